This is an optimization exercise on Yosys and OpenROAD, whose aim is small area, not a production implementation. At most, simulation tests tie the RTL to the original design; equivalence was not proved. Order is by start time. A run may have started before the one above it ended, and the first run may already hold edits. Not every run is shown, and edits may drop behaviour that the tests do not exercise. Function not checked in runs 3 to 6: the RTL went through the layout flow alone. Power is estimated from default activity; no workload was simulated.

<file path="flow/run.sh">
#!/bin/bash
# synth_recipe.tcl (not shown) runs the flow's synth.tcl, then flattens the netlist and writes it again
# the make line also repeats each setting of config.mk as NAME=value (left out here)
make -C /OpenROAD-flow-scripts/flow DESIGN_CONFIG=/design/flow/config.mk WORK_HOME=/design/flow/orfs CLKGATE_MAP_FILE= SYNTH_SCRIPT=/design/flow/synth_recipe.tcl finish
</file>
<file path="flow/config.mk">
export PLATFORM = sky130hd
export DESIGN_NAME = top
export DESIGN_NICKNAME = top
export VERILOG_FILES = /design/flow/design.v
export SDC_FILE = /design/flow/constraint.sdc
export NUM_CORES = 4
export LEC_CHECK = 0
export CAP_MARGIN = 20
export CORE_MARGIN = 2
export CORE_UTILIZATION = 40
export PLACE_DENSITY = 0.6
export SLEW_MARGIN = 20
</file>
<file path="flow/constraint.sdc">
create_clock -name core_clock -period 10.0 [get_ports {clk}]
set_input_delay 2.0000 -clock core_clock [delete_from_list [all_inputs] [get_ports {clk}]]
set_output_delay 2.0000 -clock core_clock [all_outputs]
set_load 0.01 [all_outputs]
</file>
<file path="flow/design.v">
module vga_sync(
	input clk,reset,
	output hsync,vsync, video_on,p_tick,
	output [9:0] x,y 
	);
	localparam H_DISPLAY       = 640;  
	localparam H_L_BORDER      =  48;  
	localparam H_R_BORDER      =  16;  
	localparam H_RETRACE       =  96;  
	localparam H_MAX           = H_DISPLAY + H_L_BORDER + H_R_BORDER + H_RETRACE - 1;
	localparam START_H_RETRACE = H_DISPLAY + H_R_BORDER;
	localparam END_H_RETRACE   = H_DISPLAY + H_R_BORDER + H_RETRACE - 1;
	localparam V_DISPLAY       = 480;  
	localparam V_T_BORDER      =  10;  
	localparam V_B_BORDER      =  33;  
	localparam V_RETRACE       =   2;  
	localparam V_MAX           = V_DISPLAY + V_T_BORDER + V_B_BORDER + V_RETRACE - 1;
   localparam START_V_RETRACE = V_DISPLAY + V_B_BORDER;
	localparam END_V_RETRACE   = V_DISPLAY + V_B_BORDER + V_RETRACE - 1;
	reg pixel_reg;
	wire pixel_next;
	wire pixel_tick;
	always @(posedge clk)
		if(!reset)
		  pixel_reg <= 0;
		else
		  pixel_reg <= pixel_next;
	assign pixel_next = pixel_reg + 1;  
	assign pixel_tick = (pixel_reg == 0);  
	reg [9:0] h_count_reg, h_count_next, v_count_reg, v_count_next;
	reg vsync_reg, hsync_reg;
	wire vsync_next, hsync_next;
	always @(posedge clk)
		if(!reset)
			begin
           		v_count_reg <= 0;
            		h_count_reg <= 0;
            		vsync_reg   <= 0;
            		hsync_reg   <= 0;
			end
		else
			begin
            		v_count_reg <= v_count_next;
            		h_count_reg <= h_count_next;
            		vsync_reg   <= vsync_next;
            		hsync_reg   <= hsync_next;
			end
	always @*
		begin
		h_count_next = pixel_tick ? 
		               h_count_reg == H_MAX ? 0 : h_count_reg + 1
			       : h_count_reg;
		v_count_next = pixel_tick && h_count_reg == H_MAX ? 
		               (v_count_reg == V_MAX ? 0 : v_count_reg + 1) 
			       : v_count_reg;
		end
   assign hsync_next = h_count_reg >= START_H_RETRACE && h_count_reg <= END_H_RETRACE;
   assign vsync_next = v_count_reg >= START_V_RETRACE && v_count_reg <= END_V_RETRACE;
   assign video_on = (h_count_reg < H_DISPLAY) && (v_count_reg < V_DISPLAY);
   assign hsync  = hsync_reg;
   assign vsync  = vsync_reg;
   assign x      = h_count_reg;
   assign y      = v_count_reg;
   assign p_tick = pixel_tick;
endmodule
module render(
	input clk, reset,
	input [9:0] x, y, 
	input video_on,
	output [11:0]rgb,
	input clk_1ms,
	input paddle1_on, paddle2_on, ball_on, 
	input [11:0]rgb_paddle1, rgb_paddle2, rgb_ball,
	input [1:0] game_state
	);
	reg [11:0] rgb_reg;
	localparam H_ACTIVE	= 640;
	localparam V_ACTIVE	= 480;
	localparam zero		= 0;
	localparam X_blocksize = 50;  
	localparam Y_blocksize = 50;
	always @(posedge clk)
	begin
	if (!reset)
		rgb_reg <= 0; 
	else
		begin
			if (game_state == 2'b01)
			begin
				if (paddle1_on)
					rgb_reg <= rgb_paddle1;
				else if (paddle2_on) 
					rgb_reg <= rgb_paddle2;
				else if (ball_on)
					rgb_reg <= rgb_ball;
				else
					rgb_reg <= 12'b000000000000; 
			end
			else if (game_state == 2'b10)
				rgb_reg <= rgb_paddle1;
			else if (game_state == 2'b11)
				rgb_reg <= rgb_paddle2;
			else rgb_reg <= 0;
		end
	end
	assign rgb = (video_on) ? rgb_reg : 8'b0;
endmodule
module clock_divider(
    input clk, reset,
    output clk_1ms
    );
    localparam DIV_COUNT = 1249;
    reg clk_div;
    reg [27:0] i;
    assign clk_1ms = (i == DIV_COUNT) && !clk_div;
	 always @ (posedge clk)
    begin
        if (!reset)
        begin
            i <= 0;
            clk_div <= 0;
        end
        else if (i == DIV_COUNT) 
        begin
            i <= 0;
            clk_div <= ~clk_div;
        end
        else i <= i+1;
    end
endmodule
module ball(
	input clk,clk_1ms,reset,
	input [9:0] x, y,
	output ball_on,
	output [11:0] rgb_ball,
	input [9:0] x_paddle1, x_paddle2, y_paddle1, y_paddle2,
	output reg [3:0]  p1_score, p2_score,
	input [1:0] game_state
	);
	localparam H_ACTIVE	= 640;
	localparam V_ACTIVE	= 480;
	localparam ball_width = 16;  
	localparam ball_height = 16; 
	localparam paddlewidth = 16;
	localparam paddleheight = 80;
	integer dx, dy;
	reg [9:0] x_ball, y_ball;
	always @ (posedge clk)
	begin
		if(!reset)
		begin
			dx = 1;
			dy = 1;
			x_ball <= H_ACTIVE/2;
			y_ball <= V_ACTIVE/2;
			p1_score <= 0;
			p2_score <= 0;	
		end
		else if (!clk_1ms)
		begin
			x_ball <= x_ball;
			y_ball <= y_ball;
		end
		else if (game_state == 2'b01)
		begin
			if (y_ball == (ball_height/2)+1) 
				dy = dy*-1;
			if (y_ball == (V_ACTIVE-(ball_height/2)-1)) 
				dy = dy*-1;
			if (x_ball > (x_paddle2-ball_width/2) && y_ball > (y_paddle2 - paddleheight/2) && y_ball < (y_paddle2 + paddleheight/2))
				dx = dx*-1;
			if (x_ball < (x_paddle1+ball_width/2) && y_ball > (y_paddle1 - paddleheight/2) && y_ball < (y_paddle1 + paddleheight/2))
				dx = dx*-1;
			if (x_ball == (H_ACTIVE -ball_width/2)) 
			begin 
				x_ball <= H_ACTIVE/2;
				y_ball <= V_ACTIVE/2;
				dy = dy*-1;
				dx = dx*-1; 
				p1_score <= p1_score+1;
			end
			else if (x_ball == 0) 
			begin 
				x_ball <= H_ACTIVE/2;
				y_ball <= V_ACTIVE/2;
				dy = dy*-1;
				dx = dx*-1;
				p2_score <= p2_score+1;
			end
			else
			begin
				x_ball <= x_ball + dx;
				y_ball <= y_ball - dy;	
			end
		end
		else  
		begin
			x_ball <= x_ball;
			y_ball <= y_ball;
		end	
	end
	assign ball_on = (x >= x_ball-(ball_width/2) && x <= x_ball+(ball_width/2) && y >= y_ball-(ball_height/2) && y <= y_ball+(ball_height/2))?1:0;
	assign rgb_ball = 12'b111111111111; 
endmodule
module paddle(
	input clk, clk_1ms,reset, 
	input button, button1, button2, button3,
	input [9:0] x, y,
	output paddle1_on,paddle2_on,
	output [11:0] rgb_paddle1, rgb_paddle2,
	output reg [9:0] x_paddle1,
	output reg [9:0] y_paddle1,
	output reg [9:0] x_paddle2,
	output reg [9:0] y_paddle2
	);
	localparam H_active = 640;
	localparam V_active = 480;
	localparam paddlewidth = 20;
	localparam paddleheight = 40;
	localparam L_position = 20;
	localparam R_position = 20;
	always @ (posedge clk)
	begin
		if(!reset)
		begin	
			x_paddle1 <= L_position + (paddlewidth/2);
			y_paddle1 <= V_active/2;
		end
		else if (!clk_1ms)
			y_paddle1 <= y_paddle1;
		else if (!button && y_paddle1-(paddleheight/2) > 0)
			y_paddle1 <= y_paddle1-1;
		else if (!button1 && y_paddle1+(paddleheight/2) < V_active)
			y_paddle1 <= y_paddle1+1;
		else y_paddle1 <= y_paddle1;
	end
	assign paddle1_on = (x >= x_paddle1-(paddlewidth/2) && x <= x_paddle1+(paddlewidth/2) && y >= y_paddle1-(paddleheight/2) && y < y_paddle1+(paddleheight/2))?1:0;
	assign rgb_paddle1 = 12'b000011110000; 
	always @ (posedge clk)
	begin
		if(!reset)
		begin	
			x_paddle2 <= H_active-(R_position + (paddlewidth/2));
			y_paddle2 <= V_active/2;
		end
		else if (!clk_1ms)
			y_paddle2 <= y_paddle2;
		else if (!button2 && y_paddle2-(paddleheight/2) > 0)
			y_paddle2 <= y_paddle2-1;
		else if (!button3 && y_paddle2+(paddleheight/2) < V_active )
			y_paddle2 <= y_paddle2+1;
		else y_paddle2 <= y_paddle2;
	end
	assign paddle2_on = (x >= x_paddle2-(paddlewidth/2) && x <= x_paddle2+(paddlewidth/2) && y >= y_paddle2-(paddleheight/2) && y < y_paddle2+(paddleheight/2))?1:0;
	assign rgb_paddle2 = 12'b110000001100;  
endmodule
module game_state(
	input clk, clk_1ms, reset,
	input [3:0] p1_score, p2_score,
	output reg [1:0] game_state
	);
	localparam [3:0] win = 4'b0101;  
	localparam [59:0] timer = 32'd0;  
	always @ (posedge clk)
	begin
		if (!reset)
			game_state <= 0;
		else 
		begin
			if ( p1_score == win)
				game_state <= 2'b10; 
			else if ( p2_score == win)
				game_state <= 2'b11; 
			else if ( timer <= 32'd59)
				game_state <= 2'b01; 
			else if (timer == 32'd10)
				if (p1_score > p2_score)
					game_state <= 2'b10; 
				else if (p1_score < p2_score)
					game_state <= 2'b11; 
		end
	end
endmodule
module seven_seg (
	input clk, clk_1ms, reset,
	input [3:0] p1_score, p2_score,
	output reg [6:0] seg1, seg2
	);
	always @ (*)
	begin
	if (!reset)
	begin
		seg1 = 7'b1111111;
		seg2 = 7'b1111111;
	end
	else 
	begin
		case (p2_score)
			4'h0 : seg1 = 7'b1000000;   
			4'h1 : seg1 = 7'b1111001;   
			4'h2 : seg1 = 7'b0100100;   
			4'h3 : seg1 = 7'b0110000;   
			4'h4 : seg1 = 7'b0011001;   
			4'h5 : seg1 = 7'b0010010;   
			4'h6 : seg1 = 7'b0000010;   
			4'h7 : seg1 = 7'b1111000;   
			4'h8 : seg1 = 7'b0000000;   
			4'h9 : seg1 = 7'b0010000;   
			default : seg1 = 7'b1111111;
		endcase
		case (p1_score)
			4'h0 : seg2 = 7'b1000000;   
			4'h1 : seg2 = 7'b1111001;   
			4'h2 : seg2 = 7'b0100100;   
			4'h3 : seg2 = 7'b0110000;   
			4'h4 : seg2 = 7'b0011001;   
			4'h5 : seg2 = 7'b0010010;   
			4'h6 : seg2 = 7'b0000010;   
			4'h7 : seg2 = 7'b1111000;   
			4'h8 : seg2 = 7'b0000000;   
			4'h9 : seg2 = 7'b0010000;   
			default : seg2 = 7'b1111111;
		endcase
	end
	end
endmodule
module Timer(
  input wire reset,
  input clk,
  output reg [6:0] seg_left,
  output reg [6:0] seg_right
);
reg [59:0] timer;
reg [31:0] count;
wire [6:0] segments [0:9];
assign segments[0] = 7'b1000000;  
assign segments[1] = 7'b1111001;  
assign segments[2] = 7'b0100100;  
assign segments[3] = 7'b0110000;  
assign segments[4] = 7'b0011001;  
assign segments[5] = 7'b0010010;  
assign segments[6] = 7'b0000010;  
assign segments[7] = 7'b1111000;  
assign segments[8] = 7'b0000000;  
assign segments[9] = 7'b0011000;  
always @(posedge clk)
begin
    count<= count + 32'd1;
	 if(~reset)
	 begin
		timer <= 0;
		count <= 32'd0;
		seg_left <= 7'b1111111;  
		seg_right <= 7'b1111111;
	 end
	 if(count == 32'd50000)  
	 begin
		timer <= timer + 1;
		count <= 0;
		if(timer > 60)
		begin
			timer <= 0;
			seg_left <= 7'b1111111;  
			seg_right <= 7'b1111111;
		end
		case(timer)
			32'd0: begin seg_left <= segments[0]; seg_right <= segments[1];end
			32'd1: begin seg_left <= segments[0]; seg_right <= segments[2];end
			32'd2: begin seg_left <= segments[0]; seg_right <= segments[3];end
			32'd3: begin seg_left <= segments[0]; seg_right <= segments[4];end
			32'd4: begin seg_left <= segments[0]; seg_right <= segments[5];end
			32'd5: begin seg_left <= segments[0]; seg_right <= segments[6];end
			32'd6: begin seg_left <= segments[0]; seg_right <= segments[7];end
			32'd7: begin seg_left <= segments[0]; seg_right <= segments[8];end
			32'd8: begin seg_left <= segments[0]; seg_right <= segments[9];end
			32'd9: begin seg_left <= segments[1]; seg_right <= segments[0];end
			32'd10: begin seg_left <= segments[1]; seg_right <= segments[1];end
			32'd11: begin seg_left <= segments[1]; seg_right <= segments[2];end
			32'd12: begin seg_left <= segments[1]; seg_right <= segments[3];end
			32'd13: begin seg_left <= segments[1]; seg_right <= segments[4];end
			32'd14: begin seg_left <= segments[1]; seg_right <= segments[5];end
			32'd15: begin seg_left <= segments[1]; seg_right <= segments[6];end
			32'd16: begin seg_left <= segments[1]; seg_right <= segments[7];end
			32'd17: begin seg_left <= segments[1]; seg_right <= segments[8];end
			32'd18: begin seg_left <= segments[1]; seg_right <= segments[9];end
			32'd19: begin seg_left <= segments[2]; seg_right <= segments[0];end
			32'd20: begin seg_left <= segments[2]; seg_right <= segments[1];end
			32'd21: begin seg_left <= segments[2]; seg_right <= segments[2];end
			32'd22: begin seg_left <= segments[2]; seg_right <= segments[3];end
			32'd23: begin seg_left <= segments[2]; seg_right <= segments[4];end
			32'd24: begin seg_left <= segments[2]; seg_right <= segments[5];end
			32'd25: begin seg_left <= segments[2]; seg_right <= segments[6];end
			32'd26: begin seg_left <= segments[2]; seg_right <= segments[7];end
			32'd27: begin seg_left <= segments[2]; seg_right <= segments[8];end
			32'd28: begin seg_left <= segments[2]; seg_right <= segments[9];end
			32'd29: begin seg_left <= segments[3]; seg_right <= segments[0];end
			32'd30: begin seg_left <= segments[3]; seg_right <= segments[1];end
			32'd31: begin seg_left <= segments[3]; seg_right <= segments[2];end
			32'd32: begin seg_left <= segments[3]; seg_right <= segments[3];end
			32'd33: begin seg_left <= segments[3]; seg_right <= segments[4];end
			32'd34: begin seg_left <= segments[3]; seg_right <= segments[5];end
			32'd35: begin seg_left <= segments[3]; seg_right <= segments[6];end
			32'd36: begin seg_left <= segments[3]; seg_right <= segments[7];end
			32'd37: begin seg_left <= segments[3]; seg_right <= segments[8];end
			32'd38: begin seg_left <= segments[3]; seg_right <= segments[9];end
			32'd39: begin seg_left <= segments[4]; seg_right <= segments[0];end
			32'd40: begin seg_left <= segments[4]; seg_right <= segments[1];end
			32'd41: begin seg_left <= segments[4]; seg_right <= segments[2];end
			32'd42: begin seg_left <= segments[4]; seg_right <= segments[3];end
			32'd43: begin seg_left <= segments[4]; seg_right <= segments[4];end
			32'd44: begin seg_left <= segments[4]; seg_right <= segments[5];end
			32'd45: begin seg_left <= segments[4]; seg_right <= segments[6];end
			32'd46: begin seg_left <= segments[4]; seg_right <= segments[7];end
			32'd47: begin seg_left <= segments[4]; seg_right <= segments[8];end
			32'd48: begin seg_left <= segments[4]; seg_right <= segments[9];end
			32'd49: begin seg_left <= segments[5]; seg_right <= segments[0];end
			32'd50: begin seg_left <= segments[5]; seg_right <= segments[1];end
			32'd51: begin seg_left <= segments[5]; seg_right <= segments[2];end
			32'd52: begin seg_left <= segments[5]; seg_right <= segments[3];end
			32'd53: begin seg_left <= segments[5]; seg_right <= segments[4];end
			32'd54: begin seg_left <= segments[5]; seg_right <= segments[5];end
			32'd55: begin seg_left <= segments[5]; seg_right <= segments[6];end
			32'd56: begin seg_left <= segments[5]; seg_right <= segments[7];end
			32'd57: begin seg_left <= segments[5]; seg_right <= segments[8];end
			32'd58: begin seg_left <= segments[5]; seg_right <= segments[9];end
			32'd59: begin seg_left <= segments[6]; seg_right <= segments[0];end
		endcase
	end
end
endmodule 
module top (
	input clk, reset, button, button1, button2, button3,
	output [11:0] rgb,
	output hsync, vsync, 
	output [6:0] seg1, seg2,
	output [6:0] seg_left, seg_right
	);
	wire [9:0] x,y;
	wire video_on;
	wire clk_1ms;
	wire [11:0] rgb_paddle1, rgb_paddle2, rgb_ball;
	wire ball_on, paddle1_on, paddle2_on;
	wire [9:0] x_paddle1, x_paddle2, y_paddle1, y_paddle2;
	wire [3:0] p1_score, p2_score;
	wire [1:0] game_state;
	wire [4:0] row; 
	wire [3:0] col;
	vga_sync v1	(.clk(clk), .reset(reset), .hsync(hsync), .vsync(vsync), .x(x), .y(y), .video_on(video_on), .p_tick());
	render r1	(.clk(clk), .reset(reset), .x(x), .y(y), .video_on(video_on), .rgb(rgb), .clk_1ms(clk_1ms),
					.paddle1_on(paddle1_on), .paddle2_on(paddle2_on), .ball_on(ball_on), 
					.rgb_paddle1(rgb_paddle1), .rgb_paddle2(rgb_paddle2), .rgb_ball(rgb_ball),
					.game_state(game_state));
	clock_divider c1 (.clk(clk), .reset(reset), .clk_1ms(clk_1ms));
	ball b1 	(.clk(clk), .clk_1ms(clk_1ms), .reset(reset), .x(x), .y(y),  .ball_on(ball_on), .rgb_ball(rgb_ball),
				.x_paddle1(x_paddle1), .x_paddle2(x_paddle2), .y_paddle1(y_paddle1), .y_paddle2(y_paddle2),
				.p1_score(p1_score), .p2_score(p2_score), .game_state(game_state));
	paddle p1	(.clk(clk), .clk_1ms(clk_1ms), .reset(reset), .x(x), .y(y),
					 .button(button), .button1(button1),  .button2(button2), .button3(button3),
					.paddle1_on(paddle1_on), .rgb_paddle1(rgb_paddle1), .paddle2_on(paddle2_on), .rgb_paddle2(rgb_paddle2),
					.x_paddle1(x_paddle1), .x_paddle2(x_paddle2), .y_paddle1(y_paddle1), .y_paddle2(y_paddle2) );
	game_state gs1 (.clk(clk), .clk_1ms(clk_1ms), .reset(reset), .p1_score(p1_score), .p2_score(p2_score), .game_state(game_state));
	seven_seg ss1 (.clk(clk), .clk_1ms(clk_1ms), .reset(reset), .p1_score(p1_score), .p2_score(p2_score), .seg1(seg1), .seg2(seg2));
	Timer t1 (.reset(reset), .clk(clk), .seg_left(seg_left), .seg_right(seg_right));
endmodule
</file>
==> impl_metrics.tcl, run 1 <==
set metrics [dict create \
    met1_length_um 19100 \
    rsz0062_at_grt "no" \
    end_kind "flop" \
    place_ws_ns 4.54 \
    synth_ff_type "dfxtp_1" \
    reg_top3 "t1.timer (60), t1.count (32), c1.i (28)" \
    arrival_ns 5.96 \
    setup_violations 0 \
    synth.lib_cells_used.distinct 93 \
    max-slew-margin-rel 0.316 \
    ant_nets 0 \
    cts.clk_slew.worst_paths_ns 0.06 \
    area_growth_pct 12.0 \
    cp.required_ns 10.44 \
    grt_antenna_before_repair 0 \
    fin_crit_ns 5.53 \
    gp_congestion 0.871 \
    grt_pass1_wl_um 64700 \
    power.leakage_nw 7.12 \
    wl_met3_um 1770 \
    crit_start "p1.y_paddle1[5]" \
    num_vias 13900 \
    fillers 3955 \
    fin_crit_sh 0.553 \
    rows 74 \
    clock.fmax_ghz 0.181 \
    cts_tree "built" \
    cts_buffer_depth 3 \
    final_common_cell "nor2_1" \
    worst_pin_slew_ns 1.03 \
    synthArstFlopShare 0 \
    antenna_cells 0 \
    grt-ovfl-total 0 \
    highest_layer "met4" \
    synth_top_area_share 0.220 \
    top_register "t1.timer" \
    critPathLaunchType "flop" \
    ys_top_cells_by_area "dfxtp_1 22%, ha_1 13%, edfxtp_1 11%, xnor2_1 5.3%, xor2_1 5.3%" \
    ys_seq_area_frac 0.328 \
    clk_latency_ns 0.59 \
    synth-edff-count 60 \
    pwr_density_cell_nw_per_um2 122 \
    dpl.hpwl_um 27400 \
    drv_cap 0 \
    nNetsFinal 2163 \
    critPathMaxFanout 37 \
    seqCellArea_um2 5470 \
    clock_skew_ns 0.0336 \
    largest_register_ffs 60 \
    drc_errors 0 \
    root_buffer "clkbuf_16" \
    start_util 0.406 \
    grt_util_all_layers 0.176 \
    vias_per_cell 5.50 \
    wire_per_inst_um 15.4 \
    totalWireLength_um 38900 \
    hold_path.class "flop to flop" \
    drtPass1Iterations 5 \
    drt-initial-drc-count 872 \
    dieHeight_um 208 \
    layout_common_cells "227 x nor2_1, 183 x dfxtp_1, 176 x ha_1, 126 x a21oi_1, 118 x nand2_1" \
    wl_met2_um 17200 \
    h-tree-depth 1 \
    ios 48 \
    grt_max_degree 92 \
    syn_area_per_cell_um2 8.62 \
    crit_type "flop to flop" \
    portBuffers 47 \
    cts_buffers 28 \
    layout-drive-gt1-share 0.0506 \
    vdd_ir_drop_max_uv 133 \
    hp-start "c1.i[0]" \
    fin_ws_ns 4.47 \
    netlist_instances 1934 \
    status "complete, no violations" \
    grt_pass1_vias 13000 \
    setup_tns_ns 0 \
    syn_area_um2 16700 \
    synth_seq_cells 243 \
    yosysWarnings 8 \
    r2r_start "p1.y_paddle1[5]" \
    cts_setup_buffers 0 \
    die_area_um2 43300 \
    clock_sinks 243 \
    multi_input_area_um2 10700 \
    yosysTopAreaCell "dfxtp_1" \
    core_area_um2 41000 \
    cts_resized 0 \
    maxSlewViolCount 0 \
    die_w_um 208 \
    cts_hold_buffers 0 \
    finalHoldViolations 0 \
]
## kinds of logic (layout without fill, tap and decap cells)
logic type | after synthesis | after routing | share of synthesized area
multiplexers | 10 | 10 | 0.00653
adder cells (fa/ha/maj) | 180 | 180 | 0.137
AND/OR/NAND/NOR | 744 | 744 | 0.229
XOR/XNOR | 200 | 200 | 0.105
buffers and inverters | 174 | 186 | 0.0434
AO/OA/AOI/OAI | 382 | 382 | 0.151
other | 1 | 53 | 0.000225
flip-flops | 243 | 243 | 0.328
## layer usage
layer | up-vias | global-route usage
li1 | 7054 | -
met1 | 6539 | 0.246
met2 | 253 | 0.283
met3 | 63 | 0.0242
met4 | 0 | 0.0496
met5 | - | 0
## through the flow
stage                     utilization  hold slack [ns]  power (W)  std cells  instance area (um^2)
after floorplan                     -            0.441    0.00119       1986                 16900
after global placement          0.431            0.456    0.00122       2478                 17700
after detailed placement        0.431            0.470    0.00123       2479                 17700
after CTS                       0.455            0.484    0.00231       2530                 18600
after global routing            0.455            0.498    0.00237       2530                 18700
final                           0.455            0.479    0.00228       2530                 18700
## synthesized netlist by cell type, types with 6 or more instances
master     instances
or2_2              6
a211o_1            7
nand2b_1          28
o21bai_1           6
a31oi_1           11
nand2_1          119
o31ai_1            8
buf_1              9
buf_2             22
xor2_1           100
o2111ai_1         17
inv_1             73
nor4b_1            8
dfxtp_1          183
a2111oi_0          8
o21ai_0           66
a211oi_1           8
xnor2_1          100
o211ai_1          17
o22ai_1            7
o21a_1            16
nor2_1           228
nor4_1            45
and2_1             8
a21oi_1          126
nor3_1            54
or4_1             18
nand4_1           45
nand3b_1           8
a41oi_1           10
buf_4              9
mux2i_1            6
clkbuf_1          57
nand3_1           73
ha_1             176
nor2b_1           25
nor3b_1            7
a21o_1            15
and3_1            24
or3_1             20
edfxtp_1          60
## path summary, 6_finish.rpt
check	endpoint	slack, ns	depth (start not counted)
setup / recovery	b1.x_ball[9]	4.47	20
hold reg to reg	c1.i[0]	0.48	1
hold / removal	c1.i[0]	0.48	1
setup reg to reg	b1.x_ball[9]	4.47	20
## critical path: stages, from the launching register on
cell and delay (ns):
dfxtp_1 0.78, o21ai_0 0.34, nand2_1 0.16, xor2_1 0.16, ha_1 0.26, nand2_1 0.07, nor3_1 0.05, nor4bb_1 0.31
o2111ai_1 0.21, a221oi_2 0.28, nor2_2 0.05, buf_4 0.26, xnor2_1 0.28, ha_1 0.28, a21oi_1 0.19, o211ai_1 0.16
o41a_1 0.38, a41oi_1 0.33, a21oi_1 0.10, mux2_2 0.27, or4_1 0.45
## where the power goes
| group | total [W] | internal (W) | switching [W] |
|---|---|---|---|
| sequential | 0.00106 | 0.00103 | 0.0000266 |
| clock | 0.00107 | 0.000644 | 0.000424 |
| combinational | 0.000147 | 0.0000608 | 0.0000865 |
## area by class of cell
type | count | area share
flip-flops and latches | 243 | 0.293
repair buffers | 60 | 0.0303
clock inverters | 11 | 0.00851
clock buffers | 40 | 0.0437
inverters | 75 | 0.0151
multi-input cells | 1569 | 0.574
well taps | 532 | 0.0357
==> inputs of run 2 (changes only) <==
==> flow/design.v (replaced) <==
module top (
	input clk, reset, button, button1, button2, button3,
	output [11:0] rgb,
	output hsync, vsync,
	output [6:0] seg1, seg2,
	output [6:0] seg_left, seg_right
	);
	reg [10:0] w;
	reg [9:0] v;
	wire wend = (w == 11'd1599);
	always @(posedge clk) begin
		if (!reset) begin
			w <= 11'd1;
			v <= 10'd0;
		end else begin
			w <= wend ? 11'd0 : w + 11'd1;
			if (wend) v <= (v == 10'd524) ? 10'd0 : v + 10'd1;
		end
	end
	wire [9:0] x = w[10:1];
	wire [9:0] y = v;
	reg hs_r, vs_r;
	always @(posedge clk) begin
		hs_r <= reset & (x >= 10'd656) & (x <= 10'd751);
		vs_r <= reset & (y >= 10'd513) & (y <= 10'd514);
	end
	assign hsync = hs_r;
	assign vsync = vs_r;
	wire video_on = (x < 10'd640) & (y < 10'd480);
	reg [11:0] dv;
	wire step = ((dv & 12'hDCF) == (12'h539 & 12'hDCF));
	wire dwrap = ((dv & 12'hD7F) == (12'h524 & 12'hD7F));
	always @(posedge clk)
		dv <= (reset & ~dwrap) ? {dv[10:0], ~(dv[10] ^ dv[11])} : 12'd0;
	reg [1:0] gs;
	reg [2:0] s1, s2;
	wire on = (gs == 2'b01);
	always @(posedge clk)
		if (!reset) gs <= 2'b00;
		else if (s1 == 3'd5) gs <= 2'b10;
		else if (s2 == 3'd5) gs <= 2'b11;
		else gs <= 2'b01;
	reg [8:0] p1, p2;
	always @(posedge clk)
		if (!reset) begin
			p1 <= 9'd220;
			p2 <= 9'd220;
		end else if (step) begin
			if (!button && p1 != 9'd0) p1 <= p1 - 9'd1;
			else if (!button1 && p1 != 9'd440) p1 <= p1 + 9'd1;
			if (!button2 && p2 != 9'd0) p2 <= p2 - 9'd1;
			else if (!button3 && p2 != 9'd440) p2 <= p2 + 9'd1;
		end
	reg [9:0] xb;
	reg [8:0] yb;
	reg dx, dy;    
	wire [9:0] d1 = {1'b0, yb} - {1'b0, p1} + 10'd19;
	wire [9:0] d2 = {1'b0, yb} - {1'b0, p2} + 10'd19;
	wire hit1 = (xb < 10'd38) & (p1 >= 9'd20) & (d1 <= 10'd78);
	wire hit2 = (xb > 10'd602) & (p2 >= 9'd20) & (d2 <= 10'd78);
	wire outr = (xb == 10'd632);
	wire outl = (xb == 10'd0);
	wire dxn = dx ^ hit1 ^ hit2 ^ outr ^ outl;
	wire dyn = dy ^ (yb == 9'd9) ^ (yb == 9'd471) ^ outr ^ outl;
	always @(posedge clk)
		if (!reset) begin
			dx <= 1'b1; dy <= 1'b1;
			xb <= 10'd320; yb <= 9'd240;
			s1 <= 3'd0; s2 <= 3'd0;
		end else if (step & on) begin
			dx <= dxn; dy <= dyn;
			if (outr | outl) begin
				xb <= 10'd320; yb <= 9'd240;
				if (outr) s1 <= s1 + 3'd1;
				else s2 <= s2 + 3'd1;
			end else begin
				xb <= dxn ? xb + 10'd1 : xb - 10'd1;
				yb <= dyn ? yb - 9'd1 : yb + 9'd1;
			end
		end
	wire [9:0] bx = x - xb + 10'd8;
	wire [9:0] by = y - {1'b0, yb} + 10'd8;
	wire ball_on = (xb >= 10'd8) & (bx <= 10'd16) & (by <= 10'd16);
	wire [9:0] q1 = y - {1'b0, p1};
	wire [9:0] q2 = y - {1'b0, p2};
	wire pad1_on = (x >= 10'd20) & (x <= 10'd40) & (q1 < 10'd40);
	wire pad2_on = (x >= 10'd600) & (x <= 10'd620) & (q2 < 10'd40);
	reg c, b;
	always @(posedge clk)
		if (!reset) begin
			c <= 1'b0; b <= 1'b0;
		end else case (gs)
			2'b01: begin
				c <= pad1_on | (~pad2_on & ball_on);
				b <= ~pad1_on & (pad2_on | ball_on);
			end
			2'b10: begin c <= 1'b1; b <= 1'b0; end
			2'b11: begin c <= 1'b0; b <= 1'b1; end
			default: begin c <= 1'b0; b <= 1'b0; end
		endcase
	wire rc = video_on & c, rb = video_on & b, rw = rc & b;
	assign rgb = {rb, rb, rw, rw, rc, rc, rc, rc, rb, rb, rw, rw};
	function [6:0] sdec(input [2:0] s);
		case (s)
			3'd0: sdec = 7'b1000000;
			3'd1: sdec = 7'b1111001;
			3'd2: sdec = 7'b0100100;
			3'd3: sdec = 7'b0110000;
			3'd4: sdec = 7'b0011001;
			3'd5: sdec = 7'b0010010;
			default: sdec = 7'bxxxxxxx;
		endcase
	endfunction
	assign seg1 = reset ? sdec(s2) : 7'b1111111;
	assign seg2 = reset ? sdec(s1) : 7'b1111111;
	reg [15:0] tc;
	wire tick = ((tc & 16'hF3FF) == (16'hC717 & 16'hF3FF));
	always @(posedge clk)
		tc <= (reset & ~tick) ? {tc[14:0], ~(tc[12] ^ tc[15])} : 16'd0;
	reg [2:0] tt;
	reg [3:0] tu;
	always @(posedge clk)
		if (tick) begin
			if (tt == 3'd7) begin tt <= 3'd0; tu <= 4'd0; end
			else if (tt == 3'd6) tt <= 3'd7;
			else if (tu == 4'd9) begin tt <= tt + 3'd1; tu <= 4'd0; end
			else tu <= tu + 4'd1;
		end else if (!reset) begin
			tt <= 3'd0; tu <= 4'd0;
		end
	wire blank = (tt == 3'd0) & (tu == 4'd0);
	reg [6:0] sl, sr;
	always @(*) begin
		case (tu)
			4'd0: sr = 7'b1000000;
			4'd1: sr = 7'b1111001;
			4'd2: sr = 7'b0100100;
			4'd3: sr = 7'b0110000;
			4'd4: sr = 7'b0011001;
			4'd5: sr = 7'b0010010;
			4'd6: sr = 7'b0000010;
			4'd7: sr = 7'b1111000;
			4'd8: sr = 7'b0000000;
			4'd9: sr = 7'b0011000;
			default: sr = 7'bxxxxxxx;
		endcase
		case (tt)
			3'd0: sl = 7'b1000000;
			3'd1: sl = 7'b1111001;
			3'd2: sl = 7'b0100100;
			3'd3: sl = 7'b0110000;
			3'd4: sl = 7'b0011001;
			3'd5: sl = 7'b0010010;
			default: sl = 7'b0000010;
		endcase
	end
	assign seg_left = blank ? 7'b1111111 : sl;
	assign seg_right = blank ? 7'b1111111 : sr;
endmodule
==> run 2 against run 1 <==
  * Critical path type is now input port to output port
  * Design area decreased by 45%
  * Clock-buffer cell count fell by 23
  * Wire length down 44%
  * Largest power group unchanged
  * Via count decreased by 45%
  * Non-clock buffer count down 10
  * Worst setup slack got worse by 0.26 ns
  * Still clean
  * Clock power shrank 43%
  * Register-to-register slack gained 0.47 ns
==> impl_metrics.tcl, run 2 <==
set metrics [dict create \
    status "complete, no violations" \
    critPathLaunchType "input port" \
    wire_per_inst_um 15.3 \
    drtPass1Iterations 5 \
    finalHoldViolations 0 \
    cts_buffers 17 \
    end_kind "output port" \
    maxSlewViolCount 0 \
    clk_latency_ns 0.43 \
    drc_errors 0 \
    core_area_um2 22600 \
    start_util 0.407 \
    cp.required_ns 8.00 \
    critPathMaxFanout 17 \
    area_growth_pct 12.1 \
    grt-ovfl-total 0 \
    cts_setup_buffers 0 \
    seqCellArea_um2 2350 \
    root_buffer "clkbuf_16" \
    whs_ns 0.457 \
    yosysWarnings 1 \
    synthArstFlopShare 0 \
    syn_area_per_cell_um2 8.29 \
    drt-initial-drc-count 472 \
    worst_pin_slew_ns 1.03 \
    synth_seq_cells 114 \
    clock_skew_ns 0.0121 \
    rsz0062_at_grt "no" \
    cts_tree "built" \
    die_area_um2 24300 \
    largest_register_ffs 16 \
    grt_antenna_before_repair 1 \
    synth_ff_type "dfxtp_1" \
    hold_path.class "flop to flop" \
    drv_cap 0 \
    cts_hold_buffers 0 \
    ant_nets 0 \
    cts_buffer_depth 2 \
    h-tree-depth 4 \
    ys_top_cells_by_area "dfxtp_1 23%, ha_1 19%, inv_1 4.3%, nor2_1 4.3%, xnor2_1 3.4%" \
    grt_max_degree 58 \
    die_w_um 156 \
    reg_top3 "tc (16), dv (12), w (11)" \
    layout-drive-gt1-share 0.0508 \
    rows 55 \
    post-synth-top-count-cell "ha_1" \
    yosys-top-cells-count "140 x ha_1, 107 x dfxtp_1, 105 x inv_1, 105 x nor2_1, 68 x nand2_1" \
    arrival_ns 3.78 \
    fin_crit_sh 0.578 \
    multi_input_area_um2 6150 \
    yosysTopAreaCell "dfxtp_1" \
    synth.lib_cells_used.distinct 82 \
    grt_pass1_wl_um 36200 \
    grt_util_all_layers 0.185 \
    portBuffers 47 \
    synth_top_area_share 0.233 \
    grt_pass1_vias 7240 \
    totalWireLength_um 21800 \
    dieHeight_um 156 \
    num_vias 7682 \
    ys_seq_area_frac 0.255 \
    cts_resized 0 \
    synth-edff-count 7 \
    dpl.hpwl_um 16000 \
    top_register "tc" \
    vias_per_cell 5.38 \
    setup_tns_ns 0 \
    ios 48 \
    max-slew-margin-rel 0.308 \
    clock.fmax_ghz 0.173 \
    vdd_ir_drop_max_uv 89.3 \
    nNetsFinal 1282 \
    fillers 2193 \
    layout_common_cells "140 x ha_1, 107 x dfxtp_1, 105 x nor2_1, 105 x inv_1, 68 x nand2_1" \
    cts.clk_slew.worst_paths_ns 0.06 \
    setup_violations 0 \
    pwr_density_cell_nw_per_um2 121 \
    antenna_cells 0 \
    power.leakage_nw 4.68 \
    fin_crit_ns 5.78 \
    netlist_instances 1111 \
    syn_area_um2 9210 \
    gp_congestion 0.884 \
    clock_sinks 114 \
    final_common_cell "ha_1" \
    crit_type "input port to output port" \
]
-- run 2: final cells by class --
cell class	instances	share of cell area
clock buffer	17	0.0412
clock inverter	15	0.0156
inverter	107	0.0389
multi-input combinational	839	0.595
sequential	114	0.228
tap	285	0.0345
timing repair buffer	50	0.0472
-- run 2: power by group --
group | total (W) | internal, W | switching (W) | leakage (nW)
Clock | 0.000615 | 0.000355 | 0.000260 | 0.290
Combinational | 0.000147 | 0.0000654 | 0.0000816 | 3.45
Sequential | 0.000487 | 0.000470 | 0.0000170 | 0.934
-- run 2: cells by family (layout without fill, tap and decap cells) --
| kind of cell | count (synthesis) | in the layout | synth area share |
|---|---|---|---|
| simple gates | 372 | 372 | 0.207 |
| compound gates | 244 | 244 | 0.180 |
| buf+inv | 158 | 189 | 0.0775 |
| fa+ha+maj | 147 | 147 | 0.205 |
| flops | 114 | 114 | 0.255 |
| xor+xnor | 62 | 62 | 0.0589 |
| mux | 14 | 14 | 0.0155 |
-- run 2: final timing paths --
kind | startpoint | end | slack [ns] | cells after the start
worst min register to register | tc[10] | tc[11] | 0.46 | 1
worst min-delay path | tc[10] | tc[11] | 0.46 | 1
worst max-delay path | reset | seg2[1] | 4.22 | 6
worst max register to register | p2[1] | xb[8] | 4.94 | 21
-- run 2: worst max-delay path, cell delays in order --
cell,delay [ns]
buf_2,0.12
clkinv_1,0.49
buf_4,0.44
a21oi_1,0.18
inv_1,0.06
clkdlybuf4s50_1,0.47
-- run 2: per-stage QoR --
| step | setup slack, ns | std cells | instance area [um^2] | power (W) | utilization |
|---|---|---|---|---|---|
| floorplan | 4.91 | 1111 | 9210 | 0.000603 | - |
| global placement | 4.23 | 1395 | 9740 | 0.000641 | 0.430 |
| detailed placement | 4.19 | 1395 | 9740 | 0.000642 | 0.430 |
| CTS | 4.18 | 1427 | 10300 | 0.00126 | 0.456 |
| global route | 4.10 | 1427 | 10300 | 0.00130 | 0.456 |
| finish | 4.22 | 1427 | 10300 | 0.00125 | 0.456 |
-- run 2: routing by layer --
| layer | part of all wire | wire length (um) | track usage | vias up |
|---|---|---|---|---|
| met5 | 0.00055 | 12 | 0 | - |
| met4 | 0.020 | 445 | 0.0651 | 2 |
| met3 | 0.035 | 757 | 0.0314 | 29 |
| met2 | 0.45 | 9860 | 0.305 | 141 |
| met1 | 0.49 | 10800 | 0.244 | 3538 |
| li1 | - | - | - | 3972 |
==> inputs of run 3 (changes only) <==
==> flow/design.v (replaced) <==
module vga_sync (
	input clk, reset,
	output [9:0] x, y,
	output hsync, vsync, video_on
	);
	reg [10:0] w;
	reg [9:0] v;
	wire wend = (w == 11'd1599);
	always @(posedge clk)
		if (!reset) begin
			w <= 11'd1;
			v <= 10'd0;
		end else begin
			w <= wend ? 11'd0 : w + 11'd1;
			if (wend) v <= (v == 10'd524) ? 10'd0 : v + 10'd1;
		end
	assign x = w[10:1];
	assign y = v;
	reg hs_r, vs_r;
	always @(posedge clk) begin
		hs_r <= reset & (x >= 10'd656) & (x <= 10'd751);
		vs_r <= reset & (y >= 10'd513) & (y <= 10'd514);
	end
	assign hsync = hs_r;
	assign vsync = vs_r;
	assign video_on = (x < 10'd640) & (y < 10'd480);
endmodule
module render (
	input clk, reset,
	input [9:0] x, y, xs,
	input [8:0] ys, p1, p2,
	input video_on,
	input [1:0] gs,
	output [11:0] rgb
	);
	wire [9:0] bx = x - xs;
	wire [9:0] by = y - {1'b0, ys};
	wire ball_on = (xs[9:3] != 7'h7f) & (bx <= 10'd16) & (by <= 10'd16);
	wire [8:0] pr = x[9] ? p2 : p1;
	wire [9:0] q = y - {1'b0, pr};
	wire pv = (q < 10'd40);
	wire pad1_on = (x >= 10'd20) & (x <= 10'd40) & pv;
	wire pad2_on = (x >= 10'd600) & (x <= 10'd620) & pv;
	reg c, b;
	always @(posedge clk)
		if (!reset) begin
			c <= 1'b0; b <= 1'b0;
		end else case (gs)
			2'b01: begin
				c <= pad1_on | (~pad2_on & ball_on);
				b <= ~pad1_on & (pad2_on | ball_on);
			end
			2'b10: begin c <= 1'b1; b <= 1'b0; end
			2'b11: begin c <= 1'b0; b <= 1'b1; end
			default: begin c <= 1'b0; b <= 1'b0; end
		endcase
	wire rc = video_on & c, rb = video_on & b, rw = rc & b;
	assign rgb = {rb, rb, rw, rw, rc, rc, rc, rc, rb, rb, rw, rw};
endmodule
module clock_divider (
	input clk, reset,
	output step
	);
	reg [11:0] dv;
	assign step = ((dv & 12'hDCF) == (12'h539 & 12'hDCF));     
	wire dwrap = ((dv & 12'hD7F) == (12'h524 & 12'hD7F));      
	always @(posedge clk)
		dv <= (reset & ~dwrap) ? {dv[10:0], ~(dv[10] ^ dv[11])} : 12'd0;
endmodule
module ball (
	input clk, reset, step,
	input [1:0] gs,
	input [8:0] p1, p2,
	output reg [9:0] xs,
	output reg [8:0] ys,
	output reg [2:0] s1, s2
	);
	function [9:0] ud10(input [9:0] a, input en, input dn);
		integer i;
		reg t;
		begin
			t = en;
			for (i = 0; i < 10; i = i + 1) begin
				ud10[i] = a[i] ^ t;
				t = t & (a[i] ^ dn);
			end
		end
	endfunction
	function [2:0] inc3(input [2:0] a, input en);
		inc3 = {a[2] ^ (en & a[1] & a[0]), a[1] ^ (en & a[0]), a[0] ^ en};
	endfunction
	reg dx, dy;    
	wire en = step & (gs == 2'b01);
	wire neg = (xs[9:3] == 7'h7f);    
	wire [8:0] pc = (xs[9] & ~xs[8]) ? p2 : p1;
	wire [9:0] dc = {1'b0, ys} - {1'b0, pc};
	wire hitc = (pc >= 9'd20) & ((dc <= 10'd51) | (dc >= 10'd997));
	wire hit = (((xs < 10'd30) | neg) | ((xs > 10'd594) & ~neg)) & hitc;
	wire outr = (xs == 10'd624);
	wire outl = (xs == 10'd1016);
	wire out = outr | outl;
	wire dxn = dx ^ hit ^ out;
	wire dyn = dy ^ (ys == 9'd1) ^ (ys == 9'd463) ^ out;
	wire ld = ~reset | (en & out);
	wire [9:0] xsn = ud10(xs, en, ~dxn);
	wire [9:0] ysn = ud10({1'b0, ys}, en, dyn);
	always @(posedge clk) begin
		dx <= ~reset | (en ? dxn : dx);
		dy <= ~reset | (en ? dyn : dy);
		xs <= ld ? 10'd312 : xsn;
		ys <= ld ? 9'd232 : ysn[8:0];
		s1 <= reset ? inc3(s1, en & outr) : 3'd0;
		s2 <= reset ? inc3(s2, en & outl) : 3'd0;
	end
endmodule
module paddle (
	input clk, reset, step,
	input button, button1, button2, button3,
	output reg [8:0] p1, p2
	);
	function [8:0] ud9(input [8:0] a, input en, input dn);
		integer i;
		reg t;
		begin
			t = en;
			for (i = 0; i < 9; i = i + 1) begin
				ud9[i] = a[i] ^ t;
				t = t & (a[i] ^ dn);
			end
		end
	endfunction
	wire up1 = ~button & (p1 != 9'd0), dn1 = ~button1 & (p1 != 9'd440);
	wire up2 = ~button2 & (p2 != 9'd0), dn2 = ~button3 & (p2 != 9'd440);
	always @(posedge clk)
		if (!reset) begin
			p1 <= 9'd220;
			p2 <= 9'd220;
		end else begin
			p1 <= ud9(p1, step & (up1 | dn1), up1);
			p2 <= ud9(p2, step & (up2 | dn2), up2);
		end
endmodule
module game_state (
	input clk, reset,
	input [2:0] s1, s2,
	output reg [1:0] gs
	);
	always @(posedge clk)
		if (!reset) gs <= 2'b00;
		else if (s1 == 3'd5) gs <= 2'b10;
		else if (s2 == 3'd5) gs <= 2'b11;
		else gs <= 2'b01;
endmodule
module seven_seg (
	input reset,
	input [2:0] s1, s2,
	output [6:0] seg1, seg2
	);
	function [6:0] sdec(input [2:0] s);
		case (s)
			3'd0: sdec = 7'b1000000;
			3'd1: sdec = 7'b1111001;
			3'd2: sdec = 7'b0100100;
			3'd3: sdec = 7'b0110000;
			3'd4: sdec = 7'b0011001;
			3'd5: sdec = 7'b0010010;
			default: sdec = 7'bxxxxxxx;
		endcase
	endfunction
	assign seg1 = reset ? sdec(s2) : 7'b1111111;
	assign seg2 = reset ? sdec(s1) : 7'b1111111;
endmodule
module Timer (
	input clk, reset,
	output [6:0] seg_left, seg_right
	);
	reg [15:0] tc;
	wire tick = ((tc & 16'hF3FF) == (16'hC717 & 16'hF3FF));
	always @(posedge clk)
		tc <= (reset & ~tick) ? {tc[14:0], ~(tc[12] ^ tc[15])} : 16'd0;
	reg [2:0] tt;
	reg [3:0] tu;
	always @(posedge clk)
		if (tick) begin
			if (tt == 3'd7) begin tt <= 3'd0; tu <= 4'd0; end
			else if (tt == 3'd6) tt <= 3'd7;
			else if (tu == 4'd9) begin tt <= tt + 3'd1; tu <= 4'd0; end
			else tu <= tu + 4'd1;
		end else if (!reset) begin
			tt <= 3'd0; tu <= 4'd0;
		end
	wire blank = (tt == 3'd0) & (tu == 4'd0);
	reg [6:0] sl, sr;
	always @(*) begin
		case (tu)
			4'd0: sr = 7'b1000000;
			4'd1: sr = 7'b1111001;
			4'd2: sr = 7'b0100100;
			4'd3: sr = 7'b0110000;
			4'd4: sr = 7'b0011001;
			4'd5: sr = 7'b0010010;
			4'd6: sr = 7'b0000010;
			4'd7: sr = 7'b1111000;
			4'd8: sr = 7'b0000000;
			4'd9: sr = 7'b0011000;
			default: sr = 7'bxxxxxxx;
		endcase
		case (tt)
			3'd0: sl = 7'b1000000;
			3'd1: sl = 7'b1111001;
			3'd2: sl = 7'b0100100;
			3'd3: sl = 7'b0110000;
			3'd4: sl = 7'b0011001;
			3'd5: sl = 7'b0010010;
			default: sl = 7'b0000010;
		endcase
	end
	assign seg_left = blank ? 7'b1111111 : sl;
	assign seg_right = blank ? 7'b1111111 : sr;
endmodule
module top (
	input clk, reset, button, button1, button2, button3,
	output [11:0] rgb,
	output hsync, vsync,
	output [6:0] seg1, seg2,
	output [6:0] seg_left, seg_right
	);
	wire [9:0] x, y, xs;
	wire [8:0] ys, p1, p2;
	wire [2:0] s1, s2;
	wire [1:0] gs;
	wire video_on, step;
	vga_sync v1 (.clk(clk), .reset(reset), .x(x), .y(y), .hsync(hsync), .vsync(vsync), .video_on(video_on));
	clock_divider c1 (.clk(clk), .reset(reset), .step(step));
	paddle pd (.clk(clk), .reset(reset), .step(step), .button(button), .button1(button1),
		.button2(button2), .button3(button3), .p1(p1), .p2(p2));
	ball b1 (.clk(clk), .reset(reset), .step(step), .gs(gs), .p1(p1), .p2(p2), .xs(xs), .ys(ys), .s1(s1), .s2(s2));
	game_state g1 (.clk(clk), .reset(reset), .s1(s1), .s2(s2), .gs(gs));
	render r1 (.clk(clk), .reset(reset), .x(x), .y(y), .video_on(video_on), .xs(xs), .ys(ys),
		.p1(p1), .p2(p2), .gs(gs), .rgb(rgb));
	seven_seg ss (.reset(reset), .s1(s1), .s2(s2), .seg1(seg1), .seg2(seg2));
	Timer t1 (.clk(clk), .reset(reset), .seg_left(seg_left), .seg_right(seg_right));
endmodule
--- a/flow/config.mk
+++ b/flow/config.mk
@@ -9,4 +9,7 @@
 export CORE_MARGIN = 2
 export CORE_UTILIZATION = 40
+export CTS_BUF_LIST = sky130_fd_sc_hd__clkbuf_4
+export CTS_CLUSTER_DIAMETER = 100
+export CTS_CLUSTER_SIZE = 30
 export PLACE_DENSITY = 0.6
 export SLEW_MARGIN = 20
==> run 3 against run 2 <==
  * Still clean
  * Utilization fell by 0.88 points
  * Wire length fell by 20%
  * Critical path depth fell by 1
  * Combinational power fell by 68%
  * Clock power fell by 45%
  * Sequential share of layout area rose by 5.2 points
  * Clock-buffer cell count rose by 1
  * Die area fell by 16%
  * Worst setup slack got worse by 0.049 ns
  * Worst hold slack got worse by 0.0092 ns
  * Critical path type unchanged
==> impl_metrics.tcl, run 3 <==
set metrics [dict create \
    status "complete, no violations" \
    finalHoldViolations 0 \
    reg_top3 "t1.tc (16), c1.dv (12), v1.w (11)" \
    max-slew-margin-rel 0.287 \
    globalRouteMet1Util 0.240 \
    synth-edff-count 7 \
    layout_common_cells "107 x dfxtp_1, 88 x nor2_1, 86 x nand2_1, 57 x ha_1, 48 x inv_1" \
    dp_cells 1151 \
    grt_util_all_layers 0.179 \
    cts_hold_buffers 0 \
    setup_violations 0 \
    grt_antenna_before_repair 1 \
    cts.clk_slew.worst_paths_ns 0.10 \
    synth.lib_cells_used.distinct 85 \
    grt_pass1_wl_um 29000 \
    drc_errors 0 \
    portBuffers 47 \
    post-synth-top-count-cell "dfxtp_1" \
    clock_sinks 114 \
    clock.fmax_ghz 0.171 \
    drtPass1Iterations 5 \
    synth_ff_type "dfxtp_1" \
    nNetsFinal 1000 \
    synth_top_area_share 0.279 \
    drv_cap 0 \
    worst_pin_slew_ns 1.07 \
    die_w_um 143 \
    final_common_cell "dfxtp_1" \
    p_sw_frac 0.257 \
    area_growth_pct 9.26 \
    netlist_instances 928 \
    seqPwrFrac 0.548 \
    path_cells "buf_2 -> buf_4 -> inv_1 -> a21o_1 -> clkdlybuf4s50_1" \
    pwr_density_cell_nw_per_um2 101 \
    syn_area_per_cell_um2 8.28 \
    yosysWarnings 8 \
    met3_usage 0.0312 \
    maxSlewViolCount 0 \
    cts_buffer_depth 2 \
    fin_crit_sh 0.583 \
    drt-initial-drc-count 281 \
    vias_per_cell 5.36 \
    p_int_w 0.000633 \
    vdd_ir_drop_max_uv 56.2 \
    critPathLaunchType "input port" \
    dieHeight_um 143 \
    fin_crit_ns 5.83 \
    h-tree-depth 4 \
    dpl.hpwl_um 12800 \
    wire_per_inst_um 14.8 \
    cts_setup_buffers 0 \
    cp_slowest_cell "inv_1" \
    core_area_um2 18800 \
    grt-ovfl-total 0 \
    totalWireLength_um 17500 \
    cts_tree "built" \
    yosysTopAreaCell "dfxtp_1" \
    cts_buffers 17 \
    syn_area_um2 7690 \
    rsz0062_at_grt "no" \
    fillers 1912 \
    rows 50 \
    ios 48 \
    ys_seq_area_frac 0.306 \
    clock_skew_ns 0.0163 \
    cts_resized 0 \
    power.leakage_nw 3.44 \
    p_switching_w 0.000219 \
    grt_max_degree 56 \
    end_kind "output port" \
    root_buffer "clkbuf_4" \
    top_register "t1.tc" \
    largest_register_ffs 16 \
    clk_latency_ns 0.54 \
    critPathMaxFanout 55 \
    start_util 0.410 \
    synthArstFlopShare 0 \
    ys_top_cells_by_area "dfxtp_1 28%, ha_1 9.3%, nor2_1 4.3%, nand2_1 4.2%, xnor2_1 4.0%" \
    fin_cells 1184 \
    ant_nets 0 \
    pwr-share-clk 0.397 \
    num_vias 6349 \
    final_util 0.447 \
    crit_type "input port to output port" \
    gr-max-usage-layer "met2" \
    layout-drive-gt1-share 0.0664 \
    setup_tns_ns 0 \
    grt_use_met2 0.292 \
    die_area_um2 20300 \
    comb_power_share 0.056 \
    yosys-top-cells-count "107 x dfxtp_1, 88 x nor2_1, 86 x nand2_1" \
    cpPeakStageDelay_ns 0.53 \
    arrival_ns 3.83 \
    gp_congestion 0.857 \
    synth_seq_cells 114 \
    hold_path.class "flop to flop" \
    cp.required_ns 8.00 \
    grt_pass1_vias 5784 \
]
==> run 3: cells by family (layout without fill, tap and decap cells) <==
family / Yosys count / count (layout) / synth area share
adder cells (fa/ha/maj): 59 / 59 / 0.0969
XOR/XNOR: 71 / 71 / 0.0843
other: 0 / 1 / 0
multiplexers: 32 / 32 / 0.0441
AND/OR/NAND/NOR: 387 / 387 / 0.265
buffers and inverters: 108 / 129 / 0.0674
AO/OA/AOI/OAI: 157 / 157 / 0.137
flip-flops: 114 / 114 / 0.306
==> run 3: per-layer routing <==
layer,vias up,share of wire,wire length (um)
met5,-,0,0
met4,0,0.017,297
met3,23,0.036,623
met2,126,0.46,8070
met1,2951,0.49,8490
li1,3249,-,-
==> run 3: layout make-up <==
cell class	count	area (um^2)	area share
clock inverters	14	139	0.0165
inverters	48	180	0.0215
repair buffers	49	480	0.0572
well taps	234	293	0.0349
flip-flops and latches	114	2350	0.280
clock buffers	18	135	0.0161
multi-input cells	706	4820	0.573
diodes	1	2.50	0.000298
==> run 3: worst max-delay path, delay by kind of cell <==
family                 cells  cell delay (ns)
AO/OA/AOI/OAI              1             0.29
buffers and inverters      4             1.52
==> run 3: power by group through the flow <==
| stage | Clock [W] | Sequential (W) | Combinational, W |
|---|---|---|---|
| global placement | 0 | 0.000477 | 0.0000473 |
| CTS | 0.000352 | 0.000467 | 0.0000480 |
| finish | 0.000338 | 0.000467 | 0.0000474 |
| floorplan | 0 | 0.000475 | 0.0000289 |
| detailed placement | 0 | 0.000477 | 0.0000479 |
| global route | 0.000370 | 0.000467 | 0.0000524 |
==> run 3: through the flow <==
| step | setup slack, ns | power (W) | hold WS (ns) | instance area (um^2) |
|---|---|---|---|---|
| after global routing | 4.01 | 0.000890 | 0.487 | 8400 |
| final | 4.17 | 0.000852 | 0.448 | 8400 |
| after global placement | 4.15 | 0.000524 | 0.408 | 8120 |
| after detailed placement | 4.12 | 0.000525 | 0.425 | 8120 |
| after CTS | 4.13 | 0.000867 | 0.458 | 8400 |
| after floorplan | 5.08 | 0.000504 | 0.406 | 7690 |
==> run 3: worst paths after layout <==
kind                  from         to  slack [ns]  depth (start not counted)
setup / recovery     reset    seg2[6]        4.17                          5
hold / removal    c1.dv[9]  c1.dv[10]        0.45                          1
setup reg to reg  b1.xs[8]   b1.xs[6]        5.23                         16
hold reg to reg   c1.dv[9]  c1.dv[10]        0.45                          1
==> inputs of run 4 (changes only) <==
--- a/flow/config.mk
+++ b/flow/config.mk
@@ -9,7 +9,7 @@
 export CORE_MARGIN = 2
 export CORE_UTILIZATION = 40
-export CTS_BUF_LIST = sky130_fd_sc_hd__clkbuf_4
-export CTS_CLUSTER_DIAMETER = 100
-export CTS_CLUSTER_SIZE = 30
+export CTS_BUF_LIST = sky130_fd_sc_hd__clkbuf_8
+export CTS_CLUSTER_DIAMETER = 200
+export CTS_CLUSTER_SIZE = 50
 export PLACE_DENSITY = 0.6
 export SLEW_MARGIN = 20
==> run 4 against run 3 <==
  * Sequential power is essentially flat
  * Synthesized area is the same
  * Non-clock buffer count is the same
  * Wire length is essentially flat
  * Utilization grew 0.59 points
  * Critical endpoint unchanged
  * Highest routed layer unchanged
==> impl_metrics.tcl, run 4 <==
set metrics [dict create \
    grt_util_all_layers 0.178 \
    finalHoldViolations 0 \
    vias_per_cell 5.32 \
    core_area_um2 18800 \
    synth.lib_cells_used.distinct 85 \
    largest_register_ffs 16 \
    cts_buffer_depth 2 \
    grt_antenna_before_repair 0 \
    synth-edff-count 7 \
    hold_path.class "flop to flop" \
    vdd_ir_drop_max_uv 81.9 \
    synth_seq_cells 114 \
    syn_area_um2 7690 \
    post-synth-top-count-cell "dfxtp_1" \
    wl_met3_um 562 \
    ios 48 \
    ant_nets 0 \
    cts_setup_buffers 0 \
    cp.required_ns 8.00 \
    ys_top_cells_by_area "dfxtp_1 28%, ha_1 9.3%, nor2_1 4.3%, nand2_1 4.2%, xnor2_1 4.0%" \
    comb_power_share 0.050 \
    layout-drive-gt1-share 0.0664 \
    cts.clk_slew.worst_paths_ns 0.07 \
    cts_resized 0 \
    dp_cells 1151 \
    yosys-top-cells-count "107 x dfxtp_1, 88 x nor2_1, 86 x nand2_1" \
    dpl.hpwl_um 12800 \
    start_util 0.410 \
    root_buffer "clkbuf_8" \
    yosysTopAreaCell "dfxtp_1" \
    area_growth_pct 10.7 \
    cts_buffers 17 \
    placed_cell_area_um2 8120 \
    drtPass1Iterations 5 \
    ys_seq_area_frac 0.306 \
    maxSlewViolCount 0 \
    reg_top3 "t1.tc (16), c1.dv (12), v1.w (11)" \
    grt_pass1_wl_um 29000 \
    max-slew-margin-rel 0.287 \
    yosysWarnings 8 \
    cts_hold_buffers 0 \
    nNetsFinal 1000 \
    p_switching_w 0.000231 \
    layout_common_cells "107 x dfxtp_1, 88 x nor2_1, 86 x nand2_1, 57 x ha_1, 49 x inv_1" \
    crit_type "input port to output port" \
    final_util 0.453 \
    wire_per_inst_um 14.8 \
    critPathMaxFanout 55 \
    clock_sinks 114 \
    h-tree-depth 4 \
    critPathBufInv 4 \
    cts_tree "built" \
    setup_tns_ns 0 \
    final_common_cell "dfxtp_1" \
    drc_errors 0 \
    drv_cap 0 \
    synth_top_area_share 0.279 \
    drt-initial-drc-count 285 \
    p_sw_frac 0.245 \
    arrival_ns 3.83 \
    met1_length_um 8610 \
    synthArstFlopShare 0 \
    r2r_setup_slack_ns 5.25 \
    grt_pass1_vias 5816 \
    portBuffers 47 \
    setup_violations 0 \
    critPathLaunchType "input port" \
    highest_layer "met4" \
    clock_skew_ns 0.00977 \
    pwr_density_cell_nw_per_um2 111 \
    rsz0062_at_grt "no" \
    fin_crit_ns 5.83 \
    worst_pin_slew_ns 1.07 \
    power.leakage_nw 3.49 \
    grt-ovfl-total 0 \
    clock.fmax_ghz 0.171 \
    antenna_cells 0 \
    wl_met2_um 8010 \
    fin_cells 1183 \
    top_register "t1.tc" \
    p_int_w 0.000710 \
    die_w_um 143 \
    fin_crit_sh 0.583 \
    fin_area_um2 8510 \
    totalWireLength_um 17500 \
    num_vias 6296 \
    die_area_um2 20300 \
    dieHeight_um 143 \
    grt_max_degree 56 \
    cp_slowest_cell "inv_1" \
    status "complete, no violations" \
    netlist_instances 928 \
    clk_latency_ns 0.43 \
    seqPwrFrac 0.496 \
    pwr-share-clk 0.453 \
    cpPeakStageDelay_ns 0.53 \
    synth_ff_type "dfxtp_1" \
    cp_top_family "buffers and inverters" \
    path_cells "buf_2 -> buf_4 -> inv_1 -> a21o_1 -> clkdlybuf4s50_1" \
    end_kind "output port" \
    rows 50 \
    gp_congestion 0.857 \
    syn_area_per_cell_um2 8.28 \
]
[run 4: cell counts after synthesis]
Identical to the previous run, type by type.
[run 4: metrics by stage]
step	total power (W)	worst slack, ns	hold slack, ns
finish	0.000940	4.17	0.440
global route	0.000976	4.01	0.480
CTS	0.000954	4.13	0.449
detailed placement	0.000525	4.12	0.425
global placement	0.000524	4.15	0.408
floorplan	0.000504	5.08	0.406
[run 4: layout make-up]
cell class | instances | area, um^2
inverter | 48 | 180
multi-input combinational | 706 | 4820
clock inverter | 14 | 139
fill | 1906 | 10300
tap | 234 | 293
clock buffer | 18 | 248
timing repair buffer | 49 | 480
sequential | 114 | 2350
[run 4: path summary, 6_finish.rpt]
check	startpoint	end	cells after the start
max	reset	seg2[6]	5
min	c1.dv[9]	c1.dv[10]	1
max reg2reg	b1.xs[9]	b1.xs[6]	16
min reg2reg	c1.dv[9]	c1.dv[10]	1
[run 4: per-layer routing]
metal,vias up,GRT usage
met5,-,0
met4,0,0.0589
met3,20,0.0309
met2,108,0.292
met1,2926,0.239
li1,3242,-
[run 4: cells by family (layout without fill, tap and decap cells)]
family                     Yosys count  count (layout)  share of synthesized area
AOI/OAI and AO/OA                  157             157                      0.137
xor gates and xnor gates            71              71                     0.0843
adders and majority gates           59              59                     0.0969
buffers and inverters              108             129                     0.0674
DFF                                114             114                      0.306
muxes                               32              32                     0.0441
and+or+nand+nor                    387             387                      0.265
[run 4: power groups by stage]
stage | clock, W | combinational [W] | sequential (W)
after floorplan | 0 | 0.0000289 | 0.000475
after global placement | 0 | 0.0000473 | 0.000477
final | 0.000426 | 0.0000473 | 0.000467
after detailed placement | 0 | 0.0000479 | 0.000477
after CTS | 0.000439 | 0.0000480 | 0.000466
after global routing | 0.000457 | 0.0000524 | 0.000467
==> inputs of run 5 (changes only) <==
==> flow/flow/run.sh (new file) <==
#!/bin/bash
# Own layout flow: the standard ORFS flow (standard.sh, all steps), with
#  - an area-oriented ABC mapping script (abc.script) in place of ORFS's speed script,
#  - the smallest buffer for the port buffers ORFS puts on every input and output.
# Everything else (synthesis script, floorplan, power grid, taps, CTS, routing) is ORFS's.
set -euo pipefail
W=$(pwd)
rm -rf "$W/scripts"
cp -r "$FLOW_HOME/scripts" "$W/scripts"
cp "$W/flow/abc.script" "$W/scripts/abc_speed.script"
cp "$W/flow/abc.script" "$W/scripts/abc_area.script"
bash "$W/standard.sh" "SCRIPTS_DIR=$W/scripts" \
	"BUFFER_PORTS_ARGS=-buffer_cell sky130_fd_sc_hd__buf_1" finish > "$W/flow_make.log" 2>&1
==> flow/flow/abc.script (new file) <==
strash
&get -n
&deepsyn -J 20
&put
dch
amap
topo
==> flow/standard.sh (new file) <==
#!/bin/bash
# synth_recipe.tcl (not shown) runs the flow's synth.tcl, then flattens the netlist and writes it again
# the make line also repeats each setting of config.mk as NAME=value (left out here)
make -C /OpenROAD-flow-scripts/flow DESIGN_CONFIG=/design/flow/config.mk WORK_HOME=/design/flow/orfs CLKGATE_MAP_FILE= SYNTH_SCRIPT=/design/flow/synth_recipe.tcl "${@:-finish}"
--- a/flow/config.mk
+++ b/flow/config.mk
@@ -9,7 +9,7 @@
 export CORE_MARGIN = 2
 export CORE_UTILIZATION = 40
-export CTS_BUF_LIST = sky130_fd_sc_hd__clkbuf_8
-export CTS_CLUSTER_DIAMETER = 200
-export CTS_CLUSTER_SIZE = 50
+export CTS_BUF_LIST = sky130_fd_sc_hd__clkbuf_4
+export CTS_CLUSTER_DIAMETER = 100
+export CTS_CLUSTER_SIZE = 30
 export PLACE_DENSITY = 0.6
 export SLEW_MARGIN = 20
removed: flow/run.sh
==> run 5 against run 4 <==
  * Via count shrank 3.0%
  * Synthesized area shrank 12%
  * Clock skew up 0.0019 ns
  * Fmax fell by 10%
  * Clock power fell by 3%
  * Sequential power about the same
  * Worst setup slack got worse by 0.67 ns
  * Utilization fell by 0.22 points
  * Sequential share of layout area is 3.9 points higher
  * Highest routed layer unchanged
  * Non-clock buffer count unchanged
  * Design area is 12% lower
  * Die area decreased by 12%
==> impl_metrics.tcl, run 5 <==
set metrics [dict create \
    p_sw_frac 0.233 \
    ys_seq_area_frac 0.349 \
    max-slew-margin-rel 0.323 \
    finalHoldViolations 0 \
    synth.lib_cells_used.distinct 44 \
    ys_top_cells_by_area "dfxtp_1 32%, ha_1 11%, nor2_1 9.8%, clkinv_1 7.6%, a21oi_1 3.9%" \
    cts_resized 0 \
    dieHeight_um 134 \
    gp_congestion 0.840 \
    power.leakage_nw 2.79 \
    gr-max-usage-layer "met2" \
    reg_top3 "t1.tc (16), c1.dv (12), v1.w (11)" \
    pwr_density_cell_nw_per_um2 122 \
    netlist_instances 898 \
    seqPwrFrac 0.511 \
    final_util 0.451 \
    vias_per_cell 5.15 \
    cp.required_ns 8.00 \
    drc_errors 0 \
    nNetsFinal 1015 \
    grt_util_all_layers 0.185 \
    largest_register_ffs 16 \
    comb_power_share 0.033 \
    cpPeakStageDelay_ns 0.87 \
    grt-ovfl-total 0 \
    maxSlewViolCount 0 \
    grt_antenna_before_repair 1 \
    synth_seq_cells 114 \
    setup_violations 0 \
    cts_hold_buffers 0 \
    cts_buffer_depth 2 \
    pwr-share-clk 0.456 \
    yosysWarnings 8 \
    fin_crit_ns 6.50 \
    synth_top_area_share 0.317 \
    die_area_um2 17900 \
    grt_max_degree 42 \
    cp_slowest_cell "clkinv_1" \
    seqCellArea_um2 2350 \
    vdd_ir_drop_max_uv 87.3 \
    area_growth_pct 10.5 \
    num_vias 6106 \
    yosys-top-cells-count "176 x nor2_1, 136 x clkinv_1, 107 x dfxtp_1" \
    dpl.hpwl_um 12100 \
    clock.fmax_ghz 0.154 \
    cts_buffers 17 \
    drv_cap 0 \
    rows 47 \
    critPathMaxFanout 41 \
    grt_pass1_wl_um 26700 \
    setup_tns_ns 0 \
    worst_pin_slew_ns 1.00 \
    power.total_w 0.000911 \
    fin_crit_sh 0.650 \
    status "complete, no violations" \
    clk_latency_ns 0.53 \
    synth-edff-count 7 \
    grt_use_met2 0.293 \
    synth_ff_type "dfxtp_1" \
    h-tree-depth 4 \
    met3_usage 0.0431 \
    cts_tree "built" \
    path_cells "clkbuf_2 -> buf_4 -> clkinv_1 -> nor2_1 -> clkinv_1 -> nor3_1 -> or2_0 -> buf_1" \
    grt_pass1_vias 5567 \
    cts.clk_slew.worst_paths_ns 0.11 \
    wire_per_inst_um 13.3 \
    ios 48 \
    syn_area_per_cell_um2 7.52 \
    clock_sinks 114 \
    portBuffers 47 \
    syn_area_um2 6750 \
    top_register "t1.tc" \
    rsz0062_at_grt "no" \
    critPathLaunchType "input port" \
    end_kind "output port" \
    drt-initial-drc-count 274 \
    start_util 0.408 \
    p_switching_w 0.000213 \
    multi_input_area_um2 3770 \
    crit_type "input port to output port" \
    layout_common_cells "176 x nor2_1, 137 x clkinv_1, 107 x dfxtp_1, 57 x ha_1, 52 x a21oi_1" \
    final_common_cell "nor2_1" \
    p_int_w 0.000698 \
    ant_nets 0 \
    post-synth-top-count-cell "nor2_1" \
    arrival_ns 4.50 \
    globalRouteMet1Util 0.250 \
    yosysTopAreaCell "dfxtp_1" \
    root_buffer "clkbuf_4" \
    synthArstFlopShare 0 \
    clock_skew_ns 0.0117 \
    totalWireLength_um 15800 \
    cts_setup_buffers 0 \
    hold_path.class "flop to flop" \
    cpMostUsedCell "clkinv_1" \
    drtPass1Iterations 5 \
    layout-drive-gt1-share 0.0353 \
    die_w_um 134 \
    core_area_um2 16500 \
    fillers 1677 \
]
-- run 5: final timing paths --
check                                 to  startpoint  slack [ns]  depth (start not counted)
worst min-delay path            c1.dv[6]    c1.dv[5]        0.43                          2
worst min register to register  c1.dv[6]    c1.dv[5]        0.43                          2
worst max register to register  b1.xs[9]    b1.xs[9]        4.00                         28
worst max-delay path             seg1[1]       reset        3.50                          8
-- run 5: layout make-up --
cell class	count	share of cell area
Multi-Input combinational cell	633	0.506
Clock inverter	14	0.0282
Sequential cell	114	0.316
Inverter	136	0.0685
Antenna cell	2	0.000671
Tap cell	220	0.0369
Clock buffer	18	0.0181
Timing Repair Buffer	49	0.0258
-- run 5: kinds of logic after synthesis --
group,after synthesis,synth area share
simple gates,350,0.235
compound gates,224,0.214
buf+inv,151,0.0923
flops,114,0.349
fa+ha+maj,58,0.109
xor+xnor,1,0.00130
-- run 5: power by group through the flow --
stage / sequential, W / clock (W) / combinational (W)
2_1_floorplan: 0.000475 / 0 / 0.0000195
4_1_cts: 0.000466 / 0.000427 / 0.0000304
3_3_place_gp: 0.000476 / 0 / 0.0000301
5_1_grt: 0.000466 / 0.000448 / 0.0000346
3_5_place_dp: 0.000476 / 0 / 0.0000303
6_report: 0.000466 / 0.000415 / 0.0000301
-- run 5: per-stage QoR --
stage | std cells | hold WS [ns] | setup slack, ns | instance area [um^2]
after CTS | 1184 | 0.427 | 3.41 | 7450
after global placement | 1152 | 0.410 | 3.41 | 7100
after detailed placement | 1152 | 0.410 | 3.43 | 7100
final | 1186 | 0.426 | 3.50 | 7450
after floorplan | 898 | 0.403 | 4.69 | 6750
after global routing | 1186 | 0.454 | 3.22 | 7450
-- run 5: layer usage --
layer  share of wire  routed length (um)
met5               0                   0
met2            0.44                6990
met1            0.51                8120
met3           0.031                 498
met4           0.013                 203
-- run 5: worst max-delay path, delay by kind of cell --
kind	cells	cell delay, ns
buffers and inverters	5	1.61
AND/OR/NAND/NOR	3	0.87
==> inputs of run 6 (changes only) <==
--- a/flow/design.v
+++ b/flow/design.v
@@ -17,11 +17,6 @@
 	assign x = w[10:1];
 	assign y = v;
-	reg hs_r, vs_r;
-	always @(posedge clk) begin
-		hs_r <= reset & (x >= 10'd656) & (x <= 10'd751);
-		vs_r <= reset & (y >= 10'd513) & (y <= 10'd514);
-	end
-	assign hsync = hs_r;
-	assign vsync = vs_r;
+	assign hsync = (w >= 11'd1313) & (w <= 11'd1504);
+	assign vsync = (w == 11'd0) ? ((v == 10'd514) | (v == 10'd515)) : ((v == 10'd513) | (v == 10'd514));
 	assign video_on = (x < 10'd640) & (y < 10'd480);
 endmodule
@@ -32,11 +27,17 @@
 	input video_on,
 	input [1:0] gs,
+	input pre,
+	output reg hit,
 	output [11:0] rgb
 	);
+	wire neg = (xs[9:3] == 7'h7f);    
 	wire [9:0] bx = x - xs;
 	wire [9:0] by = y - {1'b0, ys};
-	wire ball_on = (xs[9:3] != 7'h7f) & (bx <= 10'd16) & (by <= 10'd16);
-	wire [8:0] pr = x[9] ? p2 : p1;
-	wire [9:0] q = y - {1'b0, pr};
+	wire ball_on = ~neg & (bx <= 10'd16) & (by <= 10'd16);
+	wire [8:0] pr = (pre ? (xs[9] & ~xs[8]) : x[9]) ? p2 : p1;
+	wire [9:0] q = (pre ? {1'b0, ys} : y) - {1'b0, pr};
+	wire hitc = (pr >= 9'd20) & ((q <= 10'd51) | (q >= 10'd997));
+	always @(posedge clk)
+		hit <= (((xs < 10'd30) | neg) | ((xs > 10'd594) & ~neg)) & hitc;
 	wire pv = (q < 10'd40);
 	wire pad1_on = (x >= 10'd20) & (x <= 10'd40) & pv;
@@ -46,5 +47,5 @@
 		if (!reset) begin
 			c <= 1'b0; b <= 1'b0;
-		end else case (gs)
+		end else if (!pre) case (gs)
 			2'b01: begin
 				c <= pad1_on | (~pad2_on & ball_on);
@@ -60,16 +61,20 @@
 module clock_divider (
 	input clk, reset,
-	output step
+	output step, pre
 	);
 	reg [11:0] dv;
-	assign step = ((dv & 12'hDCF) == (12'h539 & 12'hDCF));     
-	wire dwrap = ((dv & 12'hD7F) == (12'h524 & 12'hD7F));      
-	always @(posedge clk)
-		dv <= (reset & ~dwrap) ? {dv[10:0], ~(dv[10] ^ dv[11])} : 12'd0;
+	assign step = ((dv & 12'h3ff) == 12'h22e);     
+	assign pre = ((dv & 12'h9ff) == 12'h8e8);      
+	wire dwrap = ((dv & 12'hedf) == 12'h618);      
+	wire r = ~reset | dwrap;
+	always @(posedge clk) begin
+		dv[11:1] <= ~({11{r}} | dv[10:0]);
+		dv[0] <= ~r & (dv[10] ^ dv[11]);
+	end
 endmodule
 module ball (
 	input clk, reset, step,
 	input [1:0] gs,
-	input [8:0] p1, p2,
+	input hit,    
 	output reg [9:0] xs,
 	output reg [8:0] ys,
@@ -92,9 +97,4 @@
 	reg dx, dy;    
 	wire en = step & (gs == 2'b01);
-	wire neg = (xs[9:3] == 7'h7f);    
-	wire [8:0] pc = (xs[9] & ~xs[8]) ? p2 : p1;
-	wire [9:0] dc = {1'b0, ys} - {1'b0, pc};
-	wire hitc = (pc >= 9'd20) & ((dc <= 10'd51) | (dc >= 10'd997));
-	wire hit = (((xs < 10'd30) | neg) | ((xs > 10'd594) & ~neg)) & hitc;
 	wire outr = (xs == 10'd624);
 	wire outl = (xs == 10'd1016);
@@ -176,19 +176,38 @@
 	);
 	reg [15:0] tc;
-	wire tick = ((tc & 16'hF3FF) == (16'hC717 & 16'hF3FF));
-	always @(posedge clk)
-		tc <= (reset & ~tick) ? {tc[14:0], ~(tc[12] ^ tc[15])} : 16'd0;
+	wire tick = ((tc & 16'h7fff) == 16'h7a1a);    
+	wire r = ~reset | tick;
+	always @(posedge clk) begin
+		tc[15:1] <= ~({15{r}} | tc[14:0]);
+		tc[0] <= ~r & (tc[12] ^ tc[15]);
+	end
 	reg [2:0] tt;
+	reg [4:0] ju;
+	reg [2:0] tt_n;
+	always @(*)
+		case (tt)
+			3'd0: tt_n = 3'd1; 3'd1: tt_n = 3'd2; 3'd2: tt_n = 3'd3; 3'd3: tt_n = 3'd4;
+			3'd4: tt_n = 3'd5; 3'd5: tt_n = 3'd6; 3'd6: tt_n = 3'd7; default: tt_n = 3'd0;
+		endcase
+	wire u9 = ju[4] & ~ju[3];
+	always @(posedge clk)
+		if (tick) begin
+			if (tt[2] & tt[1]) begin    
+				tt <= tt_n; ju <= {4'd0, ~reset & ~tt[0]};
+			end else begin
+				if (u9) tt <= tt_n;
+				ju <= {ju[3:0], ~ju[4]};
+			end
+		end else if (!reset) begin
+			tt <= 3'd0; ju <= 5'd0;
+		end
 	reg [3:0] tu;
-	always @(posedge clk)
-		if (tick) begin
-			if (tt == 3'd7) begin tt <= 3'd0; tu <= 4'd0; end
-			else if (tt == 3'd6) tt <= 3'd7;
-			else if (tu == 4'd9) begin tt <= tt + 3'd1; tu <= 4'd0; end
-			else tu <= tu + 4'd1;
-		end else if (!reset) begin
-			tt <= 3'd0; tu <= 4'd0;
-		end
-	wire blank = (tt == 3'd0) & (tu == 4'd0);
+	always @(*)
+		case (ju)
+			5'b00000: tu = 4'd0; 5'b00001: tu = 4'd1; 5'b00011: tu = 4'd2; 5'b00111: tu = 4'd3;
+			5'b01111: tu = 4'd4; 5'b11111: tu = 4'd5; 5'b11110: tu = 4'd6; 5'b11100: tu = 4'd7;
+			5'b11000: tu = 4'd8; 5'b10000: tu = 4'd9; default: tu = 4'bxxxx;
+		endcase
+	wire blank = ((tt == 3'd0) & (ju == 5'd0)) | ((tt == 3'd7) & ju[0]);
 	reg [6:0] sl, sr;
 	always @(*) begin
@@ -230,13 +249,13 @@
 	wire [2:0] s1, s2;
 	wire [1:0] gs;
-	wire video_on, step;
+	wire video_on, step, pre, hit;
 	vga_sync v1 (.clk(clk), .reset(reset), .x(x), .y(y), .hsync(hsync), .vsync(vsync), .video_on(video_on));
-	clock_divider c1 (.clk(clk), .reset(reset), .step(step));
+	clock_divider c1 (.clk(clk), .reset(reset), .step(step), .pre(pre));
 	paddle pd (.clk(clk), .reset(reset), .step(step), .button(button), .button1(button1),
 		.button2(button2), .button3(button3), .p1(p1), .p2(p2));
-	ball b1 (.clk(clk), .reset(reset), .step(step), .gs(gs), .p1(p1), .p2(p2), .xs(xs), .ys(ys), .s1(s1), .s2(s2));
+	ball b1 (.clk(clk), .reset(reset), .step(step), .gs(gs), .hit(hit), .xs(xs), .ys(ys), .s1(s1), .s2(s2));
 	game_state g1 (.clk(clk), .reset(reset), .s1(s1), .s2(s2), .gs(gs));
 	render r1 (.clk(clk), .reset(reset), .x(x), .y(y), .video_on(video_on), .xs(xs), .ys(ys),
-		.p1(p1), .p2(p2), .gs(gs), .rgb(rgb));
+		.p1(p1), .p2(p2), .gs(gs), .pre(pre), .hit(hit), .rgb(rgb));
 	seven_seg ss (.reset(reset), .s1(s1), .s2(s2), .seg1(seg1), .seg2(seg2));
 	Timer t1 (.clk(clk), .reset(reset), .seg_left(seg_left), .seg_right(seg_right));
==> flow/flow/run.sh (replaced) <==
#!/bin/bash
# Own layout flow: the standard ORFS flow (standard.sh, all steps), with
#  - an area-oriented ABC mapping script (abc.script) in place of ORFS's speed script,
#  - the smallest buffer for the port buffers ORFS puts on every input and output,
#  - clock tree of clkbuf_4 cells without dummy loads.
# Everything else (synthesis script, floorplan, power grid, taps, CTS, routing) is ORFS's.
set -euo pipefail
W=$(pwd)
rm -rf "$W/scripts"
cp -r "$FLOW_HOME/scripts" "$W/scripts"
cp "$W/flow/abc.script" "$W/scripts/abc_speed.script"
cp "$W/flow/abc.script" "$W/scripts/abc_area.script"
bash "$W/standard.sh" "SCRIPTS_DIR=$W/scripts" \
	"BUFFER_PORTS_ARGS=-buffer_cell sky130_fd_sc_hd__buf_1" \
	"CTS_ARGS=-sink_clustering_enable -repair_clock_nets -dont_use_dummy_load -buf_list sky130_fd_sc_hd__clkbuf_8 -sink_clustering_size 20 -sink_clustering_max_diameter 80" \
	finish > "$W/flow_make.log" 2>&1
--- a/flow/config.mk
+++ b/flow/config.mk
@@ -9,7 +9,4 @@
 export CORE_MARGIN = 2
 export CORE_UTILIZATION = 40
-export CTS_BUF_LIST = sky130_fd_sc_hd__clkbuf_4
-export CTS_CLUSTER_DIAMETER = 100
-export CTS_CLUSTER_SIZE = 30
 export PLACE_DENSITY = 0.6
 export SLEW_MARGIN = 20
==> run 6 against run 5 <==
  * Sequential share of layout area rose by 1.8 points
  * Synthesized area fell by 5.1%
  * Clock skew rose by 0.025 ns
  * Combinational power rose by 72%
  * Worst setup slack improved by 0.33 ns
  * Critical path depth rose by 22
  * Power fell by 18%
  * Design area fell by 7.4%
  * Fmax rose by 5.4%
  * Via count fell by 4.7%
  * Wire length fell by 7.1%
  * Highest routed layer unchanged
==> impl_metrics.tcl, run 6 <==
set metrics [dict create \
    status "complete, no violations" \
    synthArstFlopShare 0 \
    cts.clk_slew.worst_paths_ns 0.12 \
    cpPeakStageDelay_ns 0.68 \
    post-synth-top-count-cell "nor2_1" \
    largest_register_ffs 16 \
    cp.required_ns 10.29 \
    area_growth_pct 7.81 \
    num_vias 5817 \
    die_area_um2 17000 \
    cts_buffers 9 \
    setup_violations 0 \
    totalWireLength_um 14700 \
    arrival_ns 6.45 \
    reg_top3 "t1.tc (16), c1.dv (12), v1.w (11)" \
    synth.lib_cells_used.distinct 50 \
    yosysWarnings 8 \
    hp-start "t1.tc[8]" \
    syn_area_um2 6400 \
    cpMostUsedCell "nor2_1" \
    h-tree-depth 3 \
    crit_start "c1.dv[7]" \
    r2r_start "c1.dv[7]" \
    rsz0062_at_grt "no" \
    synth_xor_area_frac 0.00273 \
    power.total_w 0.000743 \
    globalRouteMet1Util 0.250 \
    layout-drive-gt1-share 0.0167 \
    root_buffer "clkbuf_8" \
    drtPass1Iterations 4 \
    cts_hold_buffers 0 \
    worst_pin_slew_ns 1.11 \
    gr-max-usage-layer "met2" \
    die_w_um 131 \
    critPathMaxFanout 14 \
    dpl.hpwl_um 11400 \
    ios 48 \
    cts_setup_buffers 0 \
    end_kind "flop" \
    power.leakage_nw 2.44 \
    clock_sinks 111 \
    fillers 1682 \
    grt_pass1_vias 5257 \
    ant_nets 0 \
    fin_crit_sh 0.617 \
    setup_tns_ns 0 \
    grt_util_all_layers 0.183 \
    grt_pass1_wl_um 24900 \
    synth_ff_type "dfxtp_1" \
    synth.area.mux_share 0 \
    clk_latency_ns 0.40 \
    vdd_ir_drop_max_uv 57.8 \
    wire_per_inst_um 13.2 \
    synth_fa_ha_area_frac 0.0871 \
    hold_path.class "flop to flop" \
    pwr_density_cell_nw_per_um2 108 \
    grt-ovfl-total 0 \
    crit_type "flop to flop" \
    core_area_um2 15800 \
    max-slew-margin-rel 0.254 \
    synth-edff-count 8 \
    syn_area_per_cell_um2 7.51 \
    clock_skew_ns 0.0365 \
    grt_use_met2 0.295 \
    vias_per_cell 5.22 \
    critPathLaunchType "flop" \
    finalHoldViolations 0 \
    rows 46 \
    maxSlewViolCount 0 \
    synth_compound_area_frac 0.240 \
    cts_buffer_depth 2 \
    nNetsFinal 951 \
    ys_top_cells_by_area "dfxtp_1 32%, nor2_1 10%, ha_1 8.4%, clkinv_1 7.7%, o21ai_0 4.6%" \
    layout_common_cells "171 x nor2_1, 131 x clkinv_1, 103 x dfxtp_1, 59 x o21ai_0" \
    synth_simple_gate_area_frac 0.216 \
    cts_tree "built" \
    final_common_cell "nor2_1" \
    cts_resized 0 \
    clock.fmax_ghz 0.162 \
    netlist_instances 853 \
    cp_slowest_cell "o22ai_1" \
    antenna_cells 0 \
    synth_top_family_by_area "compound AO/OA/AOI/OAI gates" \
    drt-initial-drc-count 332 \
    yosysTopAreaCell "dfxtp_1" \
    drv_cap 0 \
    drc_errors 0 \
    grt_antenna_before_repair 0 \
    grt_max_degree 28 \
    ys_seq_area_frac 0.359 \
    start_util 0.406 \
    synth_top_area_share 0.322 \
    gp_congestion 0.889 \
    met3_usage 0.0265 \
    dieHeight_um 131 \
    synth_seq_cells 111 \
    top_register "t1.tc" \
    yosys-top-cells-count "171 x nor2_1, 131 x clkinv_1, 103 x dfxtp_1" \
    final_util 0.438 \
    whs_ns 0.398 \
    fin_crit_ns 6.17 \
    portBuffers 47 \
]
## run 6: changes by cell type after synthesis, sizes merged, moves of 6 or more
| cell | before | now |
|---|---|---|
| nand3 | 12 | 18 |
| a211oi | 19 | 27 |
| or2 | 16 | 7 |
| a22oi | 13 | 5 |
| and3 | 16 | 4 |
| a31oi | 13 | 5 |
| ha | 57 | 43 |
| o21ai | 43 | 59 |
## run 6: kinds of logic after synthesis
group	Yosys count
XOR/XNOR	2
adder cells (fa/ha/maj)	44
flip-flops	111
buffers and inverters	146
AO/OA/AOI/OAI	237
AND/OR/NAND/NOR	313
## run 6: worst max-delay path, delay by kind of cell (launching register included)
family          cells  cell delay, ns
simple gates       15            1.96
flops               1            0.35
buf+inv             6            1.24
fa+ha+maj           1            0.28
compound gates      8            2.24
## run 6: cell type report
| class | instances | area, um^2 | area share |
|---|---|---|---|
| Tap cell | 216 | 270 | 0.0391 |
| Sequential cell | 111 | 2300 | 0.333 |
| Timing Repair Buffer | 52 | 214 | 0.0310 |
| Inverter | 131 | 492 | 0.0712 |
| Clock buffer | 9 | 124 | 0.0179 |
| Multi-Input combinational cell | 596 | 3500 | 0.507 |
## run 6: stage by stage
stage	setup WS [ns]	cell area [um^2]	std cells
final	3.83	6910	1115
after floorplan	4.08	6400	853
after global placement	4.16	6780	1106
after CTS	3.87	6910	1115
after detailed placement	3.89	6780	1106
after global routing	2.99	6910	1115
## run 6: final timing paths
path	endpoint	slack, ns	cells after the start
worst max register to register	r1.c	3.83	30
worst min register to register	t1.tc[9]	0.40	1
worst min-delay path	t1.tc[9]	0.40	1
worst max-delay path	r1.c	3.83	30
## run 6: power by group
group | switching, W | internal (W)
clock | 0.000142 | 0.0000814
combinational | 0.0000336 | 0.0000182
sequential | 0.00000835 | 0.000459
## run 6: per-layer routing
layer,up-vias,routed length (um)
met5,-,0
met4,0,244
met3,16,597
met2,124,6370
met1,2562,7480
li1,3115,-
==> inputs of run 7 (changes only) <==
--- a/flow/design.v
+++ b/flow/design.v
@@ -31,10 +31,21 @@
 	output [11:0] rgb
 	);
+	function [9:0] sub10(input [9:0] a, input [9:0] b);
+		integer i;
+		reg bw;
+		begin
+			bw = 1'b0;
+			for (i = 0; i < 10; i = i + 1) begin
+				sub10[i] = a[i] ^ b[i] ^ bw;
+				bw = (~a[i] & b[i]) | (~(a[i] ^ b[i]) & bw);
+			end
+		end
+	endfunction
 	wire neg = (xs[9:3] == 7'h7f);    
-	wire [9:0] bx = x - xs;
-	wire [9:0] by = y - {1'b0, ys};
+	wire [9:0] bx = sub10(x, xs);
+	wire [9:0] by = sub10(y, {1'b0, ys});
 	wire ball_on = ~neg & (bx <= 10'd16) & (by <= 10'd16);
 	wire [8:0] pr = (pre ? (xs[9] & ~xs[8]) : x[9]) ? p2 : p1;
-	wire [9:0] q = (pre ? {1'b0, ys} : y) - {1'b0, pr};
+	wire [9:0] q = sub10(pre ? {1'b0, ys} : y, {1'b0, pr});
 	wire hitc = (pr >= 9'd20) & ((q <= 10'd51) | (q >= 10'd997));
 	always @(posedge clk)
--- a/flow/config.mk
+++ b/flow/config.mk
@@ -8,5 +8,5 @@
 export CAP_MARGIN = 20
 export CORE_MARGIN = 2
-export CORE_UTILIZATION = 40
-export PLACE_DENSITY = 0.6
+export CORE_UTILIZATION = 65
+export PLACE_DENSITY = 0.75
 export SLEW_MARGIN = 20
==> run 7 against run 6 <==
  * Critical path depth is 1 lower
  * Final cell count shrank 14%
  * Design area fell by 4.1%
  * Clock-buffer cell count unchanged
  * Worst hold slack improved by 0.0095 ns
  * Worst setup slack worse by 0.68 ns
  * Wire length shrank 8.3%
  * Still clean
==> impl_metrics.tcl, run 7 <==
set metrics [dict create \
    cp_slowest_cell "o32ai_2" \
    wl_met2_um 6170 \
    setup_violations 0 \
    drtPass1Iterations 5 \
    rsz0062_at_grt "no" \
    seqCellArea_um2 2300 \
    fin_crit_sh 0.685 \
    die_w_um 102 \
    grt_pass1_vias 5028 \
    max-slew-margin-rel 0.438 \
    drc_errors 0 \
    synth_ff_type "dfxtp_1" \
    wire_per_inst_um 14.1 \
    portBuffers 47 \
    synth_compound_area_frac 0.213 \
    grt_max_degree 31 \
    clock_skew_ns 0.0246 \
    reg_top3 "t1.tc (16), c1.dv (12), v1.w (11)" \
    clock_sinks 111 \
    grt-ovfl-total 0 \
    root_buffer "clkbuf_8" \
    fin_ws_ns 3.15 \
    cts_hold_buffers 0 \
    synth_xor_area_frac 0 \
    cp.required_ns 10.26 \
    cts_resized 0 \
    synth_top_area_share 0.330 \
    ios 48 \
    syn_area_um2 6240 \
    synth_simple_gate_area_frac 0.193 \
    die_area_um2 10400 \
    wl_met3_um 956 \
    arrival_ns 7.11 \
    end_kind "flop" \
    multi_input_area_um2 3310 \
    layout-drive-gt1-share 0.0157 \
    whs_ns 0.407 \
    power.leakage_nw 2.26 \
    cpPeakStageDelay_ns 0.49 \
    setup_tns_ns 0 \
    num_vias 5532 \
    maxSlewViolCount 0 \
    synth_seq_cells 111 \
    hold_path.class "flop to flop" \
    gp_congestion 0.875 \
    pwr_density_cell_nw_per_um2 110 \
    drt-initial-drc-count 278 \
    ys_seq_area_frac 0.369 \
    worst_pin_slew_ns 0.831 \
    place_ws_ns 2.98 \
    grt_util_all_layers 0.275 \
    synth.lib_cells_used.distinct 43 \
    dieHeight_um 102 \
    cts.clk_slew.worst_paths_ns 0.10 \
    grt_pass1_wl_um 22900 \
    area_growth_pct 6.07 \
    cpMostUsedCell "fa_1" \
    largest_register_ffs 16 \
    cts_buffer_depth 2 \
    vdd_ir_drop_max_uv 113 \
    yosysTopAreaCell "dfxtp_1" \
    start_util 0.672 \
    clock.fmax_ghz 0.146 \
    finalHoldViolations 0 \
    status "complete, no violations" \
    vias_per_cell 5.78 \
    grt_antenna_before_repair 0 \
    met1_length_um 6170 \
    syn_area_per_cell_um2 7.96 \
    cts_setup_buffers 0 \
    yosys-top-cells-count "139 x clkinv_1, 139 x nor2_1, 103 x dfxtp_1" \
    antenna_cells 0 \
    top_register "t1.tc" \
    synth_fa_ha_area_frac 0.123 \
    crit_type "flop to flop" \
    critPathMaxFanout 14 \
    synth.area.mux_share 0 \
    cts_tree "built" \
    fin_crit_ns 6.85 \
    highest_layer "met4" \
    rows 35 \
    h-tree-depth 3 \
    drv_cap 0 \
    fillers 785 \
    synth-edff-count 8 \
    ys_top_cells_by_area "dfxtp_1 33%, clkinv_1 8.4%, nor2_1 8.4%, fa_1 7.7%, ha_1 4.6%" \
    clk_latency_ns 0.38 \
    layout_common_cells "139 x clkinv_1, 139 x nor2_1, 103 x dfxtp_1, 53 x a21oi_1, 47 x buf_1" \
    synth_top_family_by_area "compound AO/OA/AOI/OAI gates" \
    synthArstFlopShare 0 \
    nNetsFinal 883 \
    cts_buffers 9 \
    core_area_um2 9280 \
    totalWireLength_um 13500 \
    yosysWarnings 8 \
    netlist_instances 784 \
    critPathLaunchType "flop" \
    ant_nets 0 \
    dpl.hpwl_um 10600 \
]
==> run 7: cell types whose count changed in the layout (fill, tap and decap cells not counted), sizes merged, moves of 7 or more <==
| cell | change |
|---|---|
| a211oi | -9 |
| clkinv | +8 |
| fa | +23 |
| ha | -20 |
| nand2 | -7 |
| nor2 | -32 |
| o21ai | -20 |
==> run 7: worst paths after layout <==
check                start        to  slack, ns  cells past startpoint
setup / recovery  c1.dv[4]      r1.c       3.15                     29
hold / removal    t1.tc[5]  t1.tc[6]       0.41                      1
hold reg to reg   t1.tc[5]  t1.tc[6]       0.41                      1
setup reg to reg  c1.dv[4]      r1.c       3.15                     29
==> run 7: cell families after synthesis <==
family,after synthesis
buffers and inverters,154
AOI/OAI and AO/OA,205
adders and majority gates,47
and+or+nand+nor,267
DFF,111
==> run 7: critical path: cells and delay by family, from the launching register on <==
kind | cells | cell delay [ns]
flops | 1 | 0.35
buf+inv | 7 | 0.93
compound gates | 5 | 1.23
simple gates | 8 | 1.11
fa+ha+maj | 9 | 3.11
==> run 7: area by class of cell <==
| cell class | instances | share of cell area |
|---|---|---|
| multi-input combinational | 519 | 0.500 |
| sequential | 111 | 0.348 |
| inverter | 139 | 0.0788 |
| timing repair buffer | 50 | 0.0301 |
| tap | 129 | 0.0244 |
| clock buffer | 9 | 0.0187 |
==> run 7: layer usage <==
layer	vias up	global-route usage
met1	2516	0.373
met3	20	0.0670
met5	-	0
met2	175	0.450
met4	0	0.0646
li1	2821	-
==> run 7: per-stage QoR <==
step	cells	total power, W	utilization	area [um^2]
final	957	0.000730	0.713	6620
after global routing	957	0.000761	0.713	6620
after CTS	957	0.000738	0.712	6610
after detailed placement	948	0.000528	0.699	6490
after global placement	948	0.000525	0.699	6490
after floorplan	784	0.000510	-	6240
==> run 7: power breakdown <==
| group | total (W) | switching (W) | internal [W] |
|---|---|---|---|
| registers | 0.000468 | 0.00000884 | 0.000459 |
| clock network | 0.000213 | 0.000132 | 0.0000812 |
| logic | 0.0000498 | 0.0000327 | 0.0000171 |
==> inputs of run 8 (changes only) <==
--- a/flow/flow/run.sh
+++ b/flow/flow/run.sh
@@ -13,4 +13,4 @@
 bash "$W/standard.sh" "SCRIPTS_DIR=$W/scripts" \
 	"BUFFER_PORTS_ARGS=-buffer_cell sky130_fd_sc_hd__buf_1" \
-	"CTS_ARGS=-sink_clustering_enable -repair_clock_nets -dont_use_dummy_load -buf_list sky130_fd_sc_hd__clkbuf_8 -sink_clustering_size 20 -sink_clustering_max_diameter 80" \
+	"CTS_ARGS=-sink_clustering_enable -repair_clock_nets -dont_use_dummy_load -root_buf sky130_fd_sc_hd__clkbuf_8 -buf_list sky130_fd_sc_hd__clkbuf_4 -sink_clustering_size 10 -sink_clustering_max_diameter 50" \
 	finish > "$W/flow_make.log" 2>&1
==> run 8 against run 7 <==
  * Still clean on timing, DRC and antenna
  * Via count unchanged
  * Power unchanged
  * First-iteration DRC count unchanged
  * Sequential power about the same
  * Clock power about the same
  * Fmax unchanged
  * Synthesized area unchanged
==> impl_metrics.tcl, run 8 <==
set metrics [dict create \
    ios 48 \
    hold_path.class "flop to flop" \
    fin_crit_sh 0.685 \
    root_buffer "clkbuf_8" \
    totalWireLength_um 13500 \
    worst_pin_slew_ns 0.831 \
    yosysWarnings 8 \
    dpl.hpwl_um 10600 \
    start_util 0.672 \
    cts_resized 0 \
    gp_congestion 0.875 \
    setup_tns_ns 0 \
    cp.required_ns 10.26 \
    crit_start "c1.dv[4]" \
    area_growth_pct 6.07 \
    clk_latency_ns 0.38 \
    nNetsFinal 883 \
    clock_skew_ns 0.0246 \
    met3_usage 0.0670 \
    ys_seq_area_frac 0.369 \
    cts.clk_slew.worst_paths_ns 0.10 \
    largest_register_ffs 16 \
    cts_hold_buffers 0 \
    final_util 0.713 \
    layout_common_cells "139 x clkinv_1, 139 x nor2_1, 103 x dfxtp_1, 53 x a21oi_1, 47 x buf_1" \
    whs_ns 0.407 \
    critPathLaunchType "flop" \
    crit_type "flop to flop" \
    clock.fmax_ghz 0.146 \
    power.leakage_nw 2.26 \
    critPathMaxFanout 14 \
    drtPass1Iterations 5 \
    grt-ovfl-total 0 \
    h-tree-depth 3 \
    gr-max-usage-layer "met2" \
    grt_util_all_layers 0.275 \
    reg_top3 "t1.tc (16), c1.dv (12), v1.w (11)" \
    ant_nets 0 \
    vdd_ir_drop_max_uv 113 \
    num_vias 5532 \
    die_w_um 102 \
    drt-initial-drc-count 278 \
    synth-edff-count 8 \
    fin_cells 957 \
    dieHeight_um 102 \
    yosysTopAreaCell "dfxtp_1" \
    synth.lib_cells_used.distinct 43 \
    setup_violations 0 \
    core_area_um2 9280 \
    finalHoldViolations 0 \
    r2r_setup_slack_ns 3.15 \
    antenna_cells 0 \
    syn_area_um2 6240 \
    globalRouteMet1Util 0.373 \
    maxSlewViolCount 0 \
    pwr_density_cell_nw_per_um2 110 \
    ys_top_cells_by_area "dfxtp_1 33%, clkinv_1 8.4%, nor2_1 8.4%, fa_1 7.7%, ha_1 4.6%" \
    grt_pass1_vias 5028 \
    vias_per_cell 5.78 \
    grt_max_degree 31 \
    cts_buffer_depth 2 \
    grt_antenna_before_repair 0 \
    status "complete, no violations" \
    rsz0062_at_grt "no" \
    arrival_ns 7.11 \
    reg2reg_depth 29 \
    netlist_instances 784 \
    synth_top_area_share 0.330 \
    synthArstFlopShare 0 \
    dp_cells 948 \
    r2r-end "r1.c" \
    r2r_start "c1.dv[4]" \
    power.total_w 0.000730 \
    hp-start "t1.tc[5]" \
    syn_area_per_cell_um2 7.96 \
    top_register "t1.tc" \
    cp_slowest_cell "o32ai_2" \
    drc_errors 0 \
    end_kind "flop" \
    cpPeakStageDelay_ns 0.49 \
    rows 35 \
    cpMostUsedCell "fa_1" \
    clock_sinks 111 \
    drv_cap 0 \
    synth_ff_type "dfxtp_1" \
    fin_crit_ns 6.85 \
    layout-drive-gt1-share 0.0157 \
    wire_per_inst_um 14.1 \
    yosys-top-cells-count "139 x clkinv_1, 139 x nor2_1, 103 x dfxtp_1" \
    die_area_um2 10400 \
    cts_setup_buffers 0 \
    max-slew-margin-rel 0.438 \
    endpoint "r1.c" \
    grt_use_met2 0.450 \
    grt_pass1_wl_um 22900 \
    portBuffers 47 \
    synth_seq_cells 111 \
    cts_tree "built" \
    cts_buffers 9 \
]
run 8: cell counts after synthesis:
Identical to the previous run, type by type.
run 8: area by class of cell:
| cell class | count | area (um^2) |
|---|---|---|
| well taps | 129 | 161 |
| fillers | 785 | 2660 |
| multi-input cells | 519 | 3310 |
| flip-flops and latches | 111 | 2300 |
| inverters | 139 | 522 |
| clock buffers | 9 | 124 |
| repair buffers | 50 | 199 |
run 8: logic make-up (layout without fill, tap and decap cells):
group | after synthesis | in the layout | share of synthesized area
AOI/OAI and AO/OA | 205 | 205 | 0.213
adders and majority gates | 47 | 47 | 0.123
buffers and inverters | 154 | 198 | 0.102
DFF | 111 | 111 | 0.369
and+or+nand+nor | 267 | 267 | 0.193
run 8: worst min path at each step:
| stage | endpoint | slack [ns] | cells after the start |
|---|---|---|---|
| floorplan | c1.dv[10] | 0.38 | 1 |
| global placement | c1.dv[1] | 0.39 | 1 |
| detailed placement | t1.tc[8] | 0.40 | 1 |
| CTS | t1.tc[6] | 0.41 | 1 |
| global route | t1.tc[12] | 0.43 | 1 |
| finish | t1.tc[6] | 0.41 | 1 |
run 8: critical path: cells and delay by family, from the launching register on:
family	cells	cell delay (ns)
AOI/OAI and AO/OA	5	1.23
adders and majority gates	9	3.11
buffers and inverters	7	0.93
DFF	1	0.35
and+or+nand+nor	8	1.11
run 8: power by group:
| part | switching (W) | internal [W] |
|---|---|---|
| Combinational | 0.0000327 | 0.0000171 |
| Sequential | 0.00000884 | 0.000459 |
| Clock | 0.000132 | 0.0000812 |
run 8: metrics by stage:
step / area [um^2] / setup WS [ns]
5_1_grt: 6620 / 2.67
6_report: 6620 / 3.15
3_3_place_gp: 6490 / 3.29
3_5_place_dp: 6490 / 2.98
4_1_cts: 6610 / 2.94
2_1_floorplan: 6240 / 3.75
run 8: routing by layer:
layer / wire length (um) / share of wire / vias up
li1: - / - / 2821
met1: 6170 / 0.46 / 2516
met2: 6170 / 0.46 / 175
met3: 956 / 0.071 / 20
met4: 172 / 0.013 / 0
met5: 0 / 0 / -
==> inputs of run 9 (changes only) <==
==> flow/flow/run.sh (replaced) <==
#!/bin/bash
# Own layout flow: the standard ORFS flow (standard.sh, all steps), with
#  - an area-oriented ABC mapping script (abc.script) in place of ORFS's speed script,
#  - the smallest buffer for the port buffers ORFS puts on every input and output,
#  - a clock tree of clkbuf_8 cells without dummy loads.
# Everything else (synthesis script, floorplan, power grid, taps, CTS, routing) is ORFS's.
set -euo pipefail
W=$(pwd)
rm -rf "$W/scripts"
cp -r "$FLOW_HOME/scripts" "$W/scripts"
cp "$W/flow/abc.script" "$W/scripts/abc_speed.script"
cp "$W/flow/abc.script" "$W/scripts/abc_area.script"
bash "$W/standard.sh" "SCRIPTS_DIR=$W/scripts" \
	"BUFFER_PORTS_ARGS=-buffer_cell sky130_fd_sc_hd__buf_1" \
	"CTS_ARGS=-sink_clustering_enable -repair_clock_nets -dont_use_dummy_load -buf_list sky130_fd_sc_hd__clkbuf_8 -sink_clustering_size 20 -sink_clustering_max_diameter 80" \
	finish > "$W/flow_make.log" 2>&1
==> run 9 against run 8 <==
  * Clock skew unchanged
  * Via count unchanged
  * Design area unchanged
==> impl_metrics.tcl, run 9 <==
set metrics [dict create \
    status "complete, no violations" \
    ios 48 \
    critPathBufInv 7 \
    critPathLaunchType "flop" \
    ys_top_cells_by_area "dfxtp_1 33%, clkinv_1 8.4%, nor2_1 8.4%, fa_1 7.7%, ha_1 4.6%" \
    ant_nets 0 \
    drc_errors 0 \
    synth_seq_cells 111 \
    syn_area_per_cell_um2 7.96 \
    cts.clk_slew.worst_paths_ns 0.10 \
    drt-initial-drc-count 278 \
    fin_crit_sh 0.685 \
    yosysTopAreaCell "dfxtp_1" \
    clock_skew_ns 0.0246 \
    synth.lib_cells_used.distinct 43 \
    cp_slowest_cell "o32ai_2" \
    nNetsFinal 883 \
    cpMostUsedCell "fa_1" \
    synth-edff-count 8 \
    die_area_um2 10400 \
    grt_util_all_layers 0.275 \
    largest_register_ffs 16 \
    fin_crit_ns 6.85 \
    cts_hold_buffers 0 \
    yosys-top-cells-count "139 x clkinv_1, 139 x nor2_1, 103 x dfxtp_1" \
    top_register "t1.tc" \
    synth_ff_type "dfxtp_1" \
    whs_ns 0.407 \
    globalRouteMet1Util 0.373 \
    rows 35 \
    reg2reg_depth 29 \
    antenna_cells 0 \
    grt_pass1_vias 5028 \
    endpoint "r1.c" \
    grt_max_degree 31 \
    cts_resized 0 \
    r2r_setup_slack_ns 3.15 \
    h-tree-depth 3 \
    cp_top_family "adder cells" \
    cts_buffers 9 \
    setup_tns_ns 0 \
    clock.fmax_ghz 0.146 \
    ys_seq_area_frac 0.369 \
    setup_violations 0 \
    crit_start "c1.dv[4]" \
    dieHeight_um 102 \
    vias_per_cell 5.78 \
    clk_latency_ns 0.38 \
    wire_per_inst_um 14.1 \
    cts_tree "built" \
    finalHoldViolations 0 \
    maxSlewViolCount 0 \
    vdd_ir_drop_max_uv 113 \
    pwr_density_cell_nw_per_um2 110 \
    reg_top3 "t1.tc (16), c1.dv (12), v1.w (11)" \
    dpl.hpwl_um 10600 \
    num_vias 5532 \
    cts_setup_buffers 0 \
    synth_top_area_share 0.330 \
    hold_path.class "flop to flop" \
    crit_type "flop to flop" \
    cts_buffer_depth 2 \
    syn_area_um2 6240 \
    path_depth 29 \
    r2r_start "c1.dv[4]" \
    yosysWarnings 8 \
    synthArstFlopShare 0 \
    core_area_um2 9280 \
    worst_pin_slew_ns 0.831 \
    grt_use_met2 0.450 \
    area_growth_pct 6.07 \
    cpPeakStageDelay_ns 0.49 \
    netlist_instances 784 \
    arrival_ns 7.11 \
    drtPass1Iterations 5 \
    gp_congestion 0.875 \
    start_util 0.672 \
    grt_pass1_wl_um 22900 \
    rsz0062_at_grt "no" \
    critPathMaxFanout 14 \
    layout_common_cells "139 x clkinv_1, 139 x nor2_1, 103 x dfxtp_1, 53 x a21oi_1, 47 x buf_1" \
    drv_cap 0 \
    die_w_um 102 \
    met3_usage 0.0670 \
    portBuffers 47 \
    totalWireLength_um 13500 \
    grt_antenna_before_repair 0 \
    cp.required_ns 10.26 \
    max-slew-margin-rel 0.438 \
    end_kind "flop" \
    clock_sinks 111 \
    power.leakage_nw 2.26 \
    gr-max-usage-layer "met2" \
    layout-drive-gt1-share 0.0157 \
    root_buffer "clkbuf_8" \
    grt-ovfl-total 0 \
    r2r-end "r1.c" \
]
==> run 9: how the worst min path moves through the flow <==
stage,start,slack [ns],depth (start not counted),to
2_1_floorplan,c1.dv[9],0.38,1,c1.dv[10]
3_3_place_gp,c1.dv[0],0.39,1,c1.dv[1]
3_5_place_dp,t1.tc[7],0.40,1,t1.tc[8]
4_1_cts,t1.tc[5],0.41,1,t1.tc[6]
5_1_grt,t1.tc[11],0.43,1,t1.tc[12]
6_report,t1.tc[5],0.41,1,t1.tc[6]
==> run 9: final cells by class <==
type / count / area, um^2
well taps: 129 / 161
multi-input cells: 519 / 3310
inverters: 139 / 522
fillers: 785 / 2660
repair buffers: 50 / 199
clock buffers: 9 / 124
flip-flops and latches: 111 / 2300
==> run 9: cells by family after synthesis <==
family | synth area share
compound gates | 0.213
fa+ha+maj | 0.123
buf+inv | 0.102
flops | 0.369
simple gates | 0.193
==> run 9: routing by layer <==
layer	part of all wire	vias to the layer above	wire, um
met2	0.46	175	6170
met1	0.46	2516	6170
li1	-	2821	-
met5	0	-	0
met3	0.071	20	956
met4	0.013	0	172
==> run 9: stage by stage <==
step / setup slack [ns] / cells / instance area, um^2 / utilization / power (W)
after detailed placement: 2.98 / 948 / 6490 / 0.699 / 0.000528
after floorplan: 3.75 / 784 / 6240 / - / 0.000510
after global routing: 2.67 / 957 / 6620 / 0.713 / 0.000761
after CTS: 2.94 / 957 / 6610 / 0.712 / 0.000738
final: 3.15 / 957 / 6620 / 0.713 / 0.000730
after global placement: 3.29 / 948 / 6490 / 0.699 / 0.000525
==> run 9: report_power, final <==
group	internal [W]	switching, W	total (W)
Combinational	0.0000171	0.0000327	0.0000498
Sequential	0.000459	0.00000884	0.000468
Clock	0.0000812	0.000132	0.000213
==> inputs of run 10 (changes only) <==
--- a/flow/design.v
+++ b/flow/design.v
@@ -4,14 +4,16 @@
 	output hsync, vsync, video_on
 	);
-	reg [10:0] w;
-	reg [9:0] v;
+	reg [10:0] nw;
+	reg [9:0] nv;
+	wire [10:0] w = ~nw;
+	wire [9:0] v = ~nv;
 	wire wend = (w == 11'd1599);
 	always @(posedge clk)
 		if (!reset) begin
-			w <= 11'd1;
-			v <= 10'd0;
+			nw <= ~11'd1;
+			nv <= ~10'd0;
 		end else begin
-			w <= wend ? 11'd0 : w + 11'd1;
-			if (wend) v <= (v == 10'd524) ? 10'd0 : v + 10'd1;
+			nw <= ~(wend ? 11'd0 : w + 11'd1);
+			if (wend) nv <= ~((v == 10'd524) ? 10'd0 : v + 10'd1);
 		end
 	assign x = w[10:1];
@@ -88,6 +90,6 @@
 	input [1:0] gs,
 	input hit,    
-	output reg [9:0] xs,
-	output reg [8:0] ys,
+	output [9:0] xs,
+	output [8:0] ys,
 	output reg [2:0] s1, s2
 	);
@@ -106,4 +108,8 @@
 		inc3 = {a[2] ^ (en & a[1] & a[0]), a[1] ^ (en & a[0]), a[0] ^ en};
 	endfunction
+	reg [9:0] nxs;
+	reg [8:0] nys;
+	assign xs = ~nxs;
+	assign ys = ~nys;
 	reg dx, dy;    
 	wire en = step & (gs == 2'b01);
@@ -119,6 +125,6 @@
 		dx <= ~reset | (en ? dxn : dx);
 		dy <= ~reset | (en ? dyn : dy);
-		xs <= ld ? 10'd312 : xsn;
-		ys <= ld ? 9'd232 : ysn[8:0];
+		nxs <= ~(ld ? 10'd312 : xsn);
+		nys <= ~(ld ? 9'd232 : ysn[8:0]);
 		s1 <= reset ? inc3(s1, en & outr) : 3'd0;
 		s2 <= reset ? inc3(s2, en & outl) : 3'd0;
@@ -128,6 +134,9 @@
 	input clk, reset, step,
 	input button, button1, button2, button3,
-	output reg [8:0] p1, p2
-	);
+	output [8:0] p1, p2
+	);
+	reg [8:0] np1, np2;
+	assign p1 = ~np1;
+	assign p2 = ~np2;
 	function [8:0] ud9(input [8:0] a, input en, input dn);
 		integer i;
@@ -145,9 +154,9 @@
 	always @(posedge clk)
 		if (!reset) begin
-			p1 <= 9'd220;
-			p2 <= 9'd220;
+			np1 <= ~9'd220;
+			np2 <= ~9'd220;
 		end else begin
-			p1 <= ud9(p1, step & (up1 | dn1), up1);
-			p2 <= ud9(p2, step & (up2 | dn2), up2);
+			np1 <= ~ud9(p1, step & (up1 | dn1), up1);
+			np2 <= ~ud9(p2, step & (up2 | dn2), up2);
 		end
 endmodule
--- a/flow/flow/run.sh
+++ b/flow/flow/run.sh
@@ -1,4 +1,5 @@
 #!/bin/bash
 # Own layout flow: the standard ORFS flow (standard.sh, all steps), with
+#  - no separate full/half-adder extraction (ADDER_MAP_FILE empty): ABC maps all logic,
 #  - an area-oriented ABC mapping script (abc.script) in place of ORFS's speed script,
 #  - the smallest buffer for the port buffers ORFS puts on every input and output,
@@ -11,5 +12,5 @@
 cp "$W/flow/abc.script" "$W/scripts/abc_speed.script"
 cp "$W/flow/abc.script" "$W/scripts/abc_area.script"
-bash "$W/standard.sh" "SCRIPTS_DIR=$W/scripts" \
+bash "$W/standard.sh" "SCRIPTS_DIR=$W/scripts" "ADDER_MAP_FILE=" \
 	"BUFFER_PORTS_ARGS=-buffer_cell sky130_fd_sc_hd__buf_1" \
 	"CTS_ARGS=-sink_clustering_enable -repair_clock_nets -dont_use_dummy_load -buf_list sky130_fd_sc_hd__clkbuf_8 -sink_clustering_size 20 -sink_clustering_max_diameter 80" \
==> run 10 against run 9 <==
  * Worst hold slack improved by 0.0083 ns
  * Power fell by 0.97%
  * Clock skew is 0.0070 ns higher
  * Clock-buffer cell count is the same
  * Sequential power is essentially flat
  * Fmax is 9.6% lower
  * Flip-flop and latch count is the same
==> impl_metrics.tcl, run 10 <==
set metrics [dict create \
    status "complete, no violations" \
    pwr-share-clk 0.293 \
    cpMostUsedCell "nand2_1" \
    synth_ff_type "dfxtp_1" \
    cts_buffer_depth 2 \
    antenna_cells 0 \
    ys_top_cells_by_area "dfxtp_1 35%, nor2_1 10%, clkinv_1 7.4%, o21ai_0 4.2%, a21oi_1 4.1%" \
    cts_resized 0 \
    critPathLaunchType "flop" \
    drc_errors 0 \
    fin_crit_sh 0.758 \
    p_switching_w 0.000168 \
    synth_compound_area_frac 0.275 \
    gp_congestion 0.932 \
    clock_skew_ns 0.0315 \
    grt-ovfl-total 0 \
    rsz0062_at_grt "no" \
    hold_depth 1 \
    synth_fa_ha_area_frac 0 \
    path_depth 28 \
    p_int_w 0.000555 \
    syn_area_per_cell_um2 7.36 \
    vias_per_cell 6.19 \
    yosysTopAreaCell "dfxtp_1" \
    clock_sinks 111 \
    syn_area_um2 5820 \
    drt-initial-drc-count 477 \
    end_kind "flop" \
    power.total_w 0.000723 \
    setup_tns_ns 0 \
    max-slew-margin-rel 0.337 \
    cp.required_ns 10.31 \
    fin_crit_ns 7.58 \
    top_register "t1.tc" \
    totalWireLength_um 13900 \
    post-synth-top-count-cell "nor2_1" \
    drtPass1Iterations 6 \
    start_util 0.667 \
    die_w_um 98.6 \
    synth_top_family_by_area "compound AO/OA/AOI/OAI gates" \
    num_vias 5838 \
    maxSlewViolCount 0 \
    synth_simple_gate_area_frac 0.234 \
    synth_seq_cells 111 \
    yosys-top-cells-count "156 x nor2_1, 115 x clkinv_1, 103 x dfxtp_1" \
    synth.area.mux_share 0 \
    synthArstFlopShare 0 \
    synth-edff-count 8 \
    largest_register_ffs 16 \
    area_growth_pct 6.15 \
    cp_top_family "simple AND/OR/NAND/NOR gates" \
    pwr_density_cell_nw_per_um2 117 \
    synth_xor_area_frac 0.00151 \
    synth_top_area_share 0.354 \
    root_buffer "clkbuf_8" \
    power.leakage_nw 2.04 \
    grt_pass1_wl_um 23200 \
    grt_util_all_layers 0.287 \
    layout-drive-gt1-share 0.0168 \
    clock.fmax_ghz 0.132 \
    rows 34 \
    core_area_um2 8720 \
    grt_max_degree 30 \
    cts_hold_buffers 0 \
    ios 48 \
    dpl.hpwl_um 10700 \
    arrival_ns 7.89 \
    setup_violations 0 \
    reg2reg_depth 28 \
    netlist_instances 790 \
    critPathBufInv 3 \
    whs_ns 0.415 \
    dieHeight_um 98.6 \
    grt_antenna_before_repair 0 \
    p_sw_frac 0.233 \
    ys_seq_area_frac 0.396 \
    portBuffers 47 \
    wire_per_inst_um 14.8 \
    seqPwrFrac 0.646 \
    yosysWarnings 8 \
    finalHoldViolations 0 \
    h-tree-depth 3 \
    layout_common_cells "156 x nor2_1, 115 x clkinv_1, 103 x dfxtp_1, 49 x nand2_1" \
    cp_slowest_cell "nor3_2" \
    final_util 0.708 \
    nNetsFinal 843 \
    hold_path.class "flop to flop" \
    cts_setup_buffers 0 \
    final_common_cell "nor2_1" \
    grt_pass1_vias 5225 \
    die_area_um2 9720 \
    reg_top3 "t1.tc (16), c1.dv (12), v1.nw (11)" \
    clk_latency_ns 0.38 \
    cts.clk_slew.worst_paths_ns 0.11 \
    synth.lib_cells_used.distinct 46 \
    worst_pin_slew_ns 0.989 \
    critPathMaxFanout 15 \
    drv_cap 0 \
    cts_tree "built" \
    comb_power_share 0.062 \
    cpPeakStageDelay_ns 0.77 \
    cts_buffers 9 \
    crit_type "flop to flop" \
    vdd_ir_drop_max_uv 78.2 \
    ant_nets 0 \
]
run 10: changes by cell type after synthesis, moves of 11 or more:
| cell | before | now |
|---|---|---|
| fa_1 | 24 | 0 |
| clkinv_1 | 139 | 115 |
| nor2_1 | 139 | 156 |
| nand2_1 | 38 | 49 |
| o21a_1 | 7 | 18 |
| ha_1 | 23 | 0 |
run 10: path summary, 6_finish.rpt:
| check | startpoint | to | slack [ns] |
|---|---|---|---|
| worst max-delay path | c1.dv[0] | r1.c | 2.42 |
| worst min-delay path | t1.tc[5] | t1.tc[6] | 0.42 |
| worst max register to register | c1.dv[0] | r1.c | 2.42 |
| worst min register to register | t1.tc[5] | t1.tc[6] | 0.42 |
run 10: cells by family (layout without fill, tap and decap cells):
kind of cell	after synthesis	in the layout
simple gates	304	304
compound gates	244	244
buf+inv	130	175
flops	111	111
xor+xnor	1	1
run 10: layout make-up:
cell class,count,area [um^2]
Tap cell,108,135
Multi-Input combinational cell,549,2980
Inverter,115,432
Clock buffer,9,124
Fill cell,751,2550
Sequential cell,111,2300
Timing Repair Buffer,51,206
run 10: power by group through the flow:
stage          Sequential, W  Combinational [W]  Clock [W]
6_report            0.000467          0.0000446   0.000212
5_1_grt             0.000469          0.0000501   0.000231
4_1_cts             0.000467          0.0000446   0.000215
3_5_place_dp        0.000477          0.0000444          0
3_3_place_gp        0.000476          0.0000427          0
2_1_floorplan       0.000475          0.0000308          0
run 10: metrics by stage:
stage,std cells,worst slack [ns],cell area (um^2)
3_5_place_dp,934,2.65,6050
5_1_grt,943,1.65,6170
6_report,943,2.42,6170
4_1_cts,943,2.59,6170
2_1_floorplan,790,3.46,5820
3_3_place_gp,934,3.21,6050
run 10: routing by layer:
metal  share of wire  wire (um)  vias to the layer above  global-route usage
met5               0          0                        -                   0
met4           0.027        371                        0              0.0906
met3           0.068        950                       35              0.0652
met2            0.45       6310                      221               0.469
met1            0.45       6310                     2651               0.380
li1                -          -                     2931                   -
run 10: worst register-to-register path, delay by kind of cell (launching register included):
kind / cells / cell delay, ns
flip-flops: 1 / 0.33
AND/OR/NAND/NOR: 12 / 3.05
buffers and inverters: 3 / 1.16
AO/OA/AOI/OAI: 13 / 2.96
==> inputs of run 11 (changes only) <==
--- a/flow/design.v
+++ b/flow/design.v
@@ -29,5 +29,4 @@
 	input video_on,
 	input [1:0] gs,
-	input pre,
 	output reg hit,
 	output [11:0] rgb
@@ -48,9 +47,11 @@
 	wire [9:0] by = sub10(y, {1'b0, ys});
 	wire ball_on = ~neg & (bx <= 10'd16) & (by <= 10'd16);
-	wire [8:0] pr = (pre ? (xs[9] & ~xs[8]) : x[9]) ? p2 : p1;
-	wire [9:0] q = sub10(pre ? {1'b0, ys} : y, {1'b0, pr});
+	wire s = x[9] & x[8] & ~x[4];
+	wire [8:0] pr = (s ? (xs[9] & ~xs[8]) : x[9]) ? p2 : p1;
+	wire [9:0] q = sub10(s ? {1'b0, ys} : y, {1'b0, pr});
 	wire hitc = (pr >= 9'd20) & ((q <= 10'd51) | (q >= 10'd997));
 	always @(posedge clk)
-		hit <= (((xs < 10'd30) | neg) | ((xs > 10'd594) & ~neg)) & hitc;
+		if (!reset) hit <= 1'b0;
+		else if (s) hit <= (((xs < 10'd30) | neg) | ((xs > 10'd594) & ~neg)) & hitc;
 	wire pv = (q < 10'd40);
 	wire pad1_on = (x >= 10'd20) & (x <= 10'd40) & pv;
@@ -60,5 +61,5 @@
 		if (!reset) begin
 			c <= 1'b0; b <= 1'b0;
-		end else if (!pre) case (gs)
+		end else case (gs)
 			2'b01: begin
 				c <= pad1_on | (~pad2_on & ball_on);
@@ -74,9 +75,8 @@
 module clock_divider (
 	input clk, reset,
-	output step, pre
+	output step
 	);
 	reg [11:0] dv;
 	assign step = ((dv & 12'h3ff) == 12'h22e);     
-	assign pre = ((dv & 12'h9ff) == 12'h8e8);      
 	wire dwrap = ((dv & 12'hedf) == 12'h618);      
 	wire r = ~reset | dwrap;
@@ -269,7 +269,7 @@
 	wire [2:0] s1, s2;
 	wire [1:0] gs;
-	wire video_on, step, pre, hit;
+	wire video_on, step, hit;
 	vga_sync v1 (.clk(clk), .reset(reset), .x(x), .y(y), .hsync(hsync), .vsync(vsync), .video_on(video_on));
-	clock_divider c1 (.clk(clk), .reset(reset), .step(step), .pre(pre));
+	clock_divider c1 (.clk(clk), .reset(reset), .step(step));
 	paddle pd (.clk(clk), .reset(reset), .step(step), .button(button), .button1(button1),
 		.button2(button2), .button3(button3), .p1(p1), .p2(p2));
@@ -277,5 +277,5 @@
 	game_state g1 (.clk(clk), .reset(reset), .s1(s1), .s2(s2), .gs(gs));
 	render r1 (.clk(clk), .reset(reset), .x(x), .y(y), .video_on(video_on), .xs(xs), .ys(ys),
-		.p1(p1), .p2(p2), .gs(gs), .pre(pre), .hit(hit), .rgb(rgb));
+		.p1(p1), .p2(p2), .gs(gs), .hit(hit), .rgb(rgb));
 	seven_seg ss (.reset(reset), .s1(s1), .s2(s2), .seg1(seg1), .seg2(seg2));
 	Timer t1 (.clk(clk), .reset(reset), .seg_left(seg_left), .seg_right(seg_right));
==> run 11 against run 10 <==
  * Still clean on timing, DRC and antenna
  * Final cell count decreased by 0.21%
  * Power rose by 0.60%
  * Synthesized cell count shrank 0.25%
  * Flip-flop and latch count is the same
  * Global-route usage grew 1.5 points
  * Critical endpoint is now r1.b
  * Largest cell class unchanged
  * Largest power group unchanged
==> impl_metrics.tcl, run 11 <==
set metrics [dict create \
    status "complete, no violations" \
    fillers 761 \
    grt_util_all_layers 0.302 \
    portBuffers 47 \
    rsz0062_at_grt "no" \
    seqCellArea_um2 2300 \
    netlist_instances 788 \
    arrival_ns 6.89 \
    clock.fmax_ghz 0.151 \
    synth-edff-count 8 \
    synth_top_area_share 0.356 \
    largest_register_ffs 16 \
    rows 34 \
    dieHeight_um 98.3 \
    r2r_start "v1.nw[5]" \
    syn_area_um2 5790 \
    maxSlewViolCount 0 \
    cpPeakStageDelay_ns 0.65 \
    multi_input_area_um2 2940 \
    yosysWarnings 8 \
    hold_end "c1.dv[7]" \
    worst_pin_slew_ns 0.825 \
    drc_errors 0 \
    cts_buffers 9 \
    top_register "t1.tc" \
    cts_buffer_depth 2 \
    max-slew-margin-rel 0.445 \
    num_vias 5746 \
    synth.lib_cells_used.distinct 46 \
    critPathMaxFanout 14 \
    cts.clk_slew.worst_paths_ns 0.11 \
    setup_tns_ns 0 \
    cts_hold_buffers 0 \
    final_util 0.707 \
    grt-ovfl-total 0 \
    syn_area_per_cell_um2 7.34 \
    synth_seq_cells 111 \
    ant_nets 0 \
    synthArstFlopShare 0 \
    drtPass1Iterations 5 \
    yosysTopAreaCell "dfxtp_1" \
    root_buffer "clkbuf_8" \
    grt_pass1_wl_um 24200 \
    post-synth-top-count-cell "nor2_1" \
    die_area_um2 9670 \
    ys_top_cells_by_area "dfxtp_1 36%, nor2_1 10%, clkinv_1 7.5%, o21ai_0 4.2%, edfxtp_1 4.2%" \
    clock_skew_ns 0.0285 \
    clock_sinks 111 \
    gp_congestion 0.944 \
    grt_pass1_vias 5300 \
    ios 48 \
    grt_max_degree 33 \
    drv_cap 0 \
    clk_latency_ns 0.37 \
    cp.required_ns 10.27 \
    antenna_cells 0 \
    cp_slowest_cell "o21ai_1" \
    critPathLaunchType "flop" \
    dpl.hpwl_um 11100 \
    reg_top3 "t1.tc (16), c1.dv (12), v1.nw (11)" \
    pwr_density_cell_nw_per_um2 119 \
    layout-drive-gt1-share 0.0156 \
    fin_crit_sh 0.662 \
    yosys-top-cells-count "160 x nor2_1, 116 x clkinv_1, 103 x dfxtp_1" \
    start_util 0.667 \
    fin_crit_ns 6.62 \
    power.leakage_nw 2.13 \
    wire_per_inst_um 15.3 \
    totalWireLength_um 14400 \
    finalHoldViolations 0 \
    nNetsFinal 841 \
    final_common_cell "nor2_1" \
    power.total_w 0.000728 \
    vias_per_cell 6.11 \
    core_area_um2 8680 \
    cts_tree "built" \
    grt_antenna_before_repair 0 \
    crit_type "flop to flop" \
    r2r_setup_slack_ns 3.38 \
    layout_common_cells "160 x nor2_1, 116 x clkinv_1, 103 x dfxtp_1, 64 x nand2_1" \
    h-tree-depth 3 \
    cts_resized 0 \
    drt-initial-drc-count 299 \
    hp-start "c1.dv[6]" \
    reg2reg_depth 31 \
    hold_depth 1 \
    hold_path.class "flop to flop" \
    synth_ff_type "dfxtp_1" \
    die_w_um 98.3 \
    vdd_ir_drop_max_uv 84.3 \
    cts_setup_buffers 0 \
    r2r-end "r1.b" \
    setup_violations 0 \
    ys_seq_area_frac 0.398 \
    area_growth_pct 6.10 \
    end_kind "flop" \
]
## run 11: cell families (layout without fill, tap and decap cells)
logic type / count (synthesis) / count (layout) / share of synthesized area
AOI/OAI and AO/OA: 240 / 240 / 0.277
buffers and inverters: 131 / 176 / 0.0947
DFF: 111 / 111 / 0.398
and+or+nand+nor: 306 / 306 / 0.231
## run 11: final cells by class
class / instances / share of cell area
clock buffers: 9 / 0.0202
inverters: 116 / 0.0709
multi-input cells: 546 / 0.478
flip-flops and latches: 111 / 0.375
well taps: 108 / 0.0220
repair buffers: 51 / 0.0336
## run 11: worst max path at each step
stage | from | end | slack [ns] | depth (start not counted)
after floorplan | v1.nw[5] | r1.b | 3.37 | 30
after global placement | v1.nw[5] | r1.b | 3.43 | 31
after global routing | v1.nw[5] | r1.c | 2.78 | 32
after detailed placement | v1.nw[5] | r1.b | 3.19 | 31
after CTS | v1.nw[5] | r1.c | 3.16 | 32
final | v1.nw[5] | r1.b | 3.38 | 31
## run 11: routing by layer
metal,vias to the layer above,global-route usage,wire length (um)
li1,2913,-,-
met1,2601,0.381,6310
met2,198,0.521,7030
met3,34,0.0537,745
met4,0,0.109,366
met5,-,0,0
## run 11: critical path: cells and delay by family (launching register included)
family | cells | cell delay [ns]
DFF | 1 | 0.42
and+or+nand+nor | 10 | 1.98
buffers and inverters | 5 | 1.19
AOI/OAI and AO/OA | 16 | 2.95
## run 11: report_power, final
| group | total, W | internal [W] | switching (W) |
|---|---|---|---|
| clock | 0.000216 | 0.0000813 | 0.000134 |
| combinational | 0.0000451 | 0.0000151 | 0.0000301 |
| sequential | 0.000467 | 0.000458 | 0.00000834 |
| total | 0.000728 | 0.000555 | 0.000173 |
## run 11: per-stage QoR
step / cells / setup WS [ns] / instance area [um^2] / hold WS [ns]
finish: 941 / 3.38 / 6140 / 0.411
detailed placement: 932 / 3.19 / 6010 / 0.395
floorplan: 788 / 3.37 / 5790 / 0.378
global placement: 932 / 3.43 / 6010 / 0.392
global route: 941 / 2.78 / 6140 / 0.430
CTS: 941 / 3.16 / 6140 / 0.411
==> inputs of run 12 (changes only) <==
--- a/flow/design.v
+++ b/flow/design.v
@@ -204,10 +204,5 @@
 	reg [2:0] tt;
 	reg [4:0] ju;
-	reg [2:0] tt_n;
-	always @(*)
-		case (tt)
-			3'd0: tt_n = 3'd1; 3'd1: tt_n = 3'd2; 3'd2: tt_n = 3'd3; 3'd3: tt_n = 3'd4;
-			3'd4: tt_n = 3'd5; 3'd5: tt_n = 3'd6; 3'd6: tt_n = 3'd7; default: tt_n = 3'd0;
-		endcase
+	wire [2:0] tt_n = tt + 3'd1;
 	wire u9 = ju[4] & ~ju[3];
 	always @(posedge clk)
@@ -222,37 +217,30 @@
 			tt <= 3'd0; ju <= 5'd0;
 		end
-	reg [3:0] tu;
-	always @(*)
-		case (ju)
-			5'b00000: tu = 4'd0; 5'b00001: tu = 4'd1; 5'b00011: tu = 4'd2; 5'b00111: tu = 4'd3;
-			5'b01111: tu = 4'd4; 5'b11111: tu = 4'd5; 5'b11110: tu = 4'd6; 5'b11100: tu = 4'd7;
-			5'b11000: tu = 4'd8; 5'b10000: tu = 4'd9; default: tu = 4'bxxxx;
-		endcase
+	wire [9:0] d;
+	assign d[0] = ~ju[4] & ~ju[0];
+	assign d[1] = ju[0] & ~ju[1];
+	assign d[2] = ju[1] & ~ju[2];
+	assign d[3] = ju[2] & ~ju[3];
+	assign d[4] = ju[3] & ~ju[4];
+	assign d[5] = ju[4] & ju[0];
+	assign d[6] = ju[1] & ~ju[0];
+	assign d[7] = ju[2] & ~ju[1];
+	assign d[8] = ju[3] & ~ju[2];
+	assign d[9] = ju[4] & ~ju[3];
 	wire blank = ((tt == 3'd0) & (ju == 5'd0)) | ((tt == 3'd7) & ju[0]);
-	reg [6:0] sl, sr;
-	always @(*) begin
-		case (tu)
-			4'd0: sr = 7'b1000000;
-			4'd1: sr = 7'b1111001;
-			4'd2: sr = 7'b0100100;
-			4'd3: sr = 7'b0110000;
-			4'd4: sr = 7'b0011001;
-			4'd5: sr = 7'b0010010;
-			4'd6: sr = 7'b0000010;
-			4'd7: sr = 7'b1111000;
-			4'd8: sr = 7'b0000000;
-			4'd9: sr = 7'b0011000;
-			default: sr = 7'bxxxxxxx;
-		endcase
-		case (tt)
-			3'd0: sl = 7'b1000000;
-			3'd1: sl = 7'b1111001;
-			3'd2: sl = 7'b0100100;
-			3'd3: sl = 7'b0110000;
-			3'd4: sl = 7'b0011001;
-			3'd5: sl = 7'b0010010;
-			default: sl = 7'b0000010;
-		endcase
-	end
+	wire [6:0] sr = {d[0] | d[1] | d[7],
+			d[1] | d[2] | d[3] | d[7],
+			d[1] | d[3] | d[4] | d[5] | d[7] | d[9],
+			d[1] | d[4] | d[7] | d[9],
+			d[2],
+			d[5] | d[6],
+			d[1] | d[4]};
+	wire [6:0] sl = {tt == 3'd0 | tt == 3'd1,
+			tt == 3'd1 | tt == 3'd2 | tt == 3'd3,
+			tt == 3'd1 | tt == 3'd3 | tt == 3'd4 | tt == 3'd5,
+			tt == 3'd1 | tt == 3'd4,
+			tt == 3'd2,
+			tt == 3'd5 | tt[2] & tt[1],
+			tt == 3'd1 | tt == 3'd4};
 	assign seg_left = blank ? 7'b1111111 : sl;
 	assign seg_right = blank ? 7'b1111111 : sr;
==> run 12 against run 11 <==
  * Global-route usage is 1.5 points lower
  * Largest power group unchanged
  * Via count is 1.4% lower
  * Register-to-register slack worse by 0.32 ns
  * Clock skew hardly changed
  * Critical endpoint is now r1.c
  * Still clean
==> impl_metrics.tcl, run 12 <==
set metrics [dict create \
    status "complete, no violations" \
    nNetsFinal 822 \
    yosysTopAreaCell "dfxtp_1" \
    antenna_cells 0 \
    hold_path.class "flop to flop" \
    drv_cap 0 \
    yosysWarnings 8 \
    critPathBufInv 5 \
    die_area_um2 9380 \
    grt_antenna_before_repair 0 \
    netlist_instances 768 \
    seqPwrFrac 0.641 \
    max-slew-margin-rel 0.272 \
    wire_per_inst_um 14.8 \
    finalHoldViolations 0 \
    cp.required_ns 10.24 \
    start_util 0.675 \
    top_register "t1.tc" \
    vias_per_cell 6.17 \
    cts_buffers 9 \
    yosys-top-cells-count "163 x nor2_1, 114 x clkinv_1, 99 x dfxtp_1" \
    synth-edff-count 8 \
    pwr-share-clk 0.304 \
    critPathMaxFanout 13 \
    synth_ff_type "dfxtp_1" \
    dpl.hpwl_um 10500 \
    num_vias 5668 \
    pwr_density_cell_nw_per_um2 117 \
    synth_top_family_by_area "compound AO/OA/AOI/OAI gates" \
    post-synth-top-count-cell "nor2_1" \
    cts_buffer_depth 2 \
    cp_slowest_cell "o21ai_0" \
    drt-initial-drc-count 390 \
    h-tree-depth 3 \
    syn_area_per_cell_um2 7.30 \
    synth_simple_gate_area_frac 0.223 \
    layout_common_cells "163 x nor2_1, 114 x clkinv_1, 99 x dfxtp_1, 65 x o21ai_0, 56 x nand2_1" \
    whs_ns 0.391 \
    critPathLaunchType "flop" \
    final_common_cell "nor2_1" \
    drtPass1Iterations 5 \
    ant_nets 0 \
    clock.fmax_ghz 0.144 \
    vdd_ir_drop_max_uv 105 \
    grt_pass1_wl_um 22700 \
    setup_violations 0 \
    cts_tree "built" \
    synth_top_area_share 0.354 \
    fin_crit_sh 0.693 \
    rows 33 \
    crit_type "flop to flop" \
    p_sw_frac 0.234 \
    synth.lib_cells_used.distinct 46 \
    ys_top_cells_by_area "dfxtp_1 35%, nor2_1 11%, clkinv_1 7.6%, o21ai_0 5.8%, edfxtp_1 4.3%" \
    cp_top_family "compound AO/OA/AOI/OAI gates" \
    synth.area.mux_share 0 \
    clock_skew_ns 0.0285 \
    clock_sinks 107 \
    cpPeakStageDelay_ns 0.92 \
    cts_hold_buffers 0 \
    cts.clk_slew.worst_paths_ns 0.10 \
    dieHeight_um 96.9 \
    rsz0062_at_grt "no" \
    area_growth_pct 6.36 \
    p_int_w 0.000536 \
    synth_fa_ha_area_frac 0 \
    synth_compound_area_frac 0.284 \
    totalWireLength_um 13600 \
    synth_seq_cells 107 \
    power.leakage_nw 2.01 \
    grt-ovfl-total 0 \
    root_buffer "clkbuf_8" \
    die_w_um 96.9 \
    core_area_um2 8300 \
    p_switching_w 0.000164 \
    cts_resized 0 \
    drc_errors 0 \
    comb_power_share 0.055 \
    gp_congestion 0.948 \
    grt_util_all_layers 0.288 \
    setup_tns_ns 0 \
    ys_seq_area_frac 0.396 \
    portBuffers 47 \
    maxSlewViolCount 0 \
    fin_crit_ns 6.93 \
    cts_setup_buffers 0 \
    worst_pin_slew_ns 1.08 \
    reg_top3 "t1.tc (16), c1.dv (12), v1.nw (11)" \
    syn_area_um2 5610 \
    grt_max_degree 30 \
    synthArstFlopShare 0 \
    fillers 699 \
    layout-drive-gt1-share 0.0172 \
    synth_xor_area_frac 0 \
    arrival_ns 7.17 \
    end_kind "flop" \
    largest_register_ffs 16 \
    ios 48 \
    grt_pass1_vias 5058 \
    clk_latency_ns 0.37 \
]
[run 12: cell types whose count changed after synthesis, moves of 5 or more]
cell      change
nor3_1        -7
nand2_1       -8
and3_1        -5
a211oi_1      -8
nor4_1        -8
o22ai_1       -5
o21ai_0      +16
o211ai_1      -6
[run 12: cell type report]
class | count | area, um^2 | area share
sequential | 107 | 2220 | 0.373
multi-input combinational | 532 | 2840 | 0.477
inverter | 114 | 428 | 0.0718
tap | 105 | 131 | 0.0220
clock buffer | 9 | 124 | 0.0208
timing repair buffer | 52 | 214 | 0.0359
[run 12: logic make-up after synthesis]
group | after synthesis
flops | 107
simple gates | 289
buf+inv | 129
compound gates | 243
[run 12: path summary, 6_finish.rpt]
kind	slack, ns	cells after the start	endpoint	start
max	3.07	30	r1.c	v1.nw[5]
min	0.39	1	t1.tc[5]	t1.tc[4]
max reg2reg	3.07	30	r1.c	v1.nw[5]
min reg2reg	0.39	1	t1.tc[5]	t1.tc[4]
[run 12: per-stage QoR]
stage	instance area [um^2]	setup slack [ns]	instances	util	power [W]
floorplan	5610	3.58	768	-	0.000483
global placement	5840	3.59	910	0.703	0.000495
detailed placement	5840	3.24	910	0.703	0.000497
CTS	5960	3.21	919	0.718	0.000703
global route	5960	2.28	919	0.718	0.000724
finish	5960	3.07	919	0.718	0.000700
[run 12: worst reg2reg max path: cells and delay by family, from the launching register on]
| family | cells | cell delay, ns |
|---|---|---|
| buf+inv | 5 | 1.26 |
| compound gates | 12 | 3.02 |
| flops | 1 | 0.41 |
| simple gates | 13 | 2.14 |
[run 12: power groups by stage]
| stage | sequential, W | clock [W] | combinational (W) |
|---|---|---|---|
| after floorplan | 0.000457 | 0 | 0.0000262 |
| after global placement | 0.000458 | 0 | 0.0000370 |
| after detailed placement | 0.000459 | 0 | 0.0000384 |
| after CTS | 0.000449 | 0.000216 | 0.0000386 |
| after global routing | 0.000450 | 0.000230 | 0.0000435 |
| final | 0.000449 | 0.000213 | 0.0000386 |
[run 12: routing by layer]
metal	wire [um]	share of wire	GRT usage	vias to the layer above
met5	0	0	0	-
met4	251	0.018	0.0813	0
met3	983	0.072	0.0520	25
met2	6170	0.45	0.482	207
met1	6170	0.45	0.381	2610
li1	-	-	-	2826
==> inputs of run 13 (changes only) <==
--- a/flow/design.v
+++ b/flow/design.v
@@ -58,16 +58,9 @@
 	wire pad2_on = (x >= 10'd600) & (x <= 10'd620) & pv;
 	reg c, b;
-	always @(posedge clk)
-		if (!reset) begin
-			c <= 1'b0; b <= 1'b0;
-		end else case (gs)
-			2'b01: begin
-				c <= pad1_on | (~pad2_on & ball_on);
-				b <= ~pad1_on & (pad2_on | ball_on);
-			end
-			2'b10: begin c <= 1'b1; b <= 1'b0; end
-			2'b11: begin c <= 1'b0; b <= 1'b1; end
-			default: begin c <= 1'b0; b <= 1'b0; end
-		endcase
+	wire on = ~gs[1] & gs[0];
+	always @(posedge clk) begin
+		c <= reset & (on ? (pad1_on | (~pad2_on & ball_on)) : (gs[1] & ~gs[0]));
+		b <= reset & (on ? (~pad1_on & (pad2_on | ball_on)) : (gs[1] & gs[0]));
+	end
 	wire rc = video_on & c, rb = video_on & b, rw = rc & b;
 	assign rgb = {rb, rb, rw, rw, rc, rc, rc, rc, rb, rb, rw, rw};
@@ -166,9 +159,7 @@
 	output reg [1:0] gs
 	);
-	always @(posedge clk)
-		if (!reset) gs <= 2'b00;
-		else if (s1 == 3'd5) gs <= 2'b10;
-		else if (s2 == 3'd5) gs <= 2'b11;
-		else gs <= 2'b01;
+	wire w1 = (s1 == 3'd5), w2 = (s2 == 3'd5);
+	always @(posedge clk)
+		gs <= reset ? {w1 | w2, ~w1} : 2'b00;
 endmodule
 module seven_seg (
@@ -178,13 +169,11 @@
 	);
 	function [6:0] sdec(input [2:0] s);
-		case (s)
-			3'd0: sdec = 7'b1000000;
-			3'd1: sdec = 7'b1111001;
-			3'd2: sdec = 7'b0100100;
-			3'd3: sdec = 7'b0110000;
-			3'd4: sdec = 7'b0011001;
-			3'd5: sdec = 7'b0010010;
-			default: sdec = 7'bxxxxxxx;
-		endcase
+		sdec = {s == 3'd0 | s == 3'd1,
+			s == 3'd1 | s == 3'd2 | s == 3'd3,
+			s == 3'd1 | s == 3'd3 | s == 3'd4 | s == 3'd5,
+			s == 3'd1 | s == 3'd4,
+			s == 3'd2,
+			s == 3'd5,
+			s == 3'd1 | s == 3'd4};
 	endfunction
 	assign seg1 = reset ? sdec(s2) : 7'b1111111;
==> run 13 against run 12 <==
  * Register-to-register slack better by 0.36 ns
  * Combinational power hardly changed
  * First-iteration DRC count down 27%
  * Design area decreased by 1.1%
  * Flip-flop and latch count unchanged
  * Power is 0.35% lower
  * Clock skew is 0.0097 ns higher
  * Sequential power hardly changed
  * Synthesized area fell by 1.2%
  * Global-route usage grew 1.5 points
  * Via count down 1.9%
==> impl_metrics.tcl, run 13 <==
set metrics [dict create \
    cts_setup_buffers 0 \
    clock_sinks 107 \
    crit_start "v1.nw[5]" \
    ant_nets 0 \
    final_util 0.714 \
    ys_seq_area_frac 0.401 \
    setup_tns_ns 0 \
    cts.clk_slew.worst_paths_ns 0.12 \
    rsz0062_at_grt "no" \
    cp_slowest_cell "nor2_1" \
    grt_antenna_before_repair 0 \
    vias_per_cell 6.17 \
    dieHeight_um 96.3 \
    ys_top_cells_by_area "dfxtp_1 36%, nor2_1 10%, clkinv_1 7.9%, o21ai_0 5.4%, o221ai_1 4.7%" \
    layout-drive-gt1-share 0.0176 \
    synth.lib_cells_used.distinct 40 \
    dp_cells 891 \
    grt_max_degree 25 \
    dpl.hpwl_um 10500 \
    antenna_cells 0 \
    fillers 711 \
    seqCellArea_um2 2220 \
    num_vias 5558 \
    grt_util_all_layers 0.303 \
    r2r_start "v1.nw[5]" \
    pwr_density_cell_nw_per_um2 118 \
    drv_cap 0 \
    grt_pass1_wl_um 21900 \
    synth_top_area_share 0.358 \
    syn_area_per_cell_um2 7.39 \
    clk_latency_ns 0.37 \
    placed_cell_area_um2 5770 \
    core_area_um2 8260 \
    drtPass1Iterations 5 \
    die_area_um2 9280 \
    reg_top3 "t1.tc (16), c1.dv (12), v1.nw (11)" \
    fin_crit_sh 0.657 \
    hp-start "t1.tc[11]" \
    max-slew-margin-rel 0.424 \
    totalWireLength_um 13600 \
    crit_type "flop to flop" \
    status "complete, no violations" \
    post-synth-top-count-cell "nor2_1" \
    reg2reg_depth 32 \
    portBuffers 47 \
    gp_congestion 0.956 \
    drt-initial-drc-count 283 \
    wire_per_inst_um 15.1 \
    maxSlewViolCount 0 \
    cts_hold_buffers 0 \
    grt-ovfl-total 0 \
    final_common_cell "nor2_1" \
    fin_area_um2 5890 \
    r2r-end "r1.c" \
    multi_input_area_um2 2770 \
    h-tree-depth 3 \
    cts_buffers 9 \
    rows 33 \
    clock.fmax_ghz 0.152 \
    top_register "t1.tc" \
    cts_buffer_depth 2 \
    area_growth_pct 6.39 \
    hold_depth 1 \
    hold_path.class "flop to flop" \
    finalHoldViolations 0 \
    synth_seq_cells 107 \
    clock_skew_ns 0.0382 \
    synthArstFlopShare 0 \
    hold_end "t1.tc[12]" \
    drc_errors 0 \
    die_w_um 96.3 \
    whs_ns 0.387 \
    netlist_instances 750 \
    fin_crit_ns 6.57 \
    yosysTopAreaCell "dfxtp_1" \
    yosysWarnings 8 \
    cpPeakStageDelay_ns 0.64 \
    nNetsFinal 804 \
    r2r_setup_slack_ns 3.43 \
    grt_pass1_vias 4810 \
    start_util 0.671 \
    syn_area_um2 5540 \
    vdd_ir_drop_max_uv 135 \
    arrival_ns 6.87 \
    critPathLaunchType "flop" \
    cts_tree "built" \
    cp.required_ns 10.29 \
    ios 48 \
    layout_common_cells "150 x nor2_1, 116 x clkinv_1, 99 x dfxtp_1, 60 x o21ai_0, 56 x nand2_1" \
    power.leakage_nw 1.98 \
    critPathMaxFanout 14 \
    setup_violations 0 \
    end_kind "flop" \
    synth_ff_type "dfxtp_1" \
    worst_pin_slew_ns 0.854 \
    cpMostUsedCell "o21ai_0" \
    largest_register_ffs 16 \
    root_buffer "clkbuf_8" \
    fin_cells 901 \
    yosys-top-cells-count "150 x nor2_1, 116 x clkinv_1, 99 x dfxtp_1" \
    cts_resized 0 \
    synth-edff-count 8 \
]
==> run 13: per-layer routing <==
metal	wire length, um	part of all wire	global-route usage
met5	0	0	0
met4	621	0.046	0.130
met3	845	0.062	0.0532
met2	6190	0.46	0.506
met1	5930	0.44	0.384
==> run 13: final cells by class <==
class                      instances  area share
clock buffer                       9      0.0210
tap                              105      0.0223
timing repair buffer              52      0.0359
sequential                       107       0.377
inverter                         116      0.0739
multi-input combinational        512       0.470
==> run 13: how the worst max path moves through the flow <==
stage	cells past startpoint	to	slack, ns
global route	32	r1.c	2.66
floorplan	31	r1.c	4.24
detailed placement	31	r1.c	3.09
finish	32	r1.c	3.43
CTS	31	r1.c	3.06
global placement	31	r1.c	3.65
==> run 13: kinds of logic after synthesis <==
family,synth area share
AOI/OAI and AO/OA,0.291
buffers and inverters,0.0989
DFF,0.401
and+or+nand+nor,0.209
==> run 13: per-stage QoR <==
| step | worst slack, ns | total power [W] |
|---|---|---|
| final | 3.43 | 0.000698 |
| after CTS | 3.06 | 0.000702 |
| after global placement | 3.65 | 0.000496 |
| after global routing | 2.66 | 0.000721 |
| after floorplan | 4.24 | 0.000483 |
| after detailed placement | 3.09 | 0.000498 |
==> run 13: worst max-delay path: cells and delay by family, from the launching register on <==
kind            cells  cell delay [ns]
simple gates       13             2.55
compound gates     15             2.39
buf+inv             4             1.12
flops               1             0.44
==> run 13: power by group <==
group / switching, W / internal [W]
Combinational: 0.0000263 / 0.0000123
Sequential: 0.00000740 / 0.000442
Clock: 0.000129 / 0.0000813
==> inputs of run 14 (changes only) <==
--- a/flow/config.mk
+++ b/flow/config.mk
@@ -6,7 +6,7 @@
 export NUM_CORES = 4
 export LEC_CHECK = 0
-export CAP_MARGIN = 20
+export CAP_MARGIN = 5
 export CORE_MARGIN = 2
 export CORE_UTILIZATION = 65
 export PLACE_DENSITY = 0.75
-export SLEW_MARGIN = 20
+export SLEW_MARGIN = 5
==> run 14 against run 13 <==
  * Via count grew 0.22%
  * Global-route usage is the same
  * Sequential share of layout area is essentially flat
  * Synthesized cell count is the same
  * Design area is essentially flat
  * Wire length grew 0.36%
  * Combinational power is essentially flat
  * Flip-flop and latch count is the same
  * Utilization shrank 0.061 points
  * Die area is the same
  * Final cell count shrank 0.11%
  * First-iteration DRC count shrank 2.5%
  * Critical path type unchanged
  * Critical endpoint unchanged
  * Largest cell class unchanged
==> impl_metrics.tcl, run 14 <==
set metrics [dict create \
    wire_per_inst_um 15.2 \
    cpMostUsedCell "o21ai_0" \
    critPathMaxFanout 14 \
    grt_util_all_layers 0.303 \
    power.total_w 0.000700 \
    critPathLaunchType "flop" \
    grt_antenna_before_repair 0 \
    antenna_cells 0 \
    cts_resized 0 \
    cts_buffer_depth 2 \
    worst_pin_slew_ns 1.16 \
    root_buffer "clkbuf_8" \
    hold_end "t1.tc[12]" \
    maxSlewViolCount 0 \
    gp_congestion 0.956 \
    clock_sinks 107 \
    syn_area_um2 5540 \
    hp-start "t1.tc[11]" \
    ant_nets 0 \
    cts_buffers 9 \
    setup_tns_ns 0 \
    arrival_ns 7.37 \
    finalHoldViolations 0 \
    synth-edff-count 8 \
    clock_skew_ns 0.0408 \
    nNetsFinal 803 \
    power.leakage_nw 1.98 \
    drc_errors 0 \
    post-synth-top-count-cell "nor2_1" \
    ys_top_cells_by_area "dfxtp_1 36%, nor2_1 10%, clkinv_1 7.9%, o21ai_0 5.4%, o221ai_1 4.7%" \
    dp_cells 891 \
    cts_tree "built" \
    totalWireLength_um 13600 \
    layout_common_cells "150 x nor2_1, 116 x clkinv_1, 99 x dfxtp_1, 60 x o21ai_0, 56 x nand2_1" \
    synth_seq_cells 107 \
    fin_ws_ns 2.92 \
    drt-initial-drc-count 276 \
    pwr_density_cell_nw_per_um2 119 \
    syn_area_per_cell_um2 7.39 \
    p_int_w 0.000535 \
    end_kind "flop" \
    synth.lib_cells_used.distinct 40 \
    die_w_um 96.3 \
    hold_path.class "flop to flop" \
    grt_max_degree 25 \
    cpPeakStageDelay_ns 1.01 \
    reg2reg_depth 31 \
    cts.clk_slew.worst_paths_ns 0.12 \
    netlist_instances 750 \
    hold_depth 1 \
    fin_crit_ns 7.08 \
    rows 33 \
    yosysTopAreaCell "dfxtp_1" \
    die_area_um2 9280 \
    synth_top_area_share 0.358 \
    comb_power_share 0.055 \
    cts_setup_buffers 0 \
    final_common_cell "nor2_1" \
    start_util 0.671 \
    pwr-share-clk 0.303 \
    fin_crit_sh 0.708 \
    clk_latency_ns 0.38 \
    core_area_um2 8260 \
    reg_top3 "t1.tc (16), c1.dv (12), v1.nw (11)" \
    h-tree-depth 3 \
    r2r_start "v1.nw[5]" \
    area_growth_pct 6.30 \
    place_ws_ns 3.09 \
    vdd_ir_drop_max_uv 137 \
    largest_register_ffs 16 \
    status "complete, no violations" \
    r2r_setup_slack_ns 2.92 \
    fin_cells 900 \
    portBuffers 47 \
    rsz0062_at_grt "no" \
    p_switching_w 0.000164 \
    yosysWarnings 8 \
    num_vias 5570 \
    final_util 0.713 \
    synthArstFlopShare 0 \
    yosys-top-cells-count "150 x nor2_1, 116 x clkinv_1, 99 x dfxtp_1" \
    grt-ovfl-total 0 \
    ys_seq_area_frac 0.401 \
    synth_ff_type "dfxtp_1" \
    vias_per_cell 6.19 \
    dpl.hpwl_um 10500 \
    setup_violations 0 \
    cp.required_ns 10.29 \
    fillers 711 \
    crit_type "flop to flop" \
    layout-drive-gt1-share 0.0164 \
    p_sw_frac 0.235 \
    cts_hold_buffers 0 \
    ios 48 \
    r2r-end "r1.c" \
    cp_slowest_cell "o21ai_0" \
    grt_pass1_wl_um 21900 \
    max-slew-margin-rel 0.215 \
    seqPwrFrac 0.642 \
    clock.fmax_ghz 0.141 \
    dieHeight_um 96.3 \
    drtPass1Iterations 5 \
    drv_cap 0 \
    top_register "t1.tc" \
    grt_pass1_vias 4810 \
]
run 14: cell counts after synthesis:
Identical to the previous run, type by type.
run 14: worst max path at each step:
stage	slack [ns]	from	to	depth (start not counted)
after CTS	3.06	v1.nw[5]	r1.c	31
after floorplan	4.24	v1.nw[5]	r1.c	31
after global placement	3.65	v1.nw[5]	r1.c	31
final	2.92	v1.nw[5]	r1.c	31
after global routing	2.10	v1.nw[5]	r1.c	31
after detailed placement	3.09	v1.nw[5]	r1.c	31
run 14: metal layers:
metal  global-route usage  part of all wire
met1                0.384              0.44
met2                0.506              0.45
met3               0.0532             0.063
met4                0.130             0.047
met5                    0                 0
run 14: final cells by class:
type                       count  area [um^2]  area share
clock buffer                   9          124      0.0210
inverter                     116          435      0.0739
multi-input combinational    512         2770       0.470
sequential                   107         2220       0.377
tap                          105          131      0.0223
timing repair buffer          51          206      0.0351
run 14: per-stage QoR:
stage,cell area (um^2),hold slack (ns)
floorplan,5540,0.383
global placement,5770,0.394
detailed placement,5770,0.400
CTS,5890,0.386
global route,5890,0.419
finish,5890,0.383
run 14: logic make-up (layout without fill, tap and decap cells):
logic type / count (synthesis) / count (layout) / synth area share
AND/OR/NAND/NOR: 270 / 270 / 0.209
AO/OA/AOI/OAI: 242 / 242 / 0.291
buffers and inverters: 131 / 176 / 0.0989
flip-flops: 107 / 107 / 0.401
run 14: worst max-delay path: cells and delay by family (launching register included):
family	cells	cell delay, ns
simple gates	13	2.53
buf+inv	3	1.13
flops	1	0.44
compound gates	15	2.91
run 14: power groups by stage:
stage | Sequential, W | Combinational [W] | Clock [W]
floorplan | 0.000457 | 0.0000257 | 0
finish | 0.000449 | 0.0000387 | 0.000212
global placement | 0.000458 | 0.0000373 | 0
CTS | 0.000449 | 0.0000388 | 0.000215
global route | 0.000451 | 0.0000435 | 0.000227
detailed placement | 0.000459 | 0.0000387 | 0

==> afterwards: timing with drivers on the ports <==
How much do the figures lean on ideal ports? The routed layouts below were timed once more, with nothing changed but the port constraints. Step 1 assumes that a clkbuf_16 drives the clock port and a buf_2 every other input. Step 2 moves the port delays by t, midway between the first and last clock arrival at a register: inputs arrive t later, outputs are due t later. That takes back most of the time a late clock gives input paths. Three values: ideal ports, drivers, drivers and shift; two values: the first two.
| run | t (ns) | setup slack, ns | hold slack, ns | worst setup path at the end | slew at the worst register clock pin (ns) |
|---|---|---|---|---|---|
| run 1 | 0.624 | 4.474 / 4.474 / 4.474 | 0.479 / 0.479 / 0.479 | register to register | 0.06 / 0.06 |
| run 2 | 0.469 | 4.218 / 4.197 / 4.197 | 0.457 / 0.457 / 0.457 | input to output | 0.06 / 0.06 |
| run 3 | 0.565 | 4.168 / 4.144 / 4.144 | 0.448 / 0.448 / 0.448 | input to output | 0.12 / 0.12 |
| run 4 | 0.466 | 4.168 / 4.144 / 4.144 | 0.440 / 0.440 / 0.440 | input to output | 0.08 / 0.08 |
| run 5 | 0.566 | 3.500 / 3.477 / 3.477 | 0.426 / 0.426 / 0.426 | input to output | 0.11 / 0.11 |
| run 6 | 0.424 | 3.832 / 3.832 / 3.832 | 0.398 / 0.398 / 0.398 | register to register | 0.12 / 0.12 |
| run 7 | 0.398 | 3.148 / 3.148 / 3.148 | 0.407 / 0.407 / 0.407 | register to register | 0.10 / 0.10 |
| run 8 | 0.398 | 3.148 / 3.148 / 3.148 | 0.407 / 0.407 / 0.407 | register to register | 0.10 / 0.10 |
| run 9 | 0.398 | 3.148 / 3.148 / 3.148 | 0.407 / 0.407 / 0.407 | register to register | 0.10 / 0.10 |
| run 10 | 0.398 | 2.421 / 2.421 / 2.421 | 0.415 / 0.415 / 0.415 | register to register | 0.11 / 0.11 |
| run 11 | 0.392 | 3.383 / 3.383 / 3.383 | 0.411 / 0.411 / 0.411 | register to register | 0.11 / 0.11 |
| run 12 | 0.390 | 3.068 / 3.068 / 3.068 | 0.391 / 0.391 / 0.391 | register to register | 0.11 / 0.11 |
| run 13 | 0.389 | 3.425 / 3.425 / 3.425 | 0.387 / 0.387 / 0.387 | register to register | 0.12 / 0.12 |
| run 14 | 0.391 | 2.920 / 2.920 / 2.920 | 0.383 / 0.383 / 0.383 | register to register | 0.12 / 0.12 |
After both steps every run listed still meets setup and hold.
